From an optimization exercise on the open Yosys and OpenROAD flow, aimed at small area; shortcuts taken in it are not production practice.
In this exercise RTL edits were held to simulation tests only and were not proved equivalent to the original.
Runs are listed by start time; runs that overlapped did not see each other's results, and the first one shown may already differ from the original design.
Not every run is shown, and edits may drop behaviour that the tests do not exercise.

`run.sh`:
```
#!/bin/bash
# synth_recipe.tcl (not shown) runs the flow's synth.tcl, then flattens the netlist and writes it again
# the make line also repeats each setting of config.mk as NAME=value (left out here)
make -C /OpenROAD-flow-scripts/flow DESIGN_CONFIG=/design/flow/config.mk WORK_HOME=/design/flow/orfs CLKGATE_MAP_FILE= SYNTH_SCRIPT=/design/flow/synth_recipe.tcl finish
```
`config.mk`:
```
export PLATFORM = sky130hd
export DESIGN_NAME = MIPS_Processor
export DESIGN_NICKNAME = MIPS_Processor
export VERILOG_FILES = /design/flow/design.v
export SDC_FILE = /design/flow/constraint.sdc
export NUM_CORES = 4
export LEC_CHECK = 0
export CAP_MARGIN = 20
export CORE_MARGIN = 2
export CORE_UTILIZATION = 40
export SLEW_MARGIN = 20
```
`constraint.sdc`:
```
create_clock -name core_clock -period 18.0 [get_ports {clk_M}]
set_input_delay 3.6000 -clock core_clock [delete_from_list [all_inputs] [get_ports {clk_M}]]
set_output_delay 3.6000 -clock core_clock [all_outputs]
set_load 0.01 [all_outputs]
```
`design.v`:
```
module MUX #(parameter Width = 2) (
    input wire [Width - 1:0] IN0,
    input wire [Width - 1:0] IN1,
    input wire       sel,  
    output reg [Width - 1:0] OUT
);
always @ (*)
begin
    if (sel)
        OUT = IN1;
    else 
        OUT = IN0;
end
endmodule
module Adder (
    input  wire [31:0]   A,
    input  wire [31:0]   B,
    output reg  [31:0]   C
);
always @(*)
    begin
        C = A+B;
    end
endmodule
module Sign_Extend (
    input  wire [15:0] Inst,
    output wire  [31:0] Signlmm
);
    assign Signlmm = { {16{Inst[15]}} , Inst};
endmodule
module Shift_Left_Twice # (parameter Width= 6) (
    input wire    [Width - 1:0]  IN,
    output wire   [Width - 1:0]  OUT
); 
assign OUT = IN << 2;
endmodule
module Register (
    output reg   [31:0]   Reg_out,
    input  wire  [31:0]   Reg_in,
    input  wire           Reg_clk,
    input  wire           Reg_rst
);
always @ (posedge Reg_clk or negedge Reg_rst)
begin 
    if (!Reg_rst)
        Reg_out <= 16'b0;
    else
        Reg_out <= Reg_in;
end
endmodule
module Register_File ( 
    output wire  [31:0]                 readData1, readData2,
    input  wire  [31:0]                 writeData,
    input  wire  [$clog2 (32)-1:0]      readAddr1, readAddr2, writeAddr,
    input  wire                         writeEnable, 
    input  wire                         clk, 
    input  wire                         reset
);
reg [31:0] MEM [0:31];
integer i;
always @ (posedge clk or negedge reset)
    begin
        if (!reset)
            begin 
                for (i=0; i<32; i=i+1)
                    begin
                        MEM [i] <= { (32) {1'b0} };
                    end
            end
        else if (writeEnable) 
            begin
                MEM[writeAddr] <= writeData;
            end
    end 
assign readData1 = MEM[readAddr1];
assign readData2 = MEM[readAddr2];
endmodule
module ALU (
    input  wire  [31:0] A, B,
    input  wire  [2:0] ALU_FUNC,
    output reg   [31:0] ALU_OUT,
    output wire  Zero_Flag
);
always @ (*)
begin
    case (ALU_FUNC)
            3'b000: 
                begin
                 ALU_OUT = (A & B);
                end
            3'b001: 
                begin
                 ALU_OUT = (A | B);
                end
            3'b010:
                begin
                 ALU_OUT = A + B;
                end
            3'b100:
                begin
                    ALU_OUT = A - B;
                end
            3'b101: 
                begin
                 ALU_OUT = A * B;
                end
            3'b110: 
                begin
                if (A < B)
                  begin
                    ALU_OUT = 32'b1;
                  end
                else 
                  begin
                    ALU_OUT = 32'b0;
                  end
                end
            default:  ALU_OUT = 32'b0;
    endcase
end
assign Zero_Flag = (ALU_OUT == 32'b0);
endmodule
module ALU_Decoder(
  input  wire [1:0] ALUOp,
  input  wire [5:0] Funct,
  output reg  [2:0] ALUControl
);
always @(*)
    begin
            case(ALUOp) 
            2'b00 : ALUControl=3'b010;
            2'b01 : ALUControl=3'b100;
            2'b10 :
            begin
              case (Funct) 
                6'b100000 : ALUControl=3'b010;
                6'b100010 : ALUControl=3'b100;  
                6'b101010 : ALUControl=3'b110; 
                6'b011100 : ALUControl=3'b101;
                default   : ALUControl=3'b010;
              endcase
            end
            default     : ALUControl=3'b010;
            endcase
    end
endmodule 
module Main_Decoder (
   input  wire  [5:0]  Opcode,
   output reg          Jump,
   output reg          MemtoReg,   
   output reg          MemWrite,
   output reg          Branch,
   output reg          ALUSrc,
   output reg          RegDst,
   output reg          RegWrite,
   output reg   [1:0]  ALUOp    
);
always @(*)
    begin
            case(Opcode) 
                6'b100011 : 
                    begin
                            Jump     = 1'b0;
                            ALUOp    = 2'b00;
                            MemtoReg = 1'b1;
                            MemWrite = 1'b0;
                            Branch   = 1'b0;
                            ALUSrc   = 1'b1;
                            RegDst   = 1'b0;
                            RegWrite = 1'b1;
                    end
                6'b101011 : 
                    begin
                            Jump     = 1'b0;
                            ALUOp    = 2'b00;
                            MemtoReg = 1'b1;
                            MemWrite = 1'b1;
                            Branch   = 1'b0;
                            ALUSrc   = 1'b1;
                            RegDst   = 1'b0;
                            RegWrite = 1'b0;
                    end
                6'b000000 : 
                    begin
                            Jump     = 1'b0;
                            ALUOp    = 2'b10;
                            MemtoReg = 1'b0;
                            MemWrite = 1'b0;
                            Branch   = 1'b0;
                            ALUSrc   = 1'b0;
                            RegDst   = 1'b1;
                            RegWrite = 1'b1;
                    end
                6'b001000 : 
                    begin
                            Jump     = 1'b0;
                            ALUOp    = 2'b00;
                            MemtoReg = 1'b0;
                            MemWrite = 1'b0;
                            Branch   = 1'b0;
                            ALUSrc   = 1'b1;
                            RegDst   = 1'b0;
                            RegWrite = 1'b1;
                    end
                6'b000100 : 
                    begin
                            Jump     = 1'b0;
                            ALUOp    = 2'b01;
                            MemtoReg = 1'b0;
                            MemWrite = 1'b0;
                            Branch   = 1'b1;
                            ALUSrc   = 1'b0;
                            RegDst   = 1'b0;
                            RegWrite = 1'b0;
                    end
                6'b000010 : 
                    begin
                            Jump     = 1'b1;
                            ALUOp    = 2'b00;
                            MemtoReg = 1'b0;
                            MemWrite = 1'b0;
                            Branch   = 1'b0;
                            ALUSrc   = 1'b0;
                            RegDst   = 1'b0;
                            RegWrite = 1'b0;
                    end       
                default   : 
                    begin
                            Jump     = 1'b0;
                            ALUOp    = 2'b00;
                            MemtoReg = 1'b0;
                            MemWrite = 1'b0;
                            Branch   = 1'b0;
                            ALUSrc   = 1'b0;
                            RegDst   = 1'b0;
                            RegWrite = 1'b0;
                    end
            endcase     
    end
endmodule
module Control_Unit (  
   output wire           Jump_C,
   output wire           MemtoReg_C,   
   output wire           MemWrite_C,
   output wire           Branch_C,
   output wire           ALUSrc_C,
   output wire           RegDst_C,
   output wire           RegWrite_C,
   output wire    [2:0]  ALUControl_C,
   input wire     [5:0]  Opcode_C,
   input wire     [5:0]  Funct_C
);
wire [1:0] ALUOp_D;
ALU_Decoder AD (
    .ALUOp (ALUOp_D),
    .Funct (Funct_C),
    .ALUControl (ALUControl_C)
);
Main_Decoder MD (
   .Opcode (Opcode_C),
   .Jump (Jump_C),
   .MemtoReg (MemtoReg_C),   
   .MemWrite (MemWrite_C),
   .Branch (Branch_C),
   .ALUSrc (ALUSrc_C),
   .RegDst (RegDst_C),
   .RegWrite (RegWrite_C),
   .ALUOp (ALUOp_D)     
);
endmodule
module Datapath (
    output   wire   [31:0]    PC_Datapath,
    output   wire   [31:0]    ALU_Out_Datapath,
    output   wire   [31:0]    writeData_D,
    input    wire             RegWrite_D, RegDst_D, ALUSrc_D, MemToReg_D, Branch_D, Jump_D, 
    input    wire   [2:0]     ALUControl_D, 
    input    wire             clk_Datapath, rst_Datapath, 
    input    wire   [31:0]    Instr_Datapath,
    input    wire   [31:0]    RD_Datapath
);
wire                   Zero_signal, PCSrc;
wire       [31:0]      RD1, Result, B_ALU, Signlmm_D, PCPlus4, PCBranch, Signlmm_Shifted;
wire       [31:0]      PC1, PC2, PCJump; 
wire       [27:0]      Instr_Shifted;
wire       [4:0]       writeAddr_D;
assign PCSrc   = Branch_D & Zero_signal;
assign PCJump  = {PCPlus4 [31:28] , Instr_Shifted};
ALU A (
    .A         (RD1), 
    .B         (B_ALU),
    .ALU_FUNC  (ALUControl_D),
    .ALU_OUT   (ALU_Out_Datapath),
    .Zero_Flag (Zero_signal)
);
Register_File RF (
    .readData1    (RD1), 
    .readData2    (writeData_D),
    .writeData    (Result),
    .readAddr1    (Instr_Datapath [25:21]), 
    .readAddr2    (Instr_Datapath [20:16]), 
    .writeAddr    (writeAddr_D),
    .writeEnable  (RegWrite_D), 
    .clk          (clk_Datapath), 
    .reset        (rst_Datapath) 
);
Register PC_reg (
    .Reg_out (PC_Datapath),
    .Reg_in  (PC2),
    .Reg_clk (clk_Datapath),
    .Reg_rst (rst_Datapath)
);
MUX #(.Width(32)) DataMemMux (
    .IN0 (ALU_Out_Datapath),
    .IN1 (RD_Datapath),
    .sel (MemToReg_D),
    .OUT (Result)
);
MUX #(.Width(32)) ALU_Mux (
    .IN0 (writeData_D),
    .IN1 (Signlmm_D),
    .sel (ALUSrc_D),
    .OUT (B_ALU)
);
MUX #(.Width(5)) WriteAddrMux (
    .IN0 (Instr_Datapath [20:16]),
    .IN1 (Instr_Datapath [15:11]),
    .sel (RegDst_D),
    .OUT (writeAddr_D)
);
MUX #(.Width(32)) PCMUX1 (
    .IN0 (PCPlus4),
    .IN1 (PCBranch),
    .sel (PCSrc),
    .OUT (PC1)
);
MUX #(.Width(32)) PCMUX2 (
    .IN0 (PC1),
    .IN1 (PCJump),
    .sel (Jump_D),
    .OUT (PC2)
);
Adder PC4 (
    .A (PC_Datapath),
    .B (32'd4),
    .C (PCPlus4)
);
Adder PC_Branch (
    .A (Signlmm_Shifted),
    .B (PCPlus4),
    .C (PCBranch)
);
Sign_Extend S (
    .Inst    (Instr_Datapath [15:0]),
    .Signlmm (Signlmm_D)
);
Shift_Left_Twice #(.Width(32)) SL1 (
    .IN  (Signlmm_D),
    .OUT (Signlmm_Shifted)
);
Shift_Left_Twice #(.Width(28) ) SL2 (
    .IN  ({2'b0,Instr_Datapath [25:0]}),
    .OUT (Instr_Shifted)
);
endmodule
module MIPS_Processor (
    output    wire       [31:0]      PC_M,
    output    wire       [31:0]      ALU_OUT_M,
    output    wire       [31:0]      writeData_M,
    output    wire                   MemWrite_M,
    input     wire       [31:0]      Instr_M, RD_M,
    input     wire                   clk_M, rst_M
);
wire            Jump, MemtoReg, Branch, ALUSrc, RegDst, RegWrite; 
wire  [2:0]     ALUControl;
Control_Unit CU (
   . Jump_C          (Jump),
   . MemtoReg_C      (MemtoReg),   
   . MemWrite_C      (MemWrite_M),
   . Branch_C        (Branch),
   . ALUSrc_C        (ALUSrc),
   . RegDst_C        (RegDst),
   . RegWrite_C      (RegWrite),
   . ALUControl_C    (ALUControl),
   . Opcode_C        (Instr_M [31:26]),
   . Funct_C         (Instr_M [5:0])
);
Datapath DP (
    .PC_Datapath        (PC_M),
    .ALU_Out_Datapath   (ALU_OUT_M),
    .writeData_D        (writeData_M),
    .RegWrite_D         (RegWrite),
    .RegDst_D           (RegDst), 
    .ALUSrc_D           (ALUSrc), 
    .MemToReg_D         (MemtoReg), 
    .Branch_D           (Branch), 
    .Jump_D             (Jump), 
    .ALUControl_D       (ALUControl), 
    .clk_Datapath       (clk_M), 
    .rst_Datapath       (rst_M), 
    .Instr_Datapath     (Instr_M),
    .RD_Datapath        (RD_M)
);
endmodule
```
==> impl_metrics.ini, run 1 <==
[status]
outcome = timing/DRC/antenna clean

[worst_setup_path]
startpoint_type = primary input
slowest_delay_ns = 0.76
reg2regPathDepth = 41
end_kind = output port
critical_path.endpoint = ALU_OUT_M[31]
timing.rr.end = DP.PC_reg.Reg_out[24]
cp.required_ns = 14.40
reg2reg_setup_slack_ns = 5.34
critPathSlowestCell = nor4_1
rr_startpoint = DP.RF.MEM[18][4]
crit_arrival_ns = 14.22
path_max_fanout = 20
crit_path_frequent_cell = fa_1
path_class = primary input to output port
startpoint = Instr_M[25]

[clock_tree]
ctsLongestPathBuffers = 3
cts.clk_slew.worst_paths_ns = 0.06
cts_made_buffers = 116
cts.htree.levels = 3
cts-root-buf = clkbuf_16
cts_tree = yes
cts_sinks = 1054
clk_latency_ns = 0.86

[routing]
vias_per_cell = 6.61
finalWirelength_um = 430000
routedWlPerCell_um = 36.7
drc_errors = 0
drtIter0Drc = 13059
vias = 77661
dr.pass1.iters = 14
ant_nets = 0

[yosys]
syn-instance-count = 8912
synth_area_leader_cell = dfrtp_1
synth_area_per_cell_um2 = 8.39
syn_area_um2 = 74800
ys_ff_latch = 1054
ys.flop_type = dfrtp_1
synth_area_leaders = dfrtp_1 (35%), fa_1 (11%), o21ai_0 (7.4%)
seq_area_frac_synth_pct = 35.3
synth_edf_count = 0
synth_top_area_share_pct = 35.3
synth.distinct_cells = 94
yosys_warnings = 9
async_flop_share_pct = 100

[layout]
drive_above_1_share_pct = 12.3
fill_cells = 17978
area_delta_synth_final_pct = 17.2
fin_nets = 9866
seqCellArea_um2 = 26400
multi_input_area_um2 = 44100

[timing]
slew_headroom_pct = 12.9
worst_slew_pin_slew_ns = 1.31
worst_clock_skew_ns = 0.108
setup_viol = 0
fin_crit_sh_pct = 99.0
rsz0062_at_grt = false
finalHoldViolCount = 0
layout_min_cycle_time_ns = 17.82
slew_viol_final = 0
fin_setup_tns_ns = 0
max_freq_mhz = 56.1

[floorplanning]
dieWidth_um = 436
die_h_um = 436
dieArea_um2 = 190000
io-pin-count = 163
num_rows = 158
start_util_pct = 40.3
fp.coreArea_um2 = 186000

[grt]
grt_pass1_vias = 73764
antenna_found_initial = 40
grt_usage_pct = 44.3
grt_pass1_wl_um = 595000
grt_max_degree = 139
overflow = 0

[place]
hpwl_um = 305000
place_congestion = 1.03
numPortBuffers = 160

[worst_hold_path]
hold_class = register to register

[flow_run]
cap_viol_max_count = 0
[sequential cells by signal, summed over array words and instances, names as in the netlist]
name / count
DP.PC_reg.Reg_out: 30
DP.RF.MEM: 1024
[metrics by stage]
stage	area, um2	std cells	utilization (%)	worst slack, ns	hold WS [ns]
2_1_floorplan	74800	8913	-	1.61	0.459
6_report	87700	11742	47.2	0.182	0.506
5_1_grt	87600	11722	47.2	0.00669	0.529
4_1_cts	87300	11700	47.0	0.0423	0.502
3_3_place_gp	83100	11481	44.7	0.0357	0.477
3_5_place_dp	83100	11483	44.8	0.0309	0.489
[cells in the mapped netlist (25+ instances only)]
| cell | instances |
|---|---|
| ha_1 | 251 |
| xor2_1 | 27 |
| or3_1 | 28 |
| a2111oi_0 | 50 |
| xnor2_1 | 112 |
| nand2_1 | 1456 |
| nor2_1 | 554 |
| nand3_1 | 568 |
| o21bai_1 | 26 |
| a21oi_1 | 197 |
| nand2b_1 | 36 |
| inv_1 | 625 |
| a22o_1 | 26 |
| o21ai_0 | 1104 |
| and3_1 | 167 |
| mux2_2 | 41 |
| a22oi_1 | 549 |
| nor2b_1 | 28 |
| a21o_1 | 44 |
| nor3_1 | 73 |
| buf_1 | 49 |
| a211oi_1 | 25 |
| a221oi_1 | 36 |
| clkbuf_1 | 531 |
| nand4_1 | 208 |
| a31oi_1 | 25 |
| fa_1 | 411 |
| dfrtp_1 | 1054 |
| nor4_1 | 59 |
| buf_2 | 135 |
| mux2i_1 | 62 |
[timing repair]
action / 4_1_cts / 5_1_grt
endpoints found under the setup margin: 1 / 7
gates resized for setup: 1 / 37
pin swaps: 0 / 5
hold buffers: 0 / 0
gates cloned: 0 / 1
setup buffers: 0 / 14
[cell usage in the layout, fill, tap and decap left out, types with 27 or more instances in the layout]
cell             instances
and3_1                 166
fa_1                   411
nand4_1                208
inv_1                  621
dfrtp_1               1054
clkbuf_16              117
a21oi_1                189
mux2i_1                 32
a221oi_1                35
clkinv_2                30
a22oi_1                547
a21o_1                  44
ha_1                   251
nand3_1                562
xnor2_1                112
or3_1                   27
nand2_1               1434
nor3_1                  63
nor4_1                  54
buf_12                  61
clkdlybuf4s50_1        151
clkbuf_8                28
a2111oi_0               47
nor2_1                 523
o21ai_0               1096
xor2_1                  27
mux2_2                  41
buf_4                  601
[how the worst min path moves through the flow]
| stage | startpoint | end | slack, ns | cells after the start |
|---|---|---|---|---|
| floorplan | DP.RF.MEM[11][22] | DP.RF.MEM[11][22] | 0.46 | 2 |
| global placement | DP.RF.MEM[8][27] | DP.RF.MEM[8][27] | 0.48 | 2 |
| CTS | DP.RF.MEM[7][22] | DP.RF.MEM[7][22] | 0.50 | 2 |
| detailed placement | DP.RF.MEM[7][22] | DP.RF.MEM[7][22] | 0.49 | 2 |
| global route | DP.RF.MEM[31][27] | DP.RF.MEM[31][27] | 0.53 | 2 |
| finish | DP.RF.MEM[7][22] | DP.RF.MEM[7][22] | 0.51 | 2 |
[worst max-delay path, delay by kind of cell]
kind	cells	cell delay (ns)
and+or+nand+nor	9	1.75
xor gates and xnor gates	2	0.53
adders and majority gates	9	3.54
AOI/OAI and AO/OA	8	1.48
buffers and inverters	14	3.24
[cells by family (layout without fill, tap and decap cells)]
| group | Yosys count | count (layout) | share of synthesized area, % |
|---|---|---|---|
| and+or+nand+nor | 3288 | 3289 | 20.0 |
| AOI/OAI and AO/OA | 2291 | 2291 | 19.2 |
| buffers and inverters | 1368 | 1691 | 7.12 |
| DFF | 1054 | 1054 | 35.3 |
| adders and majority gates | 662 | 662 | 15.2 |
| xor gates and xnor gates | 145 | 145 | 1.81 |
| muxes | 103 | 103 | 1.45 |
| other | 1 | 27 | 0.00502 |
[per-layer routing]
metal	GRT usage, %	vias up	part of all wire (%)
met2	63.4	6381	41
li1	-	31367	-
met5	0.529	-	0.097
met1	57.4	38112	38
met3	14.6	1777	13
met4	28.1	24	8.0
[layout make-up]
| cell class | instances | area share (%) |
|---|---|---|
| Multi-Input combinational cell | 6492 | 50.3 |
| Sequential cell | 1054 | 30.1 |
| Timing Repair Buffer | 826 | 8.42 |
| Clock buffer | 154 | 3.79 |
| Tap cell | 2480 | 3.54 |
| Inverter | 648 | 2.80 |
| Clock inverter | 63 | 0.948 |
| Antenna cell | 25 | 0.0714 |
Power of run 1 is not shown: the default activity estimate is doubtful for this run.
==> run 2, diff against run 1 <==
==> design.v (replaced) <==
module FA (input wire a, b, c, output wire s, co);
assign s  = a ^ b ^ c;
assign co = (a & b) | (a & c) | (b & c);
endmodule
module HA (input wire a, b, output wire s, co);
assign s  = a ^ b;
assign co = a & b;
endmodule
module OAI22 (input wire a, b, c, d, output wire y);
assign y = ~((a | b) & (c | d));
endmodule
module AOI222 (input wire a, b, c, d, e, f, output wire y);
assign y = ~((a & b) | (c & d) | (e & f));
endmodule
module NAND2 (input wire a, b, output wire y);
assign y = ~(a & b);
endmodule
module NOR2 (input wire a, b, output wire y);
assign y = ~(a | b);
endmodule
module NAND4 (input wire a, b, c, d, output wire y);
assign y = ~(a & b & c & d);
endmodule
module OR3 (input wire a, b, c, output wire y);
assign y = a | b | c;
endmodule
module XOR2 (input wire a, b, output wire y);
assign y = a ^ b;
endmodule
module Adder (
    input  wire [29:0]   A,
    output wire [29:0]   C
);
wire [30:0] cy;
assign cy[0] = 1'b1;
genvar i;
generate
    for (i = 0; i < 30; i = i + 1) begin : I
        HA h (.a(A[i]), .b(cy[i]), .s(C[i]), .co(cy[i+1]));
    end
endgenerate
endmodule
module Branch_Adder (
    input  wire [29:0]   A,
    input  wire [15:0]   B,
    output wire [29:0]   C
);
wire [30:0] cy;
assign cy[0] = 1'b1;
genvar i;
generate
    for (i = 0; i < 30; i = i + 1) begin : I
        FA f (.a(A[i]), .b(B[i < 16 ? i : 15]), .c(cy[i]), .s(C[i]), .co(cy[i+1]));
    end
endgenerate
endmodule
module Sign_Extend;
endmodule
module Shift_Left_Twice;
endmodule
module Register (
    output reg   [29:0]   Reg_out,
    input  wire  [29:0]   Reg_in,
    input  wire           Reg_clk,
    input  wire           Reg_rst
);
always @ (posedge Reg_clk or negedge Reg_rst)
begin
    if (!Reg_rst)
        Reg_out <= 30'b0;
    else
        Reg_out <= Reg_in;
end
endmodule
module Register_File (
    output wire  [31:0]                 readData1, readData2,
    input  wire  [31:0]                 writeData,
    input  wire  [4:0]                  readAddr1, readAddr2, writeAddr,
    input  wire                         writeEnable,
    input  wire                         clk,
    input  wire                         reset
);
reg  [31:0] valid;
wire [31:0] we, sel1, sel2;
wire [31:0] q [0:31];
Decoder WD (.addr(writeAddr), .en({32{writeEnable}}), .sel(we));
Decoder R1 (.addr(readAddr1), .en(valid), .sel(sel1));
Decoder R2 (.addr(readAddr2), .en(valid), .sel(sel2));
genvar i, b;
generate
    for (i = 0; i < 32; i = i + 1) begin : R
        reg [31:0] data;
        always @(posedge clk)
            if (we[i]) data <= writeData;
        assign q[i] = data;
    end
endgenerate
always @(posedge clk or negedge reset)
    if (!reset) valid <= 32'b0;
    else        valid <= valid | we;
generate
    for (b = 0; b < 32; b = b + 1) begin : B
        wire [31:0] col;
        for (i = 0; i < 32; i = i + 1) begin : C
            assign col[i] = q[i][b];
        end
        ReadMux M1 (.d(col), .sel(sel1), .y(readData1[b]));
        ReadMux M2 (.d(col), .sel(sel2), .y(readData2[b]));
    end
endgenerate
endmodule
module Decoder (
    input  wire [4:0]  addr,
    input  wire [31:0] en,
    output wire [31:0] sel
);
genvar i;
generate
    for (i = 0; i < 32; i = i + 1) begin : D
        assign sel[i] = en[i] & (addr == i);
    end
endgenerate
endmodule
module ReadMux (
    input  wire [31:0] d,
    input  wire [31:0] sel,
    output wire        y
);
wire [11:0] t;
genvar k;
generate
    for (k = 0; k < 10; k = k + 1) begin : G
        AOI222 g (.a(d[3*k]), .b(sel[3*k]), .c(d[3*k+1]), .d(sel[3*k+1]),
                  .e(d[3*k+2]), .f(sel[3*k+2]), .y(t[k]));
    end
endgenerate
NAND2 n0 (.a(d[30]), .b(sel[30]), .y(t[10]));
NAND2 n1 (.a(d[31]), .b(sel[31]), .y(t[11]));
wire [2:0] u;
NAND4 m0 (.a(t[0]), .b(t[1]), .c(t[2]),  .d(t[3]),  .y(u[0]));
NAND4 m1 (.a(t[4]), .b(t[5]), .c(t[6]),  .d(t[7]),  .y(u[1]));
NAND4 m2 (.a(t[8]), .b(t[9]), .c(t[10]), .d(t[11]), .y(u[2]));
OR3   o  (.a(u[0]), .b(u[1]), .c(u[2]), .y(y));
endmodule
module ALU (
    input  wire  [31:0] A, B,
    input  wire         Sub, Mul, Slt,
    output wire  [31:0] ALU_OUT,
    output wire         Zero_Flag
);
wire [32:0] sum = {1'b0, A} + {1'b0, B ^ {32{Sub}}} + {32'b0, Sub};
wire [31:0] prod;
Multiplier M (.A(A), .B(B), .P(prod));
assign ALU_OUT   = Mul ? prod : Slt ? {31'b0, ~sum[32]} : sum[31:0];
assign Zero_Flag = (sum[31:0] == 32'b0);
endmodule
module Multiplier (
    input  wire [31:0] A, B,
    output wire [31:0] P
);
wire [31:0] An = ~A;
wire one0, two0, neg0;
BoothEnc e0 (.b2(B[1]), .b1(B[0]), .b0(1'b0), .onen(one0), .twon(two0), .neg(neg0));
wire pp0_0;
BoothSel0 s0_0 (.an(An[0]), .onen(one0), .neg(neg0), .pp(pp0_0));
wire pp0_1;
BoothSel s0_1 (.an(An[1]), .am1n(An[0]), .onen(one0), .twon(two0), .neg(neg0), .pp(pp0_1));
wire pp0_2;
BoothSel s0_2 (.an(An[2]), .am1n(An[1]), .onen(one0), .twon(two0), .neg(neg0), .pp(pp0_2));
wire pp0_3;
BoothSel s0_3 (.an(An[3]), .am1n(An[2]), .onen(one0), .twon(two0), .neg(neg0), .pp(pp0_3));
wire pp0_4;
BoothSel s0_4 (.an(An[4]), .am1n(An[3]), .onen(one0), .twon(two0), .neg(neg0), .pp(pp0_4));
wire pp0_5;
BoothSel s0_5 (.an(An[5]), .am1n(An[4]), .onen(one0), .twon(two0), .neg(neg0), .pp(pp0_5));
wire pp0_6;
BoothSel s0_6 (.an(An[6]), .am1n(An[5]), .onen(one0), .twon(two0), .neg(neg0), .pp(pp0_6));
wire pp0_7;
BoothSel s0_7 (.an(An[7]), .am1n(An[6]), .onen(one0), .twon(two0), .neg(neg0), .pp(pp0_7));
wire pp0_8;
BoothSel s0_8 (.an(An[8]), .am1n(An[7]), .onen(one0), .twon(two0), .neg(neg0), .pp(pp0_8));
wire pp0_9;
BoothSel s0_9 (.an(An[9]), .am1n(An[8]), .onen(one0), .twon(two0), .neg(neg0), .pp(pp0_9));
wire pp0_10;
BoothSel s0_10 (.an(An[10]), .am1n(An[9]), .onen(one0), .twon(two0), .neg(neg0), .pp(pp0_10));
wire pp0_11;
BoothSel s0_11 (.an(An[11]), .am1n(An[10]), .onen(one0), .twon(two0), .neg(neg0), .pp(pp0_11));
wire pp0_12;
BoothSel s0_12 (.an(An[12]), .am1n(An[11]), .onen(one0), .twon(two0), .neg(neg0), .pp(pp0_12));
wire pp0_13;
BoothSel s0_13 (.an(An[13]), .am1n(An[12]), .onen(one0), .twon(two0), .neg(neg0), .pp(pp0_13));
wire pp0_14;
BoothSel s0_14 (.an(An[14]), .am1n(An[13]), .onen(one0), .twon(two0), .neg(neg0), .pp(pp0_14));
wire pp0_15;
BoothSel s0_15 (.an(An[15]), .am1n(An[14]), .onen(one0), .twon(two0), .neg(neg0), .pp(pp0_15));
wire pp0_16;
BoothSel s0_16 (.an(An[16]), .am1n(An[15]), .onen(one0), .twon(two0), .neg(neg0), .pp(pp0_16));
wire pp0_17;
BoothSel s0_17 (.an(An[17]), .am1n(An[16]), .onen(one0), .twon(two0), .neg(neg0), .pp(pp0_17));
wire pp0_18;
BoothSel s0_18 (.an(An[18]), .am1n(An[17]), .onen(one0), .twon(two0), .neg(neg0), .pp(pp0_18));
wire pp0_19;
BoothSel s0_19 (.an(An[19]), .am1n(An[18]), .onen(one0), .twon(two0), .neg(neg0), .pp(pp0_19));
wire pp0_20;
BoothSel s0_20 (.an(An[20]), .am1n(An[19]), .onen(one0), .twon(two0), .neg(neg0), .pp(pp0_20));
wire pp0_21;
BoothSel s0_21 (.an(An[21]), .am1n(An[20]), .onen(one0), .twon(two0), .neg(neg0), .pp(pp0_21));
wire pp0_22;
BoothSel s0_22 (.an(An[22]), .am1n(An[21]), .onen(one0), .twon(two0), .neg(neg0), .pp(pp0_22));
wire pp0_23;
BoothSel s0_23 (.an(An[23]), .am1n(An[22]), .onen(one0), .twon(two0), .neg(neg0), .pp(pp0_23));
wire pp0_24;
BoothSel s0_24 (.an(An[24]), .am1n(An[23]), .onen(one0), .twon(two0), .neg(neg0), .pp(pp0_24));
wire pp0_25;
BoothSel s0_25 (.an(An[25]), .am1n(An[24]), .onen(one0), .twon(two0), .neg(neg0), .pp(pp0_25));
wire pp0_26;
BoothSel s0_26 (.an(An[26]), .am1n(An[25]), .onen(one0), .twon(two0), .neg(neg0), .pp(pp0_26));
wire pp0_27;
BoothSel s0_27 (.an(An[27]), .am1n(An[26]), .onen(one0), .twon(two0), .neg(neg0), .pp(pp0_27));
wire pp0_28;
BoothSel s0_28 (.an(An[28]), .am1n(An[27]), .onen(one0), .twon(two0), .neg(neg0), .pp(pp0_28));
wire pp0_29;
BoothSel s0_29 (.an(An[29]), .am1n(An[28]), .onen(one0), .twon(two0), .neg(neg0), .pp(pp0_29));
wire pp0_30;
BoothSel s0_30 (.an(An[30]), .am1n(An[29]), .onen(one0), .twon(two0), .neg(neg0), .pp(pp0_30));
wire pp0_31;
BoothSel s0_31 (.an(An[31]), .am1n(An[30]), .onen(one0), .twon(two0), .neg(neg0), .pp(pp0_31));
wire one1, two1, neg1;
BoothEnc e1 (.b2(B[3]), .b1(B[2]), .b0(B[1]), .onen(one1), .twon(two1), .neg(neg1));
wire pp1_0;
BoothSel0 s1_0 (.an(An[0]), .onen(one1), .neg(neg1), .pp(pp1_0));
wire pp1_1;
BoothSel s1_1 (.an(An[1]), .am1n(An[0]), .onen(one1), .twon(two1), .neg(neg1), .pp(pp1_1));
wire pp1_2;
BoothSel s1_2 (.an(An[2]), .am1n(An[1]), .onen(one1), .twon(two1), .neg(neg1), .pp(pp1_2));
wire pp1_3;
BoothSel s1_3 (.an(An[3]), .am1n(An[2]), .onen(one1), .twon(two1), .neg(neg1), .pp(pp1_3));
wire pp1_4;
BoothSel s1_4 (.an(An[4]), .am1n(An[3]), .onen(one1), .twon(two1), .neg(neg1), .pp(pp1_4));
wire pp1_5;
BoothSel s1_5 (.an(An[5]), .am1n(An[4]), .onen(one1), .twon(two1), .neg(neg1), .pp(pp1_5));
wire pp1_6;
BoothSel s1_6 (.an(An[6]), .am1n(An[5]), .onen(one1), .twon(two1), .neg(neg1), .pp(pp1_6));
wire pp1_7;
BoothSel s1_7 (.an(An[7]), .am1n(An[6]), .onen(one1), .twon(two1), .neg(neg1), .pp(pp1_7));
wire pp1_8;
BoothSel s1_8 (.an(An[8]), .am1n(An[7]), .onen(one1), .twon(two1), .neg(neg1), .pp(pp1_8));
wire pp1_9;
BoothSel s1_9 (.an(An[9]), .am1n(An[8]), .onen(one1), .twon(two1), .neg(neg1), .pp(pp1_9));
wire pp1_10;
BoothSel s1_10 (.an(An[10]), .am1n(An[9]), .onen(one1), .twon(two1), .neg(neg1), .pp(pp1_10));
wire pp1_11;
BoothSel s1_11 (.an(An[11]), .am1n(An[10]), .onen(one1), .twon(two1), .neg(neg1), .pp(pp1_11));
wire pp1_12;
BoothSel s1_12 (.an(An[12]), .am1n(An[11]), .onen(one1), .twon(two1), .neg(neg1), .pp(pp1_12));
wire pp1_13;
BoothSel s1_13 (.an(An[13]), .am1n(An[12]), .onen(one1), .twon(two1), .neg(neg1), .pp(pp1_13));
wire pp1_14;
BoothSel s1_14 (.an(An[14]), .am1n(An[13]), .onen(one1), .twon(two1), .neg(neg1), .pp(pp1_14));
wire pp1_15;
BoothSel s1_15 (.an(An[15]), .am1n(An[14]), .onen(one1), .twon(two1), .neg(neg1), .pp(pp1_15));
wire pp1_16;
BoothSel s1_16 (.an(An[16]), .am1n(An[15]), .onen(one1), .twon(two1), .neg(neg1), .pp(pp1_16));
wire pp1_17;
BoothSel s1_17 (.an(An[17]), .am1n(An[16]), .onen(one1), .twon(two1), .neg(neg1), .pp(pp1_17));
wire pp1_18;
BoothSel s1_18 (.an(An[18]), .am1n(An[17]), .onen(one1), .twon(two1), .neg(neg1), .pp(pp1_18));
wire pp1_19;
BoothSel s1_19 (.an(An[19]), .am1n(An[18]), .onen(one1), .twon(two1), .neg(neg1), .pp(pp1_19));
wire pp1_20;
BoothSel s1_20 (.an(An[20]), .am1n(An[19]), .onen(one1), .twon(two1), .neg(neg1), .pp(pp1_20));
wire pp1_21;
BoothSel s1_21 (.an(An[21]), .am1n(An[20]), .onen(one1), .twon(two1), .neg(neg1), .pp(pp1_21));
wire pp1_22;
BoothSel s1_22 (.an(An[22]), .am1n(An[21]), .onen(one1), .twon(two1), .neg(neg1), .pp(pp1_22));
wire pp1_23;
BoothSel s1_23 (.an(An[23]), .am1n(An[22]), .onen(one1), .twon(two1), .neg(neg1), .pp(pp1_23));
wire pp1_24;
BoothSel s1_24 (.an(An[24]), .am1n(An[23]), .onen(one1), .twon(two1), .neg(neg1), .pp(pp1_24));
wire pp1_25;
BoothSel s1_25 (.an(An[25]), .am1n(An[24]), .onen(one1), .twon(two1), .neg(neg1), .pp(pp1_25));
wire pp1_26;
BoothSel s1_26 (.an(An[26]), .am1n(An[25]), .onen(one1), .twon(two1), .neg(neg1), .pp(pp1_26));
wire pp1_27;
BoothSel s1_27 (.an(An[27]), .am1n(An[26]), .onen(one1), .twon(two1), .neg(neg1), .pp(pp1_27));
wire pp1_28;
BoothSel s1_28 (.an(An[28]), .am1n(An[27]), .onen(one1), .twon(two1), .neg(neg1), .pp(pp1_28));
wire pp1_29;
BoothSel s1_29 (.an(An[29]), .am1n(An[28]), .onen(one1), .twon(two1), .neg(neg1), .pp(pp1_29));
wire one2, two2, neg2;
BoothEnc e2 (.b2(B[5]), .b1(B[4]), .b0(B[3]), .onen(one2), .twon(two2), .neg(neg2));
wire pp2_0;
BoothSel0 s2_0 (.an(An[0]), .onen(one2), .neg(neg2), .pp(pp2_0));
wire pp2_1;
BoothSel s2_1 (.an(An[1]), .am1n(An[0]), .onen(one2), .twon(two2), .neg(neg2), .pp(pp2_1));
wire pp2_2;
BoothSel s2_2 (.an(An[2]), .am1n(An[1]), .onen(one2), .twon(two2), .neg(neg2), .pp(pp2_2));
wire pp2_3;
BoothSel s2_3 (.an(An[3]), .am1n(An[2]), .onen(one2), .twon(two2), .neg(neg2), .pp(pp2_3));
wire pp2_4;
BoothSel s2_4 (.an(An[4]), .am1n(An[3]), .onen(one2), .twon(two2), .neg(neg2), .pp(pp2_4));
wire pp2_5;
BoothSel s2_5 (.an(An[5]), .am1n(An[4]), .onen(one2), .twon(two2), .neg(neg2), .pp(pp2_5));
wire pp2_6;
BoothSel s2_6 (.an(An[6]), .am1n(An[5]), .onen(one2), .twon(two2), .neg(neg2), .pp(pp2_6));
wire pp2_7;
BoothSel s2_7 (.an(An[7]), .am1n(An[6]), .onen(one2), .twon(two2), .neg(neg2), .pp(pp2_7));
wire pp2_8;
BoothSel s2_8 (.an(An[8]), .am1n(An[7]), .onen(one2), .twon(two2), .neg(neg2), .pp(pp2_8));
wire pp2_9;
BoothSel s2_9 (.an(An[9]), .am1n(An[8]), .onen(one2), .twon(two2), .neg(neg2), .pp(pp2_9));
wire pp2_10;
BoothSel s2_10 (.an(An[10]), .am1n(An[9]), .onen(one2), .twon(two2), .neg(neg2), .pp(pp2_10));
wire pp2_11;
BoothSel s2_11 (.an(An[11]), .am1n(An[10]), .onen(one2), .twon(two2), .neg(neg2), .pp(pp2_11));
wire pp2_12;
BoothSel s2_12 (.an(An[12]), .am1n(An[11]), .onen(one2), .twon(two2), .neg(neg2), .pp(pp2_12));
wire pp2_13;
BoothSel s2_13 (.an(An[13]), .am1n(An[12]), .onen(one2), .twon(two2), .neg(neg2), .pp(pp2_13));
wire pp2_14;
BoothSel s2_14 (.an(An[14]), .am1n(An[13]), .onen(one2), .twon(two2), .neg(neg2), .pp(pp2_14));
wire pp2_15;
BoothSel s2_15 (.an(An[15]), .am1n(An[14]), .onen(one2), .twon(two2), .neg(neg2), .pp(pp2_15));
wire pp2_16;
BoothSel s2_16 (.an(An[16]), .am1n(An[15]), .onen(one2), .twon(two2), .neg(neg2), .pp(pp2_16));
wire pp2_17;
BoothSel s2_17 (.an(An[17]), .am1n(An[16]), .onen(one2), .twon(two2), .neg(neg2), .pp(pp2_17));
wire pp2_18;
BoothSel s2_18 (.an(An[18]), .am1n(An[17]), .onen(one2), .twon(two2), .neg(neg2), .pp(pp2_18));
wire pp2_19;
BoothSel s2_19 (.an(An[19]), .am1n(An[18]), .onen(one2), .twon(two2), .neg(neg2), .pp(pp2_19));
wire pp2_20;
BoothSel s2_20 (.an(An[20]), .am1n(An[19]), .onen(one2), .twon(two2), .neg(neg2), .pp(pp2_20));
wire pp2_21;
BoothSel s2_21 (.an(An[21]), .am1n(An[20]), .onen(one2), .twon(two2), .neg(neg2), .pp(pp2_21));
wire pp2_22;
BoothSel s2_22 (.an(An[22]), .am1n(An[21]), .onen(one2), .twon(two2), .neg(neg2), .pp(pp2_22));
wire pp2_23;
BoothSel s2_23 (.an(An[23]), .am1n(An[22]), .onen(one2), .twon(two2), .neg(neg2), .pp(pp2_23));
wire pp2_24;
BoothSel s2_24 (.an(An[24]), .am1n(An[23]), .onen(one2), .twon(two2), .neg(neg2), .pp(pp2_24));
wire pp2_25;
BoothSel s2_25 (.an(An[25]), .am1n(An[24]), .onen(one2), .twon(two2), .neg(neg2), .pp(pp2_25));
wire pp2_26;
BoothSel s2_26 (.an(An[26]), .am1n(An[25]), .onen(one2), .twon(two2), .neg(neg2), .pp(pp2_26));
wire pp2_27;
BoothSel s2_27 (.an(An[27]), .am1n(An[26]), .onen(one2), .twon(two2), .neg(neg2), .pp(pp2_27));
wire one3, two3, neg3;
BoothEnc e3 (.b2(B[7]), .b1(B[6]), .b0(B[5]), .onen(one3), .twon(two3), .neg(neg3));
wire pp3_0;
BoothSel0 s3_0 (.an(An[0]), .onen(one3), .neg(neg3), .pp(pp3_0));
wire pp3_1;
BoothSel s3_1 (.an(An[1]), .am1n(An[0]), .onen(one3), .twon(two3), .neg(neg3), .pp(pp3_1));
wire pp3_2;
BoothSel s3_2 (.an(An[2]), .am1n(An[1]), .onen(one3), .twon(two3), .neg(neg3), .pp(pp3_2));
wire pp3_3;
BoothSel s3_3 (.an(An[3]), .am1n(An[2]), .onen(one3), .twon(two3), .neg(neg3), .pp(pp3_3));
wire pp3_4;
BoothSel s3_4 (.an(An[4]), .am1n(An[3]), .onen(one3), .twon(two3), .neg(neg3), .pp(pp3_4));
wire pp3_5;
BoothSel s3_5 (.an(An[5]), .am1n(An[4]), .onen(one3), .twon(two3), .neg(neg3), .pp(pp3_5));
wire pp3_6;
BoothSel s3_6 (.an(An[6]), .am1n(An[5]), .onen(one3), .twon(two3), .neg(neg3), .pp(pp3_6));
wire pp3_7;
BoothSel s3_7 (.an(An[7]), .am1n(An[6]), .onen(one3), .twon(two3), .neg(neg3), .pp(pp3_7));
wire pp3_8;
BoothSel s3_8 (.an(An[8]), .am1n(An[7]), .onen(one3), .twon(two3), .neg(neg3), .pp(pp3_8));
wire pp3_9;
BoothSel s3_9 (.an(An[9]), .am1n(An[8]), .onen(one3), .twon(two3), .neg(neg3), .pp(pp3_9));
wire pp3_10;
BoothSel s3_10 (.an(An[10]), .am1n(An[9]), .onen(one3), .twon(two3), .neg(neg3), .pp(pp3_10));
wire pp3_11;
BoothSel s3_11 (.an(An[11]), .am1n(An[10]), .onen(one3), .twon(two3), .neg(neg3), .pp(pp3_11));
wire pp3_12;
BoothSel s3_12 (.an(An[12]), .am1n(An[11]), .onen(one3), .twon(two3), .neg(neg3), .pp(pp3_12));
wire pp3_13;
BoothSel s3_13 (.an(An[13]), .am1n(An[12]), .onen(one3), .twon(two3), .neg(neg3), .pp(pp3_13));
wire pp3_14;
BoothSel s3_14 (.an(An[14]), .am1n(An[13]), .onen(one3), .twon(two3), .neg(neg3), .pp(pp3_14));
wire pp3_15;
BoothSel s3_15 (.an(An[15]), .am1n(An[14]), .onen(one3), .twon(two3), .neg(neg3), .pp(pp3_15));
wire pp3_16;
BoothSel s3_16 (.an(An[16]), .am1n(An[15]), .onen(one3), .twon(two3), .neg(neg3), .pp(pp3_16));
wire pp3_17;
BoothSel s3_17 (.an(An[17]), .am1n(An[16]), .onen(one3), .twon(two3), .neg(neg3), .pp(pp3_17));
wire pp3_18;
BoothSel s3_18 (.an(An[18]), .am1n(An[17]), .onen(one3), .twon(two3), .neg(neg3), .pp(pp3_18));
wire pp3_19;
BoothSel s3_19 (.an(An[19]), .am1n(An[18]), .onen(one3), .twon(two3), .neg(neg3), .pp(pp3_19));
wire pp3_20;
BoothSel s3_20 (.an(An[20]), .am1n(An[19]), .onen(one3), .twon(two3), .neg(neg3), .pp(pp3_20));
wire pp3_21;
BoothSel s3_21 (.an(An[21]), .am1n(An[20]), .onen(one3), .twon(two3), .neg(neg3), .pp(pp3_21));
wire pp3_22;
BoothSel s3_22 (.an(An[22]), .am1n(An[21]), .onen(one3), .twon(two3), .neg(neg3), .pp(pp3_22));
wire pp3_23;
BoothSel s3_23 (.an(An[23]), .am1n(An[22]), .onen(one3), .twon(two3), .neg(neg3), .pp(pp3_23));
wire pp3_24;
BoothSel s3_24 (.an(An[24]), .am1n(An[23]), .onen(one3), .twon(two3), .neg(neg3), .pp(pp3_24));
wire pp3_25;
BoothSel s3_25 (.an(An[25]), .am1n(An[24]), .onen(one3), .twon(two3), .neg(neg3), .pp(pp3_25));
wire one4, two4, neg4;
BoothEnc e4 (.b2(B[9]), .b1(B[8]), .b0(B[7]), .onen(one4), .twon(two4), .neg(neg4));
wire pp4_0;
BoothSel0 s4_0 (.an(An[0]), .onen(one4), .neg(neg4), .pp(pp4_0));
wire pp4_1;
BoothSel s4_1 (.an(An[1]), .am1n(An[0]), .onen(one4), .twon(two4), .neg(neg4), .pp(pp4_1));
wire pp4_2;
BoothSel s4_2 (.an(An[2]), .am1n(An[1]), .onen(one4), .twon(two4), .neg(neg4), .pp(pp4_2));
wire pp4_3;
BoothSel s4_3 (.an(An[3]), .am1n(An[2]), .onen(one4), .twon(two4), .neg(neg4), .pp(pp4_3));
wire pp4_4;
BoothSel s4_4 (.an(An[4]), .am1n(An[3]), .onen(one4), .twon(two4), .neg(neg4), .pp(pp4_4));
wire pp4_5;
BoothSel s4_5 (.an(An[5]), .am1n(An[4]), .onen(one4), .twon(two4), .neg(neg4), .pp(pp4_5));
wire pp4_6;
BoothSel s4_6 (.an(An[6]), .am1n(An[5]), .onen(one4), .twon(two4), .neg(neg4), .pp(pp4_6));
wire pp4_7;
BoothSel s4_7 (.an(An[7]), .am1n(An[6]), .onen(one4), .twon(two4), .neg(neg4), .pp(pp4_7));
wire pp4_8;
BoothSel s4_8 (.an(An[8]), .am1n(An[7]), .onen(one4), .twon(two4), .neg(neg4), .pp(pp4_8));
wire pp4_9;
BoothSel s4_9 (.an(An[9]), .am1n(An[8]), .onen(one4), .twon(two4), .neg(neg4), .pp(pp4_9));
wire pp4_10;
BoothSel s4_10 (.an(An[10]), .am1n(An[9]), .onen(one4), .twon(two4), .neg(neg4), .pp(pp4_10));
wire pp4_11;
BoothSel s4_11 (.an(An[11]), .am1n(An[10]), .onen(one4), .twon(two4), .neg(neg4), .pp(pp4_11));
wire pp4_12;
BoothSel s4_12 (.an(An[12]), .am1n(An[11]), .onen(one4), .twon(two4), .neg(neg4), .pp(pp4_12));
wire pp4_13;
BoothSel s4_13 (.an(An[13]), .am1n(An[12]), .onen(one4), .twon(two4), .neg(neg4), .pp(pp4_13));
wire pp4_14;
BoothSel s4_14 (.an(An[14]), .am1n(An[13]), .onen(one4), .twon(two4), .neg(neg4), .pp(pp4_14));
wire pp4_15;
BoothSel s4_15 (.an(An[15]), .am1n(An[14]), .onen(one4), .twon(two4), .neg(neg4), .pp(pp4_15));
wire pp4_16;
BoothSel s4_16 (.an(An[16]), .am1n(An[15]), .onen(one4), .twon(two4), .neg(neg4), .pp(pp4_16));
wire pp4_17;
BoothSel s4_17 (.an(An[17]), .am1n(An[16]), .onen(one4), .twon(two4), .neg(neg4), .pp(pp4_17));
wire pp4_18;
BoothSel s4_18 (.an(An[18]), .am1n(An[17]), .onen(one4), .twon(two4), .neg(neg4), .pp(pp4_18));
wire pp4_19;
BoothSel s4_19 (.an(An[19]), .am1n(An[18]), .onen(one4), .twon(two4), .neg(neg4), .pp(pp4_19));
wire pp4_20;
BoothSel s4_20 (.an(An[20]), .am1n(An[19]), .onen(one4), .twon(two4), .neg(neg4), .pp(pp4_20));
wire pp4_21;
BoothSel s4_21 (.an(An[21]), .am1n(An[20]), .onen(one4), .twon(two4), .neg(neg4), .pp(pp4_21));
wire pp4_22;
BoothSel s4_22 (.an(An[22]), .am1n(An[21]), .onen(one4), .twon(two4), .neg(neg4), .pp(pp4_22));
wire pp4_23;
BoothSel s4_23 (.an(An[23]), .am1n(An[22]), .onen(one4), .twon(two4), .neg(neg4), .pp(pp4_23));
wire one5, two5, neg5;
BoothEnc e5 (.b2(B[11]), .b1(B[10]), .b0(B[9]), .onen(one5), .twon(two5), .neg(neg5));
wire pp5_0;
BoothSel0 s5_0 (.an(An[0]), .onen(one5), .neg(neg5), .pp(pp5_0));
wire pp5_1;
BoothSel s5_1 (.an(An[1]), .am1n(An[0]), .onen(one5), .twon(two5), .neg(neg5), .pp(pp5_1));
wire pp5_2;
BoothSel s5_2 (.an(An[2]), .am1n(An[1]), .onen(one5), .twon(two5), .neg(neg5), .pp(pp5_2));
wire pp5_3;
BoothSel s5_3 (.an(An[3]), .am1n(An[2]), .onen(one5), .twon(two5), .neg(neg5), .pp(pp5_3));
wire pp5_4;
BoothSel s5_4 (.an(An[4]), .am1n(An[3]), .onen(one5), .twon(two5), .neg(neg5), .pp(pp5_4));
wire pp5_5;
BoothSel s5_5 (.an(An[5]), .am1n(An[4]), .onen(one5), .twon(two5), .neg(neg5), .pp(pp5_5));
wire pp5_6;
BoothSel s5_6 (.an(An[6]), .am1n(An[5]), .onen(one5), .twon(two5), .neg(neg5), .pp(pp5_6));
wire pp5_7;
BoothSel s5_7 (.an(An[7]), .am1n(An[6]), .onen(one5), .twon(two5), .neg(neg5), .pp(pp5_7));
wire pp5_8;
BoothSel s5_8 (.an(An[8]), .am1n(An[7]), .onen(one5), .twon(two5), .neg(neg5), .pp(pp5_8));
wire pp5_9;
BoothSel s5_9 (.an(An[9]), .am1n(An[8]), .onen(one5), .twon(two5), .neg(neg5), .pp(pp5_9));
wire pp5_10;
BoothSel s5_10 (.an(An[10]), .am1n(An[9]), .onen(one5), .twon(two5), .neg(neg5), .pp(pp5_10));
wire pp5_11;
BoothSel s5_11 (.an(An[11]), .am1n(An[10]), .onen(one5), .twon(two5), .neg(neg5), .pp(pp5_11));
wire pp5_12;
BoothSel s5_12 (.an(An[12]), .am1n(An[11]), .onen(one5), .twon(two5), .neg(neg5), .pp(pp5_12));
wire pp5_13;
BoothSel s5_13 (.an(An[13]), .am1n(An[12]), .onen(one5), .twon(two5), .neg(neg5), .pp(pp5_13));
wire pp5_14;
BoothSel s5_14 (.an(An[14]), .am1n(An[13]), .onen(one5), .twon(two5), .neg(neg5), .pp(pp5_14));
wire pp5_15;
BoothSel s5_15 (.an(An[15]), .am1n(An[14]), .onen(one5), .twon(two5), .neg(neg5), .pp(pp5_15));
wire pp5_16;
BoothSel s5_16 (.an(An[16]), .am1n(An[15]), .onen(one5), .twon(two5), .neg(neg5), .pp(pp5_16));
wire pp5_17;
BoothSel s5_17 (.an(An[17]), .am1n(An[16]), .onen(one5), .twon(two5), .neg(neg5), .pp(pp5_17));
wire pp5_18;
BoothSel s5_18 (.an(An[18]), .am1n(An[17]), .onen(one5), .twon(two5), .neg(neg5), .pp(pp5_18));
wire pp5_19;
BoothSel s5_19 (.an(An[19]), .am1n(An[18]), .onen(one5), .twon(two5), .neg(neg5), .pp(pp5_19));
wire pp5_20;
BoothSel s5_20 (.an(An[20]), .am1n(An[19]), .onen(one5), .twon(two5), .neg(neg5), .pp(pp5_20));
wire pp5_21;
BoothSel s5_21 (.an(An[21]), .am1n(An[20]), .onen(one5), .twon(two5), .neg(neg5), .pp(pp5_21));
wire one6, two6, neg6;
BoothEnc e6 (.b2(B[13]), .b1(B[12]), .b0(B[11]), .onen(one6), .twon(two6), .neg(neg6));
wire pp6_0;
BoothSel0 s6_0 (.an(An[0]), .onen(one6), .neg(neg6), .pp(pp6_0));
wire pp6_1;
BoothSel s6_1 (.an(An[1]), .am1n(An[0]), .onen(one6), .twon(two6), .neg(neg6), .pp(pp6_1));
wire pp6_2;
BoothSel s6_2 (.an(An[2]), .am1n(An[1]), .onen(one6), .twon(two6), .neg(neg6), .pp(pp6_2));
wire pp6_3;
BoothSel s6_3 (.an(An[3]), .am1n(An[2]), .onen(one6), .twon(two6), .neg(neg6), .pp(pp6_3));
wire pp6_4;
BoothSel s6_4 (.an(An[4]), .am1n(An[3]), .onen(one6), .twon(two6), .neg(neg6), .pp(pp6_4));
wire pp6_5;
BoothSel s6_5 (.an(An[5]), .am1n(An[4]), .onen(one6), .twon(two6), .neg(neg6), .pp(pp6_5));
wire pp6_6;
BoothSel s6_6 (.an(An[6]), .am1n(An[5]), .onen(one6), .twon(two6), .neg(neg6), .pp(pp6_6));
wire pp6_7;
BoothSel s6_7 (.an(An[7]), .am1n(An[6]), .onen(one6), .twon(two6), .neg(neg6), .pp(pp6_7));
wire pp6_8;
BoothSel s6_8 (.an(An[8]), .am1n(An[7]), .onen(one6), .twon(two6), .neg(neg6), .pp(pp6_8));
wire pp6_9;
BoothSel s6_9 (.an(An[9]), .am1n(An[8]), .onen(one6), .twon(two6), .neg(neg6), .pp(pp6_9));
wire pp6_10;
BoothSel s6_10 (.an(An[10]), .am1n(An[9]), .onen(one6), .twon(two6), .neg(neg6), .pp(pp6_10));
wire pp6_11;
BoothSel s6_11 (.an(An[11]), .am1n(An[10]), .onen(one6), .twon(two6), .neg(neg6), .pp(pp6_11));
wire pp6_12;
BoothSel s6_12 (.an(An[12]), .am1n(An[11]), .onen(one6), .twon(two6), .neg(neg6), .pp(pp6_12));
wire pp6_13;
BoothSel s6_13 (.an(An[13]), .am1n(An[12]), .onen(one6), .twon(two6), .neg(neg6), .pp(pp6_13));
wire pp6_14;
BoothSel s6_14 (.an(An[14]), .am1n(An[13]), .onen(one6), .twon(two6), .neg(neg6), .pp(pp6_14));
wire pp6_15;
BoothSel s6_15 (.an(An[15]), .am1n(An[14]), .onen(one6), .twon(two6), .neg(neg6), .pp(pp6_15));
wire pp6_16;
BoothSel s6_16 (.an(An[16]), .am1n(An[15]), .onen(one6), .twon(two6), .neg(neg6), .pp(pp6_16));
wire pp6_17;
BoothSel s6_17 (.an(An[17]), .am1n(An[16]), .onen(one6), .twon(two6), .neg(neg6), .pp(pp6_17));
wire pp6_18;
BoothSel s6_18 (.an(An[18]), .am1n(An[17]), .onen(one6), .twon(two6), .neg(neg6), .pp(pp6_18));
wire pp6_19;
BoothSel s6_19 (.an(An[19]), .am1n(An[18]), .onen(one6), .twon(two6), .neg(neg6), .pp(pp6_19));
wire one7, two7, neg7;
BoothEnc e7 (.b2(B[15]), .b1(B[14]), .b0(B[13]), .onen(one7), .twon(two7), .neg(neg7));
wire pp7_0;
BoothSel0 s7_0 (.an(An[0]), .onen(one7), .neg(neg7), .pp(pp7_0));
wire pp7_1;
BoothSel s7_1 (.an(An[1]), .am1n(An[0]), .onen(one7), .twon(two7), .neg(neg7), .pp(pp7_1));
wire pp7_2;
BoothSel s7_2 (.an(An[2]), .am1n(An[1]), .onen(one7), .twon(two7), .neg(neg7), .pp(pp7_2));
wire pp7_3;
BoothSel s7_3 (.an(An[3]), .am1n(An[2]), .onen(one7), .twon(two7), .neg(neg7), .pp(pp7_3));
wire pp7_4;
BoothSel s7_4 (.an(An[4]), .am1n(An[3]), .onen(one7), .twon(two7), .neg(neg7), .pp(pp7_4));
wire pp7_5;
BoothSel s7_5 (.an(An[5]), .am1n(An[4]), .onen(one7), .twon(two7), .neg(neg7), .pp(pp7_5));
wire pp7_6;
BoothSel s7_6 (.an(An[6]), .am1n(An[5]), .onen(one7), .twon(two7), .neg(neg7), .pp(pp7_6));
wire pp7_7;
BoothSel s7_7 (.an(An[7]), .am1n(An[6]), .onen(one7), .twon(two7), .neg(neg7), .pp(pp7_7));
wire pp7_8;
BoothSel s7_8 (.an(An[8]), .am1n(An[7]), .onen(one7), .twon(two7), .neg(neg7), .pp(pp7_8));
wire pp7_9;
BoothSel s7_9 (.an(An[9]), .am1n(An[8]), .onen(one7), .twon(two7), .neg(neg7), .pp(pp7_9));
wire pp7_10;
BoothSel s7_10 (.an(An[10]), .am1n(An[9]), .onen(one7), .twon(two7), .neg(neg7), .pp(pp7_10));
wire pp7_11;
BoothSel s7_11 (.an(An[11]), .am1n(An[10]), .onen(one7), .twon(two7), .neg(neg7), .pp(pp7_11));
wire pp7_12;
BoothSel s7_12 (.an(An[12]), .am1n(An[11]), .onen(one7), .twon(two7), .neg(neg7), .pp(pp7_12));
wire pp7_13;
BoothSel s7_13 (.an(An[13]), .am1n(An[12]), .onen(one7), .twon(two7), .neg(neg7), .pp(pp7_13));
wire pp7_14;
BoothSel s7_14 (.an(An[14]), .am1n(An[13]), .onen(one7), .twon(two7), .neg(neg7), .pp(pp7_14));
wire pp7_15;
BoothSel s7_15 (.an(An[15]), .am1n(An[14]), .onen(one7), .twon(two7), .neg(neg7), .pp(pp7_15));
wire pp7_16;
BoothSel s7_16 (.an(An[16]), .am1n(An[15]), .onen(one7), .twon(two7), .neg(neg7), .pp(pp7_16));
wire pp7_17;
BoothSel s7_17 (.an(An[17]), .am1n(An[16]), .onen(one7), .twon(two7), .neg(neg7), .pp(pp7_17));
wire one8, two8, neg8;
BoothEnc e8 (.b2(B[17]), .b1(B[16]), .b0(B[15]), .onen(one8), .twon(two8), .neg(neg8));
wire pp8_0;
BoothSel0 s8_0 (.an(An[0]), .onen(one8), .neg(neg8), .pp(pp8_0));
wire pp8_1;
BoothSel s8_1 (.an(An[1]), .am1n(An[0]), .onen(one8), .twon(two8), .neg(neg8), .pp(pp8_1));
wire pp8_2;
BoothSel s8_2 (.an(An[2]), .am1n(An[1]), .onen(one8), .twon(two8), .neg(neg8), .pp(pp8_2));
wire pp8_3;
BoothSel s8_3 (.an(An[3]), .am1n(An[2]), .onen(one8), .twon(two8), .neg(neg8), .pp(pp8_3));
wire pp8_4;
BoothSel s8_4 (.an(An[4]), .am1n(An[3]), .onen(one8), .twon(two8), .neg(neg8), .pp(pp8_4));
wire pp8_5;
BoothSel s8_5 (.an(An[5]), .am1n(An[4]), .onen(one8), .twon(two8), .neg(neg8), .pp(pp8_5));
wire pp8_6;
BoothSel s8_6 (.an(An[6]), .am1n(An[5]), .onen(one8), .twon(two8), .neg(neg8), .pp(pp8_6));
wire pp8_7;
BoothSel s8_7 (.an(An[7]), .am1n(An[6]), .onen(one8), .twon(two8), .neg(neg8), .pp(pp8_7));
wire pp8_8;
BoothSel s8_8 (.an(An[8]), .am1n(An[7]), .onen(one8), .twon(two8), .neg(neg8), .pp(pp8_8));
wire pp8_9;
BoothSel s8_9 (.an(An[9]), .am1n(An[8]), .onen(one8), .twon(two8), .neg(neg8), .pp(pp8_9));
wire pp8_10;
BoothSel s8_10 (.an(An[10]), .am1n(An[9]), .onen(one8), .twon(two8), .neg(neg8), .pp(pp8_10));
wire pp8_11;
BoothSel s8_11 (.an(An[11]), .am1n(An[10]), .onen(one8), .twon(two8), .neg(neg8), .pp(pp8_11));
wire pp8_12;
BoothSel s8_12 (.an(An[12]), .am1n(An[11]), .onen(one8), .twon(two8), .neg(neg8), .pp(pp8_12));
wire pp8_13;
BoothSel s8_13 (.an(An[13]), .am1n(An[12]), .onen(one8), .twon(two8), .neg(neg8), .pp(pp8_13));
wire pp8_14;
BoothSel s8_14 (.an(An[14]), .am1n(An[13]), .onen(one8), .twon(two8), .neg(neg8), .pp(pp8_14));
wire pp8_15;
BoothSel s8_15 (.an(An[15]), .am1n(An[14]), .onen(one8), .twon(two8), .neg(neg8), .pp(pp8_15));
wire one9, two9, neg9;
BoothEnc e9 (.b2(B[19]), .b1(B[18]), .b0(B[17]), .onen(one9), .twon(two9), .neg(neg9));
wire pp9_0;
BoothSel0 s9_0 (.an(An[0]), .onen(one9), .neg(neg9), .pp(pp9_0));
wire pp9_1;
BoothSel s9_1 (.an(An[1]), .am1n(An[0]), .onen(one9), .twon(two9), .neg(neg9), .pp(pp9_1));
wire pp9_2;
BoothSel s9_2 (.an(An[2]), .am1n(An[1]), .onen(one9), .twon(two9), .neg(neg9), .pp(pp9_2));
wire pp9_3;
BoothSel s9_3 (.an(An[3]), .am1n(An[2]), .onen(one9), .twon(two9), .neg(neg9), .pp(pp9_3));
wire pp9_4;
BoothSel s9_4 (.an(An[4]), .am1n(An[3]), .onen(one9), .twon(two9), .neg(neg9), .pp(pp9_4));
wire pp9_5;
BoothSel s9_5 (.an(An[5]), .am1n(An[4]), .onen(one9), .twon(two9), .neg(neg9), .pp(pp9_5));
wire pp9_6;
BoothSel s9_6 (.an(An[6]), .am1n(An[5]), .onen(one9), .twon(two9), .neg(neg9), .pp(pp9_6));
wire pp9_7;
BoothSel s9_7 (.an(An[7]), .am1n(An[6]), .onen(one9), .twon(two9), .neg(neg9), .pp(pp9_7));
wire pp9_8;
BoothSel s9_8 (.an(An[8]), .am1n(An[7]), .onen(one9), .twon(two9), .neg(neg9), .pp(pp9_8));
wire pp9_9;
BoothSel s9_9 (.an(An[9]), .am1n(An[8]), .onen(one9), .twon(two9), .neg(neg9), .pp(pp9_9));
wire pp9_10;
BoothSel s9_10 (.an(An[10]), .am1n(An[9]), .onen(one9), .twon(two9), .neg(neg9), .pp(pp9_10));
wire pp9_11;
BoothSel s9_11 (.an(An[11]), .am1n(An[10]), .onen(one9), .twon(two9), .neg(neg9), .pp(pp9_11));
wire pp9_12;
BoothSel s9_12 (.an(An[12]), .am1n(An[11]), .onen(one9), .twon(two9), .neg(neg9), .pp(pp9_12));
wire pp9_13;
BoothSel s9_13 (.an(An[13]), .am1n(An[12]), .onen(one9), .twon(two9), .neg(neg9), .pp(pp9_13));
wire one10, two10, neg10;
BoothEnc e10 (.b2(B[21]), .b1(B[20]), .b0(B[19]), .onen(one10), .twon(two10), .neg(neg10));
wire pp10_0;
BoothSel0 s10_0 (.an(An[0]), .onen(one10), .neg(neg10), .pp(pp10_0));
wire pp10_1;
BoothSel s10_1 (.an(An[1]), .am1n(An[0]), .onen(one10), .twon(two10), .neg(neg10), .pp(pp10_1));
wire pp10_2;
BoothSel s10_2 (.an(An[2]), .am1n(An[1]), .onen(one10), .twon(two10), .neg(neg10), .pp(pp10_2));
wire pp10_3;
BoothSel s10_3 (.an(An[3]), .am1n(An[2]), .onen(one10), .twon(two10), .neg(neg10), .pp(pp10_3));
wire pp10_4;
BoothSel s10_4 (.an(An[4]), .am1n(An[3]), .onen(one10), .twon(two10), .neg(neg10), .pp(pp10_4));
wire pp10_5;
BoothSel s10_5 (.an(An[5]), .am1n(An[4]), .onen(one10), .twon(two10), .neg(neg10), .pp(pp10_5));
wire pp10_6;
BoothSel s10_6 (.an(An[6]), .am1n(An[5]), .onen(one10), .twon(two10), .neg(neg10), .pp(pp10_6));
wire pp10_7;
BoothSel s10_7 (.an(An[7]), .am1n(An[6]), .onen(one10), .twon(two10), .neg(neg10), .pp(pp10_7));
wire pp10_8;
BoothSel s10_8 (.an(An[8]), .am1n(An[7]), .onen(one10), .twon(two10), .neg(neg10), .pp(pp10_8));
wire pp10_9;
BoothSel s10_9 (.an(An[9]), .am1n(An[8]), .onen(one10), .twon(two10), .neg(neg10), .pp(pp10_9));
wire pp10_10;
BoothSel s10_10 (.an(An[10]), .am1n(An[9]), .onen(one10), .twon(two10), .neg(neg10), .pp(pp10_10));
wire pp10_11;
BoothSel s10_11 (.an(An[11]), .am1n(An[10]), .onen(one10), .twon(two10), .neg(neg10), .pp(pp10_11));
wire one11, two11, neg11;
BoothEnc e11 (.b2(B[23]), .b1(B[22]), .b0(B[21]), .onen(one11), .twon(two11), .neg(neg11));
wire pp11_0;
BoothSel0 s11_0 (.an(An[0]), .onen(one11), .neg(neg11), .pp(pp11_0));
wire pp11_1;
BoothSel s11_1 (.an(An[1]), .am1n(An[0]), .onen(one11), .twon(two11), .neg(neg11), .pp(pp11_1));
wire pp11_2;
BoothSel s11_2 (.an(An[2]), .am1n(An[1]), .onen(one11), .twon(two11), .neg(neg11), .pp(pp11_2));
wire pp11_3;
BoothSel s11_3 (.an(An[3]), .am1n(An[2]), .onen(one11), .twon(two11), .neg(neg11), .pp(pp11_3));
wire pp11_4;
BoothSel s11_4 (.an(An[4]), .am1n(An[3]), .onen(one11), .twon(two11), .neg(neg11), .pp(pp11_4));
wire pp11_5;
BoothSel s11_5 (.an(An[5]), .am1n(An[4]), .onen(one11), .twon(two11), .neg(neg11), .pp(pp11_5));
wire pp11_6;
BoothSel s11_6 (.an(An[6]), .am1n(An[5]), .onen(one11), .twon(two11), .neg(neg11), .pp(pp11_6));
wire pp11_7;
BoothSel s11_7 (.an(An[7]), .am1n(An[6]), .onen(one11), .twon(two11), .neg(neg11), .pp(pp11_7));
wire pp11_8;
BoothSel s11_8 (.an(An[8]), .am1n(An[7]), .onen(one11), .twon(two11), .neg(neg11), .pp(pp11_8));
wire pp11_9;
BoothSel s11_9 (.an(An[9]), .am1n(An[8]), .onen(one11), .twon(two11), .neg(neg11), .pp(pp11_9));
wire one12, two12, neg12;
BoothEnc e12 (.b2(B[25]), .b1(B[24]), .b0(B[23]), .onen(one12), .twon(two12), .neg(neg12));
wire pp12_0;
BoothSel0 s12_0 (.an(An[0]), .onen(one12), .neg(neg12), .pp(pp12_0));
wire pp12_1;
BoothSel s12_1 (.an(An[1]), .am1n(An[0]), .onen(one12), .twon(two12), .neg(neg12), .pp(pp12_1));
wire pp12_2;
BoothSel s12_2 (.an(An[2]), .am1n(An[1]), .onen(one12), .twon(two12), .neg(neg12), .pp(pp12_2));
wire pp12_3;
BoothSel s12_3 (.an(An[3]), .am1n(An[2]), .onen(one12), .twon(two12), .neg(neg12), .pp(pp12_3));
wire pp12_4;
BoothSel s12_4 (.an(An[4]), .am1n(An[3]), .onen(one12), .twon(two12), .neg(neg12), .pp(pp12_4));
wire pp12_5;
BoothSel s12_5 (.an(An[5]), .am1n(An[4]), .onen(one12), .twon(two12), .neg(neg12), .pp(pp12_5));
wire pp12_6;
BoothSel s12_6 (.an(An[6]), .am1n(An[5]), .onen(one12), .twon(two12), .neg(neg12), .pp(pp12_6));
wire pp12_7;
BoothSel s12_7 (.an(An[7]), .am1n(An[6]), .onen(one12), .twon(two12), .neg(neg12), .pp(pp12_7));
wire one13, two13, neg13;
BoothEnc e13 (.b2(B[27]), .b1(B[26]), .b0(B[25]), .onen(one13), .twon(two13), .neg(neg13));
wire pp13_0;
BoothSel0 s13_0 (.an(An[0]), .onen(one13), .neg(neg13), .pp(pp13_0));
wire pp13_1;
BoothSel s13_1 (.an(An[1]), .am1n(An[0]), .onen(one13), .twon(two13), .neg(neg13), .pp(pp13_1));
wire pp13_2;
BoothSel s13_2 (.an(An[2]), .am1n(An[1]), .onen(one13), .twon(two13), .neg(neg13), .pp(pp13_2));
wire pp13_3;
BoothSel s13_3 (.an(An[3]), .am1n(An[2]), .onen(one13), .twon(two13), .neg(neg13), .pp(pp13_3));
wire pp13_4;
BoothSel s13_4 (.an(An[4]), .am1n(An[3]), .onen(one13), .twon(two13), .neg(neg13), .pp(pp13_4));
wire pp13_5;
BoothSel s13_5 (.an(An[5]), .am1n(An[4]), .onen(one13), .twon(two13), .neg(neg13), .pp(pp13_5));
wire one14, two14, neg14;
BoothEnc e14 (.b2(B[29]), .b1(B[28]), .b0(B[27]), .onen(one14), .twon(two14), .neg(neg14));
wire pp14_0;
BoothSel0 s14_0 (.an(An[0]), .onen(one14), .neg(neg14), .pp(pp14_0));
wire pp14_1;
BoothSel s14_1 (.an(An[1]), .am1n(An[0]), .onen(one14), .twon(two14), .neg(neg14), .pp(pp14_1));
wire pp14_2;
BoothSel s14_2 (.an(An[2]), .am1n(An[1]), .onen(one14), .twon(two14), .neg(neg14), .pp(pp14_2));
wire pp14_3;
BoothSel s14_3 (.an(An[3]), .am1n(An[2]), .onen(one14), .twon(two14), .neg(neg14), .pp(pp14_3));
wire one15, two15, neg15;
BoothEnc e15 (.b2(B[31]), .b1(B[30]), .b0(B[29]), .onen(one15), .twon(two15), .neg(neg15));
wire pp15_0;
BoothSel0 s15_0 (.an(An[0]), .onen(one15), .neg(neg15), .pp(pp15_0));
wire pp15_1;
BoothSel s15_1 (.an(An[1]), .am1n(An[0]), .onen(one15), .twon(two15), .neg(neg15), .pp(pp15_1));
wire s1, c2;
HA us1 (.a(pp0_24), .b(pp1_22), .s(s1), .co(c2));
wire s3, c4;
HA us3 (.a(pp0_25), .b(pp1_23), .s(s3), .co(c4));
wire s5, c6;
FA us5 (.a(pp0_26), .b(pp1_24), .c(pp2_22), .s(s5), .co(c6));
wire s7, c8;
HA us7 (.a(pp3_20), .b(pp4_18), .s(s7), .co(c8));
wire s9, c10;
FA us9 (.a(pp0_27), .b(pp1_25), .c(pp2_23), .s(s9), .co(c10));
wire s11, c12;
HA us11 (.a(pp3_21), .b(pp4_19), .s(s11), .co(c12));
wire s13, c14;
FA us13 (.a(pp0_28), .b(pp1_26), .c(pp2_24), .s(s13), .co(c14));
wire s15, c16;
FA us15 (.a(pp3_22), .b(pp4_20), .c(pp5_18), .s(s15), .co(c16));
wire s17, c18;
HA us17 (.a(pp6_16), .b(pp7_14), .s(s17), .co(c18));
wire s19, c20;
FA us19 (.a(pp0_29), .b(pp1_27), .c(pp2_25), .s(s19), .co(c20));
wire s21, c22;
FA us21 (.a(pp3_23), .b(pp4_21), .c(pp5_19), .s(s21), .co(c22));
wire s23, c24;
HA us23 (.a(pp6_17), .b(pp7_15), .s(s23), .co(c24));
wire s25, c26;
FA us25 (.a(pp0_30), .b(pp1_28), .c(pp2_26), .s(s25), .co(c26));
wire s27, c28;
FA us27 (.a(pp3_24), .b(pp4_22), .c(pp5_20), .s(s27), .co(c28));
wire s29, c30;
FA us29 (.a(pp6_18), .b(pp7_16), .c(pp8_14), .s(s29), .co(c30));
wire s31, c32;
HA us31 (.a(pp9_12), .b(pp10_10), .s(s31), .co(c32));
wire s33 = pp0_31 ^ pp1_29 ^ pp2_27;
wire s35 = pp3_25 ^ pp4_23 ^ pp5_21;
wire s37 = pp6_19 ^ pp7_17 ^ pp8_15;
wire s39 = pp9_13 ^ pp10_11;
wire s41, c42;
HA us41 (.a(pp0_16), .b(pp1_14), .s(s41), .co(c42));
wire s43, c44;
HA us43 (.a(pp0_17), .b(pp1_15), .s(s43), .co(c44));
wire s45, c46;
FA us45 (.a(pp0_18), .b(pp1_16), .c(pp2_14), .s(s45), .co(c46));
wire s47, c48;
HA us47 (.a(pp3_12), .b(pp4_10), .s(s47), .co(c48));
wire s49, c50;
FA us49 (.a(pp0_19), .b(pp1_17), .c(pp2_15), .s(s49), .co(c50));
wire s51, c52;
HA us51 (.a(pp3_13), .b(pp4_11), .s(s51), .co(c52));
wire s53, c54;
FA us53 (.a(pp0_20), .b(pp1_18), .c(pp2_16), .s(s53), .co(c54));
wire s55, c56;
FA us55 (.a(pp3_14), .b(pp4_12), .c(pp5_10), .s(s55), .co(c56));
wire s57, c58;
HA us57 (.a(pp6_8), .b(pp7_6), .s(s57), .co(c58));
wire s59, c60;
FA us59 (.a(pp0_21), .b(pp1_19), .c(pp2_17), .s(s59), .co(c60));
wire s61, c62;
FA us61 (.a(pp3_15), .b(pp4_13), .c(pp5_11), .s(s61), .co(c62));
wire s63, c64;
HA us63 (.a(pp6_9), .b(pp7_7), .s(s63), .co(c64));
wire s65, c66;
FA us65 (.a(pp0_22), .b(pp1_20), .c(pp2_18), .s(s65), .co(c66));
wire s67, c68;
FA us67 (.a(pp3_16), .b(pp4_14), .c(pp5_12), .s(s67), .co(c68));
wire s69, c70;
FA us69 (.a(pp6_10), .b(pp7_8), .c(pp8_6), .s(s69), .co(c70));
wire s71, c72;
HA us71 (.a(pp9_4), .b(pp10_2), .s(s71), .co(c72));
wire s73, c74;
FA us73 (.a(pp0_23), .b(pp1_21), .c(pp2_19), .s(s73), .co(c74));
wire s75, c76;
FA us75 (.a(pp3_17), .b(pp4_15), .c(pp5_13), .s(s75), .co(c76));
wire s77, c78;
FA us77 (.a(pp6_11), .b(pp7_9), .c(pp8_7), .s(s77), .co(c78));
wire s79, c80;
HA us79 (.a(pp9_5), .b(pp10_3), .s(s79), .co(c80));
wire s81, c82;
FA us81 (.a(s1), .b(pp2_20), .c(pp3_18), .s(s81), .co(c82));
wire s83, c84;
FA us83 (.a(pp4_16), .b(pp5_14), .c(pp6_12), .s(s83), .co(c84));
wire s85, c86;
FA us85 (.a(pp7_10), .b(pp8_8), .c(pp9_6), .s(s85), .co(c86));
wire s87, c88;
FA us87 (.a(pp10_4), .b(pp11_2), .c(pp12_0), .s(s87), .co(c88));
wire s89, c90;
FA us89 (.a(c2), .b(s3), .c(pp2_21), .s(s89), .co(c90));
wire s91, c92;
FA us91 (.a(pp3_19), .b(pp4_17), .c(pp5_15), .s(s91), .co(c92));
wire s93, c94;
FA us93 (.a(pp6_13), .b(pp7_11), .c(pp8_9), .s(s93), .co(c94));
wire s95, c96;
FA us95 (.a(pp9_7), .b(pp10_5), .c(pp11_3), .s(s95), .co(c96));
wire s97, c98;
FA us97 (.a(c4), .b(s5), .c(s7), .s(s97), .co(c98));
wire s99, c100;
FA us99 (.a(pp5_16), .b(pp6_14), .c(pp7_12), .s(s99), .co(c100));
wire s101, c102;
FA us101 (.a(pp8_10), .b(pp9_8), .c(pp10_6), .s(s101), .co(c102));
wire s103, c104;
FA us103 (.a(pp11_4), .b(pp12_2), .c(pp13_0), .s(s103), .co(c104));
wire s105, c106;
FA us105 (.a(c6), .b(c8), .c(s9), .s(s105), .co(c106));
wire s107, c108;
FA us107 (.a(s11), .b(pp5_17), .c(pp6_15), .s(s107), .co(c108));
wire s109, c110;
FA us109 (.a(pp7_13), .b(pp8_11), .c(pp9_9), .s(s109), .co(c110));
wire s111, c112;
FA us111 (.a(pp10_7), .b(pp11_5), .c(pp12_3), .s(s111), .co(c112));
wire s113, c114;
FA us113 (.a(c10), .b(c12), .c(s13), .s(s113), .co(c114));
wire s115, c116;
FA us115 (.a(s15), .b(s17), .c(pp8_12), .s(s115), .co(c116));
wire s117, c118;
FA us117 (.a(pp9_10), .b(pp10_8), .c(pp11_6), .s(s117), .co(c118));
wire s119, c120;
FA us119 (.a(pp12_4), .b(pp13_2), .c(pp14_0), .s(s119), .co(c120));
wire s121, c122;
FA us121 (.a(c14), .b(c16), .c(c18), .s(s121), .co(c122));
wire s123, c124;
FA us123 (.a(s19), .b(s21), .c(s23), .s(s123), .co(c124));
wire s125, c126;
FA us125 (.a(pp8_13), .b(pp9_11), .c(pp10_9), .s(s125), .co(c126));
wire s127, c128;
FA us127 (.a(pp11_7), .b(pp12_5), .c(pp13_3), .s(s127), .co(c128));
wire s129, c130;
FA us129 (.a(c20), .b(c22), .c(c24), .s(s129), .co(c130));
wire s131, c132;
FA us131 (.a(s25), .b(s27), .c(s29), .s(s131), .co(c132));
wire s133, c134;
FA us133 (.a(s31), .b(pp11_8), .c(pp12_6), .s(s133), .co(c134));
wire s135, c136;
FA us135 (.a(pp13_4), .b(pp14_2), .c(pp15_0), .s(s135), .co(c136));
wire s137 = c26 ^ c28 ^ c30;
wire s139 = c32 ^ s33 ^ s35;
wire s141 = s37 ^ s39 ^ pp11_9;
wire s143 = pp12_7 ^ pp13_5 ^ pp14_3;
wire s145, c146;
HA us145 (.a(pp0_10), .b(pp1_8), .s(s145), .co(c146));
wire s147, c148;
HA us147 (.a(pp0_11), .b(pp1_9), .s(s147), .co(c148));
wire s149, c150;
FA us149 (.a(pp0_12), .b(pp1_10), .c(pp2_8), .s(s149), .co(c150));
wire s151, c152;
HA us151 (.a(pp3_6), .b(pp4_4), .s(s151), .co(c152));
wire s153, c154;
FA us153 (.a(pp0_13), .b(pp1_11), .c(pp2_9), .s(s153), .co(c154));
wire s155, c156;
HA us155 (.a(pp3_7), .b(pp4_5), .s(s155), .co(c156));
wire s157, c158;
FA us157 (.a(pp0_14), .b(pp1_12), .c(pp2_10), .s(s157), .co(c158));
wire s159, c160;
FA us159 (.a(pp3_8), .b(pp4_6), .c(pp5_4), .s(s159), .co(c160));
wire s161, c162;
HA us161 (.a(pp6_2), .b(pp7_0), .s(s161), .co(c162));
wire s163, c164;
FA us163 (.a(pp0_15), .b(pp1_13), .c(pp2_11), .s(s163), .co(c164));
wire s165, c166;
FA us165 (.a(pp3_9), .b(pp4_7), .c(pp5_5), .s(s165), .co(c166));
wire s167, c168;
HA us167 (.a(pp6_3), .b(pp7_1), .s(s167), .co(c168));
wire s169, c170;
FA us169 (.a(s41), .b(pp2_12), .c(pp3_10), .s(s169), .co(c170));
wire s171, c172;
FA us171 (.a(pp4_8), .b(pp5_6), .c(pp6_4), .s(s171), .co(c172));
wire s173, c174;
FA us173 (.a(pp7_2), .b(pp8_0), .c(neg8), .s(s173), .co(c174));
wire s175, c176;
FA us175 (.a(c42), .b(s43), .c(pp2_13), .s(s175), .co(c176));
wire s177, c178;
FA us177 (.a(pp3_11), .b(pp4_9), .c(pp5_7), .s(s177), .co(c178));
wire s179, c180;
FA us179 (.a(pp6_5), .b(pp7_3), .c(pp8_1), .s(s179), .co(c180));
wire s181, c182;
FA us181 (.a(c44), .b(s45), .c(s47), .s(s181), .co(c182));
wire s183, c184;
FA us183 (.a(pp5_8), .b(pp6_6), .c(pp7_4), .s(s183), .co(c184));
wire s185, c186;
FA us185 (.a(pp8_2), .b(pp9_0), .c(neg9), .s(s185), .co(c186));
wire s187, c188;
FA us187 (.a(c46), .b(c48), .c(s49), .s(s187), .co(c188));
wire s189, c190;
FA us189 (.a(s51), .b(pp5_9), .c(pp6_7), .s(s189), .co(c190));
wire s191, c192;
FA us191 (.a(pp7_5), .b(pp8_3), .c(pp9_1), .s(s191), .co(c192));
wire s193, c194;
FA us193 (.a(c50), .b(c52), .c(s53), .s(s193), .co(c194));
wire s195, c196;
FA us195 (.a(s55), .b(s57), .c(pp8_4), .s(s195), .co(c196));
wire s197, c198;
FA us197 (.a(pp9_2), .b(pp10_0), .c(neg10), .s(s197), .co(c198));
wire s199, c200;
FA us199 (.a(c54), .b(c56), .c(c58), .s(s199), .co(c200));
wire s201, c202;
FA us201 (.a(s59), .b(s61), .c(s63), .s(s201), .co(c202));
wire s203, c204;
FA us203 (.a(pp8_5), .b(pp9_3), .c(pp10_1), .s(s203), .co(c204));
wire s205, c206;
FA us205 (.a(c60), .b(c62), .c(c64), .s(s205), .co(c206));
wire s207, c208;
FA us207 (.a(s65), .b(s67), .c(s69), .s(s207), .co(c208));
wire s209, c210;
FA us209 (.a(s71), .b(pp11_0), .c(neg11), .s(s209), .co(c210));
wire s211, c212;
FA us211 (.a(c66), .b(c68), .c(c70), .s(s211), .co(c212));
wire s213, c214;
FA us213 (.a(c72), .b(s73), .c(s75), .s(s213), .co(c214));
wire s215, c216;
FA us215 (.a(s77), .b(s79), .c(pp11_1), .s(s215), .co(c216));
wire s217, c218;
FA us217 (.a(c74), .b(c76), .c(c78), .s(s217), .co(c218));
wire s219, c220;
FA us219 (.a(c80), .b(s81), .c(s83), .s(s219), .co(c220));
wire s221, c222;
FA us221 (.a(s85), .b(s87), .c(neg12), .s(s221), .co(c222));
wire s223, c224;
FA us223 (.a(c82), .b(c84), .c(c86), .s(s223), .co(c224));
wire s225, c226;
FA us225 (.a(c88), .b(s89), .c(s91), .s(s225), .co(c226));
wire s227, c228;
FA us227 (.a(s93), .b(s95), .c(pp12_1), .s(s227), .co(c228));
wire s229, c230;
FA us229 (.a(c90), .b(c92), .c(c94), .s(s229), .co(c230));
wire s231, c232;
FA us231 (.a(c96), .b(s97), .c(s99), .s(s231), .co(c232));
wire s233, c234;
FA us233 (.a(s101), .b(s103), .c(neg13), .s(s233), .co(c234));
wire s235, c236;
FA us235 (.a(c98), .b(c100), .c(c102), .s(s235), .co(c236));
wire s237, c238;
FA us237 (.a(c104), .b(s105), .c(s107), .s(s237), .co(c238));
wire s239, c240;
FA us239 (.a(s109), .b(s111), .c(pp13_1), .s(s239), .co(c240));
wire s241, c242;
FA us241 (.a(c106), .b(c108), .c(c110), .s(s241), .co(c242));
wire s243, c244;
FA us243 (.a(c112), .b(s113), .c(s115), .s(s243), .co(c244));
wire s245, c246;
FA us245 (.a(s117), .b(s119), .c(neg14), .s(s245), .co(c246));
wire s247, c248;
FA us247 (.a(c114), .b(c116), .c(c118), .s(s247), .co(c248));
wire s249, c250;
FA us249 (.a(c120), .b(s121), .c(s123), .s(s249), .co(c250));
wire s251, c252;
FA us251 (.a(s125), .b(s127), .c(pp14_1), .s(s251), .co(c252));
wire s253, c254;
FA us253 (.a(c122), .b(c124), .c(c126), .s(s253), .co(c254));
wire s255, c256;
FA us255 (.a(c128), .b(s129), .c(s131), .s(s255), .co(c256));
wire s257, c258;
FA us257 (.a(s133), .b(s135), .c(neg15), .s(s257), .co(c258));
wire s259 = c130 ^ c132 ^ c134;
wire s261 = c136 ^ s137 ^ s139;
wire s263 = s141 ^ s143 ^ pp15_1;
wire s265, c266;
HA us265 (.a(pp0_6), .b(pp1_4), .s(s265), .co(c266));
wire s267, c268;
HA us267 (.a(pp0_7), .b(pp1_5), .s(s267), .co(c268));
wire s269, c270;
FA us269 (.a(pp0_8), .b(pp1_6), .c(pp2_4), .s(s269), .co(c270));
wire s271, c272;
HA us271 (.a(pp3_2), .b(pp4_0), .s(s271), .co(c272));
wire s273, c274;
FA us273 (.a(pp0_9), .b(pp1_7), .c(pp2_5), .s(s273), .co(c274));
wire s275, c276;
HA us275 (.a(pp3_3), .b(pp4_1), .s(s275), .co(c276));
wire s277, c278;
FA us277 (.a(s145), .b(pp2_6), .c(pp3_4), .s(s277), .co(c278));
wire s279, c280;
FA us279 (.a(pp4_2), .b(pp5_0), .c(neg5), .s(s279), .co(c280));
wire s281, c282;
FA us281 (.a(c146), .b(s147), .c(pp2_7), .s(s281), .co(c282));
wire s283, c284;
FA us283 (.a(pp3_5), .b(pp4_3), .c(pp5_1), .s(s283), .co(c284));
wire s285, c286;
FA us285 (.a(c148), .b(s149), .c(s151), .s(s285), .co(c286));
wire s287, c288;
FA us287 (.a(pp5_2), .b(pp6_0), .c(neg6), .s(s287), .co(c288));
wire s289, c290;
FA us289 (.a(c150), .b(c152), .c(s153), .s(s289), .co(c290));
wire s291, c292;
FA us291 (.a(s155), .b(pp5_3), .c(pp6_1), .s(s291), .co(c292));
wire s293, c294;
FA us293 (.a(c154), .b(c156), .c(s157), .s(s293), .co(c294));
wire s295, c296;
FA us295 (.a(s159), .b(s161), .c(neg7), .s(s295), .co(c296));
wire s297, c298;
FA us297 (.a(c158), .b(c160), .c(c162), .s(s297), .co(c298));
wire s299, c300;
FA us299 (.a(s163), .b(s165), .c(s167), .s(s299), .co(c300));
wire s301, c302;
FA us301 (.a(c164), .b(c166), .c(c168), .s(s301), .co(c302));
wire s303, c304;
FA us303 (.a(s169), .b(s171), .c(s173), .s(s303), .co(c304));
wire s305, c306;
FA us305 (.a(c170), .b(c172), .c(c174), .s(s305), .co(c306));
wire s307, c308;
FA us307 (.a(s175), .b(s177), .c(s179), .s(s307), .co(c308));
wire s309, c310;
FA us309 (.a(c176), .b(c178), .c(c180), .s(s309), .co(c310));
wire s311, c312;
FA us311 (.a(s181), .b(s183), .c(s185), .s(s311), .co(c312));
wire s313, c314;
FA us313 (.a(c182), .b(c184), .c(c186), .s(s313), .co(c314));
wire s315, c316;
FA us315 (.a(s187), .b(s189), .c(s191), .s(s315), .co(c316));
wire s317, c318;
FA us317 (.a(c188), .b(c190), .c(c192), .s(s317), .co(c318));
wire s319, c320;
FA us319 (.a(s193), .b(s195), .c(s197), .s(s319), .co(c320));
wire s321, c322;
FA us321 (.a(c194), .b(c196), .c(c198), .s(s321), .co(c322));
wire s323, c324;
FA us323 (.a(s199), .b(s201), .c(s203), .s(s323), .co(c324));
wire s325, c326;
FA us325 (.a(c200), .b(c202), .c(c204), .s(s325), .co(c326));
wire s327, c328;
FA us327 (.a(s205), .b(s207), .c(s209), .s(s327), .co(c328));
wire s329, c330;
FA us329 (.a(c206), .b(c208), .c(c210), .s(s329), .co(c330));
wire s331, c332;
FA us331 (.a(s211), .b(s213), .c(s215), .s(s331), .co(c332));
wire s333, c334;
FA us333 (.a(c212), .b(c214), .c(c216), .s(s333), .co(c334));
wire s335, c336;
FA us335 (.a(s217), .b(s219), .c(s221), .s(s335), .co(c336));
wire s337, c338;
FA us337 (.a(c218), .b(c220), .c(c222), .s(s337), .co(c338));
wire s339, c340;
FA us339 (.a(s223), .b(s225), .c(s227), .s(s339), .co(c340));
wire s341, c342;
FA us341 (.a(c224), .b(c226), .c(c228), .s(s341), .co(c342));
wire s343, c344;
FA us343 (.a(s229), .b(s231), .c(s233), .s(s343), .co(c344));
wire s345, c346;
FA us345 (.a(c230), .b(c232), .c(c234), .s(s345), .co(c346));
wire s347, c348;
FA us347 (.a(s235), .b(s237), .c(s239), .s(s347), .co(c348));
wire s349, c350;
FA us349 (.a(c236), .b(c238), .c(c240), .s(s349), .co(c350));
wire s351, c352;
FA us351 (.a(s241), .b(s243), .c(s245), .s(s351), .co(c352));
wire s353, c354;
FA us353 (.a(c242), .b(c244), .c(c246), .s(s353), .co(c354));
wire s355, c356;
FA us355 (.a(s247), .b(s249), .c(s251), .s(s355), .co(c356));
wire s357, c358;
FA us357 (.a(c248), .b(c250), .c(c252), .s(s357), .co(c358));
wire s359, c360;
FA us359 (.a(s253), .b(s255), .c(s257), .s(s359), .co(c360));
wire s361 = c254 ^ c256 ^ c258;
wire s363 = s259 ^ s261 ^ s263;
wire s365, c366;
HA us365 (.a(pp0_4), .b(pp1_2), .s(s365), .co(c366));
wire s367, c368;
HA us367 (.a(pp0_5), .b(pp1_3), .s(s367), .co(c368));
wire s369, c370;
FA us369 (.a(s265), .b(pp2_2), .c(pp3_0), .s(s369), .co(c370));
wire s371, c372;
FA us371 (.a(c266), .b(s267), .c(pp2_3), .s(s371), .co(c372));
wire s373, c374;
FA us373 (.a(c268), .b(s269), .c(s271), .s(s373), .co(c374));
wire s375, c376;
FA us375 (.a(c270), .b(c272), .c(s273), .s(s375), .co(c376));
wire s377, c378;
FA us377 (.a(c274), .b(c276), .c(s277), .s(s377), .co(c378));
wire s379, c380;
FA us379 (.a(c278), .b(c280), .c(s281), .s(s379), .co(c380));
wire s381, c382;
FA us381 (.a(c282), .b(c284), .c(s285), .s(s381), .co(c382));
wire s383, c384;
FA us383 (.a(c286), .b(c288), .c(s289), .s(s383), .co(c384));
wire s385, c386;
FA us385 (.a(c290), .b(c292), .c(s293), .s(s385), .co(c386));
wire s387, c388;
FA us387 (.a(c294), .b(c296), .c(s297), .s(s387), .co(c388));
wire s389, c390;
FA us389 (.a(c298), .b(c300), .c(s301), .s(s389), .co(c390));
wire s391, c392;
FA us391 (.a(c302), .b(c304), .c(s305), .s(s391), .co(c392));
wire s393, c394;
FA us393 (.a(c306), .b(c308), .c(s309), .s(s393), .co(c394));
wire s395, c396;
FA us395 (.a(c310), .b(c312), .c(s313), .s(s395), .co(c396));
wire s397, c398;
FA us397 (.a(c314), .b(c316), .c(s317), .s(s397), .co(c398));
wire s399, c400;
FA us399 (.a(c318), .b(c320), .c(s321), .s(s399), .co(c400));
wire s401, c402;
FA us401 (.a(c322), .b(c324), .c(s325), .s(s401), .co(c402));
wire s403, c404;
FA us403 (.a(c326), .b(c328), .c(s329), .s(s403), .co(c404));
wire s405, c406;
FA us405 (.a(c330), .b(c332), .c(s333), .s(s405), .co(c406));
wire s407, c408;
FA us407 (.a(c334), .b(c336), .c(s337), .s(s407), .co(c408));
wire s409, c410;
FA us409 (.a(c338), .b(c340), .c(s341), .s(s409), .co(c410));
wire s411, c412;
FA us411 (.a(c342), .b(c344), .c(s345), .s(s411), .co(c412));
wire s413, c414;
FA us413 (.a(c346), .b(c348), .c(s349), .s(s413), .co(c414));
wire s415, c416;
FA us415 (.a(c350), .b(c352), .c(s353), .s(s415), .co(c416));
wire s417, c418;
FA us417 (.a(c354), .b(c356), .c(s357), .s(s417), .co(c418));
wire s419 = c358 ^ c360 ^ s361;
wire s421, c422;
HA us421 (.a(pp0_2), .b(pp1_0), .s(s421), .co(c422));
wire s423, c424;
HA us423 (.a(pp0_3), .b(pp1_1), .s(s423), .co(c424));
wire s425, c426;
FA us425 (.a(s365), .b(pp2_0), .c(neg2), .s(s425), .co(c426));
wire s427, c428;
FA us427 (.a(c366), .b(s367), .c(pp2_1), .s(s427), .co(c428));
wire s429, c430;
FA us429 (.a(c368), .b(s369), .c(neg3), .s(s429), .co(c430));
wire s431, c432;
FA us431 (.a(c370), .b(s371), .c(pp3_1), .s(s431), .co(c432));
wire s433, c434;
FA us433 (.a(c372), .b(s373), .c(neg4), .s(s433), .co(c434));
wire s435, c436;
FA us435 (.a(c374), .b(s375), .c(s275), .s(s435), .co(c436));
wire s437, c438;
FA us437 (.a(c376), .b(s377), .c(s279), .s(s437), .co(c438));
wire s439, c440;
FA us439 (.a(c378), .b(s379), .c(s283), .s(s439), .co(c440));
wire s441, c442;
FA us441 (.a(c380), .b(s381), .c(s287), .s(s441), .co(c442));
wire s443, c444;
FA us443 (.a(c382), .b(s383), .c(s291), .s(s443), .co(c444));
wire s445, c446;
FA us445 (.a(c384), .b(s385), .c(s295), .s(s445), .co(c446));
wire s447, c448;
FA us447 (.a(c386), .b(s387), .c(s299), .s(s447), .co(c448));
wire s449, c450;
FA us449 (.a(c388), .b(s389), .c(s303), .s(s449), .co(c450));
wire s451, c452;
FA us451 (.a(c390), .b(s391), .c(s307), .s(s451), .co(c452));
wire s453, c454;
FA us453 (.a(c392), .b(s393), .c(s311), .s(s453), .co(c454));
wire s455, c456;
FA us455 (.a(c394), .b(s395), .c(s315), .s(s455), .co(c456));
wire s457, c458;
FA us457 (.a(c396), .b(s397), .c(s319), .s(s457), .co(c458));
wire s459, c460;
FA us459 (.a(c398), .b(s399), .c(s323), .s(s459), .co(c460));
wire s461, c462;
FA us461 (.a(c400), .b(s401), .c(s327), .s(s461), .co(c462));
wire s463, c464;
FA us463 (.a(c402), .b(s403), .c(s331), .s(s463), .co(c464));
wire s465, c466;
FA us465 (.a(c404), .b(s405), .c(s335), .s(s465), .co(c466));
wire s467, c468;
FA us467 (.a(c406), .b(s407), .c(s339), .s(s467), .co(c468));
wire s469, c470;
FA us469 (.a(c408), .b(s409), .c(s343), .s(s469), .co(c470));
wire s471, c472;
FA us471 (.a(c410), .b(s411), .c(s347), .s(s471), .co(c472));
wire s473, c474;
FA us473 (.a(c412), .b(s413), .c(s351), .s(s473), .co(c474));
wire s475, c476;
FA us475 (.a(c414), .b(s415), .c(s355), .s(s475), .co(c476));
wire s477, c478;
FA us477 (.a(c416), .b(s417), .c(s359), .s(s477), .co(c478));
wire s479 = c418 ^ s419 ^ s363;
wire [31:0] X = {c478, c476, c474, c472, c470, c468, c466, c464, c462, c460, c458, c456, c454, c452, c450, c448, c446, c444, c442, c440, c438, c436, c434, c432, c430, c428, c426, c424, c422, s421, pp0_1, pp0_0};
wire [31:0] Y = {s479, s477, s475, s473, s471, s469, s467, s465, s463, s461, s459, s457, s455, s453, s451, s449, s447, s445, s443, s441, s439, s437, s435, s433, s431, s429, s427, s425, s423, neg1, 1'b0, neg0};
CPA32 F (.X(X), .Y(Y), .S(P));
endmodule
module CPA32 (
    input  wire [31:0] X, Y,
    output wire [31:0] S
);
wire [31:0] g0 = X & Y;
wire [31:0] p0 = X ^ Y;
wire g481 = g0[1] | (p0[1] & g0[0]);
wire g483 = g0[3] | (p0[3] & g0[2]);
wire p484 = p0[3] & p0[2];
wire g485 = g0[5] | (p0[5] & g0[4]);
wire p486 = p0[5] & p0[4];
wire g487 = g0[7] | (p0[7] & g0[6]);
wire p488 = p0[7] & p0[6];
wire g489 = g0[9] | (p0[9] & g0[8]);
wire p490 = p0[9] & p0[8];
wire g491 = g0[11] | (p0[11] & g0[10]);
wire p492 = p0[11] & p0[10];
wire g493 = g0[13] | (p0[13] & g0[12]);
wire p494 = p0[13] & p0[12];
wire g495 = g0[15] | (p0[15] & g0[14]);
wire p496 = p0[15] & p0[14];
wire g497 = g0[17] | (p0[17] & g0[16]);
wire p498 = p0[17] & p0[16];
wire g499 = g0[19] | (p0[19] & g0[18]);
wire p500 = p0[19] & p0[18];
wire g501 = g0[21] | (p0[21] & g0[20]);
wire p502 = p0[21] & p0[20];
wire g503 = g0[23] | (p0[23] & g0[22]);
wire p504 = p0[23] & p0[22];
wire g505 = g0[25] | (p0[25] & g0[24]);
wire p506 = p0[25] & p0[24];
wire g507 = g0[27] | (p0[27] & g0[26]);
wire p508 = p0[27] & p0[26];
wire g509 = g0[29] | (p0[29] & g0[28]);
wire p510 = p0[29] & p0[28];
wire g511 = g0[31] | (p0[31] & g0[30]);
wire p512 = p0[31] & p0[30];
wire g513 = g483 | (p484 & g481);
wire g515 = g487 | (p488 & g485);
wire p516 = p488 & p486;
wire g517 = g491 | (p492 & g489);
wire p518 = p492 & p490;
wire g519 = g495 | (p496 & g493);
wire p520 = p496 & p494;
wire g521 = g499 | (p500 & g497);
wire p522 = p500 & p498;
wire g523 = g503 | (p504 & g501);
wire p524 = p504 & p502;
wire g525 = g507 | (p508 & g505);
wire p526 = p508 & p506;
wire g527 = g511 | (p512 & g509);
wire p528 = p512 & p510;
wire g529 = g515 | (p516 & g513);
wire g531 = g519 | (p520 & g517);
wire p532 = p520 & p518;
wire g533 = g523 | (p524 & g521);
wire p534 = p524 & p522;
wire g535 = g527 | (p528 & g525);
wire p536 = p528 & p526;
wire g537 = g531 | (p532 & g529);
wire g539 = g535 | (p536 & g533);
wire p540 = p536 & p534;
wire g541 = g539 | (p540 & g537);
wire g543 = g533 | (p534 & g537);
wire g545 = g517 | (p518 & g529);
wire g547 = g521 | (p522 & g537);
wire g549 = g525 | (p526 & g543);
wire g551 = g485 | (p486 & g513);
wire g553 = g489 | (p490 & g529);
wire g555 = g493 | (p494 & g545);
wire g557 = g497 | (p498 & g537);
wire g559 = g501 | (p502 & g547);
wire g561 = g505 | (p506 & g543);
wire g563 = g509 | (p510 & g549);
wire g565 = g0[2] | (p0[2] & g481);
wire g567 = g0[4] | (p0[4] & g513);
wire g569 = g0[6] | (p0[6] & g551);
wire g571 = g0[8] | (p0[8] & g529);
wire g573 = g0[10] | (p0[10] & g553);
wire g575 = g0[12] | (p0[12] & g545);
wire g577 = g0[14] | (p0[14] & g555);
wire g579 = g0[16] | (p0[16] & g537);
wire g581 = g0[18] | (p0[18] & g557);
wire g583 = g0[20] | (p0[20] & g547);
wire g585 = g0[22] | (p0[22] & g559);
wire g587 = g0[24] | (p0[24] & g543);
wire g589 = g0[26] | (p0[26] & g561);
wire g591 = g0[28] | (p0[28] & g549);
wire g593 = g0[30] | (p0[30] & g563);
assign S[0] = p0[0];
assign S[1] = p0[1] ^ g0[0];
assign S[2] = p0[2] ^ g481;
assign S[3] = p0[3] ^ g565;
assign S[4] = p0[4] ^ g513;
assign S[5] = p0[5] ^ g567;
assign S[6] = p0[6] ^ g551;
assign S[7] = p0[7] ^ g569;
assign S[8] = p0[8] ^ g529;
assign S[9] = p0[9] ^ g571;
assign S[10] = p0[10] ^ g553;
assign S[11] = p0[11] ^ g573;
assign S[12] = p0[12] ^ g545;
assign S[13] = p0[13] ^ g575;
assign S[14] = p0[14] ^ g555;
assign S[15] = p0[15] ^ g577;
assign S[16] = p0[16] ^ g537;
assign S[17] = p0[17] ^ g579;
assign S[18] = p0[18] ^ g557;
assign S[19] = p0[19] ^ g581;
assign S[20] = p0[20] ^ g547;
assign S[21] = p0[21] ^ g583;
assign S[22] = p0[22] ^ g559;
assign S[23] = p0[23] ^ g585;
assign S[24] = p0[24] ^ g543;
assign S[25] = p0[25] ^ g587;
assign S[26] = p0[26] ^ g561;
assign S[27] = p0[27] ^ g589;
assign S[28] = p0[28] ^ g549;
assign S[29] = p0[29] ^ g591;
assign S[30] = p0[30] ^ g563;
assign S[31] = p0[31] ^ g593;
endmodule
module BoothEnc (input wire b2, b1, b0, output wire onen, twon, neg);
assign onen = ~(b1 ^ b0);
assign twon = ~((b2 & ~b1 & ~b0) | (~b2 & b1 & b0));
assign neg  = b2;
endmodule
module BoothSel (input wire an, am1n, onen, twon, neg, output wire pp);
wire x;
OAI22 g (.a(onen), .b(an), .c(twon), .d(am1n), .y(x));
XOR2  h (.a(x), .b(neg), .y(pp));
endmodule
module BoothSel0 (input wire an, onen, neg, output wire pp);
wire x;
NOR2 g (.a(onen), .b(an), .y(x));
XOR2 h (.a(x), .b(neg), .y(pp));
endmodule
module ALU_Decoder;
endmodule
module Main_Decoder;
endmodule
module Control_Unit (
   output wire           Jump_C,
   output wire           MemtoReg_C,
   output wire           MemWrite_C,
   output wire           Branch_C,
   output wire           ALUSrc_C,
   output wire           RegDst_C,
   output wire           RegWrite_C,
   output wire           Sub_C,
   output wire           Mul_C,
   output wire           Slt_C,
   input wire     [5:0]  Opcode_C,
   input wire     [5:0]  Funct_C
);
wire rtype = ~Opcode_C[5] & ~Opcode_C[3];
assign Jump_C     = Opcode_C[1] & ~Opcode_C[5];
assign Branch_C   = Opcode_C[2];
assign MemtoReg_C = Opcode_C[5];
assign MemWrite_C = Opcode_C[5] & Opcode_C[3];
assign ALUSrc_C   = Opcode_C[5] | Opcode_C[3];
assign RegDst_C   = rtype;
assign RegWrite_C = ~Opcode_C[2] & ~(Opcode_C[1] & ~Opcode_C[5]) & ~(Opcode_C[5] & Opcode_C[3]);
assign Sub_C      = Opcode_C[2] | (rtype & Funct_C[1]);
assign Slt_C      = rtype & Funct_C[3] & Funct_C[1];
assign Mul_C      = rtype & ~Funct_C[5];
endmodule
module Datapath (
    output   wire   [31:0]    PC_Datapath,
    output   wire   [31:0]    ALU_Out_Datapath,
    output   wire   [31:0]    writeData_D,
    input    wire             RegWrite_D, RegDst_D, ALUSrc_D, MemToReg_D, Branch_D, Jump_D,
    input    wire             Sub_D, Mul_D, Slt_D,
    input    wire             clk_Datapath, rst_Datapath,
    input    wire   [31:0]    Instr_Datapath,
    input    wire   [31:0]    RD_Datapath
);
wire        Zero_signal;
wire [31:0] RD1, Result, B_ALU, SignImm;
wire [29:0] PC_hi, PCPlus4, PCBranch, PCNext;
assign SignImm = {{16{Instr_Datapath[15]}}, Instr_Datapath[15:0]};
assign B_ALU = ALUSrc_D ? SignImm : writeData_D;
ALU A (
    .A(RD1), .B(B_ALU), .Sub(Sub_D), .Mul(Mul_D), .Slt(Slt_D),
    .ALU_OUT(ALU_Out_Datapath), .Zero_Flag(Zero_signal)
);
assign Result = MemToReg_D ? RD_Datapath : ALU_Out_Datapath;
Register_File RF (
    .readData1(RD1), .readData2(writeData_D),
    .writeData(Result),
    .readAddr1(Instr_Datapath[25:21]), .readAddr2(Instr_Datapath[20:16]),
    .writeAddr(RegDst_D ? Instr_Datapath[15:11] : Instr_Datapath[20:16]),
    .writeEnable(RegWrite_D),
    .clk(clk_Datapath), .reset(rst_Datapath)
);
Register PC_reg (.Reg_out(PC_hi), .Reg_in(PCNext), .Reg_clk(clk_Datapath), .Reg_rst(rst_Datapath));
assign PC_Datapath = {PC_hi, 2'b00};
Adder PC4 (.A(PC_hi), .C(PCPlus4));
Branch_Adder PC_Branch (.A(PC_hi), .B(Instr_Datapath[15:0]), .C(PCBranch));
assign PCNext = Jump_D ? {PCPlus4[29:26], Instr_Datapath[25:0]}
              : (Branch_D & Zero_signal) ? PCBranch : PCPlus4;
endmodule
module MIPS_Processor (
    output    wire       [31:0]      PC_M,
    output    wire       [31:0]      ALU_OUT_M,
    output    wire       [31:0]      writeData_M,
    output    wire                   MemWrite_M,
    input     wire       [31:0]      Instr_M, RD_M,
    input     wire                   clk_M, rst_M
);
wire Jump, MemtoReg, Branch, ALUSrc, RegDst, RegWrite, Sub, Mul, Slt;
Control_Unit CU (
   .Jump_C(Jump), .MemtoReg_C(MemtoReg), .MemWrite_C(MemWrite_M), .Branch_C(Branch),
   .ALUSrc_C(ALUSrc), .RegDst_C(RegDst), .RegWrite_C(RegWrite),
   .Sub_C(Sub), .Mul_C(Mul), .Slt_C(Slt),
   .Opcode_C(Instr_M[31:26]), .Funct_C(Instr_M[5:0])
);
Datapath DP (
    .PC_Datapath(PC_M), .ALU_Out_Datapath(ALU_OUT_M), .writeData_D(writeData_M),
    .RegWrite_D(RegWrite), .RegDst_D(RegDst), .ALUSrc_D(ALUSrc), .MemToReg_D(MemtoReg),
    .Branch_D(Branch), .Jump_D(Jump), .Sub_D(Sub), .Mul_D(Mul), .Slt_D(Slt),
    .clk_Datapath(clk_M), .rst_Datapath(rst_M),
    .Instr_Datapath(Instr_M), .RD_Datapath(RD_M)
);
endmodule
--- a/config.mk
+++ b/config.mk
@@ -8,4 +8,6 @@
 export CAP_MARGIN = 20
 export CORE_MARGIN = 2
-export CORE_UTILIZATION = 40
+export CORE_UTILIZATION = 55
 export SLEW_MARGIN = 20
+export SYNTH_HIERARCHICAL = 1
+export SYNTH_MINIMUM_KEEP_SIZE = 0
==> run 2 against run 1 <==
Compared with the run above:
- via count is 41% lower
- cell count is 49% lower
- sequential share of layout area is 18 points higher
==> impl_metrics.ini, run 2 <==
[grt]
grt_pass1_vias = 44582
grt_pass1_wl_um = 321000
grt_max_degree = 81
grt_usage_pct = 42.1
overflow = 0
antenna_found_initial = 17

[layout]
largest_register_ffs = 1024
reg_top3 = DP.RF.R.data x1024, DP.RF.valid x32, DP.PC_reg.Reg_out x30
layout.cells.most_common_list = edfxtp_1 (1024), a222oi_1 (640), xor2_1 (324), o22ai_1 (256), fa_1 (243)
fill_cells = 8002
drive_above_1_share_pct = 13.9
area_delta_synth_final_pct = 14.6
fin_nets = 4885
regMostFlops = DP.RF.R.data
final_common_cell = edfxtp_1

[routing]
vias = 46028
drc_errors = 0
dr_wl_met3_um = 33000
ant_nets = 0
wl_met2_um = 103000
vias_per_cell = 7.74
highest_layer = met5
finalWirelength_um = 232000
drtIter0Drc = 9845
dr.pass1.iters = 13
met1_length_um = 80400
routedWlPerCell_um = 39.0

[yosys]
synth_area_leader_cell = edfxtp_1
synth_edf_count = 1024
synth_area_per_cell_um2 = 14.5
async_flop_share_pct = 5.71
synth.distinct_cells = 90
synth_most_common_cell = edfxtp_1
synth_top_area_share_pct = 52.9
syn-instance-count = 4012
syn_area_um2 = 58100
synthTopCellsByCount = edfxtp_1 (1024), a222oi_1 (640), xor2_1 (324)
seq_area_frac_synth_pct = 55.6
yosys_warnings = 8
ys_ff_latch = 1086
synth_area_leaders = edfxtp_1 (53%), a222oi_1 (11%), fa_1 (8.4%)
ys.flop_type = edfxtp_1

[clock_tree]
ctsResizeCount = 0
cts.clk_slew.worst_paths_ns = 0.06
cts-root-buf = clkbuf_16
ctsHoldBuffers = 0
cts_setup_buffers = 0
cts_made_buffers = 110
cts_tree = yes
ctsLongestPathBuffers = 3
cts.htree.levels = 3
cts_sinks = 1086
clk_latency_ns = 0.73

[worst_setup_path]
crit_arrival_ns = 14.07
cp.required_ns = 14.40
reg2regPathDepth = 31
end_kind = output port
crit_path_frequent_cell = fa_1
critPathSlowestCell = clkdlybuf4s50_1
startpoint_type = primary input
path_class = primary input to output port
slowest_delay_ns = 0.94
path_max_fanout = 17

[place]
numPortBuffers = 158
hpwl_um = 155000
place_congestion = 0.991
pre_cts_slack_ns = 0.632

[worst_hold_path]
min_path_cells = 1
hold_class = register to register

[timing]
slew_headroom_pct = 20.0
fin_ws_ns = 0.327
fin_crit_sh_pct = 98.2
layout_min_cycle_time_ns = 17.67
finalHoldViolCount = 0
max_freq_mhz = 56.6
setup_viol = 0
worst_clock_skew_ns = 0.0502
rsz0062_at_grt = false
fin_setup_tns_ns = 0
slew_viol_final = 0
worst_slew_pin_slew_ns = 1.20

[floorplanning]
fp.coreArea_um2 = 105000
start_util_pct = 55.3
die_h_um = 329
dieWidth_um = 329
dieArea_um2 = 108000
io-pin-count = 163
num_rows = 119

[flow_run]
cap_viol_max_count = 0

[status]
outcome = timing/DRC/antenna clean
run 2: cell count changes in the layout (fill, tap and decap cells not counted), sizes merged, moves of 491 or more:
cell    delta
a222oi   +618
a22oi    -548
dfrtp    -992
edfxtp  +1024
inv      -520
nand2   -1253
nand3    -552
nor2     -491
o21ai   -1070
run 2: logic make-up (layout without fill, tap and decap cells):
group                      Yosys count  count (layout)  share of synthesized area (%)
muxes                               60              60                           1.18
adders and majority gates          364             364                           11.0
xor gates and xnor gates           381             381                           5.83
AOI/OAI and AO/OA                 1129            1129                           17.0
DFF                               1086            1086                           55.6
and+or+nand+nor                    820             820                           8.02
other                                4              14                         0.0258
buffers and inverters              168             700                           1.34
run 2: metal layers:
metal	track usage (%)	vias up
li1	-	18376
met1	53.4	22870
met2	64.0	3878
met3	13.6	890
met4	24.1	14
met5	0	-
run 2: path summary, 6_finish.rpt:
| check | start | end | slack [ns] |
|---|---|---|---|
| min in group asynchronous | rst_M | DP.PC_reg.Reg_out[24] | 3.09 |
| min reg2reg | DP.RF.valid[17] | DP.RF.valid[17] | 0.48 |
| max | Instr_M[17] | ALU_OUT_M[31] | 0.33 |
| max in group asynchronous | rst_M | DP.RF.valid[17] | 14.32 |
| max reg2reg | DP.PC_reg.Reg_out[0] | DP.PC_reg.Reg_out[29] | 4.87 |
| min | DP.RF.valid[17] | DP.RF.valid[17] | 0.48 |
run 2: critical path, delay by kind of cell:
kind	cells	cell delay, ns
AO/OA/AOI/OAI	6	1.18
multiplexers	1	0.40
buffers and inverters	5	2.47
adder cells (fa/ha/maj)	8	3.62
AND/OR/NAND/NOR	8	2.34
XOR/XNOR	2	0.37
run 2: modules after synthesis (local to each module, per instance), excerpt:
| module | flops+latches | cell area (um2) | cells inside | times used |
|---|---|---|---|---|
| Datapath | 0 | 1810 | 226 | 1 |
| CPA32 | 0 | 1260 | 145 | 1 |
| Register | 30 | 751 | 30 | 1 |
| Decoder | 0 | 325 | 48 | 3 |
| FA | 0 | 20.0 | 1 | 226 |
| HA | 0 | 12.5 | 1 | 59 |
| XOR2 | 0 | 8.76 | 1 | 272 |
| OAI22 | 0 | 6.26 | 1 | 256 |
| OR3 | 0 | 6.26 | 1 | 64 |
| Adder | 0 | 3.75 | 1 | 1 |
| NOR2 | 0 | 3.75 | 1 | 16 |
| NAND2 | 0 | 3.75 | 1 | 128 |
run 2: layout make-up:
class                   instances  area (um2)  share of cell area, %
diodes                          6        15.0                 0.0226
clock buffers                 127        2840                   4.26
clock inverters                78         679                   1.02
inverters                     105         394                  0.592
multi-input cells            2762       25200                   37.9
flip-flops and latches       1086       32300                   48.5
well taps                    1391        1740                   2.61
repair buffers                390        3350                   5.03
run 2: metrics by stage:
| stage | utilization [%] | instances | hold slack, ns | instance area (um2) |
|---|---|---|---|---|
| 4_1_cts | 63.4 | 5939 | 0.473 | 66500 |
| 6_report | 63.4 | 5945 | 0.476 | 66600 |
| 5_1_grt | 63.4 | 5939 | 0.498 | 66500 |
| 3_3_place_gp | 60.0 | 5734 | 0.452 | 63000 |
| 3_5_place_dp | 60.0 | 5734 | 0.454 | 63000 |
| 2_1_floorplan | - | 4016 | 0.436 | 58100 |
Power of run 2 is not shown: the default activity estimate is doubtful for this run.
==> run 3, diff against run 2 <==
--- a/design.v
+++ b/design.v
@@ -28,4 +28,10 @@
 assign y = a ^ b;
 endmodule
+module AO22 (input wire a, b, c, d, output wire y);
+assign y = (a & b) | (c & d);
+endmodule
+module INV (input wire a, output wire y);
+assign y = ~a;
+endmodule
 module Adder (
     input  wire [29:0]   A,
@@ -83,4 +89,5 @@
 reg  [31:0] valid;
 wire [31:0] we, sel1, sel2;
+wire [31:0] wen = ~we;
 wire [31:0] q [0:31];
 Decoder WD (.addr(writeAddr), .en({32{writeEnable}}), .sel(we));
@@ -90,8 +97,5 @@
 generate
     for (i = 0; i < 32; i = i + 1) begin : R
-        reg [31:0] data;
-        always @(posedge clk)
-            if (we[i]) data <= writeData;
-        assign q[i] = data;
+        RegRow row (.clk(clk), .we(we[i]), .wen(wen[i]), .wd(writeData), .q(q[i]));
     end
 endgenerate
@@ -143,23 +147,47 @@
 OR3   o  (.a(u[0]), .b(u[1]), .c(u[2]), .y(y));
 endmodule
+module RegRow (
+    input  wire        clk,
+    input  wire        we, wen,
+    input  wire [31:0] wd,
+    output reg  [31:0] q
+);
+wire [31:0] d;
+genvar b;
+generate
+    for (b = 0; b < 32; b = b + 1) begin : S
+        AO22 m (.a(we), .b(wd[b]), .c(wen), .d(q[b]), .y(d[b]));
+    end
+endgenerate
+always @(posedge clk)
+    q <= d;
+endmodule
 module ALU (
-    input  wire  [31:0] A, B,
-    input  wire         Sub, Mul, Slt,
+    input  wire  [31:0] A, RT, IMM,
+    input  wire         ALUSrc, Sub, Mul, Slt,
     output wire  [31:0] ALU_OUT,
     output wire         Zero_Flag
 );
-wire [32:0] sum = {1'b0, A} + {1'b0, B ^ {32{Sub}}} + {32'b0, Sub};
-wire [31:0] prod;
-Multiplier M (.A(A), .B(B), .P(prod));
-assign ALU_OUT   = Mul ? prod : Slt ? {31'b0, ~sum[32]} : sum[31:0];
-assign Zero_Flag = (sum[31:0] == 32'b0);
+wire selR = ~ALUSrc & ~Mul;
+wire [31:0] rtx = RT ^ {32{Sub}};
+wire [31:0] C;
+genvar g;
+generate for (g = 0; g < 32; g = g + 1) begin : CS
+    AO22 c (.a(IMM[g]), .b(ALUSrc), .c(rtx[g]), .d(selR), .y(C[g]));
+end endgenerate
+wire [31:0] P;
+Multiplier M (.A(A), .B(RT), .Mul(Mul), .C(C), .Cin(Sub), .P(P));
+wire lt = (A[31] ~^ C[31]) ? ~A[31] : P[31];
+assign ALU_OUT   = Slt ? {31'b0, lt} : P;
+assign Zero_Flag = (P == 32'b0);
 endmodule
 module Multiplier (
-    input  wire [31:0] A, B,
+    input  wire [31:0] A, B, C,
+    input  wire        Mul, Cin,
     output wire [31:0] P
 );
 wire [31:0] An = ~A;
 wire one0, two0, neg0;
-BoothEnc e0 (.b2(B[1]), .b1(B[0]), .b0(1'b0), .onen(one0), .twon(two0), .neg(neg0));
+BoothEnc0 e0 (.b2(B[1]), .b1(B[0]), .en(Mul), .onen(one0), .twon(two0), .neg(neg0));
 wire pp0_0;
 BoothSel0 s0_0 (.an(An[0]), .onen(one0), .neg(neg0), .pp(pp0_0));
@@ -227,5 +255,5 @@
 BoothSel s0_31 (.an(An[31]), .am1n(An[30]), .onen(one0), .twon(two0), .neg(neg0), .pp(pp0_31));
 wire one1, two1, neg1;
-BoothEnc e1 (.b2(B[3]), .b1(B[2]), .b0(B[1]), .onen(one1), .twon(two1), .neg(neg1));
+BoothEnc e1 (.b2(B[3]), .b1(B[2]), .b0(B[1]), .en(Mul), .onen(one1), .twon(two1), .neg(neg1));
 wire pp1_0;
 BoothSel0 s1_0 (.an(An[0]), .onen(one1), .neg(neg1), .pp(pp1_0));
@@ -289,5 +317,5 @@
 BoothSel s1_29 (.an(An[29]), .am1n(An[28]), .onen(one1), .twon(two1), .neg(neg1), .pp(pp1_29));
 wire one2, two2, neg2;
-BoothEnc e2 (.b2(B[5]), .b1(B[4]), .b0(B[3]), .onen(one2), .twon(two2), .neg(neg2));
+BoothEnc e2 (.b2(B[5]), .b1(B[4]), .b0(B[3]), .en(Mul), .onen(one2), .twon(two2), .neg(neg2));
 wire pp2_0;
 BoothSel0 s2_0 (.an(An[0]), .onen(one2), .neg(neg2), .pp(pp2_0));
@@ -347,5 +375,5 @@
 BoothSel s2_27 (.an(An[27]), .am1n(An[26]), .onen(one2), .twon(two2), .neg(neg2), .pp(pp2_27));
 wire one3, two3, neg3;
-BoothEnc e3 (.b2(B[7]), .b1(B[6]), .b0(B[5]), .onen(one3), .twon(two3), .neg(neg3));
+BoothEnc e3 (.b2(B[7]), .b1(B[6]), .b0(B[5]), .en(Mul), .onen(one3), .twon(two3), .neg(neg3));
 wire pp3_0;
 BoothSel0 s3_0 (.an(An[0]), .onen(one3), .neg(neg3), .pp(pp3_0));
@@ -401,5 +429,5 @@
 BoothSel s3_25 (.an(An[25]), .am1n(An[24]), .onen(one3), .twon(two3), .neg(neg3), .pp(pp3_25));
 wire one4, two4, neg4;
-BoothEnc e4 (.b2(B[9]), .b1(B[8]), .b0(B[7]), .onen(one4), .twon(two4), .neg(neg4));
+BoothEnc e4 (.b2(B[9]), .b1(B[8]), .b0(B[7]), .en(Mul), .onen(one4), .twon(two4), .neg(neg4));
 wire pp4_0;
 BoothSel0 s4_0 (.an(An[0]), .onen(one4), .neg(neg4), .pp(pp4_0));
@@ -451,5 +479,5 @@
 BoothSel s4_23 (.an(An[23]), .am1n(An[22]), .onen(one4), .twon(two4), .neg(neg4), .pp(pp4_23));
 wire one5, two5, neg5;
-BoothEnc e5 (.b2(B[11]), .b1(B[10]), .b0(B[9]), .onen(one5), .twon(two5), .neg(neg5));
+BoothEnc e5 (.b2(B[11]), .b1(B[10]), .b0(B[9]), .en(Mul), .onen(one5), .twon(two5), .neg(neg5));
 wire pp5_0;
 BoothSel0 s5_0 (.an(An[0]), .onen(one5), .neg(neg5), .pp(pp5_0));
@@ -497,5 +525,5 @@
 BoothSel s5_21 (.an(An[21]), .am1n(An[20]), .onen(one5), .twon(two5), .neg(neg5), .pp(pp5_21));
 wire one6, two6, neg6;
-BoothEnc e6 (.b2(B[13]), .b1(B[12]), .b0(B[11]), .onen(one6), .twon(two6), .neg(neg6));
+BoothEnc e6 (.b2(B[13]), .b1(B[12]), .b0(B[11]), .en(Mul), .onen(one6), .twon(two6), .neg(neg6));
 wire pp6_0;
 BoothSel0 s6_0 (.an(An[0]), .onen(one6), .neg(neg6), .pp(pp6_0));
@@ -539,5 +567,5 @@
 BoothSel s6_19 (.an(An[19]), .am1n(An[18]), .onen(one6), .twon(two6), .neg(neg6), .pp(pp6_19));
 wire one7, two7, neg7;
-BoothEnc e7 (.b2(B[15]), .b1(B[14]), .b0(B[13]), .onen(one7), .twon(two7), .neg(neg7));
+BoothEnc e7 (.b2(B[15]), .b1(B[14]), .b0(B[13]), .en(Mul), .onen(one7), .twon(two7), .neg(neg7));
 wire pp7_0;
 BoothSel0 s7_0 (.an(An[0]), .onen(one7), .neg(neg7), .pp(pp7_0));
@@ -577,5 +605,5 @@
 BoothSel s7_17 (.an(An[17]), .am1n(An[16]), .onen(one7), .twon(two7), .neg(neg7), .pp(pp7_17));
 wire one8, two8, neg8;
-BoothEnc e8 (.b2(B[17]), .b1(B[16]), .b0(B[15]), .onen(one8), .twon(two8), .neg(neg8));
+BoothEnc e8 (.b2(B[17]), .b1(B[16]), .b0(B[15]), .en(Mul), .onen(one8), .twon(two8), .neg(neg8));
 wire pp8_0;
 BoothSel0 s8_0 (.an(An[0]), .onen(one8), .neg(neg8), .pp(pp8_0));
@@ -611,5 +639,5 @@
 BoothSel s8_15 (.an(An[15]), .am1n(An[14]), .onen(one8), .twon(two8), .neg(neg8), .pp(pp8_15));
 wire one9, two9, neg9;
-BoothEnc e9 (.b2(B[19]), .b1(B[18]), .b0(B[17]), .onen(one9), .twon(two9), .neg(neg9));
+BoothEnc e9 (.b2(B[19]), .b1(B[18]), .b0(B[17]), .en(Mul), .onen(one9), .twon(two9), .neg(neg9));
 wire pp9_0;
 BoothSel0 s9_0 (.an(An[0]), .onen(one9), .neg(neg9), .pp(pp9_0));
@@ -641,5 +669,5 @@
 BoothSel s9_13 (.an(An[13]), .am1n(An[12]), .onen(one9), .twon(two9), .neg(neg9), .pp(pp9_13));
 wire one10, two10, neg10;
-BoothEnc e10 (.b2(B[21]), .b1(B[20]), .b0(B[19]), .onen(one10), .twon(two10), .neg(neg10));
+BoothEnc e10 (.b2(B[21]), .b1(B[20]), .b0(B[19]), .en(Mul), .onen(one10), .twon(two10), .neg(neg10));
 wire pp10_0;
 BoothSel0 s10_0 (.an(An[0]), .onen(one10), .neg(neg10), .pp(pp10_0));
@@ -667,5 +695,5 @@
 BoothSel s10_11 (.an(An[11]), .am1n(An[10]), .onen(one10), .twon(two10), .neg(neg10), .pp(pp10_11));
 wire one11, two11, neg11;
-BoothEnc e11 (.b2(B[23]), .b1(B[22]), .b0(B[21]), .onen(one11), .twon(two11), .neg(neg11));
+BoothEnc e11 (.b2(B[23]), .b1(B[22]), .b0(B[21]), .en(Mul), .onen(one11), .twon(two11), .neg(neg11));
 wire pp11_0;
 BoothSel0 s11_0 (.an(An[0]), .onen(one11), .neg(neg11), .pp(pp11_0));
@@ -689,5 +717,5 @@
 BoothSel s11_9 (.an(An[9]), .am1n(An[8]), .onen(one11), .twon(two11), .neg(neg11), .pp(pp11_9));
 wire one12, two12, neg12;
-BoothEnc e12 (.b2(B[25]), .b1(B[24]), .b0(B[23]), .onen(one12), .twon(two12), .neg(neg12));
+BoothEnc e12 (.b2(B[25]), .b1(B[24]), .b0(B[23]), .en(Mul), .onen(one12), .twon(two12), .neg(neg12));
 wire pp12_0;
 BoothSel0 s12_0 (.an(An[0]), .onen(one12), .neg(neg12), .pp(pp12_0));
@@ -707,5 +735,5 @@
 BoothSel s12_7 (.an(An[7]), .am1n(An[6]), .onen(one12), .twon(two12), .neg(neg12), .pp(pp12_7));
 wire one13, two13, neg13;
-BoothEnc e13 (.b2(B[27]), .b1(B[26]), .b0(B[25]), .onen(one13), .twon(two13), .neg(neg13));
+BoothEnc e13 (.b2(B[27]), .b1(B[26]), .b0(B[25]), .en(Mul), .onen(one13), .twon(two13), .neg(neg13));
 wire pp13_0;
 BoothSel0 s13_0 (.an(An[0]), .onen(one13), .neg(neg13), .pp(pp13_0));
@@ -721,5 +749,5 @@
 BoothSel s13_5 (.an(An[5]), .am1n(An[4]), .onen(one13), .twon(two13), .neg(neg13), .pp(pp13_5));
 wire one14, two14, neg14;
-BoothEnc e14 (.b2(B[29]), .b1(B[28]), .b0(B[27]), .onen(one14), .twon(two14), .neg(neg14));
+BoothEnc e14 (.b2(B[29]), .b1(B[28]), .b0(B[27]), .en(Mul), .onen(one14), .twon(two14), .neg(neg14));
 wire pp14_0;
 BoothSel0 s14_0 (.an(An[0]), .onen(one14), .neg(neg14), .pp(pp14_0));
@@ -731,5 +759,5 @@
 BoothSel s14_3 (.an(An[3]), .am1n(An[2]), .onen(one14), .twon(two14), .neg(neg14), .pp(pp14_3));
 wire one15, two15, neg15;
-BoothEnc e15 (.b2(B[31]), .b1(B[30]), .b0(B[29]), .onen(one15), .twon(two15), .neg(neg15));
+BoothEnc e15 (.b2(B[31]), .b1(B[30]), .b0(B[29]), .en(Mul), .onen(one15), .twon(two15), .neg(neg15));
 wire pp15_0;
 BoothSel0 s15_0 (.an(An[0]), .onen(one15), .neg(neg15), .pp(pp15_0));
@@ -737,470 +765,535 @@
 BoothSel s15_1 (.an(An[1]), .am1n(An[0]), .onen(one15), .twon(two15), .neg(neg15), .pp(pp15_1));
 wire s1, c2;
-HA us1 (.a(pp0_24), .b(pp1_22), .s(s1), .co(c2));
+HA us1 (.a(C[22]), .b(pp0_22), .s(s1), .co(c2));
 wire s3, c4;
-HA us3 (.a(pp0_25), .b(pp1_23), .s(s3), .co(c4));
+HA us3 (.a(C[23]), .b(pp0_23), .s(s3), .co(c4));
 wire s5, c6;
-FA us5 (.a(pp0_26), .b(pp1_24), .c(pp2_22), .s(s5), .co(c6));
+FA us5 (.a(C[24]), .b(pp0_24), .c(pp1_22), .s(s5), .co(c6));
 wire s7, c8;
-HA us7 (.a(pp3_20), .b(pp4_18), .s(s7), .co(c8));
+HA us7 (.a(pp2_20), .b(pp3_18), .s(s7), .co(c8));
 wire s9, c10;
-FA us9 (.a(pp0_27), .b(pp1_25), .c(pp2_23), .s(s9), .co(c10));
+FA us9 (.a(C[25]), .b(pp0_25), .c(pp1_23), .s(s9), .co(c10));
 wire s11, c12;
-HA us11 (.a(pp3_21), .b(pp4_19), .s(s11), .co(c12));
+HA us11 (.a(pp2_21), .b(pp3_19), .s(s11), .co(c12));
 wire s13, c14;
-FA us13 (.a(pp0_28), .b(pp1_26), .c(pp2_24), .s(s13), .co(c14));
+FA us13 (.a(C[26]), .b(pp0_26), .c(pp1_24), .s(s13), .co(c14));
 wire s15, c16;
-FA us15 (.a(pp3_22), .b(pp4_20), .c(pp5_18), .s(s15), .co(c16));
+FA us15 (.a(pp2_22), .b(pp3_20), .c(pp4_18), .s(s15), .co(c16));
 wire s17, c18;
-HA us17 (.a(pp6_16), .b(pp7_14), .s(s17), .co(c18));
+HA us17 (.a(pp5_16), .b(pp6_14), .s(s17), .co(c18));
 wire s19, c20;
-FA us19 (.a(pp0_29), .b(pp1_27), .c(pp2_25), .s(s19), .co(c20));
+FA us19 (.a(C[27]), .b(pp0_27), .c(pp1_25), .s(s19), .co(c20));
 wire s21, c22;
-FA us21 (.a(pp3_23), .b(pp4_21), .c(pp5_19), .s(s21), .co(c22));
+FA us21 (.a(pp2_23), .b(pp3_21), .c(pp4_19), .s(s21), .co(c22));
 wire s23, c24;
-HA us23 (.a(pp6_17), .b(pp7_15), .s(s23), .co(c24));
+HA us23 (.a(pp5_17), .b(pp6_15), .s(s23), .co(c24));
 wire s25, c26;
-FA us25 (.a(pp0_30), .b(pp1_28), .c(pp2_26), .s(s25), .co(c26));
+FA us25 (.a(C[28]), .b(pp0_28), .c(pp1_26), .s(s25), .co(c26));
 wire s27, c28;
-FA us27 (.a(pp3_24), .b(pp4_22), .c(pp5_20), .s(s27), .co(c28));
+FA us27 (.a(pp2_24), .b(pp3_22), .c(pp4_20), .s(s27), .co(c28));
 wire s29, c30;
-FA us29 (.a(pp6_18), .b(pp7_16), .c(pp8_14), .s(s29), .co(c30));
+FA us29 (.a(pp5_18), .b(pp6_16), .c(pp7_14), .s(s29), .co(c30));
 wire s31, c32;
-HA us31 (.a(pp9_12), .b(pp10_10), .s(s31), .co(c32));
-wire s33 = pp0_31 ^ pp1_29 ^ pp2_27;
-wire s35 = pp3_25 ^ pp4_23 ^ pp5_21;
-wire s37 = pp6_19 ^ pp7_17 ^ pp8_15;
-wire s39 = pp9_13 ^ pp10_11;
+HA us31 (.a(pp8_12), .b(pp9_10), .s(s31), .co(c32));
+wire s33, c34;
+FA us33 (.a(C[29]), .b(pp0_29), .c(pp1_27), .s(s33), .co(c34));
+wire s35, c36;
+FA us35 (.a(pp2_25), .b(pp3_23), .c(pp4_21), .s(s35), .co(c36));
+wire s37, c38;
+FA us37 (.a(pp5_19), .b(pp6_17), .c(pp7_15), .s(s37), .co(c38));
+wire s39, c40;
+HA us39 (.a(pp8_13), .b(pp9_11), .s(s39), .co(c40));
 wire s41, c42;
-HA us41 (.a(pp0_16), .b(pp1_14), .s(s41), .co(c42));
+FA us41 (.a(C[30]), .b(pp0_30), .c(pp1_28), .s(s41), .co(c42));
 wire s43, c44;
-HA us43 (.a(pp0_17), .b(pp1_15), .s(s43), .co(c44));
+FA us43 (.a(pp2_26), .b(pp3_24), .c(pp4_22), .s(s43), .co(c44));
 wire s45, c46;
-FA us45 (.a(pp0_18), .b(pp1_16), .c(pp2_14), .s(s45), .co(c46));
+FA us45 (.a(pp5_20), .b(pp6_18), .c(pp7_16), .s(s45), .co(c46));
 wire s47, c48;
-HA us47 (.a(pp3_12), .b(pp4_10), .s(s47), .co(c48));
+FA us47 (.a(pp8_14), .b(pp9_12), .c(pp10_10), .s(s47), .co(c48));
 wire s49, c50;
-FA us49 (.a(pp0_19), .b(pp1_17), .c(pp2_15), .s(s49), .co(c50));
-wire s51, c52;
-HA us51 (.a(pp3_13), .b(pp4_11), .s(s51), .co(c52));
-wire s53, c54;
-FA us53 (.a(pp0_20), .b(pp1_18), .c(pp2_16), .s(s53), .co(c54));
-wire s55, c56;
-FA us55 (.a(pp3_14), .b(pp4_12), .c(pp5_10), .s(s55), .co(c56));
-wire s57, c58;
-HA us57 (.a(pp6_8), .b(pp7_6), .s(s57), .co(c58));
-wire s59, c60;
-FA us59 (.a(pp0_21), .b(pp1_19), .c(pp2_17), .s(s59), .co(c60));
+HA us49 (.a(pp11_8), .b(pp12_6), .s(s49), .co(c50));
+wire s51 = C[31] ^ pp0_31 ^ pp1_29;
+wire s53 = pp2_27 ^ pp3_25 ^ pp4_23;
+wire s55 = pp5_21 ^ pp6_19 ^ pp7_17;
+wire s57 = pp8_15 ^ pp9_13 ^ pp10_11;
+wire s59 = pp11_9 ^ pp12_7;
 wire s61, c62;
-FA us61 (.a(pp3_15), .b(pp4_13), .c(pp5_11), .s(s61), .co(c62));
+HA us61 (.a(C[14]), .b(pp0_14), .s(s61), .co(c62));
 wire s63, c64;
-HA us63 (.a(pp6_9), .b(pp7_7), .s(s63), .co(c64));
+HA us63 (.a(C[15]), .b(pp0_15), .s(s63), .co(c64));
 wire s65, c66;
-FA us65 (.a(pp0_22), .b(pp1_20), .c(pp2_18), .s(s65), .co(c66));
+FA us65 (.a(C[16]), .b(pp0_16), .c(pp1_14), .s(s65), .co(c66));
 wire s67, c68;
-FA us67 (.a(pp3_16), .b(pp4_14), .c(pp5_12), .s(s67), .co(c68));
+HA us67 (.a(pp2_12), .b(pp3_10), .s(s67), .co(c68));
 wire s69, c70;
-FA us69 (.a(pp6_10), .b(pp7_8), .c(pp8_6), .s(s69), .co(c70));
+FA us69 (.a(C[17]), .b(pp0_17), .c(pp1_15), .s(s69), .co(c70));
 wire s71, c72;
-HA us71 (.a(pp9_4), .b(pp10_2), .s(s71), .co(c72));
+HA us71 (.a(pp2_13), .b(pp3_11), .s(s71), .co(c72));
 wire s73, c74;
-FA us73 (.a(pp0_23), .b(pp1_21), .c(pp2_19), .s(s73), .co(c74));
+FA us73 (.a(C[18]), .b(pp0_18), .c(pp1_16), .s(s73), .co(c74));
 wire s75, c76;
-FA us75 (.a(pp3_17), .b(pp4_15), .c(pp5_13), .s(s75), .co(c76));
+FA us75 (.a(pp2_14), .b(pp3_12), .c(pp4_10), .s(s75), .co(c76));
 wire s77, c78;
-FA us77 (.a(pp6_11), .b(pp7_9), .c(pp8_7), .s(s77), .co(c78));
+HA us77 (.a(pp5_8), .b(pp6_6), .s(s77), .co(c78));
 wire s79, c80;
-HA us79 (.a(pp9_5), .b(pp10_3), .s(s79), .co(c80));
+FA us79 (.a(C[19]), .b(pp0_19), .c(pp1_17), .s(s79), .co(c80));
 wire s81, c82;
-FA us81 (.a(s1), .b(pp2_20), .c(pp3_18), .s(s81), .co(c82));
+FA us81 (.a(pp2_15), .b(pp3_13), .c(pp4_11), .s(s81), .co(c82));
 wire s83, c84;
-FA us83 (.a(pp4_16), .b(pp5_14), .c(pp6_12), .s(s83), .co(c84));
+HA us83 (.a(pp5_9), .b(pp6_7), .s(s83), .co(c84));
 wire s85, c86;
-FA us85 (.a(pp7_10), .b(pp8_8), .c(pp9_6), .s(s85), .co(c86));
+FA us85 (.a(C[20]), .b(pp0_20), .c(pp1_18), .s(s85), .co(c86));
 wire s87, c88;
-FA us87 (.a(pp10_4), .b(pp11_2), .c(pp12_0), .s(s87), .co(c88));
+FA us87 (.a(pp2_16), .b(pp3_14), .c(pp4_12), .s(s87), .co(c88));
 wire s89, c90;
-FA us89 (.a(c2), .b(s3), .c(pp2_21), .s(s89), .co(c90));
+FA us89 (.a(pp5_10), .b(pp6_8), .c(pp7_6), .s(s89), .co(c90));
 wire s91, c92;
-FA us91 (.a(pp3_19), .b(pp4_17), .c(pp5_15), .s(s91), .co(c92));
+HA us91 (.a(pp8_4), .b(pp9_2), .s(s91), .co(c92));
 wire s93, c94;
-FA us93 (.a(pp6_13), .b(pp7_11), .c(pp8_9), .s(s93), .co(c94));
+FA us93 (.a(C[21]), .b(pp0_21), .c(pp1_19), .s(s93), .co(c94));
 wire s95, c96;
-FA us95 (.a(pp9_7), .b(pp10_5), .c(pp11_3), .s(s95), .co(c96));
+FA us95 (.a(pp2_17), .b(pp3_15), .c(pp4_13), .s(s95), .co(c96));
 wire s97, c98;
-FA us97 (.a(c4), .b(s5), .c(s7), .s(s97), .co(c98));
+FA us97 (.a(pp5_11), .b(pp6_9), .c(pp7_7), .s(s97), .co(c98));
 wire s99, c100;
-FA us99 (.a(pp5_16), .b(pp6_14), .c(pp7_12), .s(s99), .co(c100));
+HA us99 (.a(pp8_5), .b(pp9_3), .s(s99), .co(c100));
 wire s101, c102;
-FA us101 (.a(pp8_10), .b(pp9_8), .c(pp10_6), .s(s101), .co(c102));
+FA us101 (.a(s1), .b(pp1_20), .c(pp2_18), .s(s101), .co(c102));
 wire s103, c104;
-FA us103 (.a(pp11_4), .b(pp12_2), .c(pp13_0), .s(s103), .co(c104));
+FA us103 (.a(pp3_16), .b(pp4_14), .c(pp5_12), .s(s103), .co(c104));
 wire s105, c106;
-FA us105 (.a(c6), .b(c8), .c(s9), .s(s105), .co(c106));
+FA us105 (.a(pp6_10), .b(pp7_8), .c(pp8_6), .s(s105), .co(c106));
 wire s107, c108;
-FA us107 (.a(s11), .b(pp5_17), .c(pp6_15), .s(s107), .co(c108));
+FA us107 (.a(pp9_4), .b(pp10_2), .c(pp11_0), .s(s107), .co(c108));
 wire s109, c110;
-FA us109 (.a(pp7_13), .b(pp8_11), .c(pp9_9), .s(s109), .co(c110));
+FA us109 (.a(c2), .b(s3), .c(pp1_21), .s(s109), .co(c110));
 wire s111, c112;
-FA us111 (.a(pp10_7), .b(pp11_5), .c(pp12_3), .s(s111), .co(c112));
+FA us111 (.a(pp2_19), .b(pp3_17), .c(pp4_15), .s(s111), .co(c112));
 wire s113, c114;
-FA us113 (.a(c10), .b(c12), .c(s13), .s(s113), .co(c114));
+FA us113 (.a(pp5_13), .b(pp6_11), .c(pp7_9), .s(s113), .co(c114));
 wire s115, c116;
-FA us115 (.a(s15), .b(s17), .c(pp8_12), .s(s115), .co(c116));
+FA us115 (.a(pp8_7), .b(pp9_5), .c(pp10_3), .s(s115), .co(c116));
 wire s117, c118;
-FA us117 (.a(pp9_10), .b(pp10_8), .c(pp11_6), .s(s117), .co(c118));
+FA us117 (.a(c4), .b(s5), .c(s7), .s(s117), .co(c118));
 wire s119, c120;
-FA us119 (.a(pp12_4), .b(pp13_2), .c(pp14_0), .s(s119), .co(c120));
+FA us119 (.a(pp4_16), .b(pp5_14), .c(pp6_12), .s(s119), .co(c120));
 wire s121, c122;
-FA us121 (.a(c14), .b(c16), .c(c18), .s(s121), .co(c122));
+FA us121 (.a(pp7_10), .b(pp8_8), .c(pp9_6), .s(s121), .co(c122));
 wire s123, c124;
-FA us123 (.a(s19), .b(s21), .c(s23), .s(s123), .co(c124));
+FA us123 (.a(pp10_4), .b(pp11_2), .c(pp12_0), .s(s123), .co(c124));
 wire s125, c126;
-FA us125 (.a(pp8_13), .b(pp9_11), .c(pp10_9), .s(s125), .co(c126));
+FA us125 (.a(c6), .b(c8), .c(s9), .s(s125), .co(c126));
 wire s127, c128;
-FA us127 (.a(pp11_7), .b(pp12_5), .c(pp13_3), .s(s127), .co(c128));
+FA us127 (.a(s11), .b(pp4_17), .c(pp5_15), .s(s127), .co(c128));
 wire s129, c130;
-FA us129 (.a(c20), .b(c22), .c(c24), .s(s129), .co(c130));
+FA us129 (.a(pp6_13), .b(pp7_11), .c(pp8_9), .s(s129), .co(c130));
 wire s131, c132;
-FA us131 (.a(s25), .b(s27), .c(s29), .s(s131), .co(c132));
+FA us131 (.a(pp9_7), .b(pp10_5), .c(pp11_3), .s(s131), .co(c132));
 wire s133, c134;
-FA us133 (.a(s31), .b(pp11_8), .c(pp12_6), .s(s133), .co(c134));
+FA us133 (.a(c10), .b(c12), .c(s13), .s(s133), .co(c134));
 wire s135, c136;
-FA us135 (.a(pp13_4), .b(pp14_2), .c(pp15_0), .s(s135), .co(c136));
-wire s137 = c26 ^ c28 ^ c30;
-wire s139 = c32 ^ s33 ^ s35;
-wire s141 = s37 ^ s39 ^ pp11_9;
-wire s143 = pp12_7 ^ pp13_5 ^ pp14_3;
+FA us135 (.a(s15), .b(s17), .c(pp7_12), .s(s135), .co(c136));
+wire s137, c138;
+FA us137 (.a(pp8_10), .b(pp9_8), .c(pp10_6), .s(s137), .co(c138));
+wire s139, c140;
+FA us139 (.a(pp11_4), .b(pp12_2), .c(pp13_0), .s(s139), .co(c140));
+wire s141, c142;
+FA us141 (.a(c14), .b(c16), .c(c18), .s(s141), .co(c142));
+wire s143, c144;
+FA us143 (.a(s19), .b(s21), .c(s23), .s(s143), .co(c144));
 wire s145, c146;
-HA us145 (.a(pp0_10), .b(pp1_8), .s(s145), .co(c146));
+FA us145 (.a(pp7_13), .b(pp8_11), .c(pp9_9), .s(s145), .co(c146));
 wire s147, c148;
-HA us147 (.a(pp0_11), .b(pp1_9), .s(s147), .co(c148));
+FA us147 (.a(pp10_7), .b(pp11_5), .c(pp12_3), .s(s147), .co(c148));
 wire s149, c150;
-FA us149 (.a(pp0_12), .b(pp1_10), .c(pp2_8), .s(s149), .co(c150));
+FA us149 (.a(c20), .b(c22), .c(c24), .s(s149), .co(c150));
 wire s151, c152;
-HA us151 (.a(pp3_6), .b(pp4_4), .s(s151), .co(c152));
+FA us151 (.a(s25), .b(s27), .c(s29), .s(s151), .co(c152));
 wire s153, c154;
-FA us153 (.a(pp0_13), .b(pp1_11), .c(pp2_9), .s(s153), .co(c154));
+FA us153 (.a(s31), .b(pp10_8), .c(pp11_6), .s(s153), .co(c154));
 wire s155, c156;
-HA us155 (.a(pp3_7), .b(pp4_5), .s(s155), .co(c156));
+FA us155 (.a(pp12_4), .b(pp13_2), .c(pp14_0), .s(s155), .co(c156));
 wire s157, c158;
-FA us157 (.a(pp0_14), .b(pp1_12), .c(pp2_10), .s(s157), .co(c158));
+FA us157 (.a(c26), .b(c28), .c(c30), .s(s157), .co(c158));
 wire s159, c160;
-FA us159 (.a(pp3_8), .b(pp4_6), .c(pp5_4), .s(s159), .co(c160));
+FA us159 (.a(c32), .b(s33), .c(s35), .s(s159), .co(c160));
 wire s161, c162;
-HA us161 (.a(pp6_2), .b(pp7_0), .s(s161), .co(c162));
+FA us161 (.a(s37), .b(s39), .c(pp10_9), .s(s161), .co(c162));
 wire s163, c164;
-FA us163 (.a(pp0_15), .b(pp1_13), .c(pp2_11), .s(s163), .co(c164));
+FA us163 (.a(pp11_7), .b(pp12_5), .c(pp13_3), .s(s163), .co(c164));
 wire s165, c166;
-FA us165 (.a(pp3_9), .b(pp4_7), .c(pp5_5), .s(s165), .co(c166));
+FA us165 (.a(c34), .b(c36), .c(c38), .s(s165), .co(c166));
 wire s167, c168;
-HA us167 (.a(pp6_3), .b(pp7_1), .s(s167), .co(c168));
+FA us167 (.a(c40), .b(s41), .c(s43), .s(s167), .co(c168));
 wire s169, c170;
-FA us169 (.a(s41), .b(pp2_12), .c(pp3_10), .s(s169), .co(c170));
+FA us169 (.a(s45), .b(s47), .c(s49), .s(s169), .co(c170));
 wire s171, c172;
-FA us171 (.a(pp4_8), .b(pp5_6), .c(pp6_4), .s(s171), .co(c172));
-wire s173, c174;
-FA us173 (.a(pp7_2), .b(pp8_0), .c(neg8), .s(s173), .co(c174));
-wire s175, c176;
-FA us175 (.a(c42), .b(s43), .c(pp2_13), .s(s175), .co(c176));
-wire s177, c178;
-FA us177 (.a(pp3_11), .b(pp4_9), .c(pp5_7), .s(s177), .co(c178));
-wire s179, c180;
-FA us179 (.a(pp6_5), .b(pp7_3), .c(pp8_1), .s(s179), .co(c180));
+FA us171 (.a(pp13_4), .b(pp14_2), .c(pp15_0), .s(s171), .co(c172));
+wire s173 = c42 ^ c44 ^ c46;
+wire s175 = c48 ^ c50 ^ s51;
+wire s177 = s53 ^ s55 ^ s57;
+wire s179 = s59 ^ pp13_5 ^ pp14_3;
 wire s181, c182;
-FA us181 (.a(c44), .b(s45), .c(s47), .s(s181), .co(c182));
+HA us181 (.a(C[8]), .b(pp0_8), .s(s181), .co(c182));
 wire s183, c184;
-FA us183 (.a(pp5_8), .b(pp6_6), .c(pp7_4), .s(s183), .co(c184));
+HA us183 (.a(C[9]), .b(pp0_9), .s(s183), .co(c184));
 wire s185, c186;
-FA us185 (.a(pp8_2), .b(pp9_0), .c(neg9), .s(s185), .co(c186));
+FA us185 (.a(C[10]), .b(pp0_10), .c(pp1_8), .s(s185), .co(c186));
 wire s187, c188;
-FA us187 (.a(c46), .b(c48), .c(s49), .s(s187), .co(c188));
+HA us187 (.a(pp2_6), .b(pp3_4), .s(s187), .co(c188));
 wire s189, c190;
-FA us189 (.a(s51), .b(pp5_9), .c(pp6_7), .s(s189), .co(c190));
+FA us189 (.a(C[11]), .b(pp0_11), .c(pp1_9), .s(s189), .co(c190));
 wire s191, c192;
-FA us191 (.a(pp7_5), .b(pp8_3), .c(pp9_1), .s(s191), .co(c192));
+HA us191 (.a(pp2_7), .b(pp3_5), .s(s191), .co(c192));
 wire s193, c194;
-FA us193 (.a(c50), .b(c52), .c(s53), .s(s193), .co(c194));
+FA us193 (.a(C[12]), .b(pp0_12), .c(pp1_10), .s(s193), .co(c194));
 wire s195, c196;
-FA us195 (.a(s55), .b(s57), .c(pp8_4), .s(s195), .co(c196));
+FA us195 (.a(pp2_8), .b(pp3_6), .c(pp4_4), .s(s195), .co(c196));
 wire s197, c198;
-FA us197 (.a(pp9_2), .b(pp10_0), .c(neg10), .s(s197), .co(c198));
+HA us197 (.a(pp5_2), .b(pp6_0), .s(s197), .co(c198));
 wire s199, c200;
-FA us199 (.a(c54), .b(c56), .c(c58), .s(s199), .co(c200));
+FA us199 (.a(C[13]), .b(pp0_13), .c(pp1_11), .s(s199), .co(c200));
 wire s201, c202;
-FA us201 (.a(s59), .b(s61), .c(s63), .s(s201), .co(c202));
+FA us201 (.a(pp2_9), .b(pp3_7), .c(pp4_5), .s(s201), .co(c202));
 wire s203, c204;
-FA us203 (.a(pp8_5), .b(pp9_3), .c(pp10_1), .s(s203), .co(c204));
+HA us203 (.a(pp5_3), .b(pp6_1), .s(s203), .co(c204));
 wire s205, c206;
-FA us205 (.a(c60), .b(c62), .c(c64), .s(s205), .co(c206));
+FA us205 (.a(s61), .b(pp1_12), .c(pp2_10), .s(s205), .co(c206));
 wire s207, c208;
-FA us207 (.a(s65), .b(s67), .c(s69), .s(s207), .co(c208));
+FA us207 (.a(pp3_8), .b(pp4_6), .c(pp5_4), .s(s207), .co(c208));
 wire s209, c210;
-FA us209 (.a(s71), .b(pp11_0), .c(neg11), .s(s209), .co(c210));
+FA us209 (.a(pp6_2), .b(pp7_0), .c(neg7), .s(s209), .co(c210));
 wire s211, c212;
-FA us211 (.a(c66), .b(c68), .c(c70), .s(s211), .co(c212));
+FA us211 (.a(c62), .b(s63), .c(pp1_13), .s(s211), .co(c212));
 wire s213, c214;
-FA us213 (.a(c72), .b(s73), .c(s75), .s(s213), .co(c214));
+FA us213 (.a(pp2_11), .b(pp3_9), .c(pp4_7), .s(s213), .co(c214));
 wire s215, c216;
-FA us215 (.a(s77), .b(s79), .c(pp11_1), .s(s215), .co(c216));
+FA us215 (.a(pp5_5), .b(pp6_3), .c(pp7_1), .s(s215), .co(c216));
 wire s217, c218;
-FA us217 (.a(c74), .b(c76), .c(c78), .s(s217), .co(c218));
+FA us217 (.a(c64), .b(s65), .c(s67), .s(s217), .co(c218));
 wire s219, c220;
-FA us219 (.a(c80), .b(s81), .c(s83), .s(s219), .co(c220));
+FA us219 (.a(pp4_8), .b(pp5_6), .c(pp6_4), .s(s219), .co(c220));
 wire s221, c222;
-FA us221 (.a(s85), .b(s87), .c(neg12), .s(s221), .co(c222));
+FA us221 (.a(pp7_2), .b(pp8_0), .c(neg8), .s(s221), .co(c222));
 wire s223, c224;
-FA us223 (.a(c82), .b(c84), .c(c86), .s(s223), .co(c224));
+FA us223 (.a(c66), .b(c68), .c(s69), .s(s223), .co(c224));
 wire s225, c226;
-FA us225 (.a(c88), .b(s89), .c(s91), .s(s225), .co(c226));
+FA us225 (.a(s71), .b(pp4_9), .c(pp5_7), .s(s225), .co(c226));
 wire s227, c228;
-FA us227 (.a(s93), .b(s95), .c(pp12_1), .s(s227), .co(c228));
+FA us227 (.a(pp6_5), .b(pp7_3), .c(pp8_1), .s(s227), .co(c228));
 wire s229, c230;
-FA us229 (.a(c90), .b(c92), .c(c94), .s(s229), .co(c230));
+FA us229 (.a(c70), .b(c72), .c(s73), .s(s229), .co(c230));
 wire s231, c232;
-FA us231 (.a(c96), .b(s97), .c(s99), .s(s231), .co(c232));
+FA us231 (.a(s75), .b(s77), .c(pp7_4), .s(s231), .co(c232));
 wire s233, c234;
-FA us233 (.a(s101), .b(s103), .c(neg13), .s(s233), .co(c234));
+FA us233 (.a(pp8_2), .b(pp9_0), .c(neg9), .s(s233), .co(c234));
 wire s235, c236;
-FA us235 (.a(c98), .b(c100), .c(c102), .s(s235), .co(c236));
+FA us235 (.a(c74), .b(c76), .c(c78), .s(s235), .co(c236));
 wire s237, c238;
-FA us237 (.a(c104), .b(s105), .c(s107), .s(s237), .co(c238));
+FA us237 (.a(s79), .b(s81), .c(s83), .s(s237), .co(c238));
 wire s239, c240;
-FA us239 (.a(s109), .b(s111), .c(pp13_1), .s(s239), .co(c240));
+FA us239 (.a(pp7_5), .b(pp8_3), .c(pp9_1), .s(s239), .co(c240));
 wire s241, c242;
-FA us241 (.a(c106), .b(c108), .c(c110), .s(s241), .co(c242));
+FA us241 (.a(c80), .b(c82), .c(c84), .s(s241), .co(c242));
 wire s243, c244;
-FA us243 (.a(c112), .b(s113), .c(s115), .s(s243), .co(c244));
+FA us243 (.a(s85), .b(s87), .c(s89), .s(s243), .co(c244));
 wire s245, c246;
-FA us245 (.a(s117), .b(s119), .c(neg14), .s(s245), .co(c246));
+FA us245 (.a(s91), .b(pp10_0), .c(neg10), .s(s245), .co(c246));
 wire s247, c248;
-FA us247 (.a(c114), .b(c116), .c(c118), .s(s247), .co(c248));
+FA us247 (.a(c86), .b(c88), .c(c90), .s(s247), .co(c248));
 wire s249, c250;
-FA us249 (.a(c120), .b(s121), .c(s123), .s(s249), .co(c250));
+FA us249 (.a(c92), .b(s93), .c(s95), .s(s249), .co(c250));
 wire s251, c252;
-FA us251 (.a(s125), .b(s127), .c(pp14_1), .s(s251), .co(c252));
+FA us251 (.a(s97), .b(s99), .c(pp10_1), .s(s251), .co(c252));
 wire s253, c254;
-FA us253 (.a(c122), .b(c124), .c(c126), .s(s253), .co(c254));
+FA us253 (.a(c94), .b(c96), .c(c98), .s(s253), .co(c254));
 wire s255, c256;
-FA us255 (.a(c128), .b(s129), .c(s131), .s(s255), .co(c256));
+FA us255 (.a(c100), .b(s101), .c(s103), .s(s255), .co(c256));
 wire s257, c258;
-FA us257 (.a(s133), .b(s135), .c(neg15), .s(s257), .co(c258));
-wire s259 = c130 ^ c132 ^ c134;
-wire s261 = c136 ^ s137 ^ s139;
-wire s263 = s141 ^ s143 ^ pp15_1;
+FA us257 (.a(s105), .b(s107), .c(neg11), .s(s257), .co(c258));
+wire s259, c260;
+FA us259 (.a(c102), .b(c104), .c(c106), .s(s259), .co(c260));
+wire s261, c262;
+FA us261 (.a(c108), .b(s109), .c(s111), .s(s261), .co(c262));
+wire s263, c264;
+FA us263 (.a(s113), .b(s115), .c(pp11_1), .s(s263), .co(c264));
 wire s265, c266;
-HA us265 (.a(pp0_6), .b(pp1_4), .s(s265), .co(c266));
+FA us265 (.a(c110), .b(c112), .c(c114), .s(s265), .co(c266));
 wire s267, c268;
-HA us267 (.a(pp0_7), .b(pp1_5), .s(s267), .co(c268));
+FA us267 (.a(c116), .b(s117), .c(s119), .s(s267), .co(c268));
 wire s269, c270;
-FA us269 (.a(pp0_8), .b(pp1_6), .c(pp2_4), .s(s269), .co(c270));
+FA us269 (.a(s121), .b(s123), .c(neg12), .s(s269), .co(c270));
 wire s271, c272;
-HA us271 (.a(pp3_2), .b(pp4_0), .s(s271), .co(c272));
+FA us271 (.a(c118), .b(c120), .c(c122), .s(s271), .co(c272));
 wire s273, c274;
-FA us273 (.a(pp0_9), .b(pp1_7), .c(pp2_5), .s(s273), .co(c274));
+FA us273 (.a(c124), .b(s125), .c(s127), .s(s273), .co(c274));
 wire s275, c276;
-HA us275 (.a(pp3_3), .b(pp4_1), .s(s275), .co(c276));
+FA us275 (.a(s129), .b(s131), .c(pp12_1), .s(s275), .co(c276));
 wire s277, c278;
-FA us277 (.a(s145), .b(pp2_6), .c(pp3_4), .s(s277), .co(c278));
+FA us277 (.a(c126), .b(c128), .c(c130), .s(s277), .co(c278));
 wire s279, c280;
-FA us279 (.a(pp4_2), .b(pp5_0), .c(neg5), .s(s279), .co(c280));
+FA us279 (.a(c132), .b(s133), .c(s135), .s(s279), .co(c280));
 wire s281, c282;
-FA us281 (.a(c146), .b(s147), .c(pp2_7), .s(s281), .co(c282));
+FA us281 (.a(s137), .b(s139), .c(neg13), .s(s281), .co(c282));
 wire s283, c284;
-FA us283 (.a(pp3_5), .b(pp4_3), .c(pp5_1), .s(s283), .co(c284));
+FA us283 (.a(c134), .b(c136), .c(c138), .s(s283), .co(c284));
 wire s285, c286;
-FA us285 (.a(c148), .b(s149), .c(s151), .s(s285), .co(c286));
+FA us285 (.a(c140), .b(s141), .c(s143), .s(s285), .co(c286));
 wire s287, c288;
-FA us287 (.a(pp5_2), .b(pp6_0), .c(neg6), .s(s287), .co(c288));
+FA us287 (.a(s145), .b(s147), .c(pp13_1), .s(s287), .co(c288));
 wire s289, c290;
-FA us289 (.a(c150), .b(c152), .c(s153), .s(s289), .co(c290));
+FA us289 (.a(c142), .b(c144), .c(c146), .s(s289), .co(c290));
 wire s291, c292;
-FA us291 (.a(s155), .b(pp5_3), .c(pp6_1), .s(s291), .co(c292));
+FA us291 (.a(c148), .b(s149), .c(s151), .s(s291), .co(c292));
 wire s293, c294;
-FA us293 (.a(c154), .b(c156), .c(s157), .s(s293), .co(c294));
+FA us293 (.a(s153), .b(s155), .c(neg14), .s(s293), .co(c294));
 wire s295, c296;
-FA us295 (.a(s159), .b(s161), .c(neg7), .s(s295), .co(c296));
+FA us295 (.a(c150), .b(c152), .c(c154), .s(s295), .co(c296));
 wire s297, c298;
-FA us297 (.a(c158), .b(c160), .c(c162), .s(s297), .co(c298));
+FA us297 (.a(c156), .b(s157), .c(s159), .s(s297), .co(c298));
 wire s299, c300;
-FA us299 (.a(s163), .b(s165), .c(s167), .s(s299), .co(c300));
+FA us299 (.a(s161), .b(s163), .c(pp14_1), .s(s299), .co(c300));
 wire s301, c302;
-FA us301 (.a(c164), .b(c166), .c(c168), .s(s301), .co(c302));
+FA us301 (.a(c158), .b(c160), .c(c162), .s(s301), .co(c302));
 wire s303, c304;
-FA us303 (.a(s169), .b(s171), .c(s173), .s(s303), .co(c304));
+FA us303 (.a(c164), .b(s165), .c(s167), .s(s303), .co(c304));
 wire s305, c306;
-FA us305 (.a(c170), .b(c172), .c(c174), .s(s305), .co(c306));
-wire s307, c308;
-FA us307 (.a(s175), .b(s177), .c(s179), .s(s307), .co(c308));
-wire s309, c310;
-FA us309 (.a(c176), .b(c178), .c(c180), .s(s309), .co(c310));
-wire s311, c312;
-FA us311 (.a(s181), .b(s183), .c(s185), .s(s311), .co(c312));
+FA us305 (.a(s169), .b(s171), .c(neg15), .s(s305), .co(c306));
+wire s307 = c166 ^ c168 ^ c170;
+wire s309 = c172 ^ s173 ^ s175;
+wire s311 = s177 ^ s179 ^ pp15_1;
 wire s313, c314;
-FA us313 (.a(c182), .b(c184), .c(c186), .s(s313), .co(c314));
+HA us313 (.a(C[4]), .b(pp0_4), .s(s313), .co(c314));
 wire s315, c316;
-FA us315 (.a(s187), .b(s189), .c(s191), .s(s315), .co(c316));
+HA us315 (.a(C[5]), .b(pp0_5), .s(s315), .co(c316));
 wire s317, c318;
-FA us317 (.a(c188), .b(c190), .c(c192), .s(s317), .co(c318));
+FA us317 (.a(C[6]), .b(pp0_6), .c(pp1_4), .s(s317), .co(c318));
 wire s319, c320;
-FA us319 (.a(s193), .b(s195), .c(s197), .s(s319), .co(c320));
+HA us319 (.a(pp2_2), .b(pp3_0), .s(s319), .co(c320));
 wire s321, c322;
-FA us321 (.a(c194), .b(c196), .c(c198), .s(s321), .co(c322));
+FA us321 (.a(C[7]), .b(pp0_7), .c(pp1_5), .s(s321), .co(c322));
 wire s323, c324;
-FA us323 (.a(s199), .b(s201), .c(s203), .s(s323), .co(c324));
+HA us323 (.a(pp2_3), .b(pp3_1), .s(s323), .co(c324));
 wire s325, c326;
-FA us325 (.a(c200), .b(c202), .c(c204), .s(s325), .co(c326));
+FA us325 (.a(s181), .b(pp1_6), .c(pp2_4), .s(s325), .co(c326));
 wire s327, c328;
-FA us327 (.a(s205), .b(s207), .c(s209), .s(s327), .co(c328));
+FA us327 (.a(pp3_2), .b(pp4_0), .c(neg4), .s(s327), .co(c328));
 wire s329, c330;
-FA us329 (.a(c206), .b(c208), .c(c210), .s(s329), .co(c330));
+FA us329 (.a(c182), .b(s183), .c(pp1_7), .s(s329), .co(c330));
 wire s331, c332;
-FA us331 (.a(s211), .b(s213), .c(s215), .s(s331), .co(c332));
+FA us331 (.a(pp2_5), .b(pp3_3), .c(pp4_1), .s(s331), .co(c332));
 wire s333, c334;
-FA us333 (.a(c212), .b(c214), .c(c216), .s(s333), .co(c334));
+FA us333 (.a(c184), .b(s185), .c(s187), .s(s333), .co(c334));
 wire s335, c336;
-FA us335 (.a(s217), .b(s219), .c(s221), .s(s335), .co(c336));
+FA us335 (.a(pp4_2), .b(pp5_0), .c(neg5), .s(s335), .co(c336));
 wire s337, c338;
-FA us337 (.a(c218), .b(c220), .c(c222), .s(s337), .co(c338));
+FA us337 (.a(c186), .b(c188), .c(s189), .s(s337), .co(c338));
 wire s339, c340;
-FA us339 (.a(s223), .b(s225), .c(s227), .s(s339), .co(c340));
+FA us339 (.a(s191), .b(pp4_3), .c(pp5_1), .s(s339), .co(c340));
 wire s341, c342;
-FA us341 (.a(c224), .b(c226), .c(c228), .s(s341), .co(c342));
+FA us341 (.a(c190), .b(c192), .c(s193), .s(s341), .co(c342));
 wire s343, c344;
-FA us343 (.a(s229), .b(s231), .c(s233), .s(s343), .co(c344));
+FA us343 (.a(s195), .b(s197), .c(neg6), .s(s343), .co(c344));
 wire s345, c346;
-FA us345 (.a(c230), .b(c232), .c(c234), .s(s345), .co(c346));
+FA us345 (.a(c194), .b(c196), .c(c198), .s(s345), .co(c346));
 wire s347, c348;
-FA us347 (.a(s235), .b(s237), .c(s239), .s(s347), .co(c348));
+FA us347 (.a(s199), .b(s201), .c(s203), .s(s347), .co(c348));
 wire s349, c350;
-FA us349 (.a(c236), .b(c238), .c(c240), .s(s349), .co(c350));
+FA us349 (.a(c200), .b(c202), .c(c204), .s(s349), .co(c350));
 wire s351, c352;
-FA us351 (.a(s241), .b(s243), .c(s245), .s(s351), .co(c352));
+FA us351 (.a(s205), .b(s207), .c(s209), .s(s351), .co(c352));
 wire s353, c354;
-FA us353 (.a(c242), .b(c244), .c(c246), .s(s353), .co(c354));
+FA us353 (.a(c206), .b(c208), .c(c210), .s(s353), .co(c354));
 wire s355, c356;
-FA us355 (.a(s247), .b(s249), .c(s251), .s(s355), .co(c356));
+FA us355 (.a(s211), .b(s213), .c(s215), .s(s355), .co(c356));
 wire s357, c358;
-FA us357 (.a(c248), .b(c250), .c(c252), .s(s357), .co(c358));
+FA us357 (.a(c212), .b(c214), .c(c216), .s(s357), .co(c358));
 wire s359, c360;
-FA us359 (.a(s253), .b(s255), .c(s257), .s(s359), .co(c360));
-wire s361 = c254 ^ c256 ^ c258;
-wire s363 = s259 ^ s261 ^ s263;
+FA us359 (.a(s217), .b(s219), .c(s221), .s(s359), .co(c360));
+wire s361, c362;
+FA us361 (.a(c218), .b(c220), .c(c222), .s(s361), .co(c362));
+wire s363, c364;
+FA us363 (.a(s223), .b(s225), .c(s227), .s(s363), .co(c364));
 wire s365, c366;
-HA us365 (.a(pp0_4), .b(pp1_2), .s(s365), .co(c366));
+FA us365 (.a(c224), .b(c226), .c(c228), .s(s365), .co(c366));
 wire s367, c368;
-HA us367 (.a(pp0_5), .b(pp1_3), .s(s367), .co(c368));
+FA us367 (.a(s229), .b(s231), .c(s233), .s(s367), .co(c368));
 wire s369, c370;
-FA us369 (.a(s265), .b(pp2_2), .c(pp3_0), .s(s369), .co(c370));
+FA us369 (.a(c230), .b(c232), .c(c234), .s(s369), .co(c370));
 wire s371, c372;
-FA us371 (.a(c266), .b(s267), .c(pp2_3), .s(s371), .co(c372));
+FA us371 (.a(s235), .b(s237), .c(s239), .s(s371), .co(c372));
 wire s373, c374;
-FA us373 (.a(c268), .b(s269), .c(s271), .s(s373), .co(c374));
+FA us373 (.a(c236), .b(c238), .c(c240), .s(s373), .co(c374));
 wire s375, c376;
-FA us375 (.a(c270), .b(c272), .c(s273), .s(s375), .co(c376));
+FA us375 (.a(s241), .b(s243), .c(s245), .s(s375), .co(c376));
 wire s377, c378;
-FA us377 (.a(c274), .b(c276), .c(s277), .s(s377), .co(c378));
+FA us377 (.a(c242), .b(c244), .c(c246), .s(s377), .co(c378));
 wire s379, c380;
-FA us379 (.a(c278), .b(c280), .c(s281), .s(s379), .co(c380));
+FA us379 (.a(s247), .b(s249), .c(s251), .s(s379), .co(c380));
 wire s381, c382;
-FA us381 (.a(c282), .b(c284), .c(s285), .s(s381), .co(c382));
+FA us381 (.a(c248), .b(c250), .c(c252), .s(s381), .co(c382));
 wire s383, c384;
-FA us383 (.a(c286), .b(c288), .c(s289), .s(s383), .co(c384));
+FA us383 (.a(s253), .b(s255), .c(s257), .s(s383), .co(c384));
 wire s385, c386;
-FA us385 (.a(c290), .b(c292), .c(s293), .s(s385), .co(c386));
+FA us385 (.a(c254), .b(c256), .c(c258), .s(s385), .co(c386));
 wire s387, c388;
-FA us387 (.a(c294), .b(c296), .c(s297), .s(s387), .co(c388));
+FA us387 (.a(s259), .b(s261), .c(s263), .s(s387), .co(c388));
 wire s389, c390;
-FA us389 (.a(c298), .b(c300), .c(s301), .s(s389), .co(c390));
+FA us389 (.a(c260), .b(c262), .c(c264), .s(s389), .co(c390));
 wire s391, c392;
-FA us391 (.a(c302), .b(c304), .c(s305), .s(s391), .co(c392));
+FA us391 (.a(s265), .b(s267), .c(s269), .s(s391), .co(c392));
 wire s393, c394;
-FA us393 (.a(c306), .b(c308), .c(s309), .s(s393), .co(c394));
+FA us393 (.a(c266), .b(c268), .c(c270), .s(s393), .co(c394));
 wire s395, c396;
-FA us395 (.a(c310), .b(c312), .c(s313), .s(s395), .co(c396));
+FA us395 (.a(s271), .b(s273), .c(s275), .s(s395), .co(c396));
 wire s397, c398;
-FA us397 (.a(c314), .b(c316), .c(s317), .s(s397), .co(c398));
+FA us397 (.a(c272), .b(c274), .c(c276), .s(s397), .co(c398));
 wire s399, c400;
-FA us399 (.a(c318), .b(c320), .c(s321), .s(s399), .co(c400));
+FA us399 (.a(s277), .b(s279), .c(s281), .s(s399), .co(c400));
 wire s401, c402;
-FA us401 (.a(c322), .b(c324), .c(s325), .s(s401), .co(c402));
+FA us401 (.a(c278), .b(c280), .c(c282), .s(s401), .co(c402));
 wire s403, c404;
-FA us403 (.a(c326), .b(c328), .c(s329), .s(s403), .co(c404));
+FA us403 (.a(s283), .b(s285), .c(s287), .s(s403), .co(c404));
 wire s405, c406;
-FA us405 (.a(c330), .b(c332), .c(s333), .s(s405), .co(c406));
+FA us405 (.a(c284), .b(c286), .c(c288), .s(s405), .co(c406));
 wire s407, c408;
-FA us407 (.a(c334), .b(c336), .c(s337), .s(s407), .co(c408));
+FA us407 (.a(s289), .b(s291), .c(s293), .s(s407), .co(c408));
 wire s409, c410;
-FA us409 (.a(c338), .b(c340), .c(s341), .s(s409), .co(c410));
+FA us409 (.a(c290), .b(c292), .c(c294), .s(s409), .co(c410));
 wire s411, c412;
-FA us411 (.a(c342), .b(c344), .c(s345), .s(s411), .co(c412));
+FA us411 (.a(s295), .b(s297), .c(s299), .s(s411), .co(c412));
 wire s413, c414;
-FA us413 (.a(c346), .b(c348), .c(s349), .s(s413), .co(c414));
+FA us413 (.a(c296), .b(c298), .c(c300), .s(s413), .co(c414));
 wire s415, c416;
-FA us415 (.a(c350), .b(c352), .c(s353), .s(s415), .co(c416));
-wire s417, c418;
-FA us417 (.a(c354), .b(c356), .c(s357), .s(s417), .co(c418));
-wire s419 = c358 ^ c360 ^ s361;
+FA us415 (.a(s301), .b(s303), .c(s305), .s(s415), .co(c416));
+wire s417 = c302 ^ c304 ^ c306;
+wire s419 = s307 ^ s309 ^ s311;
 wire s421, c422;
-HA us421 (.a(pp0_2), .b(pp1_0), .s(s421), .co(c422));
+HA us421 (.a(C[0]), .b(Cin), .s(s421), .co(c422));
 wire s423, c424;
-HA us423 (.a(pp0_3), .b(pp1_1), .s(s423), .co(c424));
+HA us423 (.a(C[2]), .b(pp0_2), .s(s423), .co(c424));
 wire s425, c426;
-FA us425 (.a(s365), .b(pp2_0), .c(neg2), .s(s425), .co(c426));
+HA us425 (.a(C[3]), .b(pp0_3), .s(s425), .co(c426));
 wire s427, c428;
-FA us427 (.a(c366), .b(s367), .c(pp2_1), .s(s427), .co(c428));
+FA us427 (.a(s313), .b(pp1_2), .c(pp2_0), .s(s427), .co(c428));
 wire s429, c430;
-FA us429 (.a(c368), .b(s369), .c(neg3), .s(s429), .co(c430));
+FA us429 (.a(c314), .b(s315), .c(pp1_3), .s(s429), .co(c430));
 wire s431, c432;
-FA us431 (.a(c370), .b(s371), .c(pp3_1), .s(s431), .co(c432));
+FA us431 (.a(c316), .b(s317), .c(s319), .s(s431), .co(c432));
 wire s433, c434;
-FA us433 (.a(c372), .b(s373), .c(neg4), .s(s433), .co(c434));
+FA us433 (.a(c318), .b(c320), .c(s321), .s(s433), .co(c434));
 wire s435, c436;
-FA us435 (.a(c374), .b(s375), .c(s275), .s(s435), .co(c436));
+FA us435 (.a(c322), .b(c324), .c(s325), .s(s435), .co(c436));
 wire s437, c438;
-FA us437 (.a(c376), .b(s377), .c(s279), .s(s437), .co(c438));
+FA us437 (.a(c326), .b(c328), .c(s329), .s(s437), .co(c438));
 wire s439, c440;
-FA us439 (.a(c378), .b(s379), .c(s283), .s(s439), .co(c440));
+FA us439 (.a(c330), .b(c332), .c(s333), .s(s439), .co(c440));
 wire s441, c442;
-FA us441 (.a(c380), .b(s381), .c(s287), .s(s441), .co(c442));
+FA us441 (.a(c334), .b(c336), .c(s337), .s(s441), .co(c442));
 wire s443, c444;
-FA us443 (.a(c382), .b(s383), .c(s291), .s(s443), .co(c444));
+FA us443 (.a(c338), .b(c340), .c(s341), .s(s443), .co(c444));
 wire s445, c446;
-FA us445 (.a(c384), .b(s385), .c(s295), .s(s445), .co(c446));
+FA us445 (.a(c342), .b(c344), .c(s345), .s(s445), .co(c446));
 wire s447, c448;
-FA us447 (.a(c386), .b(s387), .c(s299), .s(s447), .co(c448));
+FA us447 (.a(c346), .b(c348), .c(s349), .s(s447), .co(c448));
 wire s449, c450;
-FA us449 (.a(c388), .b(s389), .c(s303), .s(s449), .co(c450));
+FA us449 (.a(c350), .b(c352), .c(s353), .s(s449), .co(c450));
 wire s451, c452;
-FA us451 (.a(c390), .b(s391), .c(s307), .s(s451), .co(c452));
+FA us451 (.a(c354), .b(c356), .c(s357), .s(s451), .co(c452));
 wire s453, c454;
-FA us453 (.a(c392), .b(s393), .c(s311), .s(s453), .co(c454));
+FA us453 (.a(c358), .b(c360), .c(s361), .s(s453), .co(c454));
 wire s455, c456;
-FA us455 (.a(c394), .b(s395), .c(s315), .s(s455), .co(c456));
+FA us455 (.a(c362), .b(c364), .c(s365), .s(s455), .co(c456));
 wire s457, c458;
-FA us457 (.a(c396), .b(s397), .c(s319), .s(s457), .co(c458));
+FA us457 (.a(c366), .b(c368), .c(s369), .s(s457), .co(c458));
 wire s459, c460;
-FA us459 (.a(c398), .b(s399), .c(s323), .s(s459), .co(c460));
+FA us459 (.a(c370), .b(c372), .c(s373), .s(s459), .co(c460));
 wire s461, c462;
-FA us461 (.a(c400), .b(s401), .c(s327), .s(s461), .co(c462));
+FA us461 (.a(c374), .b(c376), .c(s377), .s(s461), .co(c462));
 wire s463, c464;
-FA us463 (.a(c402), .b(s403), .c(s331), .s(s463), .co(c464));
+FA us463 (.a(c378), .b(c380), .c(s381), .s(s463), .co(c464));
 wire s465, c466;
-FA us465 (.a(c404), .b(s405), .c(s335), .s(s465), .co(c466));
+FA us465 (.a(c382), .b(c384), .c(s385), .s(s465), .co(c466));
 wire s467, c468;
-FA us467 (.a(c406), .b(s407), .c(s339), .s(s467), .co(c468));
+FA us467 (.a(c386), .b(c388), .c(s389), .s(s467), .co(c468));
 wire s469, c470;
-FA us469 (.a(c408), .b(s409), .c(s343), .s(s469), .co(c470));
+FA us469 (.a(c390), .b(c392), .c(s393), .s(s469), .co(c470));
 wire s471, c472;
-FA us471 (.a(c410), .b(s411), .c(s347), .s(s471), .co(c472));
+FA us471 (.a(c394), .b(c396), .c(s397), .s(s471), .co(c472));
 wire s473, c474;
-FA us473 (.a(c412), .b(s413), .c(s351), .s(s473), .co(c474));
+FA us473 (.a(c398), .b(c400), .c(s401), .s(s473), .co(c474));
 wire s475, c476;
-FA us475 (.a(c414), .b(s415), .c(s355), .s(s475), .co(c476));
+FA us475 (.a(c402), .b(c404), .c(s405), .s(s475), .co(c476));
 wire s477, c478;
-FA us477 (.a(c416), .b(s417), .c(s359), .s(s477), .co(c478));
-wire s479 = c418 ^ s419 ^ s363;
-wire [31:0] X = {c478, c476, c474, c472, c470, c468, c466, c464, c462, c460, c458, c456, c454, c452, c450, c448, c446, c444, c442, c440, c438, c436, c434, c432, c430, c428, c426, c424, c422, s421, pp0_1, pp0_0};
-wire [31:0] Y = {s479, s477, s475, s473, s471, s469, s467, s465, s463, s461, s459, s457, s455, s453, s451, s449, s447, s445, s443, s441, s439, s437, s435, s433, s431, s429, s427, s425, s423, neg1, 1'b0, neg0};
+FA us477 (.a(c406), .b(c408), .c(s409), .s(s477), .co(c478));
+wire s479, c480;
+FA us479 (.a(c410), .b(c412), .c(s413), .s(s479), .co(c480));
+wire s481 = c414 ^ c416 ^ s417;
+wire s483, c484;
+HA us483 (.a(s421), .b(pp0_0), .s(s483), .co(c484));
+wire s485, c486;
+FA us485 (.a(c422), .b(C[1]), .c(pp0_1), .s(s485), .co(c486));
+wire s487, c488;
+FA us487 (.a(s423), .b(pp1_0), .c(neg1), .s(s487), .co(c488));
+wire s489, c490;
+FA us489 (.a(c424), .b(s425), .c(pp1_1), .s(s489), .co(c490));
+wire s491, c492;
+FA us491 (.a(c426), .b(s427), .c(neg2), .s(s491), .co(c492));
+wire s493, c494;
+FA us493 (.a(c428), .b(s429), .c(pp2_1), .s(s493), .co(c494));
+wire s495, c496;
+FA us495 (.a(c430), .b(s431), .c(neg3), .s(s495), .co(c496));
+wire s497, c498;
+FA us497 (.a(c432), .b(s433), .c(s323), .s(s497), .co(c498));
+wire s499, c500;
+FA us499 (.a(c434), .b(s435), .c(s327), .s(s499), .co(c500));
+wire s501, c502;
+FA us501 (.a(c436), .b(s437), .c(s331), .s(s501), .co(c502));
+wire s503, c504;
+FA us503 (.a(c438), .b(s439), .c(s335), .s(s503), .co(c504));
+wire s505, c506;
+FA us505 (.a(c440), .b(s441), .c(s339), .s(s505), .co(c506));
+wire s507, c508;
+FA us507 (.a(c442), .b(s443), .c(s343), .s(s507), .co(c508));
+wire s509, c510;
+FA us509 (.a(c444), .b(s445), .c(s347), .s(s509), .co(c510));
+wire s511, c512;
+FA us511 (.a(c446), .b(s447), .c(s351), .s(s511), .co(c512));
+wire s513, c514;
+FA us513 (.a(c448), .b(s449), .c(s355), .s(s513), .co(c514));
+wire s515, c516;
+FA us515 (.a(c450), .b(s451), .c(s359), .s(s515), .co(c516));
+wire s517, c518;
+FA us517 (.a(c452), .b(s453), .c(s363), .s(s517), .co(c518));
+wire s519, c520;
+FA us519 (.a(c454), .b(s455), .c(s367), .s(s519), .co(c520));
+wire s521, c522;
+FA us521 (.a(c456), .b(s457), .c(s371), .s(s521), .co(c522));
+wire s523, c524;
+FA us523 (.a(c458), .b(s459), .c(s375), .s(s523), .co(c524));
+wire s525, c526;
+FA us525 (.a(c460), .b(s461), .c(s379), .s(s525), .co(c526));
+wire s527, c528;
+FA us527 (.a(c462), .b(s463), .c(s383), .s(s527), .co(c528));
+wire s529, c530;
+FA us529 (.a(c464), .b(s465), .c(s387), .s(s529), .co(c530));
+wire s531, c532;
+FA us531 (.a(c466), .b(s467), .c(s391), .s(s531), .co(c532));
+wire s533, c534;
+FA us533 (.a(c468), .b(s469), .c(s395), .s(s533), .co(c534));
+wire s535, c536;
+FA us535 (.a(c470), .b(s471), .c(s399), .s(s535), .co(c536));
+wire s537, c538;
+FA us537 (.a(c472), .b(s473), .c(s403), .s(s537), .co(c538));
+wire s539, c540;
+FA us539 (.a(c474), .b(s475), .c(s407), .s(s539), .co(c540));
+wire s541, c542;
+FA us541 (.a(c476), .b(s477), .c(s411), .s(s541), .co(c542));
+wire s543, c544;
+FA us543 (.a(c478), .b(s479), .c(s415), .s(s543), .co(c544));
+wire s545 = c480 ^ s481 ^ s419;
+wire [31:0] X = {c544, c542, c540, c538, c536, c534, c532, c530, c528, c526, c524, c522, c520, c518, c516, c514, c512, c510, c508, c506, c504, c502, c500, c498, c496, c494, c492, c490, c488, c486, c484, s483};
+wire [31:0] Y = {s545, s543, s541, s539, s537, s535, s533, s531, s529, s527, s525, s523, s521, s519, s517, s515, s513, s511, s509, s507, s505, s503, s501, s499, s497, s495, s493, s491, s489, s487, s485, neg0};
 CPA32 F (.X(X), .Y(Y), .S(P));
 endmodule
@@ -1211,124 +1304,129 @@
 wire [31:0] g0 = X & Y;
 wire [31:0] p0 = X ^ Y;
-wire g481 = g0[1] | (p0[1] & g0[0]);
-wire g483 = g0[3] | (p0[3] & g0[2]);
-wire p484 = p0[3] & p0[2];
-wire g485 = g0[5] | (p0[5] & g0[4]);
-wire p486 = p0[5] & p0[4];
-wire g487 = g0[7] | (p0[7] & g0[6]);
-wire p488 = p0[7] & p0[6];
-wire g489 = g0[9] | (p0[9] & g0[8]);
-wire p490 = p0[9] & p0[8];
-wire g491 = g0[11] | (p0[11] & g0[10]);
-wire p492 = p0[11] & p0[10];
-wire g493 = g0[13] | (p0[13] & g0[12]);
-wire p494 = p0[13] & p0[12];
-wire g495 = g0[15] | (p0[15] & g0[14]);
-wire p496 = p0[15] & p0[14];
-wire g497 = g0[17] | (p0[17] & g0[16]);
-wire p498 = p0[17] & p0[16];
-wire g499 = g0[19] | (p0[19] & g0[18]);
-wire p500 = p0[19] & p0[18];
-wire g501 = g0[21] | (p0[21] & g0[20]);
-wire p502 = p0[21] & p0[20];
-wire g503 = g0[23] | (p0[23] & g0[22]);
-wire p504 = p0[23] & p0[22];
-wire g505 = g0[25] | (p0[25] & g0[24]);
-wire p506 = p0[25] & p0[24];
-wire g507 = g0[27] | (p0[27] & g0[26]);
-wire p508 = p0[27] & p0[26];
-wire g509 = g0[29] | (p0[29] & g0[28]);
-wire p510 = p0[29] & p0[28];
-wire g511 = g0[31] | (p0[31] & g0[30]);
-wire p512 = p0[31] & p0[30];
-wire g513 = g483 | (p484 & g481);
-wire g515 = g487 | (p488 & g485);
-wire p516 = p488 & p486;
-wire g517 = g491 | (p492 & g489);
-wire p518 = p492 & p490;
-wire g519 = g495 | (p496 & g493);
-wire p520 = p496 & p494;
-wire g521 = g499 | (p500 & g497);
-wire p522 = p500 & p498;
-wire g523 = g503 | (p504 & g501);
-wire p524 = p504 & p502;
-wire g525 = g507 | (p508 & g505);
-wire p526 = p508 & p506;
-wire g527 = g511 | (p512 & g509);
-wire p528 = p512 & p510;
-wire g529 = g515 | (p516 & g513);
-wire g531 = g519 | (p520 & g517);
-wire p532 = p520 & p518;
-wire g533 = g523 | (p524 & g521);
-wire p534 = p524 & p522;
-wire g535 = g527 | (p528 & g525);
-wire p536 = p528 & p526;
-wire g537 = g531 | (p532 & g529);
-wire g539 = g535 | (p536 & g533);
-wire p540 = p536 & p534;
-wire g541 = g539 | (p540 & g537);
-wire g543 = g533 | (p534 & g537);
-wire g545 = g517 | (p518 & g529);
-wire g547 = g521 | (p522 & g537);
-wire g549 = g525 | (p526 & g543);
-wire g551 = g485 | (p486 & g513);
-wire g553 = g489 | (p490 & g529);
-wire g555 = g493 | (p494 & g545);
-wire g557 = g497 | (p498 & g537);
-wire g559 = g501 | (p502 & g547);
-wire g561 = g505 | (p506 & g543);
-wire g563 = g509 | (p510 & g549);
-wire g565 = g0[2] | (p0[2] & g481);
-wire g567 = g0[4] | (p0[4] & g513);
-wire g569 = g0[6] | (p0[6] & g551);
-wire g571 = g0[8] | (p0[8] & g529);
-wire g573 = g0[10] | (p0[10] & g553);
-wire g575 = g0[12] | (p0[12] & g545);
-wire g577 = g0[14] | (p0[14] & g555);
-wire g579 = g0[16] | (p0[16] & g537);
-wire g581 = g0[18] | (p0[18] & g557);
-wire g583 = g0[20] | (p0[20] & g547);
-wire g585 = g0[22] | (p0[22] & g559);
-wire g587 = g0[24] | (p0[24] & g543);
-wire g589 = g0[26] | (p0[26] & g561);
-wire g591 = g0[28] | (p0[28] & g549);
-wire g593 = g0[30] | (p0[30] & g563);
+wire g547 = g0[1] | (p0[1] & g0[0]);
+wire g549 = g0[3] | (p0[3] & g0[2]);
+wire p550 = p0[3] & p0[2];
+wire g551 = g0[5] | (p0[5] & g0[4]);
+wire p552 = p0[5] & p0[4];
+wire g553 = g0[7] | (p0[7] & g0[6]);
+wire p554 = p0[7] & p0[6];
+wire g555 = g0[9] | (p0[9] & g0[8]);
+wire p556 = p0[9] & p0[8];
+wire g557 = g0[11] | (p0[11] & g0[10]);
+wire p558 = p0[11] & p0[10];
+wire g559 = g0[13] | (p0[13] & g0[12]);
+wire p560 = p0[13] & p0[12];
+wire g561 = g0[15] | (p0[15] & g0[14]);
+wire p562 = p0[15] & p0[14];
+wire g563 = g0[17] | (p0[17] & g0[16]);
+wire p564 = p0[17] & p0[16];
+wire g565 = g0[19] | (p0[19] & g0[18]);
+wire p566 = p0[19] & p0[18];
+wire g567 = g0[21] | (p0[21] & g0[20]);
+wire p568 = p0[21] & p0[20];
+wire g569 = g0[23] | (p0[23] & g0[22]);
+wire p570 = p0[23] & p0[22];
+wire g571 = g0[25] | (p0[25] & g0[24]);
+wire p572 = p0[25] & p0[24];
+wire g573 = g0[27] | (p0[27] & g0[26]);
+wire p574 = p0[27] & p0[26];
+wire g575 = g0[29] | (p0[29] & g0[28]);
+wire p576 = p0[29] & p0[28];
+wire g577 = g0[31] | (p0[31] & g0[30]);
+wire p578 = p0[31] & p0[30];
+wire g579 = g549 | (p550 & g547);
+wire g581 = g553 | (p554 & g551);
+wire p582 = p554 & p552;
+wire g583 = g557 | (p558 & g555);
+wire p584 = p558 & p556;
+wire g585 = g561 | (p562 & g559);
+wire p586 = p562 & p560;
+wire g587 = g565 | (p566 & g563);
+wire p588 = p566 & p564;
+wire g589 = g569 | (p570 & g567);
+wire p590 = p570 & p568;
+wire g591 = g573 | (p574 & g571);
+wire p592 = p574 & p572;
+wire g593 = g577 | (p578 & g575);
+wire p594 = p578 & p576;
+wire g595 = g581 | (p582 & g579);
+wire g597 = g585 | (p586 & g583);
+wire p598 = p586 & p584;
+wire g599 = g589 | (p590 & g587);
+wire p600 = p590 & p588;
+wire g601 = g593 | (p594 & g591);
+wire p602 = p594 & p592;
+wire g603 = g597 | (p598 & g595);
+wire g605 = g601 | (p602 & g599);
+wire p606 = p602 & p600;
+wire g607 = g605 | (p606 & g603);
+wire g609 = g599 | (p600 & g603);
+wire g611 = g583 | (p584 & g595);
+wire g613 = g587 | (p588 & g603);
+wire g615 = g591 | (p592 & g609);
+wire g617 = g551 | (p552 & g579);
+wire g619 = g555 | (p556 & g595);
+wire g621 = g559 | (p560 & g611);
+wire g623 = g563 | (p564 & g603);
+wire g625 = g567 | (p568 & g613);
+wire g627 = g571 | (p572 & g609);
+wire g629 = g575 | (p576 & g615);
+wire g631 = g0[2] | (p0[2] & g547);
+wire g633 = g0[4] | (p0[4] & g579);
+wire g635 = g0[6] | (p0[6] & g617);
+wire g637 = g0[8] | (p0[8] & g595);
+wire g639 = g0[10] | (p0[10] & g619);
+wire g641 = g0[12] | (p0[12] & g611);
+wire g643 = g0[14] | (p0[14] & g621);
+wire g645 = g0[16] | (p0[16] & g603);
+wire g647 = g0[18] | (p0[18] & g623);
+wire g649 = g0[20] | (p0[20] & g613);
+wire g651 = g0[22] | (p0[22] & g625);
+wire g653 = g0[24] | (p0[24] & g609);
+wire g655 = g0[26] | (p0[26] & g627);
+wire g657 = g0[28] | (p0[28] & g615);
+wire g659 = g0[30] | (p0[30] & g629);
 assign S[0] = p0[0];
 assign S[1] = p0[1] ^ g0[0];
-assign S[2] = p0[2] ^ g481;
-assign S[3] = p0[3] ^ g565;
-assign S[4] = p0[4] ^ g513;
-assign S[5] = p0[5] ^ g567;
-assign S[6] = p0[6] ^ g551;
-assign S[7] = p0[7] ^ g569;
-assign S[8] = p0[8] ^ g529;
-assign S[9] = p0[9] ^ g571;
-assign S[10] = p0[10] ^ g553;
-assign S[11] = p0[11] ^ g573;
-assign S[12] = p0[12] ^ g545;
-assign S[13] = p0[13] ^ g575;
-assign S[14] = p0[14] ^ g555;
-assign S[15] = p0[15] ^ g577;
-assign S[16] = p0[16] ^ g537;
-assign S[17] = p0[17] ^ g579;
-assign S[18] = p0[18] ^ g557;
-assign S[19] = p0[19] ^ g581;
-assign S[20] = p0[20] ^ g547;
-assign S[21] = p0[21] ^ g583;
-assign S[22] = p0[22] ^ g559;
-assign S[23] = p0[23] ^ g585;
-assign S[24] = p0[24] ^ g543;
-assign S[25] = p0[25] ^ g587;
-assign S[26] = p0[26] ^ g561;
-assign S[27] = p0[27] ^ g589;
-assign S[28] = p0[28] ^ g549;
-assign S[29] = p0[29] ^ g591;
-assign S[30] = p0[30] ^ g563;
-assign S[31] = p0[31] ^ g593;
-endmodule
-module BoothEnc (input wire b2, b1, b0, output wire onen, twon, neg);
-assign onen = ~(b1 ^ b0);
-assign twon = ~((b2 & ~b1 & ~b0) | (~b2 & b1 & b0));
-assign neg  = b2;
+assign S[2] = p0[2] ^ g547;
+assign S[3] = p0[3] ^ g631;
+assign S[4] = p0[4] ^ g579;
+assign S[5] = p0[5] ^ g633;
+assign S[6] = p0[6] ^ g617;
+assign S[7] = p0[7] ^ g635;
+assign S[8] = p0[8] ^ g595;
+assign S[9] = p0[9] ^ g637;
+assign S[10] = p0[10] ^ g619;
+assign S[11] = p0[11] ^ g639;
+assign S[12] = p0[12] ^ g611;
+assign S[13] = p0[13] ^ g641;
+assign S[14] = p0[14] ^ g621;
+assign S[15] = p0[15] ^ g643;
+assign S[16] = p0[16] ^ g603;
+assign S[17] = p0[17] ^ g645;
+assign S[18] = p0[18] ^ g623;
+assign S[19] = p0[19] ^ g647;
+assign S[20] = p0[20] ^ g613;
+assign S[21] = p0[21] ^ g649;
+assign S[22] = p0[22] ^ g625;
+assign S[23] = p0[23] ^ g651;
+assign S[24] = p0[24] ^ g609;
+assign S[25] = p0[25] ^ g653;
+assign S[26] = p0[26] ^ g627;
+assign S[27] = p0[27] ^ g655;
+assign S[28] = p0[28] ^ g615;
+assign S[29] = p0[29] ^ g657;
+assign S[30] = p0[30] ^ g629;
+assign S[31] = p0[31] ^ g659;
+endmodule
+module BoothEnc (input wire b2, b1, b0, en, output wire onen, twon, neg);
+assign onen = ~(en & (b1 ^ b0));
+assign twon = ~(en & ((b2 & ~b1 & ~b0) | (~b2 & b1 & b0)));
+assign neg  = en & b2;
+endmodule
+module BoothEnc0 (input wire b2, b1, en, output wire onen, twon, neg);
+assign onen = en & ~b1;
+assign twon = ~(en & b2 & ~b1);
+assign neg  = en & b2;
 endmodule
 module BoothSel (input wire an, am1n, onen, twon, neg, output wire pp);
@@ -1370,5 +1468,5 @@
 assign Sub_C      = Opcode_C[2] | (rtype & Funct_C[1]);
 assign Slt_C      = rtype & Funct_C[3] & Funct_C[1];
-assign Mul_C      = rtype & ~Funct_C[5];
+assign Mul_C      = rtype & ~Opcode_C[2] & ~Funct_C[5];
 endmodule
 module Datapath (
@@ -1383,13 +1481,19 @@
 );
 wire        Zero_signal;
-wire [31:0] RD1, Result, B_ALU, SignImm;
+wire [31:0] RD1, Result, SignImm;
 wire [29:0] PC_hi, PCPlus4, PCBranch, PCNext;
 assign SignImm = {{16{Instr_Datapath[15]}}, Instr_Datapath[15:0]};
-assign B_ALU = ALUSrc_D ? SignImm : writeData_D;
 ALU A (
-    .A(RD1), .B(B_ALU), .Sub(Sub_D), .Mul(Mul_D), .Slt(Slt_D),
+    .A(RD1), .RT(writeData_D), .IMM(SignImm), .ALUSrc(ALUSrc_D),
+    .Sub(Sub_D), .Mul(Mul_D), .Slt(Slt_D),
     .ALU_OUT(ALU_Out_Datapath), .Zero_Flag(Zero_signal)
 );
-assign Result = MemToReg_D ? RD_Datapath : ALU_Out_Datapath;
+wire MemToReg_n = ~MemToReg_D;
+genvar r;
+generate
+    for (r = 0; r < 32; r = r + 1) begin : W
+        AO22 m (.a(MemToReg_D), .b(RD_Datapath[r]), .c(MemToReg_n), .d(ALU_Out_Datapath[r]), .y(Result[r]));
+    end
+endgenerate
 Register_File RF (
     .readData1(RD1), .readData2(writeData_D),
@@ -1404,6 +1508,17 @@
 Adder PC4 (.A(PC_hi), .C(PCPlus4));
 Branch_Adder PC_Branch (.A(PC_hi), .B(Instr_Datapath[15:0]), .C(PCBranch));
-assign PCNext = Jump_D ? {PCPlus4[29:26], Instr_Datapath[25:0]}
-              : (Branch_D & Zero_signal) ? PCBranch : PCPlus4;
+wire take   = Branch_D & Zero_signal;
+wire selJ   = Jump_D;
+wire selB   = ~Jump_D & take;
+wire sel4   = ~Jump_D & ~take;
+wire [29:0] target = {PCPlus4[29:26], Instr_Datapath[25:0]};
+wire [29:0] PCNext_n;
+genvar i;
+generate
+    for (i = 0; i < 30; i = i + 1) begin : N
+        AOI222 m (.a(selJ), .b(target[i]), .c(selB), .d(PCBranch[i]), .e(sel4), .f(PCPlus4[i]), .y(PCNext_n[i]));
+        INV    v (.a(PCNext_n[i]), .y(PCNext[i]));
+    end
+endgenerate
 endmodule
 module MIPS_Processor (
==> flow/run.sh (new file) <==
#!/bin/bash
# Layout flow: the standard flow (standard.sh) with three changes to how
# the layout is made:
#  - port buffers are the smallest buffer, sky130_fd_sc_hd__buf_1,
#  - clock tree synthesis inserts no dummy loads,
#  - after global routing, gates off the critical paths are downsized
#    (repair_timing -recover_power).
# Each tool's output is in the ORFS logs under orfs/logs; standard.sh's own
# output is in standard.log.
set -e
cat >> config.mk <<'X'
export BUFFER_PORTS_ARGS = -buffer_cell sky130_fd_sc_hd__buf_1
export CTS_ARGS = -sink_clustering_enable -repair_clock_nets -dont_use_dummy_load
export RECOVER_POWER = 100
X
mkdir -p my_inputs
cp standard.sh synth_recipe.tcl config.mk constraint.sdc my_inputs/ 2>/dev/null || true
bash standard.sh > standard.log 2>&1
==> standard.sh (new file) <==
#!/bin/bash
# synth_recipe.tcl (not shown) runs the flow's synth.tcl, then flattens the netlist and writes it again
# the make line also repeats each setting of config.mk as NAME=value (left out here)
make -C /OpenROAD-flow-scripts/flow DESIGN_CONFIG=/design/flow/config.mk WORK_HOME=/design/flow/orfs CLKGATE_MAP_FILE= SYNTH_SCRIPT=/design/flow/synth_recipe.tcl "${@:-finish}"
--- a/config.mk
+++ b/config.mk
@@ -8,6 +8,9 @@
 export CAP_MARGIN = 20
 export CORE_MARGIN = 2
-export CORE_UTILIZATION = 55
+export CORE_UTILIZATION = 50
 export SLEW_MARGIN = 20
 export SYNTH_HIERARCHICAL = 1
 export SYNTH_MINIMUM_KEEP_SIZE = 0
+export BUFFER_PORTS_ARGS = -buffer_cell sky130_fd_sc_hd__buf_1
+export CTS_ARGS = -sink_clustering_enable -repair_clock_nets -dont_use_dummy_load
+export RECOVER_POWER = 100
removed: run.sh
==> run 3 against run 2 <==
Compared with the run above:
- the layout now fails its checks (capacitance limit, slew limit, setup timing)
- setup slack got worse by 0.35 ns
- global-route usage increased by 1.3 points
- clock skew rose by 0.049 ns
- utilization decreased by 6.6 points
- synthesized cell count is 18% higher
- wire length grew 9.1%
- die area up 3.7%
- hold slack worse by 0.0032 ns
- highest routed layer unchanged
==> impl_metrics.ini, run 3 <==
[status]
outcome = complete, but fails checks
so_faults = capacitance limit, slew limit, setup timing

[place]
place_inst = 6582
place_congestion = 0.975
hpwl_um = 165000
pre_cts_slack_ns = 0.375
numPortBuffers = 158

[floorplanning]
dieArea_um2 = 112000
dieWidth_um = 335
start_util_pct = 50.4
fp.coreArea_um2 = 109000
io-pin-count = 163
num_rows = 121
die_h_um = 335

[timing]
max_freq_mhz = 55.5
worst_clock_skew_ns = 0.0994
setup_viol = 1
slew_headroom_pct = -162
worst_slew_pin_slew_ns = 3.93
fin_hold_ws_ns = 0.473
layout_min_cycle_time_ns = 18.02
slew_viol_final = 1938
fin_ws_ns = -0.0230
fin_setup_tns_ns = -0.0230
finalHoldViolCount = 0
rsz0062_at_grt = false
fin_crit_sh_pct = 100

[routing]
routedWlPerCell_um = 37.7
finalWirelength_um = 253000
drtIter0Drc = 10623
drc_errors = 0
vias_per_cell = 7.85
dr.pass1.iters = 13
vias = 52601
ant_nets = 0

[worst_setup_path]
timing.rr.end = DP.PC_reg.Reg_out[29]
crit_family = simple AND/OR/NAND/NOR gates
cp.required_ns = 14.40
crit_arrival_ns = 14.42
cp.buffers_inverters = 4
startpoint_type = primary input
path_max_fanout = 17
slowest_delay_ns = 0.99
reg2regPathDepth = 32
critPathSlowestCell = and3_1
path_class = primary input to output port
end_kind = output port
rr_startpoint = DP.PC_reg.Reg_out[0]
reg2reg_setup_slack_ns = 5.11
crit_path_frequent_cell = fa_1

[clock_tree]
ctsResizeCount = 0
cts_setup_buffers = 0
clk_latency_ns = 0.75
cts.clk_slew.worst_paths_ns = 0.06
ctsLongestPathBuffers = 3
ctsHoldBuffers = 0
cts_made_buffers = 113
cts_sinks = 1086
cts_tree = yes
cts.htree.levels = 3
cts-root-buf = clkbuf_16

[yosys]
synthTopCellsByCount = a22o_1 (1088), dfxtp_1 (1024), a222oi_1 (670)
seq_area_frac_synth_pct = 40.2
synth_area_leader_cell = dfxtp_1
synth_most_common_cell = a22o_1
ys.flop_type = dfxtp_1
synth.distinct_cells = 50
syn-instance-count = 4738
ys_ff_latch = 1086
synth_top_area_share_pct = 37.4
yosys_warnings = 9
synth_area_leaders = dfxtp_1 (37%), a22o_1 (17%), a222oi_1 (12%)
synth_area_per_cell_um2 = 11.6
syn_area_um2 = 54800
async_flop_share_pct = 5.71
synth_edf_count = 0

[grt]
grt_usage_pct = 43.4
overflow = 0
grt_pass1_vias = 50333
grt_pass1_wl_um = 358000
grt_max_degree = 63
antenna_found_initial = 15

[layout]
final_common_cell = a22o_1
area_delta_synth_final_pct = 12.9
drive_above_1_share_pct = 8.09
regMostFlops = DP.RF.R.row.q
layout.cells.most_common_list = a22o_1 (1088), dfxtp_1 (1024), a222oi_1 (670), xor2_1 (331), fa_1 (272)
fin_nets = 5711
reg_top3 = DP.RF.R.row.q x1024, DP.RF.valid x32, DP.PC_reg.Reg_out x30
largest_register_ffs = 1024
stdcell_count = 6703

[flow_run]
cap_viol_max_count = 57

[worst_hold_path]
hold_end = DP.RF.valid[19]
hold_class = register to register
min_path_cells = 1
min_from = DP.RF.valid[19]
==> run 3: cell types whose count changed after synthesis, moves of 27 or more <==
cell	delta
edfxtp_1	-1024
mux2_2	-51
a222oi_1	+30
fa_1	+29
nor2b_1	+27
nand4b_1	-27
ha_1	-31
a22o_1	+1067
dfxtp_1	+1024
a21oi_1	-29
nand2_1	-45
o21ai_0	-30
==> run 3: kinds of logic after synthesis <==
family	Yosys count	synth area share (%)
compound gates	2068	33.3
other cells	3	0.0205
simple gates	720	7.58
mux	5	0.103
xor+xnor	366	5.85
fa+ha+maj	362	12.0
buf+inv	128	0.963
flops	1086	40.2
==> run 3: layer usage <==
metal,vias to the layer above,track usage (%),routed length [um]
met1,25980,55.7,93400
met5,-,0,131
li1,21485,-,-
met4,12,25.1,18000
met2,4252,62.1,103000
met3,872,16.6,38400
==> run 3: area by class of cell <==
type | instances | area [um2]
inverters | 117 | 439
clock buffers | 113 | 2830
fillers | 9522 | 47000
flip-flops and latches | 1086 | 22100
well taps | 1414 | 1770
diodes | 8 | 20.0
repair buffers | 440 | 2460
multi-input cells | 3525 | 32300
==> run 3: Yosys stat by module (local to each module, per instance), excerpt <==
| module | flops+latches | area, um2 | times used |
|---|---|---|---|
| AOI222 | 0 | 10.0 | 670 |
| Adder | 0 | 3.75 | 1 |
| CPA32 | 0 | 1260 | 1 |
| Decoder | 0 | 325 | 3 |
| HA | 0 | 12.5 | 61 |
| INV | 0 | 3.75 | 30 |
| NAND2 | 0 | 3.75 | 128 |
| NOR2 | 0 | 3.75 | 16 |
| OR3 | 0 | 6.26 | 64 |
| Register_File | 32 | 1120 | 1 |
| XOR2 | 0 | 8.76 | 272 |
==> run 3: how the worst max path moves through the flow <==
stage	start	endpoint	slack, ns	depth (start not counted)
2_1_floorplan	Instr_M[31]	ALU_OUT_M[0]	0.96	22
3_3_place_gp	Instr_M[18]	ALU_OUT_M[0]	0.39	27
3_5_place_dp	Instr_M[18]	ALU_OUT_M[0]	0.38	27
4_1_cts	Instr_M[18]	ALU_OUT_M[0]	0.38	27
5_1_grt	Instr_M[20]	ALU_OUT_M[0]	0.08	27
6_report	Instr_M[18]	ALU_OUT_M[0]	-0.02	28
==> run 3: worst register-to-register path: cells and delay by family (launching register included) <==
kind / cells / cell delay, ns
fa+ha+maj: 30 / 12.08
compound gates: 1 / 0.23
flops: 1 / 0.42
buf+inv: 1 / 0.07
==> run 3: per-stage QoR <==
step | utilization, % | area (um2)
after floorplan | - | 54800
after global placement | 54.5 | 59300
after detailed placement | 54.5 | 59300
after CTS | 57.1 | 62200
after global routing | 56.8 | 61900
final | 56.8 | 61900
Power of run 3 is not shown: the default activity estimate is doubtful for this run.
==> run 4, diff against run 3 <==
==> flow/run.sh (replaced) <==
#!/bin/bash
# Layout flow: the standard flow (standard.sh) with three changes to how
# the layout is made:
#  - port buffers are the smallest buffer, sky130_fd_sc_hd__buf_1,
#  - clock tree synthesis inserts no dummy loads and clusters up to 24
#    flip-flops (within 100 um) on each clkbuf_16 leaf buffer.
# Each tool's output is in the ORFS logs under orfs/logs; standard.sh's own
# output is in standard.log.
set -e
cat >> config.mk <<'X'
export BUFFER_PORTS_ARGS = -buffer_cell sky130_fd_sc_hd__buf_1
export CTS_ARGS = -sink_clustering_enable -repair_clock_nets -dont_use_dummy_load -buf_list sky130_fd_sc_hd__clkbuf_16 -sink_clustering_size 24 -sink_clustering_max_diameter 100
X
mkdir -p my_inputs
cp standard.sh synth_recipe.tcl config.mk constraint.sdc my_inputs/ 2>/dev/null || true
bash standard.sh > standard.log 2>&1
--- a/config.mk
+++ b/config.mk
@@ -9,8 +9,8 @@
 export CORE_MARGIN = 2
 export CORE_UTILIZATION = 50
+export SETUP_SLACK_MARGIN = 0.2
 export SLEW_MARGIN = 20
 export SYNTH_HIERARCHICAL = 1
 export SYNTH_MINIMUM_KEEP_SIZE = 0
 export BUFFER_PORTS_ARGS = -buffer_cell sky130_fd_sc_hd__buf_1
-export CTS_ARGS = -sink_clustering_enable -repair_clock_nets -dont_use_dummy_load
-export RECOVER_POWER = 100
+export CTS_ARGS = -sink_clustering_enable -repair_clock_nets -dont_use_dummy_load -buf_list sky130_fd_sc_hd__clkbuf_16 -sink_clustering_size 24 -sink_clustering_max_diameter 100
==> run 4 against run 3 <==
Compared with the run above:
- now clean on timing, DRC and antenna
- die area is the same
- synthesized area unchanged
- critical path depth is the same
- utilization down 1.1 points
- first-iteration DRC count grew 2.5%
- via count down 0.98%
- critical endpoint unchanged
- largest cell class unchanged
==> impl_metrics.ini, run 4 <==
[status]
outcome = timing/DRC/antenna clean

[clock_tree]
cts.htree.levels = 2
cts-root-buf = clkbuf_16
cts_tree = yes
cts_setup_buffers = 0
cts.clk_slew.worst_paths_ns = 0.09
cts_sinks = 1086
cts_made_buffers = 52
clk_latency_ns = 0.70
ctsLongestPathBuffers = 3
ctsHoldBuffers = 0

[timing]
worst_slew_pin_slew_ns = 1.20
slew_viol_final = 0
fin_hold_ws_ns = 0.478
fin_crit_sh_pct = 97.6
setup_viol = 0
fin_ws_ns = 0.424
fin_setup_tns_ns = 0
max_freq_mhz = 56.9
worst_clock_skew_ns = 0.0542
rsz0062_at_grt = false
finalHoldViolCount = 0
slew_headroom_pct = 19.8
layout_min_cycle_time_ns = 17.58

[floorplanning]
start_util_pct = 50.4
io-pin-count = 163
num_rows = 121
die_h_um = 335
dieArea_um2 = 112000
dieWidth_um = 335
fp.coreArea_um2 = 109000

[layout]
largest_register_ffs = 1024
fin_nets = 5650
regMostFlops = DP.RF.R.row.q
layout.cells.most_common_list = a22o_1 (1087), dfxtp_1 (1024), a222oi_1 (670), xor2_1 (331), buf_4 (279)
drive_above_1_share_pct = 8.74
reg_top3 = DP.RF.R.row.q x1024, DP.RF.valid x32, DP.PC_reg.Reg_out x30
area_delta_synth_final_pct = 10.7
final_common_cell = a22o_1
stdcell_count = 6639

[yosys]
synth_edf_count = 0
synth_area_leaders = dfxtp_1 (37%), a22o_1 (17%), a222oi_1 (12%)
synth.distinct_cells = 50
async_flop_share_pct = 5.71
synthTopCellsByCount = a22o_1 (1088), dfxtp_1 (1024), a222oi_1 (670)
yosys.area_share.simple_pct = 7.58
synth_top_area_share_pct = 37.4
synthXorXnorAreaFrac_pct = 5.85
synth_area_leader_cell = dfxtp_1
yosys_warnings = 9
seq_area_frac_synth_pct = 40.2
syn-instance-count = 4738
yosys.area_share.adder_pct = 12.0
synth_most_common_cell = a22o_1
synthMuxAreaShare_pct = 0.103
syn_area_um2 = 54800
synth_area_per_cell_um2 = 11.6
synth_top_family_by_area = compound AO/OA/AOI/OAI gates
ys.flop_type = dfxtp_1
synth_compound_area_share_pct = 33.3
ys_ff_latch = 1086

[routing]
drc_errors = 0
ant_nets = 0
vias = 52088
vias_per_cell = 7.85
routedWlPerCell_um = 37.7
dr.pass1.iters = 14
finalWirelength_um = 251000
drtIter0Drc = 10888

[worst_hold_path]
hold_end = DP.RF.valid[6]
min_from = DP.RF.valid[6]
hold_class = register to register
min_path_cells = 1

[worst_setup_path]
startpoint_type = primary input
path_class = primary input to output port
timing.rr.end = DP.PC_reg.Reg_out[29]
crit_arrival_ns = 13.98
end_kind = output port
path_max_fanout = 32
reg2regPathDepth = 32
rr_startpoint = DP.PC_reg.Reg_out[0]
reg2reg_setup_slack_ns = 5.10
cp.required_ns = 14.40

[grt]
grt_pass1_vias = 49540
antenna_found_initial = 15
grt_pass1_wl_um = 355000
grt_max_degree = 63
overflow = 0
grt_usage_pct = 43.0

[place]
place_congestion = 0.975
hpwl_um = 165000
numPortBuffers = 158
place_inst = 6582
pre_cts_slack_ns = 0.375

[flow_run]
cap_viol_max_count = 0
==> run 4: cell counts after synthesis <==
Identical to the previous run, type by type.
==> run 4: worst max-delay path by stage <==
stage	depth (start not counted)	to	from	slack [ns]
6_report	28	ALU_OUT_M[0]	Instr_M[17]	0.42
4_1_cts	27	ALU_OUT_M[0]	Instr_M[18]	0.37
3_3_place_gp	27	ALU_OUT_M[0]	Instr_M[18]	0.39
2_1_floorplan	22	ALU_OUT_M[0]	Instr_M[31]	0.96
3_5_place_dp	27	ALU_OUT_M[0]	Instr_M[18]	0.38
5_1_grt	28	ALU_OUT_M[0]	Instr_M[17]	0.29
==> run 4: cell families after synthesis <==
family / Yosys count
mux: 5
other cells: 3
buf+inv: 128
flops: 1086
simple gates: 720
fa+ha+maj: 362
xor+xnor: 366
compound gates: 2068
==> run 4: cell type report <==
| cell class | instances | area [um2] |
|---|---|---|
| Timing Repair Buffer | 440 | 2750 |
| Sequential cell | 1086 | 22100 |
| Clock buffer | 52 | 1300 |
| Multi-Input combinational cell | 3525 | 32300 |
| Fill cell | 9561 | 48200 |
| Tap cell | 1414 | 1770 |
| Antenna cell | 5 | 12.5 |
| Inverter | 117 | 439 |
==> run 4: routing by layer <==
layer / vias up / part of all wire (%) / global-route usage (%) / wire length (um)
li1: 21335 / - / - / -
met1: 25932 / 38 / 56.3 / 95000
met2: 4005 / 41 / 61.7 / 103000
met3: 808 / 14 / 14.8 / 35900
met4: 8 / 6.6 / 24.2 / 16400
met5: - / 0.033 / 0.304 / 83
==> run 4: timing repair <==
item | CTS | global route
setup endpoints to repair | 0 | 3
hold endpoints to repair | 0 | 0
gates resized for setup | 0 | 6
==> run 4: per-module statistics from Yosys, one instance, submodules excluded, a selection <==
module / copies in the design / area [um2]
CPA32: 1 / 1260
Register: 1 / 751
XOR2: 272 / 8.76
AOI222: 670 / 10.0
BoothEnc0: 1 / 20.0
Multiplier: 1 / 392
NAND2: 128 / 3.75
FA: 256 / 20.0
NAND4: 192 / 6.26
OAI22: 256 / 6.26
NOR2: 16 / 3.75
INV: 30 / 3.75
RegRow: 32 / 641
Adder: 1 / 3.75
Decoder: 3 / 325
==> run 4: worst max-delay path, stage by stage <==
cell and delay, ns:
buf_1 0.66, nor2b_1 0.35, and3_2 0.69, a222oi_1 0.50
nand4_1 0.31, or3_1 0.80, and4b_1 0.39, a21oi_2 0.39
o22ai_1 0.19, xor2_1 0.19, fa_1 0.48, fa_1 0.59
fa_1 0.46, fa_1 0.43, fa_1 0.54, fa_1 0.43
ha_1 0.35, a21o_1 0.19, a21o_1 0.17, a21oi_1 0.17
nor2_1 0.06, a211oi_1 0.24, o31ai_2 0.15, fa_1 0.41
xnor2_1 0.39, o211ai_1 0.27, o21ai_0 0.34, buf_1 0.21
==> run 4: stage by stage <==
| step | cell area (um2) | util [%] |
|---|---|---|
| global placement | 59300 | 54.5 |
| finish | 60700 | 55.7 |
| detailed placement | 59300 | 54.5 |
| floorplan | 54800 | - |
| CTS | 60600 | 55.7 |
| global route | 60600 | 55.7 |
Power of run 4 is not shown: the default activity estimate is doubtful for this run.
==> run 5, diff against run 4 <==
--- a/flow/run.sh
+++ b/flow/run.sh
@@ -1,4 +1,4 @@
 #!/bin/bash
-# Layout flow: the standard flow (standard.sh) with three changes to how
+# Layout flow: the standard flow (standard.sh) with two changes to how
 # the layout is made:
 #  - port buffers are the smallest buffer, sky130_fd_sc_hd__buf_1,
--- a/config.mk
+++ b/config.mk
@@ -6,9 +6,9 @@
 export NUM_CORES = 4
 export LEC_CHECK = 0
-export CAP_MARGIN = 20
+export CAP_MARGIN = 10
 export CORE_MARGIN = 2
 export CORE_UTILIZATION = 50
 export SETUP_SLACK_MARGIN = 0.2
-export SLEW_MARGIN = 20
+export SLEW_MARGIN = 10
 export SYNTH_HIERARCHICAL = 1
 export SYNTH_MINIMUM_KEEP_SIZE = 0
==> run 5 against run 4 <==
Compared with the run above:
- first-iteration DRC count about the same
- sequential share of layout area about the same
- hold slack better by 0.0022 ns
- via count about the same
- largest cell class unchanged
- highest routed layer unchanged
==> impl_metrics.ini, run 5 <==
[yosys]
synth.distinct_cells = 50
synth_most_common_cell = a22o_1
synth_top_area_share_pct = 37.4
ys.flop_type = dfxtp_1
synthTopCellsByCount = a22o_1 (1088), dfxtp_1 (1024), a222oi_1 (670)
seq_area_frac_synth_pct = 40.2
syn_area_um2 = 54800
synth_area_leader_cell = dfxtp_1
async_flop_share_pct = 5.71
yosys_warnings = 9
syn-instance-count = 4738
synth_area_leaders = dfxtp_1 (37%), a22o_1 (17%), a222oi_1 (12%)
synth_area_per_cell_um2 = 11.6
ys_ff_latch = 1086
synth_edf_count = 0

[worst_setup_path]
crit_path_frequent_cell = fa_1
critPathSlowestCell = and3_2
cp.buffers_inverters = 2
crit_family = adder cells
cp.required_ns = 14.40
path_max_fanout = 32
slowest_delay_ns = 0.70
path_class = primary input to output port
crit_arrival_ns = 14.01
startpoint_type = primary input
end_kind = output port

[timing]
slew_viol_final = 0
finalHoldViolCount = 0
worst_slew_pin_slew_ns = 1.18
layout_min_cycle_time_ns = 17.61
slew_headroom_pct = 21.1
rsz0062_at_grt = false
fin_ws_ns = 0.389
fin_crit_sh_pct = 97.8
max_freq_mhz = 56.8
worst_clock_skew_ns = 0.0574
setup_viol = 0
fin_setup_tns_ns = 0

[floorplanning]
dieArea_um2 = 112000
num_rows = 121
dieWidth_um = 335
io-pin-count = 163
start_util_pct = 50.4
fp.coreArea_um2 = 109000
die_h_um = 335

[grt]
antenna_found_initial = 15
grt.met1_usage_pct = 56.3
grt_max_degree = 63
grt_usage_pct = 43.0
met3_usage_pct = 14.8
grt.busiest_layer = met2
grt_use_met2_pct = 61.7
grt_pass1_wl_um = 355000
grt_pass1_vias = 49540
overflow = 0

[layout]
fin_nets = 5650
fill_cells = 9562
area_delta_synth_final_pct = 10.7
regMostFlops = DP.RF.R.row.q
layout.cells.most_common_list = a22o_1 (1087), dfxtp_1 (1024), a222oi_1 (670), xor2_1 (331), buf_4 (279)
largest_register_ffs = 1024
drive_above_1_share_pct = 8.72
final_common_cell = a22o_1
final_util_pct = 55.7
reg_top3 = DP.RF.R.row.q x1024, DP.RF.valid x32, DP.PC_reg.Reg_out x30

[routing]
drc_errors = 0
dr.pass1.iters = 14
vias_per_cell = 7.85
vias = 52120
drtIter0Drc = 10886
finalWirelength_um = 250000
ant_nets = 0
routedWlPerCell_um = 37.7

[clock_tree]
cts_tree = yes
cts-root-buf = clkbuf_16
cts.htree.levels = 2
clk_latency_ns = 0.70
ctsHoldBuffers = 0
cts.clk_slew.worst_paths_ns = 0.09
cts_sinks = 1086
ctsLongestPathBuffers = 3
cts_made_buffers = 52

[worst_hold_path]
hold_class = register to register

[place]
hpwl_um = 165000
place_congestion = 0.975
pre_cts_slack_ns = 0.375
numPortBuffers = 158

[flow_run]
cap_viol_max_count = 0

[status]
outcome = timing/DRC/antenna clean
## run 5: cell type report
type / instances / area, um2 / share of cell area (%)
multi-input combinational: 3525 / 32300 / 53.3
sequential: 1086 / 22100 / 36.3
timing repair buffer: 440 / 2750 / 4.54
tap: 1414 / 1770 / 2.92
clock buffer: 52 / 1300 / 2.14
inverter: 117 / 439 / 0.724
antenna: 8 / 20.0 / 0.0330
## run 5: worst paths after layout
kind,startpoint,endpoint,slack [ns],depth (start not counted)
max reg2reg,DP.PC_reg.Reg_out[0],DP.PC_reg.Reg_out[29],5.10,32
min,DP.RF.valid[6],DP.RF.valid[6],0.48,1
min reg2reg,DP.RF.valid[6],DP.RF.valid[6],0.48,1
max in group asynchronous,rst_M,DP.RF.valid[25],14.26,2
min in group asynchronous,rst_M,DP.PC_reg.Reg_out[22],3.11,2
max,Instr_M[17],ALU_OUT_M[0],0.39,28
## run 5: stage by stage
step / instances / area [um2] / hold slack (ns)
after detailed placement: 6582 / 59300 / 0.455
final: 6642 / 60700 / 0.481
after global routing: 6634 / 60600 / 0.502
after CTS: 6634 / 60600 / 0.480
after global placement: 6582 / 59300 / 0.451
after floorplan: 4739 / 54800 / 0.436
## run 5: kinds of logic after synthesis
kind of cell / count (synthesis) / share of synthesized area [%]
fa+ha+maj: 362 / 12.0
other cells: 3 / 0.0205
xor+xnor: 366 / 5.85
simple gates: 720 / 7.58
flops: 1086 / 40.2
mux: 5 / 0.103
buf+inv: 128 / 0.963
compound gates: 2068 / 33.3
## run 5: what timing repair did
| item | CTS | global route |
|---|---|---|
| resized for setup | 0 | 6 |
| setup endpoints to repair | 0 | 3 |
| setup buffers | 0 | 0 |
## run 5: layer usage
metal  routed length, um  share of wire (%)
met1               95000                 38
met3               35800                 14
met5                  83              0.033
met2              103000                 41
met4               16400                6.5
## run 5: modules after synthesis, one instance, submodules excluded, a selection
module         flip-flops and latches  cells  copies in the design
Register_File                      32     96                     1
Multiplier                          0     63                     1
Datapath                            0     11                     1
BoothEnc                            0      6                    15
FA                                  0      1                   256
HA                                  0      1                    61
AO22                                0      1                  1088
INV                                 0      1                    30
NOR2                                0      1                    16
Power of run 5 is not shown: the default activity estimate is doubtful for this run.
==> run 6, diff against run 5 <==
--- a/design.v
+++ b/design.v
@@ -34,4 +34,13 @@
 assign y = ~a;
 endmodule
+module AND2 (input wire a, b, output wire y);
+assign y = a & b;
+endmodule
+module AND3 (input wire a, b, c, output wire y);
+assign y = a & b & c;
+endmodule
+module OR2 (input wire a, b, output wire y);
+assign y = a | b;
+endmodule
 module Adder (
     input  wire [29:0]   A,
@@ -88,8 +97,7 @@
 );
 reg  [31:0] valid;
-wire [31:0] we, sel1, sel2;
-wire [31:0] wen = ~we;
+wire [31:0] we, wen, sel1, sel2;
 wire [31:0] q [0:31];
-Decoder WD (.addr(writeAddr), .en({32{writeEnable}}), .sel(we));
+WriteDecoder WD (.addr(writeAddr), .en(writeEnable), .we(we), .wen(wen));
 Decoder R1 (.addr(readAddr1), .en(valid), .sel(sel1));
 Decoder R2 (.addr(readAddr2), .en(valid), .sel(sel2));
@@ -100,7 +108,13 @@
     end
 endgenerate
+wire [31:0] valid_next;
+generate
+    for (i = 0; i < 32; i = i + 1) begin : V
+        OR2 o (.a(valid[i]), .b(we[i]), .y(valid_next[i]));
+    end
+endgenerate
 always @(posedge clk or negedge reset)
     if (!reset) valid <= 32'b0;
-    else        valid <= valid | we;
+    else        valid <= valid_next;
 generate
     for (b = 0; b < 32; b = b + 1) begin : B
@@ -119,8 +133,37 @@
     output wire [31:0] sel
 );
+wire [3:0] lo;
+wire [7:0] hi;
+genvar i;
+generate
+    for (i = 0; i < 4; i = i + 1) begin : L
+        assign lo[i] = (addr[1:0] == i);
+    end
+    for (i = 0; i < 8; i = i + 1) begin : H
+        assign hi[i] = (addr[4:2] == i);
+    end
+    for (i = 0; i < 32; i = i + 1) begin : D
+        AND3 g (.a(en[i]), .b(lo[i % 4]), .c(hi[i / 4]), .y(sel[i]));
+    end
+endgenerate
+endmodule
+module WriteDecoder (
+    input  wire [4:0]  addr,
+    input  wire        en,
+    output wire [31:0] we, wen
+);
+wire [3:0] lo;
+wire [7:0] hi;
 genvar i;
 generate
+    for (i = 0; i < 4; i = i + 1) begin : L
+        assign lo[i] = (addr[1:0] == i);
+    end
+    for (i = 0; i < 8; i = i + 1) begin : H
+        assign hi[i] = en & (addr[4:2] == i);
+    end
     for (i = 0; i < 32; i = i + 1) begin : D
-        assign sel[i] = en[i] & (addr == i);
+        AND2  g (.a(lo[i % 4]), .b(hi[i / 4]), .y(we[i]));
+        NAND2 n (.a(lo[i % 4]), .b(hi[i / 4]), .y(wen[i]));
     end
 endgenerate
--- a/config.mk
+++ b/config.mk
@@ -6,9 +6,9 @@
 export NUM_CORES = 4
 export LEC_CHECK = 0
-export CAP_MARGIN = 10
+export CAP_MARGIN = 20
 export CORE_MARGIN = 2
 export CORE_UTILIZATION = 50
 export SETUP_SLACK_MARGIN = 0.2
-export SLEW_MARGIN = 10
+export SLEW_MARGIN = 20
 export SYNTH_HIERARCHICAL = 1
 export SYNTH_MINIMUM_KEEP_SIZE = 0
==> run 6 against run 5 <==
Compared with the run above:
- still clean on timing, DRC and antenna
- global-route usage is 0.52 points higher
- synthesized area is 0.16% lower
- wire length is 1.7% higher
- register-to-register slack worse by 0.11 ns
- synthesized cell count is 0.25% lower
- sequential share of layout area hardly changed
- hold slack better by 0.0031 ns
- clock-buffer cell count is 1 lower
- via count is 1.4% higher
- first-iteration DRC count is 0.55% higher
- critical path type unchanged
==> impl_metrics.ini, run 6 <==
[timing]
rsz0062_at_grt = false
layout_min_cycle_time_ns = 17.55
worst_slew_pin_slew_ns = 1.32
max_freq_mhz = 57.0
slew_viol_final = 0
finalHoldViolCount = 0
slew_headroom_pct = 12.0
fin_crit_sh_pct = 97.5
setup_viol = 0
worst_clock_skew_ns = 0.106
fin_setup_tns_ns = 0

[layout]
fin_nets = 5642
final_util_pct = 55.8
final_common_cell = a22o_1
reg_top3 = DP.RF.R.row.q x1024, DP.RF.valid x32, DP.PC_reg.Reg_out x30
stdcell_count = 6636
fill_cells = 9519
fin_area_um2 = 60700
multi_input_area_um2 = 32400
largest_register_ffs = 1024
layout.cells.most_common_list = a22o_1 (1087), dfxtp_1 (1024), a222oi_1 (670), xor2_1 (331), buf_4 (279)
area_delta_synth_final_pct = 10.8
regMostFlops = DP.RF.R.row.q
seqCellArea_um2 = 22100
drive_above_1_share_pct = 8.63

[worst_setup_path]
slowest_delay_ns = 1.03
cp.buffers_inverters = 4
crit_arrival_ns = 13.95
critPathSlowestCell = and3_2
startpoint_type = primary input
crit_family = adder cells
path_max_fanout = 32
cp.required_ns = 14.40
end_kind = output port
path_class = primary input to output port
crit_path_frequent_cell = fa_1

[yosys]
syn-instance-count = 4726
synth.distinct_cells = 55
synth_top_family_by_area = compound AO/OA/AOI/OAI gates
ys_ff_latch = 1086
synth_area_leader_cell = dfxtp_1
synth_top_area_share_pct = 37.5
synth_compound_area_share_pct = 33.3
synth_area_leaders = dfxtp_1 (37%), a22o_1 (17%), a222oi_1 (12%)
syn_area_um2 = 54700
yosys_warnings = 9
ys.flop_type = dfxtp_1
seq_area_frac_synth_pct = 40.3
yosys.area_share.adder_pct = 12.0
synth_area_per_cell_um2 = 11.6
synthTopCellsByCount = a22o_1 (1088), dfxtp_1 (1024), a222oi_1 (670)
synthMuxAreaShare_pct = 0.103
yosys.area_share.simple_pct = 7.66
synthXorXnorAreaFrac_pct = 5.86
async_flop_share_pct = 5.71
synth_edf_count = 0
synth_most_common_cell = a22o_1

[routing]
finalWirelength_um = 255000
drc_errors = 0
ant_nets = 0
vias = 52836
dr.pass1.iters = 15
drtIter0Drc = 10946
vias_per_cell = 7.96
routedWlPerCell_um = 38.4

[clock_tree]
cts_setup_buffers = 0
cts-root-buf = clkbuf_16
cts_made_buffers = 51
ctsLongestPathBuffers = 3
cts_tree = yes
ctsHoldBuffers = 0
cts.htree.levels = 2
cts.clk_slew.worst_paths_ns = 0.10
cts_sinks = 1086
clk_latency_ns = 0.73
ctsResizeCount = 0

[flow_run]
cap_viol_max_count = 0

[status]
outcome = timing/DRC/antenna clean

[grt]
overflow = 0
grt_max_degree = 63
grt_usage_pct = 43.5
grt_pass1_vias = 49299
antenna_found_initial = 21
grt_pass1_wl_um = 358000

[place]
hpwl_um = 163000
place_congestion = 1.03
placed_area_um2 = 59300
place_inst = 6575
numPortBuffers = 158

[floorplanning]
fp.coreArea_um2 = 109000
dieArea_um2 = 112000
die_h_um = 335
io-pin-count = 163
dieWidth_um = 335
start_util_pct = 50.3
num_rows = 121

[worst_hold_path]
hold_class = register to register
-- run 6: worst paths after layout --
kind,slack [ns],from,end,cells past startpoint
min in group asynchronous,3.11,rst_M,DP.PC_reg.Reg_out[22],2
max,0.45,Instr_M[18],ALU_OUT_M[0],30
max reg2reg,4.99,DP.PC_reg.Reg_out[0],DP.PC_reg.Reg_out[29],32
min reg2reg,0.48,DP.RF.valid[28],DP.RF.valid[28],1
min,0.48,DP.RF.valid[28],DP.RF.valid[28],1
max in group asynchronous,14.21,rst_M,DP.RF.valid[11],2
-- run 6: cell families after synthesis --
family / count (synthesis)
xor gates and xnor gates: 366
other: 3
AOI/OAI and AO/OA: 2068
buffers and inverters: 97
and+or+nand+nor: 739
muxes: 5
adders and majority gates: 362
DFF: 1086
-- run 6: layout make-up --
| type | instances | area share, % |
|---|---|---|
| repair buffers | 445 | 4.70 |
| well taps | 1414 | 2.92 |
| diodes | 10 | 0.0413 |
| inverters | 86 | 0.532 |
| flip-flops and latches | 1086 | 36.4 |
| clock buffers | 51 | 2.10 |
| multi-input cells | 3544 | 53.3 |
-- run 6: stage by stage --
step	setup WS, ns	hold WS (ns)
after CTS	0.755	0.481
after detailed placement	0.780	0.458
after floorplan	1.11	0.438
final	0.446	0.484
after global routing	0.279	0.501
after global placement	0.833	0.452
-- run 6: Yosys stat by module (local to each module, per instance), excerpt --
module         cell area [um2]  copies in the design
ALU                        633                     1
AND3                      6.26                    64
AO22                      8.76                  1088
Control_Unit              71.3                     1
FA                        20.0                   256
HA                        12.5                    61
INV                       3.75                    30
NAND2                     3.75                   160
NAND4                     6.26                   192
NOR2                      3.75                    16
Register_File              801                     1
WriteDecoder               119                     1
XOR2                      8.76                   272
-- run 6: layer usage --
| metal | vias up | track usage, % | wire [um] |
|---|---|---|---|
| li1 | 21330 | - | - |
| met1 | 26027 | 56.3 | 93600 |
| met2 | 4521 | 62.6 | 105000 |
| met3 | 948 | 15.1 | 38200 |
| met4 | 10 | 25.8 | 18300 |
| met5 | - | 0 | 68 |
Power of run 6 is not shown: the default activity estimate is doubtful for this run.
==> run 7, diff against run 6 <==
==> flow/run.sh (replaced) <==
#!/bin/bash
# Layout flow: the standard flow (standard.sh) with two changes to how
# the layout is made:
#  - port buffers are the smallest buffer, sky130_fd_sc_hd__buf_1,
#  - clock tree synthesis inserts no dummy loads and clusters up to 28
#    flip-flops (within 90 um) on each clkbuf_16 leaf buffer.
# Each tool's output is in the ORFS logs under orfs/logs; standard.sh's own
# output is in standard.log.
set -e
cat >> config.mk <<'X'
export BUFFER_PORTS_ARGS = -buffer_cell sky130_fd_sc_hd__buf_1
export CTS_ARGS = -sink_clustering_enable -repair_clock_nets -dont_use_dummy_load -buf_list sky130_fd_sc_hd__clkbuf_16 -sink_clustering_size 28 -sink_clustering_max_diameter 90
X
mkdir -p my_inputs
cp standard.sh synth_recipe.tcl config.mk constraint.sdc my_inputs/ 2>/dev/null || true
bash standard.sh > standard.log 2>&1
--- a/config.mk
+++ b/config.mk
@@ -14,3 +14,3 @@
 export SYNTH_MINIMUM_KEEP_SIZE = 0
 export BUFFER_PORTS_ARGS = -buffer_cell sky130_fd_sc_hd__buf_1
-export CTS_ARGS = -sink_clustering_enable -repair_clock_nets -dont_use_dummy_load -buf_list sky130_fd_sc_hd__clkbuf_16 -sink_clustering_size 24 -sink_clustering_max_diameter 100
+export CTS_ARGS = -sink_clustering_enable -repair_clock_nets -dont_use_dummy_load -buf_list sky130_fd_sc_hd__clkbuf_16 -sink_clustering_size 28 -sink_clustering_max_diameter 90
==> run 7 against run 6 <==
Compared with the run above:
- hold slack hardly changed
- sequential cell count is the same
- design area down 0.16%
- critical endpoint unchanged
- largest cell class unchanged
==> impl_metrics.ini, run 7 <==
[worst_setup_path]
path_class = primary input to output port
critPathSlowestCell = buf_1
rr_startpoint = DP.PC_reg.Reg_out[0]
crit_family = adder cells
timing.rr.end = DP.PC_reg.Reg_out[29]
reg2regPathDepth = 32
reg2reg_setup_slack_ns = 4.99
crit_path_frequent_cell = fa_1
end_kind = output port
crit_arrival_ns = 13.97
cp.buffers_inverters = 5
cp.required_ns = 14.40
slowest_delay_ns = 0.84
startpoint = Instr_M[18]
critical_path.endpoint = ALU_OUT_M[0]
worst-path-stages = 31
path_max_fanout = 29
startpoint_type = primary input

[yosys]
synth_most_common_cell = a22o_1
ys.flop_type = dfxtp_1
synth_area_leaders = dfxtp_1 (37%), a22o_1 (17%), a222oi_1 (12%)
yosys_warnings = 9
synth_top_area_share_pct = 37.5
synth_area_leader_cell = dfxtp_1
synth_edf_count = 0
synthTopCellsByCount = a22o_1 (1088), dfxtp_1 (1024), a222oi_1 (670)
ys_ff_latch = 1086
async_flop_share_pct = 5.71
seq_area_frac_synth_pct = 40.3
syn_area_um2 = 54700
synth_area_per_cell_um2 = 11.6
syn-instance-count = 4726
synth.distinct_cells = 55

[routing]
finalWirelength_um = 254000
drc_errors = 0
dr.pass1.iters = 14
vias = 52677
drtIter0Drc = 10564
vias_per_cell = 7.95
ant_nets = 0
routedWlPerCell_um = 38.4

[clock_tree]
cts.htree.levels = 2
ctsLongestPathBuffers = 3
cts-root-buf = clkbuf_16
cts_setup_buffers = 0
cts_tree = yes
cts.clk_slew.worst_paths_ns = 0.09
clk_latency_ns = 0.73
cts_sinks = 1086
ctsHoldBuffers = 0
cts_made_buffers = 47
ctsResizeCount = 0

[floorplanning]
dieWidth_um = 335
dieArea_um2 = 112000
start_util_pct = 50.3
fp.coreArea_um2 = 109000
die_h_um = 335
num_rows = 121
io-pin-count = 163

[layout]
layout.cells.most_common_list = a22o_1 (1087), dfxtp_1 (1024), a222oi_1 (670), xor2_1 (331), buf_4 (279)
reg_top3 = DP.RF.R.row.q x1024, DP.RF.valid x32, DP.PC_reg.Reg_out x30
fin_nets = 5639
regMostFlops = DP.RF.R.row.q
final_util_pct = 55.7
area_delta_synth_final_pct = 10.7
drive_above_1_share_pct = 8.58
largest_register_ffs = 1024
final_common_cell = a22o_1

[timing]
layout_min_cycle_time_ns = 17.57
setup_viol = 0
worst_slew_pin_slew_ns = 1.35
finalHoldViolCount = 0
slew_viol_final = 0
max_freq_mhz = 56.9
fin_crit_sh_pct = 97.6
worst_clock_skew_ns = 0.157
slew_headroom_pct = 10.0
fin_setup_tns_ns = 0
rsz0062_at_grt = false

[worst_hold_path]
hold_class = register to register

[grt]
overflow = 0
grt_max_degree = 63
grt_pass1_wl_um = 358000
grt_pass1_vias = 49437
antenna_found_initial = 19
grt_usage_pct = 43.5

[place]
place_congestion = 1.03
numPortBuffers = 158
hpwl_um = 163000

[status]
outcome = timing/DRC/antenna clean

[flow_run]
cap_viol_max_count = 0
==> run 7: cell types whose count changed in the layout (fill, tap and decap cells not counted) <==
cell       before  now
buf_8           0    1
clkbuf_16      51   47
diode_2        10    6
==> run 7: through the flow <==
step	instance area (um2)	hold WS, ns	instances	worst slack (ns)
floorplan	54700	0.438	4727	1.11
global placement	59300	0.452	6575	0.833
detailed placement	59300	0.458	6575	0.780
CTS	60500	0.484	6622	0.755
global route	60500	0.503	6623	0.256
finish	60600	0.483	6629	0.435
==> run 7: area by class of cell <==
| type | count | area, um2 |
|---|---|---|
| clock buffers | 47 | 1180 |
| flip-flops and latches | 1086 | 22100 |
| diodes | 6 | 15.0 |
| repair buffers | 446 | 2870 |
| well taps | 1414 | 1770 |
| fillers | 9544 | 48100 |
| inverters | 86 | 323 |
| multi-input cells | 3544 | 32400 |
==> run 7: per-layer routing <==
metal | share of wire, % | global-route usage (%) | vias to the layer above
li1 | - | - | 21324
met1 | 37 | 56.0 | 25986
met2 | 41 | 62.5 | 4438
met3 | 15 | 15.4 | 921
met4 | 7.2 | 26.4 | 8
met5 | 0.022 | 0 | -
==> run 7: cells by family (layout without fill, tap and decap cells) <==
family	Yosys count	count (layout)	share of synthesized area [%]
compound gates	2068	2068	33.3
flops	1086	1086	40.3
simple gates	739	739	7.66
xor+xnor	366	366	5.86
fa+ha+maj	362	362	12.0
buf+inv	97	579	0.752
mux	5	5	0.103
other cells	3	10	0.0206
==> run 7: modules after synthesis, one instance, submodules excluded, a selection <==
module    times used  area (um2)  flops+latches
INV               30        3.75              0
HA                61        12.5              0
OR3               64        6.26              0
BoothEnc          15        41.3              0
OR2               32        6.26              0
Adder              1        3.75              0
Register           1         751             30
==> run 7: worst min-delay path by stage <==
stage | startpoint | end | slack, ns | depth (start not counted)
global placement | DP.RF.valid[2] | DP.RF.valid[2] | 0.45 | 1
global route | DP.RF.valid[4] | DP.RF.valid[4] | 0.50 | 1
CTS | DP.RF.valid[28] | DP.RF.valid[28] | 0.48 | 1
floorplan | DP.RF.valid[0] | DP.RF.valid[0] | 0.44 | 1
detailed placement | DP.RF.valid[23] | DP.RF.valid[23] | 0.46 | 1
finish | DP.RF.valid[28] | DP.RF.valid[28] | 0.48 | 1
Power of run 7 is not shown: the default activity estimate is doubtful for this run.
==> run 8, diff against run 7 <==
==> flow/run.sh (replaced) <==
#!/bin/bash
# Layout flow: the standard flow (standard.sh) with two changes to how
# the layout is made:
#  - port buffers are the smallest buffer, sky130_fd_sc_hd__buf_1,
#  - clock tree synthesis inserts no dummy loads and clusters up to 24
#    flip-flops (within 100 um) on each clkbuf_16 leaf buffer.
# Each tool's output is in the ORFS logs under orfs/logs; standard.sh's own
# output is in standard.log.
set -e
cat >> config.mk <<'X'
export BUFFER_PORTS_ARGS = -buffer_cell sky130_fd_sc_hd__buf_1
export CTS_ARGS = -sink_clustering_enable -repair_clock_nets -dont_use_dummy_load -buf_list sky130_fd_sc_hd__clkbuf_16 -sink_clustering_size 24 -sink_clustering_max_diameter 100
X
mkdir -p my_inputs
cp standard.sh synth_recipe.tcl config.mk constraint.sdc my_inputs/ 2>/dev/null || true
bash standard.sh > standard.log 2>&1
--- a/config.mk
+++ b/config.mk
@@ -9,4 +9,5 @@
 export CORE_MARGIN = 2
 export CORE_UTILIZATION = 50
+export PLACE_DENSITY = 0.72
 export SETUP_SLACK_MARGIN = 0.2
 export SLEW_MARGIN = 20
@@ -14,3 +15,3 @@
 export SYNTH_MINIMUM_KEEP_SIZE = 0
 export BUFFER_PORTS_ARGS = -buffer_cell sky130_fd_sc_hd__buf_1
-export CTS_ARGS = -sink_clustering_enable -repair_clock_nets -dont_use_dummy_load -buf_list sky130_fd_sc_hd__clkbuf_16 -sink_clustering_size 28 -sink_clustering_max_diameter 90
+export CTS_ARGS = -sink_clustering_enable -repair_clock_nets -dont_use_dummy_load -buf_list sky130_fd_sc_hd__clkbuf_16 -sink_clustering_size 24 -sink_clustering_max_diameter 100
==> run 8 against run 7 <==
Compared with the run above:
- maximum frequency shrank 0.36%
- design area shrank 0.17%
- clock skew shrank 0.041 ns
- synthesized cell count is the same
- non-clock buffer count shrank 16
- largest cell class unchanged
- wire length shrank 5.5%
- highest routed layer unchanged
- cell count shrank 0.14%
==> impl_metrics.ini, run 8 <==
[timing]
setup_viol = 0
worst_clock_skew_ns = 0.116
fin_ws_ns = 0.372
slew_viol_final = 0
finalHoldViolCount = 0
fin_crit_sh_pct = 97.9
max_freq_mhz = 56.7
rsz0062_at_grt = false
slew_headroom_pct = 22.6
layout_min_cycle_time_ns = 17.63
worst_slew_pin_slew_ns = 1.16
fin_setup_tns_ns = 0

[grt]
grt_pass1_vias = 49829
grt_usage_pct = 41.0
overflow = 0
grt_max_degree = 63
antenna_found_initial = 21
grt_pass1_wl_um = 342000

[place]
pre_cts_slack_ns = 1.01
hpwl_um = 155000
place_congestion = 0.986
numPortBuffers = 158

[layout]
regMostFlops = DP.RF.R.row.q
drive_above_1_share_pct = 8.06
fill_cells = 9415
reg_top3 = DP.RF.R.row.q x1024, DP.RF.valid x32, DP.PC_reg.Reg_out x30
fin_nets = 5627
largest_register_ffs = 1024
final_common_cell = a22o_1
layout.cells.most_common_list = a22o_1 (1084), dfxtp_1 (1024), a222oi_1 (670), xor2_1 (331), fa_1 (272)
area_delta_synth_final_pct = 10.5

[yosys]
synth_top_family_by_area = compound AO/OA/AOI/OAI gates
yosys.area_share.simple_pct = 7.66
synth_area_leaders = dfxtp_1 (37%), a22o_1 (17%), a222oi_1 (12%)
synth_compound_area_share_pct = 33.3
synth_area_leader_cell = dfxtp_1
synth_edf_count = 0
yosys.area_share.adder_pct = 12.0
yosys_warnings = 9
synth.distinct_cells = 55
ys.flop_type = dfxtp_1
synth_area_per_cell_um2 = 11.6
syn-instance-count = 4726
synthMuxAreaShare_pct = 0.103
seq_area_frac_synth_pct = 40.3
ys_ff_latch = 1086
async_flop_share_pct = 5.71
syn_area_um2 = 54700
synthXorXnorAreaFrac_pct = 5.86
synth_top_area_share_pct = 37.5
synth_most_common_cell = a22o_1
synthTopCellsByCount = a22o_1 (1088), dfxtp_1 (1024), a222oi_1 (670)

[worst_setup_path]
critical_path.endpoint = ALU_OUT_M[0]
critPathSlowestCell = buf_1
timing.rr.end = DP.PC_reg.Reg_out[29]
slowest_delay_ns = 0.78
reg2reg_setup_slack_ns = 4.99
startpoint = Instr_M[25]
rr_startpoint = DP.PC_reg.Reg_out[0]
path_max_fanout = 17
crit_path_frequent_cell = fa_1
reg2regPathDepth = 32
end_kind = output port
path_class = primary input to output port
cp.required_ns = 14.40
startpoint_type = primary input
crit_arrival_ns = 14.03

[flow_run]
cap_viol_max_count = 0

[routing]
finalWirelength_um = 240000
ant_nets = 0
vias = 53154
drc_errors = 0
drtIter0Drc = 11651
vias_per_cell = 8.03
routedWlPerCell_um = 36.3
dr.pass1.iters = 14

[worst_hold_path]
min_path_cells = 1
hold_class = register to register

[clock_tree]
ctsResizeCount = 0
cts-root-buf = clkbuf_16
cts_sinks = 1086
clk_latency_ns = 0.73
cts.clk_slew.worst_paths_ns = 0.10
cts_made_buffers = 51
cts_setup_buffers = 0
ctsHoldBuffers = 0
cts.htree.levels = 2
ctsLongestPathBuffers = 3
cts_tree = yes

[floorplanning]
die_h_um = 335
io-pin-count = 163
start_util_pct = 50.3
num_rows = 121
dieWidth_um = 335
dieArea_um2 = 112000
fp.coreArea_um2 = 109000

[status]
outcome = timing/DRC/antenna clean
run 8: cell types whose count changed in the layout (fill, tap and decap cells not counted), sizes merged:
cell	delta
clkbuf	+3
inv	-1
buf	-15
clkinv	+1
diode	+3
run 8: worst min path at each step:
stage	start	end	slack (ns)
after floorplan	DP.RF.valid[0]	DP.RF.valid[0]	0.44
after global routing	DP.RF.valid[10]	DP.RF.valid[10]	0.49
after CTS	DP.RF.valid[3]	DP.RF.valid[3]	0.48
after detailed placement	DP.RF.valid[10]	DP.RF.valid[10]	0.46
final	DP.RF.valid[3]	DP.RF.valid[3]	0.49
after global placement	DP.RF.valid[0]	DP.RF.valid[0]	0.45
run 8: cell families after synthesis:
group                      count (synthesis)
buffers and inverters                     97
and+or+nand+nor                          739
DFF                                     1086
other                                      3
muxes                                      5
adders and majority gates                362
AOI/OAI and AO/OA                       2068
xor gates and xnor gates                 366
run 8: through the flow:
step / hold slack (ns) / utilization [%] / area [um2] / std cells
after floorplan: 0.438 / - / 54700 / 4727
after global placement: 0.453 / 54.4 / 59100 / 6560
after detailed placement: 0.459 / 54.4 / 59100 / 6560
after CTS: 0.484 / 55.6 / 60400 / 6611
after global routing: 0.492 / 55.6 / 60400 / 6613
final: 0.487 / 55.6 / 60500 / 6620
run 8: area by class of cell:
cell class | count | area (um2) | area share [%]
inverters | 86 | 323 | 0.534
flip-flops and latches | 1086 | 22100 | 36.5
diodes | 9 | 22.5 | 0.0373
well taps | 1414 | 1770 | 2.93
clock buffers | 51 | 1280 | 2.11
repair buffers | 430 | 2680 | 4.43
multi-input cells | 3544 | 32300 | 53.5
run 8: per-layer routing:
| metal | track usage [%] | wire length, um |
|---|---|---|
| met3 | 18.3 | 42000 |
| met1 | 51.4 | 84300 |
| met4 | 27.0 | 19400 |
| met2 | 56.5 | 94400 |
| met5 | 0.999 | 278 |
run 8: worst max-delay path: cells and delay by family:
family          cells  cell delay (ns)
simple gates        5             2.18
fa+ha+maj           7             3.23
compound gates      9             2.03
xor+xnor            2             0.59
buf+inv             6             2.35
run 8: modules after synthesis (local to each module, per instance), a selection:
module / cells inside / area [um2] / flip-flops and latches
Control_Unit: 10 / 71.3 / 0
OAI22: 1 / 6.26 / 0
NAND2: 1 / 3.75 / 0
FA: 1 / 20.0 / 0
Register_File: 32 / 801 / 32
Branch_Adder: 1 / 3.75 / 0
AO22: 1 / 8.76 / 0
AND3: 1 / 6.26 / 0
NAND4: 1 / 6.26 / 0
Adder: 1 / 3.75 / 0
Power of run 8 is not shown: the default activity estimate is doubtful for this run.
==> run 9, diff against run 8 <==
==> flow/run.sh (replaced) <==
#!/bin/bash
# Layout flow: the standard flow (standard.sh) with two changes to how
# the layout is made:
#  - port buffers are the smallest buffer, sky130_fd_sc_hd__buf_1,
#  - clock tree synthesis inserts no dummy loads and clusters up to 28
#    flip-flops (within 90 um) on each clkbuf_16 leaf buffer.
# Each tool's output is in the ORFS logs under orfs/logs; standard.sh's own
# output is in standard.log.
set -e
cat >> config.mk <<'X'
export BUFFER_PORTS_ARGS = -buffer_cell sky130_fd_sc_hd__buf_1
export CTS_ARGS = -sink_clustering_enable -repair_clock_nets -dont_use_dummy_load -buf_list sky130_fd_sc_hd__clkbuf_16 -sink_clustering_size 28 -sink_clustering_max_diameter 90
X
mkdir -p my_inputs
cp standard.sh synth_recipe.tcl config.mk constraint.sdc my_inputs/ 2>/dev/null || true
bash standard.sh > standard.log 2>&1
--- a/config.mk
+++ b/config.mk
@@ -15,3 +15,3 @@
 export SYNTH_MINIMUM_KEEP_SIZE = 0
 export BUFFER_PORTS_ARGS = -buffer_cell sky130_fd_sc_hd__buf_1
-export CTS_ARGS = -sink_clustering_enable -repair_clock_nets -dont_use_dummy_load -buf_list sky130_fd_sc_hd__clkbuf_16 -sink_clustering_size 24 -sink_clustering_max_diameter 100
+export CTS_ARGS = -sink_clustering_enable -repair_clock_nets -dont_use_dummy_load -buf_list sky130_fd_sc_hd__clkbuf_16 -sink_clustering_size 28 -sink_clustering_max_diameter 90
==> run 9 against run 8 <==
Compared with the run above:
- cell count unchanged
- setup slack got worse by 0.065 ns
- clock skew increased by 0.035 ns
- synthesized cell count unchanged
==> impl_metrics.ini, run 9 <==
[layout]
area_delta_synth_final_pct = 10.3
final_common_cell = a22o_1
final_util_pct = 55.5
drive_above_1_share_pct = 7.99
layout.cells.most_common_list = a22o_1 (1084), dfxtp_1 (1024), a222oi_1 (670), xor2_1 (331), fa_1 (272)
fill_cells = 9404
fin_nets = 5623
reg_top3 = DP.RF.R.row.q x1024, DP.RF.valid x32, DP.PC_reg.Reg_out x30
regMostFlops = DP.RF.R.row.q
largest_register_ffs = 1024

[flow_run]
cap_viol_max_count = 0

[timing]
max_freq_mhz = 56.5
rsz0062_at_grt = false
fin_setup_tns_ns = 0
slew_viol_final = 0
fin_hold_ws_ns = 0.490
finalHoldViolCount = 0
worst_slew_pin_slew_ns = 1.20
fin_crit_sh_pct = 98.3
layout_min_cycle_time_ns = 17.69
fin_ws_ns = 0.307
slew_headroom_pct = 20.1
setup_viol = 0
worst_clock_skew_ns = 0.151

[routing]
vias = 53273
ant_nets = 0
drtIter0Drc = 12119
dr.pass1.iters = 14
routedWlPerCell_um = 36.3
drc_errors = 0
vias_per_cell = 8.05
finalWirelength_um = 240000

[worst_setup_path]
crit_path_frequent_cell = fa_1
critical_path.endpoint = ALU_OUT_M[0]
worst-path-stages = 29
path_class = primary input to output port
startpoint = Instr_M[25]
cp.buffers_inverters = 6
reg2reg_setup_slack_ns = 4.99
crit_family = adder cells
timing.rr.end = DP.PC_reg.Reg_out[29]
crit_arrival_ns = 14.09
reg2regPathDepth = 32
critPathSlowestCell = buf_1
cp.required_ns = 14.40
path_max_fanout = 16
end_kind = output port
rr_startpoint = DP.PC_reg.Reg_out[0]
startpoint_type = primary input
slowest_delay_ns = 0.78

[grt]
grt_pass1_wl_um = 342000
overflow = 0
grt_max_degree = 63
grt_pass1_vias = 49702
antenna_found_initial = 21
grt_usage_pct = 40.9

[yosys]
ys_ff_latch = 1086
synth_area_per_cell_um2 = 11.6
yosys.area_share.simple_pct = 7.66
synth_edf_count = 0
synth_area_leader_cell = dfxtp_1
synth_most_common_cell = a22o_1
synth_area_leaders = dfxtp_1 (37%), a22o_1 (17%), a222oi_1 (12%)
ys.flop_type = dfxtp_1
synthMuxAreaShare_pct = 0.103
yosys.area_share.adder_pct = 12.0
synth_top_area_share_pct = 37.5
synthTopCellsByCount = a22o_1 (1088), dfxtp_1 (1024), a222oi_1 (670)
yosys_warnings = 9
syn-instance-count = 4726
synth.distinct_cells = 55
synth_compound_area_share_pct = 33.3
syn_area_um2 = 54700
seq_area_frac_synth_pct = 40.3
synthXorXnorAreaFrac_pct = 5.86
synth_top_family_by_area = compound AO/OA/AOI/OAI gates
async_flop_share_pct = 5.71

[floorplanning]
start_util_pct = 50.3
die_h_um = 335
num_rows = 121
dieArea_um2 = 112000
io-pin-count = 163
dieWidth_um = 335
fp.coreArea_um2 = 109000

[clock_tree]
cts-root-buf = clkbuf_16
ctsLongestPathBuffers = 3
ctsHoldBuffers = 0
cts.clk_slew.worst_paths_ns = 0.10
cts_tree = yes
cts_setup_buffers = 0
clk_latency_ns = 0.72
cts.htree.levels = 2
cts_made_buffers = 47
cts_sinks = 1086
ctsResizeCount = 0

[worst_hold_path]
hold_class = register to register
min_from = DP.RF.valid[23]

[place]
place_congestion = 0.986
numPortBuffers = 158
hpwl_um = 155000
pre_cts_slack_ns = 1.01

[status]
outcome = timing/DRC/antenna clean
run 9: changes by cell type in the layout (fill, tap and decap cells not counted):
cell | previous run | this run
clkbuf_16 | 51 | 47
diode_2 | 9 | 13
run 9: worst min-delay path by stage:
stage,end,slack [ns],cells past startpoint
4_1_cts,DP.RF.valid[3],0.49,1
6_report,DP.RF.valid[23],0.49,1
3_5_place_dp,DP.RF.valid[10],0.46,1
2_1_floorplan,DP.RF.valid[0],0.44,1
5_1_grt,DP.RF.valid[10],0.49,1
3_3_place_gp,DP.RF.valid[0],0.45,1
run 9: kinds of logic after synthesis:
| kind of cell | count (synthesis) |
|---|---|
| AND/OR/NAND/NOR | 739 |
| adder cells (fa/ha/maj) | 362 |
| AO/OA/AOI/OAI | 2068 |
| flip-flops | 1086 |
| multiplexers | 5 |
| buffers and inverters | 97 |
| XOR/XNOR | 366 |
| other | 3 |
run 9: through the flow:
step / area, um2 / std cells
2_1_floorplan: 54700 / 4727
3_3_place_gp: 59100 / 6560
3_5_place_dp: 59100 / 6560
4_1_cts: 60300 / 6607
5_1_grt: 60300 / 6609
6_report: 60400 / 6620
run 9: final cells by class:
cell class                      count  area, um2  share of cell area [%]
Inverter                           86        323                   0.535
Clock buffer                       47       1180                    1.95
Timing Repair Buffer              430       2680                    4.43
Tap cell                         1414       1770                    2.93
Antenna cell                       13       32.5                  0.0539
Multi-Input combinational cell   3544      32300                    53.6
Sequential cell                  1086      22100                    36.5
run 9: per-layer routing:
layer	track usage, %	wire [um]	vias up
met3	18.0	41900	1100
li1	-	-	21287
met2	56.2	94300	4929
met4	26.8	19400	26
met5	1.95	470	-
met1	51.6	84300	25931
run 9: Yosys stat by module (local to each module, per instance), a selection:
module        flip-flops and latches  cells inside  copies in the design  cell area (um2)
RegRow                            32            32                    32              641
NAND4                              0             1                   192             6.26
AO22                               0             1                  1088             8.76
Datapath                           0            11                     1             92.6
BoothEnc0                          0             3                     1             20.0
Branch_Adder                       0             1                     1             3.75
NAND2                              0             1                   160             3.75
Power of run 9 is not shown: the default activity estimate is doubtful for this run.

[what the ideal ports hide]
The results above use ideal ports. As a check the final layouts listed here were re-extracted and re-timed, cells and wires unchanged.
Step 1 sets driving cells, clkbuf_16 on the clock port and buf_2 on the other inputs (assumed; they add their load-dependent delay and slew).
Step 2 also shifts input and output timing later by t, the mid clock arrival at the registers, as if the neighbouring blocks saw the same clock.
Three values: ideal ports, drivers, drivers and shift; two values: the first two.
run | shift t [ns] | setup WS [ns] | latest minus earliest clock arrival (ns) | cell pins on the clock port's net
run 1 | 0.885 | 0.182 / 0.060 / 0.060 | 0.108 / 0.108 | 1
run 2 | 0.782 | 0.327 / 0.295 / 0.295 | 0.050 / 0.050 | 1
run 3 | 0.775 | -0.023 / -0.055 / -0.055 | 0.099 / 0.100 | 1
run 4 | 0.750 | 0.424 / 0.398 / 0.398 | 0.055 / 0.054 | 1
run 5 | 0.750 | 0.389 / 0.362 / 0.362 | 0.057 / 0.057 | 1
run 6 | 0.748 | 0.446 / 0.413 / 0.413 | 0.107 / 0.107 | 1
run 7 | 0.729 | 0.435 / 0.402 / 0.402 | 0.156 / 0.157 | 1
run 8 | 0.745 | 0.372 / 0.345 / 0.345 | 0.115 / 0.115 | 1
run 9 | 0.721 | 0.307 / 0.280 / 0.280 | 0.151 / 0.151 | 1
For run 1, which loses most, drivers alone change the setup slack by -0.122 ns; drivers and shift together by -0.122 ns.
